Background: an optimization exercise with open tools, aiming at small area and a short achievable clock period. Do not read the settings as production practice.
Only simulation tests tie the RTL to the original design; equivalence was not proved.
Order is by start time. A run may have started before the one above it ended, and the first run may already hold edits.
The series may have gaps, and a smaller design here may also do less where the tests do not look.

==> flow/design.v <==
module MPCA_top (
    input              clk,
    input      [127:0] packets,
    input       [11:0] channel_load,
    input        [8:0] channel_capacity,
    input       [63:0] KEY,
    output reg  [15:0] grant_channel
);
reg [127:0] packets_r;
reg  [11:0] channel_load_r;
reg   [8:0] channel_capacity_r;
reg  [63:0] KEY_r;
wire [15:0] grant_channel_w;
always @(posedge clk) begin
    packets_r          <= packets;
    channel_load_r     <= channel_load;
    channel_capacity_r <= channel_capacity;
    KEY_r              <= KEY;
    grant_channel      <= grant_channel_w;
end
MPCA u_mpca (
    .packets          (packets_r),
    .channel_load     (channel_load_r),
    .channel_capacity (channel_capacity_r),
    .KEY              (KEY_r),
    .grant_channel    (grant_channel_w)
);
endmodule

module MPCA(
    input [127:0] packets,
    input  [11:0] channel_load,
    input   [8:0] channel_capacity,
    input  [63:0] KEY,
    output reg [15:0] grant_channel
);
genvar r;
wire [3:0] ch_load [0:2];         
wire [2:0] ch_cap [0:2];          
reg [15:0] k [0:3];      
wire [15:0] packet_y [0:3], packet_x [0:3];
wire [15:0] de_packet_y[0:3], de_packet_x[0:3];
reg req_valid [0:7];
reg [1:0] qos [0:7];
reg [3:0] pkt_len [0:7];
reg [1:0] congestion [0:7];
reg [1:0] prefer_ch [0:7];
reg [2:0] src_hint [0:7];
reg mode [0:7];
wire signed [6:0] qos_signed [0:7];
wire signed [6:0] pkt_len_signed [0:7];
wire signed [6:0] congestion_signed [0:7];
wire signed [6:0] src_hint_signed [0:7];
reg signed [6:0] priority_score [0:7];    
wire [6:0] congestion_signed_m3 [0:7];
wire [2:0] rank_idx [0:7];      
reg [1:0] alloc_channel [0:7];       
wire [2:0] ch_cap_final [0:2];
reg [2:0] cap0_stages [0:8];     
reg [2:0] cap1_stages [0:8];
reg [2:0] cap2_stages [0:8];
reg [1:0] pivot_stages [0:8];    
reg [1:0] alloc_channel_tmp [0:7];
reg [2:0] current_cap [0:3];     
reg [1:0] current_pivot [0:7];
reg [1:0] current_search_ch1 [0:7], current_search_ch2 [0:7], current_search_ch3 [0:7];
reg [1:0] current_channel;     
wire [3:0] mask_score [0:7];     
reg [4:0] mask [0:7];       
reg [3:0] threshold [0:7];   
wire [2:0] div_3_result [0:2];  
reg failed [0:7];
reg [4:0] ch_load_new [0:2];         
wire [1:0] max_ch;   
reg have_rebalance_packet [0:8];
reg [2:0] rebalance_packet [0:8];     
assign ch_load[0] = channel_load[3:0];
assign ch_load[1] = channel_load[7:4];
assign ch_load[2] = channel_load[11:8];
assign ch_cap[0] = channel_capacity[2:0];
assign ch_cap[1] = channel_capacity[5:3];
assign ch_cap[2] = channel_capacity[8:6];
always @(*) begin
    k[0] = KEY[15:0];
    k[1] = ({k[0][6:0], k[0][15:7]} + KEY[31:16]) ^ 16'd0;
    k[2] = ({k[1][6:0], k[1][15:7]} + KEY[47:32]) ^ 16'd1;
    k[3] = ({k[2][6:0], k[2][15:7]} + KEY[63:48]) ^ 16'd2;
end
assign packet_x[0] = packets[15:0];
assign packet_y[0] = packets[31:16];
assign packet_x[1] = packets[47:32];
assign packet_y[1] = packets[63:48];
assign packet_x[2] = packets[79:64];
assign packet_y[2] = packets[95:80];
assign packet_x[3] = packets[111:96];
assign packet_y[3] = packets[127:112];
generate
    for (r = 0; r < 4; r = r + 1) begin : de_packet_xy_gen
        wire [15:0] tmp_x_0, tmp_x_1, tmp_x_2;
        wire [15:0] tmp_y_0, tmp_y_1, tmp_y_2;
        wire [15:0] pre_ROR_y_0, pre_ROR_y_1, pre_ROR_y_2, pre_ROR_y_3;
        wire [15:0] pre_ROL_x_0, pre_ROL_x_1, pre_ROL_x_2, pre_ROL_x_3;
        assign pre_ROR_y_0 = packet_y[r] ^ packet_x[r];         assign tmp_y_0 = {pre_ROR_y_0[1:0], pre_ROR_y_0[15:2]};
        assign pre_ROL_x_0 = (packet_x[r] ^ k[3]) - tmp_y_0;    assign tmp_x_0 = {pre_ROL_x_0[8:0], pre_ROL_x_0[15:9]};
        assign pre_ROR_y_1 = tmp_y_0 ^ tmp_x_0;                 assign tmp_y_1 = {pre_ROR_y_1[1:0], pre_ROR_y_1[15:2]};
        assign pre_ROL_x_1 = (tmp_x_0 ^ k[2]) - tmp_y_1;        assign tmp_x_1 = {pre_ROL_x_1[8:0], pre_ROL_x_1[15:9]};
        assign pre_ROR_y_2 = tmp_y_1 ^ tmp_x_1;                 assign tmp_y_2 = {pre_ROR_y_2[1:0], pre_ROR_y_2[15:2]};
        assign pre_ROL_x_2 = (tmp_x_1 ^ k[1]) - tmp_y_2;        assign tmp_x_2 = {pre_ROL_x_2[8:0], pre_ROL_x_2[15:9]};
        assign pre_ROR_y_3 = tmp_y_2 ^ tmp_x_2;                 assign de_packet_y[r] = {pre_ROR_y_3[1:0], pre_ROR_y_3[15:2]};
        assign pre_ROL_x_3 = (tmp_x_2 ^ k[0]) - de_packet_y[r]; assign de_packet_x[r] = {pre_ROL_x_3[8:0], pre_ROL_x_3[15:9]};
    end
endgenerate
always @(*) begin
    integer i;
    for (i = 0; i < 4; i = i + 1) begin
        req_valid[2*i]   = de_packet_x[i][15];
        req_valid[2*i+1] = de_packet_y[i][15];
    end
end
always @(*) begin
    integer i;
    for (i = 0; i < 4; i = i + 1) begin
        qos[2*i]   = de_packet_x[i][14:13];
        qos[2*i+1] = de_packet_y[i][14:13];
    end
end
always @(*) begin
    integer i;
    for (i = 0; i < 4; i = i + 1) begin
        pkt_len[2*i]   = de_packet_x[i][12:9];
        pkt_len[2*i+1] = de_packet_y[i][12:9];
    end
end
always @(*) begin
    integer i;
    for (i = 0; i < 4; i = i + 1) begin
        congestion[2*i]   = de_packet_x[i][8:7];
        congestion[2*i+1] = de_packet_y[i][8:7];
    end
end
always @(*) begin
    integer i;
    for (i = 0; i < 4; i = i + 1) begin
        prefer_ch[2*i]   = de_packet_x[i][6:5];
        prefer_ch[2*i+1] = de_packet_y[i][6:5];
    end
end
always @(*) begin
    integer i;
    for (i = 0; i < 4; i = i + 1) begin
        src_hint[2*i]   = de_packet_x[i][4:2];
        src_hint[2*i+1] = de_packet_y[i][4:2];
    end
end
always @(*) begin
    integer i;
    for (i = 0; i < 4; i = i + 1) begin
        mode[2*i]   = de_packet_x[i][1];
        mode[2*i+1] = de_packet_y[i][1];
    end
end
generate
    for (r = 0; r < 8; r = r + 1) begin : unsigned_structure
        assign qos_signed[r]        = mode[r] ? {{5{qos[r][1]}}       , qos[r]        }: {5'b0, qos[r]};
        assign pkt_len_signed[r]    = mode[r] ? {{3{pkt_len[r][3]}}   , pkt_len[r]    }: {3'b0, pkt_len[r]};
        assign congestion_signed[r] = mode[r] ? {{5{congestion[r][1]}}, congestion[r] }: {5'b0, congestion[r]};
        assign src_hint_signed[r]   = mode[r] ? {{4{src_hint[r][2]}}  , src_hint[r]   }: {4'b0, src_hint[r]};
    end
endgenerate
wire [55:0] congestion_signed_p, congestion_signed_m3_p;
generate
    for (r = 0; r < 8; r = r + 1) begin : m3_port_pack
        assign congestion_signed_p[7*r +: 7] = congestion_signed[r];
        assign congestion_signed_m3[r] = congestion_signed_m3_p[7*r +: 7];
    end
endgenerate
MUL_SIGNED_3_TABLE m3_1 (.operand_p(congestion_signed_p), .result_p(congestion_signed_m3_p));
always @(*) begin
    integer i;
    for (i = 0; i < 8; i = i + 1) begin
        priority_score[i] = (qos_signed[i] <<< 2) - (pkt_len_signed[i] <<< 1) - congestion_signed_m3[i] + src_hint_signed[i] + 7;
    end
end
wire [7:0] req_valid_p;
wire [55:0] priority_score_p;
wire [23:0] rank_idx_p;
generate
    for (r = 0; r < 8; r = r + 1) begin : sort_port_pack
        assign req_valid_p[r] = req_valid[r];
        assign priority_score_p[7*r +: 7] = priority_score[r];
        assign rank_idx[r] = rank_idx_p[3*r +: 3];
    end
endgenerate
SORT_OPTIMIZED s1 (.req_valid_p(req_valid_p), .priority_score_p(priority_score_p), .rank_idx_p(rank_idx_p));
function [1:0] add1_mod3;      
    input [1:0] operand;
    add1_mod3 = {operand[0], (~operand[1] & ~operand[0])};       
endfunction
function [1:0] add2_mod3;      
    input [1:0] operand;
    add2_mod3 = {(~operand[1] & ~operand[0]), operand[1]};       
endfunction
always @(*) begin
    integer i;
    cap0_stages[0] = ch_cap[0];
    cap1_stages[0] = ch_cap[1];
    cap2_stages[0] = ch_cap[2];
    pivot_stages[0] = 2'd3;  
    for (i = 0; i < 8; i = i + 1) alloc_channel_tmp[i] = 2'b11;
    for (i = 0; i < 8; i = i + 1) begin
        current_cap[0] = cap0_stages[i];
        current_cap[1] = cap1_stages[i];
        current_cap[2] = cap2_stages[i];
        current_cap[3] = 3'd0;
        current_pivot[i]      = 2'd0;
        current_search_ch1[i] = 2'd0;
        current_search_ch2[i] = 2'd0;
        current_search_ch3[i] = 2'd0;
        if (req_valid[rank_idx[i]]) begin
            if (current_cap[prefer_ch[rank_idx[i]]] > 0) begin
                current_channel   = prefer_ch[rank_idx[i]];
                pivot_stages[i+1] = pivot_stages[i];
            end
            else begin
                current_pivot[i] = (pivot_stages[i] == 2'd3) ? prefer_ch[rank_idx[i]] : pivot_stages[i];
                current_search_ch1[i] = current_pivot[i];
                current_search_ch2[i] = add1_mod3(current_pivot[i]);
                current_search_ch3[i] = add2_mod3(current_pivot[i]);
                if      (current_cap[current_search_ch1[i]] > 0) current_channel = current_search_ch1[i];
                else if (current_cap[current_search_ch2[i]] > 0) current_channel = current_search_ch2[i];
                else if (current_cap[current_search_ch3[i]] > 0) current_channel = current_search_ch3[i];
                else                                             current_channel = 2'd3;
                if (current_cap[current_search_ch1[i]] > 0 || current_cap[current_search_ch2[i]] > 0 || current_cap[current_search_ch3[i]] > 0)
                     pivot_stages[i+1] = add1_mod3(current_pivot[i]);    
                else pivot_stages[i+1] = add2_mod3(current_pivot[i]);    
            end
        end
        else begin
            current_channel   = 2'b11;
            pivot_stages[i+1] = pivot_stages[i];
        end
        alloc_channel_tmp[rank_idx[i]] = current_channel;
        case(current_channel)
            2'd0:    begin cap0_stages[i+1] = current_cap[0] - 1; cap1_stages[i+1] = current_cap[1]    ; cap2_stages[i+1] = current_cap[2]    ; end
            2'd1:    begin cap0_stages[i+1] = current_cap[0]    ; cap1_stages[i+1] = current_cap[1] - 1; cap2_stages[i+1] = current_cap[2]    ; end
            2'd2:    begin cap0_stages[i+1] = current_cap[0]    ; cap1_stages[i+1] = current_cap[1]    ; cap2_stages[i+1] = current_cap[2] - 1; end
            default: begin cap0_stages[i+1] = current_cap[0]    ; cap1_stages[i+1] = current_cap[1]    ; cap2_stages[i+1] = current_cap[2]    ; end      
        endcase
    end
end
assign ch_cap_final[0] = cap0_stages[8];
assign ch_cap_final[1] = cap1_stages[8];
assign ch_cap_final[2] = cap2_stages[8];
always @(*) begin
    integer i;
    for (i = 0; i < 8; i = i + 1) begin
        mask[i] = ({priority_score[i][2:1], 1'b0} + prefer_ch[i]) + ((src_hint[i] ^ 3'd3) + ch_load[alloc_channel_tmp[i]]);
    end
end
wire [39:0] mask_p;
wire [31:0] mask_score_p;
generate
    for (r = 0; r < 8; r = r + 1) begin : m10_port_pack
        assign mask_p[5*r +: 5] = mask[r];
        assign mask_score[r] = mask_score_p[4*r +: 4];
    end
endgenerate
MOD_10_TABLE m10_1 (.operand_p(mask_p), .result_p(mask_score_p));
wire [8:0] div_3_result_p;
generate
    for (r = 0; r < 3; r = r + 1) begin : d3_port_pack
        assign div_3_result[r] = div_3_result_p[3*r +: 3];
    end
endgenerate
DIV_3_TABLE d3_1 (.operand_p(channel_load), .result_p(div_3_result_p));
always @(*) begin
    integer i;
    for (i = 0; i < 8; i = i + 1) begin
        threshold[i] = div_3_result[alloc_channel_tmp[i]] + 4'd7;
    end
end
always @(*) begin
    integer i;
    for (i = 0; i < 8; i = i + 1) begin
        failed[i] = (mask_score[i] >= threshold[i]) ? 1'b1 : 1'b0;
    end
end
always @(*) begin
    integer i;
    for (i = 0; i < 3; i = i + 1) begin      
        ch_load_new[i] = ch_load[i] +
                         (alloc_channel_tmp[0] == i) +
                         (alloc_channel_tmp[1] == i) +
                         (alloc_channel_tmp[2] == i) +
                         (alloc_channel_tmp[3] == i) +
                         (alloc_channel_tmp[4] == i) +
                         (alloc_channel_tmp[5] == i) +
                         (alloc_channel_tmp[6] == i) +
                         (alloc_channel_tmp[7] == i);
    end
end
wire tmp_ch;     
assign tmp_ch = ch_load_new[1] > ch_load_new[0];
assign max_ch = (ch_load_new[2] > ch_load_new[tmp_ch]) ? 2'd2 : tmp_ch;
always @(*) begin
    integer i;
    have_rebalance_packet[0] = 1'b0;
    rebalance_packet[0] = 3'd0;
    for (i = 0; i < 8; i = i + 1) begin
        if (~have_rebalance_packet[i] && ~failed[rank_idx[7-i]] && alloc_channel_tmp[rank_idx[7-i]] == max_ch) begin
            have_rebalance_packet[i+1] = 1'b1;
            rebalance_packet[i+1]      = rank_idx[7-i];
        end
        else begin
            have_rebalance_packet[i+1] = have_rebalance_packet[i];
            rebalance_packet[i+1]      = rebalance_packet[i];
        end
    end
end
wire [1:0] max_add1_ch, max_add2_ch;
assign max_add1_ch = add1_mod3(max_ch);
assign max_add2_ch = add2_mod3(max_ch);
always @(*) begin
    integer i;
    for (i = 0; i < 8; i = i + 1) alloc_channel[i] = alloc_channel_tmp[i];
    if (have_rebalance_packet[8] && ~(ch_load_new[0] == ch_load_new[1] && ch_load_new[1] == ch_load_new[2])) begin
        if      (ch_cap_final[max_add1_ch] > 0 && ch_load_new[max_add1_ch] < 15) alloc_channel[rebalance_packet[8]] = max_add1_ch;
        else if (ch_cap_final[max_add2_ch] > 0 && ch_load_new[max_add2_ch] < 15) alloc_channel[rebalance_packet[8]] = max_add2_ch;
        else                                                                     alloc_channel[rebalance_packet[8]] = 2'd3;
    end
end
always @(*) begin
    grant_channel = {alloc_channel[7], alloc_channel[6], alloc_channel[5], alloc_channel[4],
                     alloc_channel[3], alloc_channel[2], alloc_channel[1], alloc_channel[0]};
end
endmodule
module SORT_OPTIMIZED(
    input [7:0] req_valid_p,
    input [55:0] priority_score_p,
    output [23:0] rank_idx_p
);
wire req_valid [0:7];
wire signed [6:0] priority_score [0:7];
wire [2:0] rank_idx [0:7];
genvar gp;
generate
    for (gp = 0; gp < 8; gp = gp + 1) begin : port_unpack
        assign req_valid[gp] = req_valid_p[gp];
        assign priority_score[gp] = priority_score_p[7*gp +: 7];
        assign rank_idx_p[3*gp +: 3] = rank_idx[gp];
    end
endgenerate
reg [10:0] layer0_0, layer0_1, layer0_2, layer0_3, layer0_4, layer0_5, layer0_6, layer0_7;
reg [10:0] layer1_0, layer1_1, layer1_2, layer1_3, layer1_4, layer1_5, layer1_6, layer1_7;
reg [10:0] layer2_0, layer2_1, layer2_2, layer2_3, layer2_4, layer2_5, layer2_6, layer2_7;
reg [10:0]                     layer3_2, layer3_3, layer3_4, layer3_5                    ;
reg [10:0]           layer4_1,           layer4_3, layer4_4,           layer4_6          ;
reg [10:0]           layer5_1, layer5_2, layer5_3, layer5_4, layer5_5, layer5_6          ;
wire [10:0] input_pack [0:7];
assign input_pack[0] = {req_valid[0], priority_score[0], 3'd0};
assign input_pack[1] = {req_valid[1], priority_score[1], 3'd1};
assign input_pack[2] = {req_valid[2], priority_score[2], 3'd2};
assign input_pack[3] = {req_valid[3], priority_score[3], 3'd3};
assign input_pack[4] = {req_valid[4], priority_score[4], 3'd4};
assign input_pack[5] = {req_valid[5], priority_score[5], 3'd5};
assign input_pack[6] = {req_valid[6], priority_score[6], 3'd6};
assign input_pack[7] = {req_valid[7], priority_score[7], 3'd7};
function should_swap_packed;
    input [10:0] pack_a, pack_b;
    reg req_a, req_b;
    reg signed [6:0] score_a, score_b;
    reg [2:0] idx_a, idx_b;
    begin        
        req_a = pack_a[10];
        req_b = pack_b[10];
        score_a = pack_a[9:3];
        score_b = pack_b[9:3];
        idx_a = pack_a[2:0];
        idx_b = pack_b[2:0];
        if (req_b && (~req_a || 
                     (score_a < score_b) || 
                     (score_a == score_b && idx_a > idx_b))) should_swap_packed = 1;
        else should_swap_packed = 0;
    end
endfunction
always @(*) begin
    if (should_swap_packed(input_pack[0], input_pack[2])) begin
        layer0_0 = input_pack[2];
        layer0_2 = input_pack[0];
    end
    else begin
        layer0_0 = input_pack[0];
        layer0_2 = input_pack[2];
    end
    if (should_swap_packed(input_pack[1], input_pack[3])) begin
        layer0_1 = input_pack[3];
        layer0_3 = input_pack[1];
    end
    else begin
        layer0_1 = input_pack[1];
        layer0_3 = input_pack[3];
    end
    if (should_swap_packed(input_pack[4], input_pack[6])) begin
        layer0_4 = input_pack[6];
        layer0_6 = input_pack[4];
    end
    else begin
        layer0_4 = input_pack[4];
        layer0_6 = input_pack[6];
    end
    if (should_swap_packed(input_pack[5], input_pack[7])) begin
        layer0_5 = input_pack[7];
        layer0_7 = input_pack[5];
    end
    else begin
        layer0_5 = input_pack[5];
        layer0_7 = input_pack[7];
    end
    if (should_swap_packed(layer0_0, layer0_4)) begin
        layer1_0 = layer0_4;
        layer1_4 = layer0_0;
    end
    else begin
        layer1_0 = layer0_0;
        layer1_4 = layer0_4;
    end
    if (should_swap_packed(layer0_1, layer0_5)) begin
        layer1_1 = layer0_5;
        layer1_5 = layer0_1;
    end
    else begin
        layer1_1 = layer0_1;
        layer1_5 = layer0_5;
    end
    if (should_swap_packed(layer0_2, layer0_6)) begin
        layer1_2 = layer0_6;
        layer1_6 = layer0_2;
    end
    else begin
        layer1_2 = layer0_2;
        layer1_6 = layer0_6;
    end
    if (should_swap_packed(layer0_3, layer0_7)) begin
        layer1_3 = layer0_7;
        layer1_7 = layer0_3;
    end
    else begin
        layer1_3 = layer0_3;
        layer1_7 = layer0_7;
    end
    if (should_swap_packed(layer1_0, layer1_1)) begin
        layer2_0 = layer1_1;
        layer2_1 = layer1_0;
    end
    else begin
        layer2_0 = layer1_0;
        layer2_1 = layer1_1;
    end
    if (should_swap_packed(layer1_2, layer1_3)) begin
        layer2_2 = layer1_3;
        layer2_3 = layer1_2;
    end
    else begin
        layer2_2 = layer1_2;
        layer2_3 = layer1_3;
    end
    if (should_swap_packed(layer1_4, layer1_5)) begin
        layer2_4 = layer1_5;
        layer2_5 = layer1_4;
    end
    else begin
        layer2_4 = layer1_4;
        layer2_5 = layer1_5;
    end
    if (should_swap_packed(layer1_6, layer1_7)) begin
        layer2_6 = layer1_7;
        layer2_7 = layer1_6;
    end
    else begin
        layer2_6 = layer1_6;
        layer2_7 = layer1_7;
    end
    if (should_swap_packed(layer2_2, layer2_4)) begin
        layer3_2 = layer2_4;
        layer3_4 = layer2_2;
    end
    else begin
        layer3_2 = layer2_2;
        layer3_4 = layer2_4;
    end
    if (should_swap_packed(layer2_3, layer2_5)) begin
        layer3_3 = layer2_5;
        layer3_5 = layer2_3;
    end
    else begin
        layer3_3 = layer2_3;
        layer3_5 = layer2_5;
    end
    if (should_swap_packed(layer2_1, layer3_4)) begin
        layer4_1 = layer3_4;
        layer4_4 = layer2_1;
    end
    else begin
        layer4_1 = layer2_1;
        layer4_4 = layer3_4;
    end
    if (should_swap_packed(layer3_3, layer2_6)) begin
        layer4_3 = layer2_6;
        layer4_6 = layer3_3;
    end
    else begin
        layer4_3 = layer3_3;
        layer4_6 = layer2_6;
    end
    if (should_swap_packed(layer4_1, layer3_2)) begin
        layer5_1 = layer3_2;
        layer5_2 = layer4_1;
    end
    else begin
        layer5_1 = layer4_1;
        layer5_2 = layer3_2;
    end
    if (should_swap_packed(layer4_3, layer4_4)) begin
        layer5_3 = layer4_4;
        layer5_4 = layer4_3;
    end
    else begin
        layer5_3 = layer4_3;
        layer5_4 = layer4_4;
    end
    if (should_swap_packed(layer3_5, layer4_6)) begin
        layer5_5 = layer4_6;
        layer5_6 = layer3_5;
    end
    else begin
        layer5_5 = layer3_5;
        layer5_6 = layer4_6;
    end
end
assign rank_idx[0] = layer2_0[2:0];      
assign rank_idx[1] = layer5_1[2:0];
assign rank_idx[2] = layer5_2[2:0];
assign rank_idx[3] = layer5_3[2:0];
assign rank_idx[4] = layer5_4[2:0];
assign rank_idx[5] = layer5_5[2:0];
assign rank_idx[6] = layer5_6[2:0];
assign rank_idx[7] = layer2_7[2:0];      
endmodule
module MUL_SIGNED_3_TABLE(
    input [55:0] operand_p,        
    output [55:0] result_p     
);
wire signed [6:0] operand [0:7];
reg [6:0] result [0:7];
genvar r;
generate
    for (r = 0; r < 8; r = r + 1) begin : port_unpack
        assign operand[r] = operand_p[7*r +: 7];
        assign result_p[7*r +: 7] = result[r];
    end
endgenerate
generate
    for (r = 0; r < 8; r = r + 1) begin : MUL_SIGNED_3_TABLE_gen
        always @(*) begin
            case (operand[r])
                -2: result[r] = 7'b1111010;
                -1: result[r] = 7'b1111101;
                0:  result[r] = 7'b0000000;
                1:  result[r] = 7'b0000011;
                2:  result[r] = 7'b0000110;
                3:  result[r] = 7'b0001001;
                default: result[r] = 7'b1111111;
            endcase
        end
    end
endgenerate
endmodule
module MOD_10_TABLE(
    input [39:0] operand_p,       
    output [31:0] result_p    
);
wire [4:0] operand [0:7];
reg [3:0] result [0:7];
genvar r;
generate
    for (r = 0; r < 8; r = r + 1) begin : port_unpack
        assign operand[r] = operand_p[5*r +: 5];
        assign result_p[4*r +: 4] = result[r];
    end
endgenerate
generate
    for (r = 0; r < 8; r = r + 1) begin : MOD_10_TABLE_gen
        always @(*) begin
            case (operand[r])
                0, 10, 20, 30: result[r] = 4'd0;
                1, 11, 21    : result[r] = 4'd1;
                2, 12, 22    : result[r] = 4'd2;
                3, 13, 23    : result[r] = 4'd3;
                4, 14, 24    : result[r] = 4'd4;
                5, 15, 25    : result[r] = 4'd5;
                6, 16, 26    : result[r] = 4'd6;
                7, 17, 27    : result[r] = 4'd7;
                8, 18, 28    : result[r] = 4'd8;
                9, 19, 29    : result[r] = 4'd9;
                default: result[r] = 4'b1111;
            endcase
        end
    end
endgenerate
endmodule
module DIV_3_TABLE(
	input [11:0] operand_p,       
	output [8:0] result_p    
);
wire [3:0] operand [0:2];
reg [2:0] result [0:2];
genvar r;
generate
    for (r = 0; r < 3; r = r + 1) begin : port_unpack
        assign operand[r] = operand_p[4*r +: 4];
        assign result_p[3*r +: 3] = result[r];
    end
endgenerate
generate
    for (r = 0; r < 3; r = r + 1) begin
        always @(*) begin
            case(operand[r])
                0, 1, 2:    result[r] = 3'd0;
                3, 4, 5:    result[r] = 3'd1;
                6, 7, 8:    result[r] = 3'd2;
                9, 10, 11:  result[r] = 3'd3;
                12, 13, 14: result[r] = 3'd4;
                15:         result[r] = 3'd5;
                default: result[r] = 3'b111;
            endcase
        end
    end
endgenerate
endmodule
==> flow/run.sh <==
#!/bin/bash
# synth_recipe.tcl (not shown) runs the flow's synth.tcl, then flattens the netlist and writes it again
# the make line also repeats each setting of config.mk as NAME=value (left out here)
make -C /OpenROAD-flow-scripts/flow DESIGN_CONFIG=/design/flow/config.mk WORK_HOME=/design/flow/orfs CLKGATE_MAP_FILE= SYNTH_SCRIPT=/design/flow/synth_recipe.tcl finish
==> flow/config.mk <==
export PLATFORM = sky130hd
export DESIGN_NAME = MPCA_top
export DESIGN_NICKNAME = MPCA_top
export VERILOG_FILES = /design/flow/design.v
export SDC_FILE = /design/flow/constraint.sdc
export NUM_CORES = 4
export LEC_CHECK = 0
export CAP_MARGIN = 20
export CORE_MARGIN = 2
export CORE_UTILIZATION = 40
export SLEW_MARGIN = 20
==> flow/constraint.sdc <==
create_clock -name core_clock -period 55.0 [get_ports {clk}]
set_input_delay 11.0000 -clock core_clock [delete_from_list [all_inputs] [get_ports {clk}]]
set_output_delay 11.0000 -clock core_clock [all_outputs]
set_load 0.01 [all_outputs]
==> impl_metrics.toml, run 1 <==
[placed_design]
place_ws_ns = 1.57
port_buffers = 229
post-dp-hpwl_um = 167000
routabilityCongestion = 1.02

[synthesis]
ys_types = 135
syn_area_per_cell_sq_um = 7.86
synth_ff_type = "dfxtp_1"
synthArstFlopShare = 0
yosysSeqAreaShare = 0.0945
syn-num-nets = 7484
yosys-top-cells-area = "ha_1 (18%), xnor2_1 (9.9%), dfxtp_1 (9.5%)"
syn_area_sq_mm = 0.0504
synthCells = 6414
synth_top_area_frac = 0.176
yosys_warnings = 35
yosysTopAreaCell = "ha_1"
synth_edf_count = 0
ys_ff_latch = 238

[routing]
dr.max_layer_used = "met4"
drt-met1-wl_um = 80800
drc_errors = 0
ant_nets = 0
wl_um = 194000
route.vias.total = 48700
drtIter0Drc = 4473
drtPass1Iterations = 7
met2_length_um = 88800
met3_length_um = 12200
via_per_inst = 5.86
wl_per_cell_um = 23.4

[global_routing]
grt_pass1_wl_um = 291000
grt_pass1_vias = 47100
grt_usage = 0.290
antenna_found_initial = 1
grt_max_degree = 27
grt-ovfl-total = 0

[critical_path]
arrival_ns = 52.05
critPathBufInv = 18
crit_path_start_kind = "flop"
rr_worst_depth = 233
cpPeakStageDelay_ns = 0.74
crit_path_start = "KEY_r[7]$_DFF_P_"
r2r_end = "grant_channel[13]$_DFF_P_"
reg2reg_from = "KEY_r[7]$_DFF_P_"
required_ns = 55.56
path_class = "flop to flop"
critPathSlowestCell = "o21ai_0"
path_max_fanout = 25
r2r_slack_ns = 3.51
crit_family = "compound AO/OA/AOI/OAI gates"
cp-end-kind = "flop"
cp_common_cell = "o21ai_0"

[timing]
setup_viol = 0
fmax_mhz = 19.4
skew_ns = 0.0433
hold_violations = 0
tightest_slew_ns = 1.23
slew_violations = 0
finalCritPeriodShare = 0.936
hold_ws_ns = 1.69
post-route-min-period_ns = 51.49
slew_headroom = 0.175
setup_slack_ns = 3.51

[floorplanning]
pin_count = 230
die_w_um = 359
start_util = 0.402
die_h_um = 359
dieArea_sq_mm = 0.129
placementRows = 130
core_area_sq_mm = 0.125

[outcome]
status = "finished clean"

[cells_and_area]
n_antenna_cell = 0
synthToLayoutAreaGrowth_pct = 11.8
regArea_sq_mm = 0.00476
final_common_cell = "ha_1"
final_cell_mix = "ha_1 (709), inv_1 (569), xnor2_1 (556), a21oi_1 (467), nor2_1 (464)"
nets = 7717
fillers = 12600
drive_gt1_frac = 0.0684
multi_input_area_sq_mm = 0.0431

[clock_tree]
clk_latency_ns = 0.63
ctsHoldBuffers = 0
cts_root_buf = "clkbuf_16"
clockBufferDepth = 3
clk_pin_slew_ns = 0.09
cts_tree = "yes"
clkSinkCount = 238
h-tree-depth = 1
cts_buffers = 25

[min_path]
holdPathEnd = "grant_channel[0]$_DFF_P_"
hp-start = "channel_load_r[3]$_DFF_P_"
hp-class = "flop to flop"
hold_depth = 6

[flow_run]
max-cap-violations = 0
[worst max path at each step]
stage                                           end  slack, ns  depth (start not counted)
final                     grant_channel[13]$_DFF_P_       3.51                        233
after detailed placement   grant_channel[1]$_DFF_P_       1.57                        231
after global routing      grant_channel[14]$_DFF_P_      -0.07                        243
after CTS                  grant_channel[1]$_DFF_P_       1.34                        231
after global placement     grant_channel[1]$_DFF_P_       2.21                        230
after floorplan           grant_channel[13]$_DFF_P_       6.37                        252
[timing repair]
| action | in CTS | in global routing |
|---|---|---|
| gates resized for setup | 0 | 65 |
| setup endpoints to repair | 0 | 16 |
| setup buffers | 0 | 18 |
[metal layers]
layer	up-vias	track usage
met5	-	0
met2	2037	0.490
met4	0	0.154
met3	443	0.0305
met1	23000	0.364
li1	23200	-
[cell type report]
type                    count  share of cell area
clock buffers              35              0.0127
well taps                1650              0.0366
inverters                 579              0.0387
repair buffers            385              0.0615
multi-input cells        5418               0.764
flip-flops and latches    238              0.0846
clock inverters            11             0.00167
[cell families (layout without fill, tap and decap cells)]
| logic type | count (synthesis) | count (layout) | synth area share |
|---|---|---|---|
| buffers and inverters | 759 | 1010 | 0.0582 |
| XOR/XNOR | 959 | 959 | 0.171 |
| AND/OR/NAND/NOR | 1544 | 1545 | 0.147 |
| flip-flops | 238 | 238 | 0.0945 |
| multiplexers | 228 | 228 | 0.0503 |
| AO/OA/AOI/OAI | 1820 | 1820 | 0.243 |
| adder cells (fa/ha/maj) | 866 | 866 | 0.236 |
[per-stage QoR]
step           setup TNS, ns  cells  utilization  area, sq um
2_1_floorplan              0   6414            -        50400
3_3_place_gp               0   8251        0.440        55100
3_5_place_dp               0   8251        0.440        55100
4_1_cts                    0   8297        0.446        55900
5_1_grt               -0.312   8316        0.450        56300
6_report                   0   8316        0.450        56300
[flip-flops by register name, summed over array words and instances, names as in the netlist]
signal               cells
KEY_r                   64
packets_r              128
u_mpca.div_3_result      9
channel_load_r          12
grant_channel           16
channel_capacity_r       9
[Yosys cell counts, types with 19 or more instances]
master	n
o21bai_1	41
a211o_1	19
a21oi_1	471
inv_1	570
a31oi_1	51
clkbuf_1	115
a21o_1	168
o221ai_1	30
dfxtp_1	238
or3_1	29
mux2_2	43
a211oi_1	48
xor2_1	374
o21ai_1	34
buf_2	28
o31ai_1	26
nand2b_1	83
nor3_1	86
nand3_1	119
buf_1	23
a22oi_1	74
and3_1	53
o31a_1	21
xnor2_1	567
o22ai_1	38
o21a_1	83
nand2_1	425
fa_1	146
nand4_1	37
and2_1	38
nor2_1	465
a21boi_0	31
o211ai_1	57
nor2b_1	95
ha_1	710
o2111ai_1	23
o21ai_0	356
mux2i_1	163
[worst register-to-register path: cells and delay by family (launching register included)]
kind / cells / cell delay [ns]
multiplexers: 10 / 3.08
XOR/XNOR: 13 / 3.72
adder cells (fa/ha/maj): 28 / 9.79
flip-flops: 1 / 0.41
AO/OA/AOI/OAI: 105 / 20.84
AND/OR/NAND/NOR: 59 / 11.13
buffers and inverters: 18 / 2.44
Power of run 1 is left out: the tool's default activity adds up to more than one toggle a clock period on the data nets, which glitch-free logic cannot reach.
==> run 2, diff against run 1 <==
==> flow/design.v (replaced) <==
module MPCA_top (
    input              clk,
    input      [127:0] packets,
    input       [11:0] channel_load,
    input        [8:0] channel_capacity,
    input       [63:0] KEY,
    output reg  [15:0] grant_channel
);
reg [127:0] packets_r;
reg  [11:0] channel_load_r;
reg   [8:0] channel_capacity_r;
reg  [63:0] KEY_r;
wire [15:0] grant_channel_w;
always @(posedge clk) begin
    packets_r          <= packets;
    channel_load_r     <= channel_load;
    channel_capacity_r <= channel_capacity;
    KEY_r              <= KEY;
    grant_channel      <= grant_channel_w;
end
MPCA u_mpca (
    .packets          (packets_r),
    .channel_load     (channel_load_r),
    .channel_capacity (channel_capacity_r),
    .KEY              (KEY_r),
    .grant_channel    (grant_channel_w)
);
endmodule

module MPCA(
    input [127:0] packets,
    input  [11:0] channel_load,
    input   [8:0] channel_capacity,
    input  [63:0] KEY,
    output [15:0] grant_channel
);
integer i, j, p, c;
wire [15:0] k0 = KEY[15:0];
wire [15:0] k1 = ({k0[6:0], k0[15:7]} + KEY[31:16]);
wire [15:0] k2 = ({k1[6:0], k1[15:7]} + KEY[47:32]) ^ 16'd1;
wire [15:0] k3 = ({k2[6:0], k2[15:7]} + KEY[63:48]) ^ 16'd2;
wire [15:0] w [0:7];
genvar r;
generate
    for (r = 0; r < 4; r = r + 1) begin : dec
        wire [15:0] x0 = packets[32*r +: 16];
        wire [15:0] y0 = packets[32*r+16 +: 16];
        wire [15:0] ty1 = y0 ^ x0;              wire [15:0] y1 = {ty1[1:0], ty1[15:2]};
        wire [15:0] tx1 = (x0 ^ k3) - y1;       wire [15:0] x1 = {tx1[8:0], tx1[15:9]};
        wire [15:0] ty2 = y1 ^ x1;              wire [15:0] y2 = {ty2[1:0], ty2[15:2]};
        wire [15:0] tx2 = (x1 ^ k2) - y2;       wire [15:0] x2 = {tx2[8:0], tx2[15:9]};
        wire [15:0] ty3 = y2 ^ x2;              wire [15:0] y3 = {ty3[1:0], ty3[15:2]};
        wire [15:0] tx3 = (x2 ^ k1) - y3;       wire [15:0] x3 = {tx3[8:0], tx3[15:9]};
        wire [15:0] ty4 = y3 ^ x3;              wire [15:0] y4 = {ty4[1:0], ty4[15:2]};
        wire [15:0] tx4 = (x3 ^ k0) - y4;       wire [15:0] x4 = {tx4[8:0], tx4[15:9]};
        assign w[2*r]   = x4;
        assign w[2*r+1] = y4;
    end
endgenerate
reg        valid [0:7];
reg  [1:0] pref  [0:7];
reg  [6:0] score [0:7];
reg  [4:0] base  [0:7];    
reg  [7:0] key   [0:7];    
reg  [6:0] qe, le, ce, se;
always @(*) begin
    for (i = 0; i < 8; i = i + 1) begin
        valid[i] = w[i][15];
        pref[i]  = w[i][6:5];
        qe = w[i][1] ? {{5{w[i][14]}}, w[i][14:13]} : {5'b0, w[i][14:13]};
        le = w[i][1] ? {{3{w[i][12]}}, w[i][12:9]}  : {3'b0, w[i][12:9]};
        ce = w[i][1] ? {{5{w[i][8]}},  w[i][8:7]}   : {5'b0, w[i][8:7]};
        se = w[i][1] ? {{4{w[i][4]}},  w[i][4:2]}   : {4'b0, w[i][4:2]};
        score[i] = (qe << 2) - (le << 1) - (ce + (ce << 1)) + se + 7'd7;
        base[i]  = {2'b0, score[i][2:1], 1'b0} + {3'b0, w[i][6:5]} + {2'b0, w[i][4:2] ^ 3'd3};
        key[i]   = {w[i][15], ~score[i][6], score[i][5:0]};
    end
end
reg [63:0] bf;
reg [2:0] pos [0:7];
reg [63:0] sel;    
always @(*) begin
    for (i = 0; i < 8; i = i + 1) begin
        for (j = 0; j < 8; j = j + 1) begin
            if (j < i)      bf[8*j+i] = key[j] >= key[i];
            else if (j > i) bf[8*j+i] = key[j] >  key[i];
            else            bf[8*j+i] = 1'b0;
        end
    end
    for (i = 0; i < 8; i = i + 1) begin
        pos[i] = 3'd0;
        for (j = 0; j < 8; j = j + 1) pos[i] = pos[i] + bf[8*j+i];
    end
    for (p = 0; p < 8; p = p + 1)
        for (i = 0; i < 8; i = i + 1)
            sel[8*p+i] = (pos[i] == p);
end
reg       vs [0:7];
reg [1:0] ps [0:7];
reg [4:0] bs [0:7];
always @(*) begin
    for (p = 0; p < 8; p = p + 1) begin
        vs[p] = 1'b0; ps[p] = 2'd0; bs[p] = 5'd0;
        for (i = 0; i < 8; i = i + 1) begin
            vs[p] = vs[p] | (sel[8*p+i] & valid[i]);
            ps[p] = ps[p] | ({2{sel[8*p+i]}} & pref[i]);
            bs[p] = bs[p] | ({5{sel[8*p+i]}} & base[i]);
        end
    end
end
function [1:0] fa;   
    input [1:0] s;
    fa = {s[0], ~s[1] & ~s[0]};
endfunction
function [1:0] fb;   
    input [1:0] s;
    fb = {~s[1] & ~s[0], s[1]};
endfunction
wire [3:0] ld [0:2];
assign ld[0] = channel_load[3:0];
assign ld[1] = channel_load[7:4];
assign ld[2] = channel_load[11:8];
reg [6:0] T [0:2];       
reg [1:0] pv;            
reg [3:0] av;            
reg [1:0] g [0:7];       
reg [1:0] s;
reg       found;
always @(*) begin
    for (c = 0; c < 3; c = c + 1)
        for (j = 0; j < 7; j = j + 1)
            T[c][j] = channel_capacity[3*c +: 3] > j;
    pv = 2'd3;
    for (p = 0; p < 8; p = p + 1) begin
        av = {1'b0, T[2][0], T[1][0], T[0][0]};
        s = (pv == 2'd3) ? ps[p] : pv;
        found = av[s] | av[fa(s)] | av[fb(s)];
        if (!vs[p])            g[p] = 2'd3;
        else if (av[ps[p]])    g[p] = ps[p];
        else if (av[s])        g[p] = s;
        else if (av[fa(s)])    g[p] = fa(s);
        else if (av[fb(s)])    g[p] = fb(s);
        else                   g[p] = 2'd3;
        if (vs[p] && !av[ps[p]]) pv = found ? fa(s) : fb(s);
        for (c = 0; c < 3; c = c + 1)
            if (g[p] == c) T[c] = {1'b0, T[c][6:1]};
    end
end
reg [4:0] nw [0:2];      
reg [1:0] M;
reg       tmp;
reg       alleq;
reg [4:0] m;
reg [3:0] d;
reg [3:0] thr;
reg       fl [0:7];
reg       has;
reg [2:0] cand;
reg [1:0] dest;
reg [1:0] c1, c2;
reg [1:0] fin [0:7];
reg [3:0] cnt;
always @(*) begin
    for (c = 0; c < 3; c = c + 1) begin
        cnt = 4'd0;
        for (p = 0; p < 8; p = p + 1) cnt = cnt + (g[p] == c);
        nw[c] = ld[c] + cnt;
    end
    tmp = nw[1] > nw[0];
    M = (nw[2] > nw[tmp]) ? 2'd2 : {1'b0, tmp};
    alleq = (nw[0] == nw[1]) && (nw[1] == nw[2]);
    for (p = 0; p < 8; p = p + 1) begin
        m = bs[p] + ld[g[p][1:0] == 2'd3 ? 2'd0 : g[p]];
        d = (m == 5'd31) ? 4'd15 : m % 10;
        thr = ld[g[p][1:0] == 2'd3 ? 2'd0 : g[p]] / 3 + 4'd7;
        fl[p] = d >= thr;
    end
    has = 1'b0; cand = 3'd0;
    for (p = 7; p >= 0; p = p - 1)
        if (!has && g[p] == M && !fl[p]) begin has = 1'b1; cand = p; end
    c1 = fa(M); c2 = fb(M);
    if      (T[c1][0] && nw[c1] < 5'd15) dest = c1;
    else if (T[c2][0] && nw[c2] < 5'd15) dest = c2;
    else                                 dest = 2'd3;
    for (p = 0; p < 8; p = p + 1)
        fin[p] = (has && !alleq && cand == p) ? dest : g[p];
end
reg [15:0] gc;
always @(*) begin
    for (i = 0; i < 8; i = i + 1) begin
        gc[2*i +: 2] = 2'd0;
        for (p = 0; p < 8; p = p + 1)
            gc[2*i +: 2] = gc[2*i +: 2] | ({2{sel[8*p+i]}} & fin[p]);
    end
end
assign grant_channel = gc;
endmodule
==> run 2 against run 1 <==
Still clean. Cell count fell by 3.1%. Non-clock buffer count is 3 higher. Die area decreased by 2.9%. Global-route usage up 5.9 points. Via count down 0.90%. Count of clock-buffer cells in the layout decreased by 1. Wire length rose by 16%. Design area down 2.2%.
==> impl_metrics.toml, run 2 <==
[outcome]
status = "finished clean"

[routing]
via_per_inst = 5.99
wl_per_cell_um = 28.1
wl_um = 226000
met3_length_um = 20100
drtIter0Drc = 4889
drt-met1-wl_um = 97200
route.vias.total = 48300
ant_nets = 0
dr.max_layer_used = "met5"
met2_length_um = 96500
drc_errors = 0
drtPass1Iterations = 10

[cells_and_area]
postLayoutCoreUtil = 0.453
final_cell_mix = "ha_1 (829), inv_1 (610), xnor2_1 (493), a21oi_1 (420), xor2_1 (394)"
fillers = 12100
largest_register_ffs = 128
drive_gt1_frac = 0.0577
largest-register = "packets_r"
synthToLayoutAreaGrowth_pct = 12.6
final_common_cell = "ha_1"
nets = 7621

[floorplanning]
dieArea_sq_mm = 0.125
die_w_um = 354
core_area_sq_mm = 0.122
placementRows = 128
die_h_um = 354
pin_count = 230
start_util = 0.402

[clock_tree]
clk_pin_slew_ns = 0.10
clockBufferDepth = 3
clk_latency_ns = 0.68
h-tree-depth = 1
cts_root_buf = "clkbuf_16"
cts_tree = "yes"
clkSinkCount = 229
cts_buffers = 27
ctsHoldBuffers = 0

[placed_design]
place_ws_ns = 3.00
port_buffers = 229
routabilityCongestion = 1.05
post-dp-hpwl_um = 191000

[timing]
slew_violations = 0
hold_violations = 0
setup_slack_ns = 3.30
slew_headroom = 0.135
finalCritPeriodShare = 0.940
tightest_slew_ns = 1.30
setup_viol = 0
post-route-min-period_ns = 51.70
skew_ns = 0.0842
finalSetupTns_ns = 0
fmax_mhz = 19.3

[global_routing]
grt_pass1_wl_um = 323000
antenna_found_initial = 4
grt_pass1_vias = 46500
grt_usage = 0.349
grt-ovfl-total = 0
grt_max_degree = 26

[synthesis]
synth_commonest_cells = "ha_1 (832), inv_1 (610), xnor2_1 (510), a21oi_1 (420), xor2_1 (399)"
syn-num-nets = 7335
yosysMostFrequentCell = "ha_1"
ys_types = 135
yosysTopAreaCell = "ha_1"
synthCells = 6125
yosys_warnings = 16
yosys-top-cells-area = "ha_1 (21%), dfxtp_1 (9.4%), xnor2_1 (9.1%)"
synth_top_area_frac = 0.213
synth_edf_count = 0
synth_ff_type = "dfxtp_1"
synthArstFlopShare = 0
syn_area_sq_mm = 0.0489
ys_ff_latch = 229
syn_area_per_cell_sq_um = 7.99
yosysSeqAreaShare = 0.0937

[critical_path]
cp-end-kind = "flop"
crit_path_start_kind = "flop"
path_class = "flop to flop"
cp_common_cell = "a21oi_1"
path_max_fanout = 16
critPathSlowestCell = "xnor2_1"
required_ns = 55.47
cpPeakStageDelay_ns = 0.74
arrival_ns = 52.16

[min_path]
hp-class = "flop to flop"

[flow_run]
max-cap-violations = 0
## run 2: changes by cell type in the layout (fill, tap and decap cells not counted), moves of 31 or more
cell	delta
a21o_1	+71
a21oi_1	-47
ha_1	+120
inv_1	+41
mux2i_1	-133
nand2_1	-93
nand4_1	+36
nor2_1	-102
o21a_1	-38
o22ai_1	+50
xnor2_1	-63
xor2_1	+31
## run 2: worst paths after layout
| path | startpoint | endpoint | slack [ns] | cells after the start |
|---|---|---|---|---|
| max | KEY_r[7]$_DFF_P_ | grant_channel[9]$_DFF_P_ | 3.30 | 208 |
| min | channel_capacity_r[3]$_DFF_P_ | grant_channel[3]$_DFF_P_ | 1.50 | 6 |
| max reg2reg | KEY_r[7]$_DFF_P_ | grant_channel[9]$_DFF_P_ | 3.30 | 208 |
| min reg2reg | channel_capacity_r[3]$_DFF_P_ | grant_channel[3]$_DFF_P_ | 1.50 | 6 |
## run 2: metrics by stage
stage | hold WS, ns | std cells | cell area, sq um
after detailed placement | 1.47 | 8005 | 54100
after floorplan | 1.01 | 6125 | 48900
final | 1.50 | 8059 | 55100
after CTS | 1.47 | 8054 | 55000
after global routing | 1.59 | 8056 | 55100
after global placement | 1.40 | 8004 | 54100
## run 2: final cells by class
class,instances,area (sq um),share of cell area
Clock buffer,34,742,0.0135
Inverter,615,2310,0.0419
Tap cell,1625,2030,0.0369
Timing Repair Buffer,388,3480,0.0632
Antenna cell,3,7.51,0.000136
Clock inverter,15,159,0.00288
Sequential cell,229,4580,0.0832
Multi-Input combinational cell,5150,41800,0.758
## run 2: per-layer routing
| metal | vias up | global-route usage |
|---|---|---|
| li1 | 22400 | - |
| met1 | 23000 | 0.460 |
| met5 | - | 0 |
| met2 | 2324 | 0.542 |
| met3 | 530 | 0.0780 |
| met4 | 4 | 0.158 |
## run 2: critical path: cells and delay by family, from the launching register on
kind	cells	cell delay [ns]
buffers and inverters	22	3.06
multiplexers	3	1.28
flip-flops	1	0.40
AND/OR/NAND/NOR	37	7.79
XOR/XNOR	13	4.14
AO/OA/AOI/OAI	99	21.26
adder cells (fa/ha/maj)	34	13.43
## run 2: kinds of logic (layout without fill, tap and decap cells)
kind of cell | after synthesis | count (layout) | synth area share
other | 0 | 3 | 0
flip-flops | 229 | 229 | 0.0937
multiplexers | 40 | 40 | 0.00911
buffers and inverters | 746 | 1052 | 0.0579
AND/OR/NAND/NOR | 1379 | 1379 | 0.140
XOR/XNOR | 925 | 925 | 0.170
adder cells (fa/ha/maj) | 1005 | 1005 | 0.282
AO/OA/AOI/OAI | 1801 | 1801 | 0.248
## run 2: timing repair
action | CTS | global route
endpoints found under the setup margin | 0 | 16
setup buffers | 0 | 1
resized for setup | 0 | 21
Power of run 2 is left out for the same reason.
==> run 3, diff against run 2 <==
==> flow/design.v (replaced) <==
module MPCA_top (
    input              clk,
    input      [127:0] packets,
    input       [11:0] channel_load,
    input        [8:0] channel_capacity,
    input       [63:0] KEY,
    output reg  [15:0] grant_channel
);
reg [127:0] packets_r;
reg  [11:0] channel_load_r;
reg   [8:0] channel_capacity_r;
reg  [63:0] KEY_r;
wire [15:0] grant_channel_w;
always @(posedge clk) begin
    packets_r          <= packets;
    channel_load_r     <= channel_load;
    channel_capacity_r <= channel_capacity;
    KEY_r              <= KEY;
    grant_channel      <= grant_channel_w;
end
MPCA u_mpca (
    .packets          (packets_r),
    .channel_load     (channel_load_r),
    .channel_capacity (channel_capacity_r),
    .KEY              (KEY_r),
    .grant_channel    (grant_channel_w)
);
endmodule

module MPCA(
    input [127:0] packets,
    input  [11:0] channel_load,
    input   [8:0] channel_capacity,
    input  [63:0] KEY,
    output [15:0] grant_channel
);
integer i, j, p, c;
genvar r;
wire [15:0] k0 = KEY[15:0];
wire [15:0] k1, k2s, k3s;
add16 ka (.a({k0[6:0], k0[15:7]}), .b(KEY[31:16]), .cin(1'b0), .s(k1));
add16 kb (.a({k1[6:0], k1[15:7]}), .b(KEY[47:32]), .cin(1'b0), .s(k2s));
wire [15:0] k2 = k2s ^ 16'd1;
add16 kc (.a({k2[6:0], k2[15:7]}), .b(KEY[63:48]), .cin(1'b0), .s(k3s));
wire [15:0] k3 = k3s ^ 16'd2;
wire [15:0] w [0:7];
generate
    for (r = 0; r < 4; r = r + 1) begin : dec
        wire [15:0] x0 = packets[32*r +: 16];
        wire [15:0] y0 = packets[32*r+16 +: 16];
        wire [15:0] ty1 = y0 ^ x0;  wire [15:0] y1 = {ty1[1:0], ty1[15:2]};
        wire [15:0] tx1;  add16 s1 (.a(x0 ^ k3), .b(~y1), .cin(1'b1), .s(tx1));
        wire [15:0] x1 = {tx1[8:0], tx1[15:9]};
        wire [15:0] ty2 = y1 ^ x1;  wire [15:0] y2 = {ty2[1:0], ty2[15:2]};
        wire [15:0] tx2;  add16 s2 (.a(x1 ^ k2), .b(~y2), .cin(1'b1), .s(tx2));
        wire [15:0] x2 = {tx2[8:0], tx2[15:9]};
        wire [15:0] ty3 = y2 ^ x2;  wire [15:0] y3 = {ty3[1:0], ty3[15:2]};
        wire [15:0] tx3;  add16 s3 (.a(x2 ^ k1), .b(~y3), .cin(1'b1), .s(tx3));
        wire [15:0] x3 = {tx3[8:0], tx3[15:9]};
        wire [15:0] ty4 = y3 ^ x3;  wire [15:0] y4 = {ty4[1:0], ty4[15:2]};
        wire [15:0] tx4;  add16 s4 (.a(x3 ^ k0), .b(~y4), .cin(1'b1), .s(tx4));
        wire [15:0] x4 = {tx4[8:0], tx4[15:9]};
        assign w[2*r]   = x4;
        assign w[2*r+1] = y4;
    end
endgenerate
wire [7:0] rk [0:7];      
wire [4:0] base [0:7];    
wire [1:0] pref [0:7];
wire [7:0] valid;
generate
    for (r = 0; r < 8; r = r + 1) begin : fld
        wire m  = w[r][1];
        wire q0 = w[r][13], q1 = w[r][14];
        wire l0 = w[r][9], l1 = w[r][10], l2 = w[r][11], l3 = w[r][12];
        wire c0 = w[r][7], c1 = w[r][8];
        wire s0 = w[r][2], s1 = w[r][3], s2 = w[r][4];
        wire mc = m & c1;
    wire kk_t1 = ~c0 ^ s0;
    wire kk_t2 = ~c0 & s0;
    wire kk_t3 = ~l0 ^ ~c1 ^ ~c0;
    wire kk_t4 = (~l0 & ~c1) | (~l0 & ~c0) | (~c1 & ~c0);
    wire kk_t5 = s1 ^ kk_t2 ^ kk_t3;
    wire kk_t6 = (s1 & kk_t2) | (s1 & kk_t3) | (kk_t2 & kk_t3);
    wire kk_t7 = q0 ^ ~l1 ^ ~c1;
    wire kk_t8 = (q0 & ~l1) | (q0 & ~c1) | (~l1 & ~c1);
    wire kk_t9 = s2 ^ mc ^ kk_t4;
    wire kk_t10 = (s2 & mc) | (s2 & kk_t4) | (mc & kk_t4);
    wire kk_t11 = kk_t6 ^ kk_t7 ^ kk_t9;
    wire kk_t12 = (kk_t6 & kk_t7) | (kk_t6 & kk_t9) | (kk_t7 & kk_t9);
    wire kk_t13 = q1 ^ ~l2 ^ ~(m & s2);
    wire kk_t14 = (q1 & ~l2) | (q1 & ~(m & s2)) | (~l2 & ~(m & s2));
    wire kk_t15 = mc ^ kk_t8 ^ kk_t10;
    wire kk_t16 = (mc & kk_t8) | (mc & kk_t10) | (kk_t8 & kk_t10);
    wire kk_t17 = kk_t12 ^ kk_t13 ^ kk_t15;
    wire kk_t18 = (kk_t12 & kk_t13) | (kk_t12 & kk_t15) | (kk_t13 & kk_t15);
    wire kk_t19 = ~l3 ^ ~(m & q1) ^ kk_t14;
    wire kk_t20 = (~l3 & ~(m & q1)) | (~l3 & kk_t14) | (~(m & q1) & kk_t14);
    wire kk_t21 = kk_t16 ^ kk_t18 ^ kk_t19;
    wire kk_t22 = (kk_t16 & kk_t18) | (kk_t16 & kk_t19) | (kk_t18 & kk_t19);
    wire kk_t23 = m & l3 ^ kk_t20 ^ kk_t22;
    wire kk_t24 = (m & l3 & kk_t20) | (m & l3 & kk_t22) | (kk_t20 & kk_t22);
    wire [6:0] kk = {kk_t24, kk_t23, kk_t21, kk_t17, kk_t11, kk_t5, kk_t1};
        assign rk[r] = {w[r][15], kk};
    wire bb_t1 = w[r][5] ^ ~w[r][2];
    wire bb_t2 = w[r][5] & ~w[r][2];
    wire bb_t3 = kk[1] ^ w[r][6] ^ ~w[r][3];
    wire bb_t4 = (kk[1] & w[r][6]) | (kk[1] & ~w[r][3]) | (w[r][6] & ~w[r][3]);
    wire bb_t5 = bb_t2 ^ bb_t3;
    wire bb_t6 = bb_t2 & bb_t3;
    wire bb_t7 = kk[2] ^ w[r][4] ^ bb_t4;
    wire bb_t8 = (kk[2] & w[r][4]) | (kk[2] & bb_t4) | (w[r][4] & bb_t4);
    wire bb_t9 = bb_t6 ^ bb_t7;
    wire bb_t10 = bb_t6 & bb_t7;
    wire bb_t11 = bb_t8 ^ bb_t10;
    wire bb_t12 = bb_t8 & bb_t10;
    wire [4:0] bb = {bb_t12, bb_t11, bb_t9, bb_t5, bb_t1};
        assign base[r] = bb;
        assign pref[r] = w[r][6:5];
        assign valid[r] = w[r][15];
    end
endgenerate
function ge8;    
    input [7:0] a, b;
    integer n;
    reg t;
    begin
        t = 1'b1;
        for (n = 0; n < 8; n = n + 1) t = (a[n] & ~b[n]) | ((a[n] | ~b[n]) & t);
        ge8 = t;
    end
endfunction
function [1:0] fadd;
    input a, b, c;
    fadd = {(a & b) | (a & c) | (b & c), a ^ b ^ c};
endfunction
reg [63:0] bf;
always @(*) begin
    bf = 64'd0;
    for (i = 0; i < 8; i = i + 1)
        for (j = i + 1; j < 8; j = j + 1) begin
            bf[8*i+j] = ge8(rk[i], rk[j]);
            bf[8*j+i] = ~bf[8*i+j];
        end
end
wire [2:0] pos [0:7];
wire [63:0] sel;     
generate
    for (r = 0; r < 8; r = r + 1) begin : rnk
        wire [6:0] x;
        genvar t;
        for (t = 0; t < 7; t = t + 1) begin : cb
            assign x[t] = bf[8*(t < r ? t : t + 1) + r];
        end
        wire [1:0] a0 = fadd(x[0], x[1], x[2]);
        wire [1:0] a1 = fadd(x[3], x[4], x[5]);
        wire [1:0] a2 = fadd(a0[0], a1[0], x[6]);
        wire [1:0] a3 = fadd(a0[1], a1[1], a2[1]);
        assign pos[r] = {a3[1], a3[0], a2[0]};
        for (t = 0; t < 8; t = t + 1) begin : dc
            assign sel[8*t + r] = (pos[r] == t);
        end
    end
endgenerate
wire [1:0] v0 = fadd(valid[0], valid[1], valid[2]);
wire [1:0] v1 = fadd(valid[3], valid[4], valid[5]);
wire [1:0] v2 = fadd(valid[6], valid[7], v0[0]);
wire [1:0] v3 = fadd(v0[1], v1[1], v2[1]);
wire [1:0] v4 = fadd(v1[0], v2[0], 1'b0);
wire [1:0] v5 = fadd(v3[0], v4[1], 1'b0);
wire [1:0] v6 = fadd(v3[1], v5[1], 1'b0);
wire [3:0] nv = {v6[1], v6[0], v5[0], v4[0]};
reg       vs [0:7];
reg [1:0] ps [0:7];
always @(*) begin
    for (p = 0; p < 8; p = p + 1) begin
        vs[p] = (p == 0) ? |nv : (p < 4) ? (nv[3] | nv[2] | (p == 1 ? nv[1] : (p == 2 ? nv[1] & nv[0] : 1'b0))) :
                (p < 7) ? (nv[3] | (nv[2] & (p == 4 ? (nv[1] | nv[0]) : (p == 5 ? nv[1] : nv[1] & nv[0])))) : nv[3];
        ps[p] = 2'd0;
        for (i = 0; i < 8; i = i + 1)
            ps[p] = ps[p] | ({2{sel[8*p+i]}} & pref[i]);
    end
end
function [1:0] fa;   
    input [1:0] s;
    fa = {s[0], ~s[1] & ~s[0]};
endfunction
function [1:0] fb;   
    input [1:0] s;
    fb = {~s[1] & ~s[0], s[1]};
endfunction
wire [3:0] ld [0:2];
assign ld[0] = channel_load[3:0];
assign ld[1] = channel_load[7:4];
assign ld[2] = channel_load[11:8];
function cgt;    
    input [2:0] v;
    input integer k;
    case (k)
        0: cgt = |v;
        1: cgt = v[2] | v[1];
        2: cgt = v[2] | (v[1] & v[0]);
        3: cgt = v[2];
        4: cgt = v[2] & (v[1] | v[0]);
        5: cgt = v[2] & v[1];
        default: cgt = &v;
    endcase
endfunction
reg [6:0] T [0:2];       
reg [1:0] pv;            
reg [3:0] av;            
reg [1:0] g [0:7];       
reg [1:0] s;
reg       found;
always @(*) begin
    for (c = 0; c < 3; c = c + 1)
        for (j = 0; j < 7; j = j + 1)
            T[c][j] = cgt(channel_capacity[3*c +: 3], j);
    pv = 2'd3;
    for (p = 0; p < 8; p = p + 1) begin
        av = {1'b0, T[2][0], T[1][0], T[0][0]};
        s = (pv == 2'd3) ? ps[p] : pv;
        found = av[s] | av[fa(s)] | av[fb(s)];
        if (!vs[p])            g[p] = 2'd3;
        else if (av[ps[p]])    g[p] = ps[p];
        else if (av[s])        g[p] = s;
        else if (av[fa(s)])    g[p] = fa(s);
        else if (av[fb(s)])    g[p] = fb(s);
        else                   g[p] = 2'd3;
        if (vs[p] && !av[ps[p]]) pv = found ? fa(s) : fb(s);
        for (c = 0; c < 3; c = c + 1)
            if (g[p] == c) T[c] = {1'b0, T[c][6:1]};
    end
end
function [16:0] ft;
    input [3:0] L;
    case (L)
        4'd0: ft = 17'h00380;
        4'd1: ft = 17'h101c0;
        4'd2: ft = 17'h180e0;
        4'd3: ft = 17'h18060;
        4'd4: ft = 17'h0c030;
        4'd5: ft = 17'h06018;
        4'd6: ft = 17'h02008;
        4'd7: ft = 17'h01004;
        4'd8: ft = 17'h00802;
        4'd9: ft = 17'h00000;
        4'd10: ft = 17'h00000;
        4'd11: ft = 17'h00000;
        4'd12: ft = 17'h00000;
        4'd13: ft = 17'h00000;
        4'd14: ft = 17'h00000;
        4'd15: ft = 17'h10000;
    endcase
endfunction
reg [16:0] ftab [0:2];
reg [2:0] fl [0:7];      
always @(*) begin
    for (c = 0; c < 3; c = c + 1) ftab[c] = ft(ld[c]);
    for (i = 0; i < 8; i = i + 1)
        for (c = 0; c < 3; c = c + 1)
            fl[i][c] = ftab[c][base[i]];
end
function gt5;    
    input [4:0] a, b;
    integer n;
    reg t;
    begin
        t = 1'b0;
        for (n = 0; n < 5; n = n + 1) t = (a[n] & ~b[n]) | ((a[n] | ~b[n]) & t);
        gt5 = t;
    end
endfunction
reg [4:0] nw [0:2];      
reg [7:0] eqc;
reg [1:0] a0, a1, a2, a3, a4, a5, a6;
reg [3:0] cnt;
reg [1:0] M;
reg       g10, g01, g21, g12, g20, g02;
reg       alleq;
reg [1:0] gr [0:7];      
reg [7:0] el [0:2];      
reg [7:0] cr [0:2];      
reg       hs [0:2];
reg [7:0] isc;
reg       mv;
reg [1:0] dest;
reg [1:0] c1, c2;
reg       cy;
reg [15:0] gc;
always @(*) begin
    for (i = 0; i < 8; i = i + 1) begin
        gr[i] = 2'd0;
        for (p = 0; p < 8; p = p + 1)
            gr[i] = gr[i] | ({2{sel[8*p+i]}} & g[p]);
    end
    for (c = 0; c < 3; c = c + 1) begin
        for (p = 0; p < 8; p = p + 1) eqc[p] = (g[p] == c);
        a0 = fadd(eqc[0], eqc[1], eqc[2]);
        a1 = fadd(eqc[3], eqc[4], eqc[5]);
        a2 = fadd(eqc[6], eqc[7], a0[0]);
        a3 = fadd(a0[1], a1[1], a2[1]);
        a4 = fadd(a1[0], a2[0], 1'b0);
        a5 = fadd(a3[0], a4[1], 1'b0);
        a6 = fadd(a3[1], a5[1], 1'b0);
        cnt = {a6[1], a6[0], a5[0], a4[0]};
        cy = 1'b0;
        for (j = 0; j < 4; j = j + 1) begin
            {cy, nw[c][j]} = fadd(ld[c][j], cnt[j], cy);
        end
        nw[c][4] = cy;
        for (i = 0; i < 8; i = i + 1) el[c][i] = (gr[i] == c) & ~fl[i][c];
        for (i = 0; i < 8; i = i + 1) begin
            cr[c][i] = el[c][i];
            for (j = 0; j < 8; j = j + 1)
                if (j != i) cr[c][i] = cr[c][i] & (~el[c][j] | bf[8*j+i]);
        end
        hs[c] = |el[c];
    end
    g10 = gt5(nw[1], nw[0]); g01 = gt5(nw[0], nw[1]);
    g21 = gt5(nw[2], nw[1]); g12 = gt5(nw[1], nw[2]);
    g20 = gt5(nw[2], nw[0]); g02 = gt5(nw[0], nw[2]);
    M = (g10 ? g21 : g20) ? 2'd2 : {1'b0, g10};
    alleq = ~g10 & ~g01 & ~g21 & ~g12;
    isc = cr[M];
    mv = hs[M] & ~alleq;
    c1 = fa(M); c2 = fb(M);
    if      (T[c1][0] && !(nw[c1][4] | &nw[c1][3:0])) dest = c1;
    else if (T[c2][0] && !(nw[c2][4] | &nw[c2][3:0])) dest = c2;
    else                                              dest = 2'd3;
    for (i = 0; i < 8; i = i + 1)
        gc[2*i +: 2] = (mv & isc[i]) ? dest : gr[i];
end
assign grant_channel = gc;
endmodule
module add16(input [15:0] a, input [15:0] b, input cin, output [15:0] s);
wire [15:0] p = a ^ b;
wire [15:0] g0;
assign g0[0] = (a[0] & b[0]) | (p[0] & cin);
assign g0[15:1] = a[15:1] & b[15:1];
wire [15:0] t0 = p;
wire g1_15 = g0[15] | (t0[15] & g0[14]);
wire t1_15 = t0[15] & t0[14];
wire g1_14 = g0[14] | (t0[14] & g0[13]);
wire t1_14 = t0[14] & t0[13];
wire g1_13 = g0[13] | (t0[13] & g0[12]);
wire t1_13 = t0[13] & t0[12];
wire g1_12 = g0[12] | (t0[12] & g0[11]);
wire t1_12 = t0[12] & t0[11];
wire g1_11 = g0[11] | (t0[11] & g0[10]);
wire t1_11 = t0[11] & t0[10];
wire g1_10 = g0[10] | (t0[10] & g0[9]);
wire t1_10 = t0[10] & t0[9];
wire g1_9 = g0[9] | (t0[9] & g0[8]);
wire t1_9 = t0[9] & t0[8];
wire g1_8 = g0[8] | (t0[8] & g0[7]);
wire t1_8 = t0[8] & t0[7];
wire g1_7 = g0[7] | (t0[7] & g0[6]);
wire t1_7 = t0[7] & t0[6];
wire g1_6 = g0[6] | (t0[6] & g0[5]);
wire t1_6 = t0[6] & t0[5];
wire g1_5 = g0[5] | (t0[5] & g0[4]);
wire t1_5 = t0[5] & t0[4];
wire g1_4 = g0[4] | (t0[4] & g0[3]);
wire t1_4 = t0[4] & t0[3];
wire g1_3 = g0[3] | (t0[3] & g0[2]);
wire t1_3 = t0[3] & t0[2];
wire g1_2 = g0[2] | (t0[2] & g0[1]);
wire t1_2 = t0[2] & t0[1];
wire g1_1 = g0[1] | (t0[1] & g0[0]);
wire g2_15 = g1_15 | (t1_15 & g1_13);
wire t2_15 = t1_15 & t1_13;
wire g2_14 = g1_14 | (t1_14 & g1_12);
wire t2_14 = t1_14 & t1_12;
wire g2_13 = g1_13 | (t1_13 & g1_11);
wire t2_13 = t1_13 & t1_11;
wire g2_12 = g1_12 | (t1_12 & g1_10);
wire t2_12 = t1_12 & t1_10;
wire g2_11 = g1_11 | (t1_11 & g1_9);
wire t2_11 = t1_11 & t1_9;
wire g2_10 = g1_10 | (t1_10 & g1_8);
wire t2_10 = t1_10 & t1_8;
wire g2_9 = g1_9 | (t1_9 & g1_7);
wire t2_9 = t1_9 & t1_7;
wire g2_8 = g1_8 | (t1_8 & g1_6);
wire t2_8 = t1_8 & t1_6;
wire g2_7 = g1_7 | (t1_7 & g1_5);
wire t2_7 = t1_7 & t1_5;
wire g2_6 = g1_6 | (t1_6 & g1_4);
wire t2_6 = t1_6 & t1_4;
wire g2_5 = g1_5 | (t1_5 & g1_3);
wire t2_5 = t1_5 & t1_3;
wire g2_4 = g1_4 | (t1_4 & g1_2);
wire t2_4 = t1_4 & t1_2;
wire g2_3 = g1_3 | (t1_3 & g1_1);
wire g2_2 = g1_2 | (t1_2 & g0[0]);
wire g3_15 = g2_15 | (t2_15 & g2_11);
wire t3_15 = t2_15 & t2_11;
wire g3_14 = g2_14 | (t2_14 & g2_10);
wire t3_14 = t2_14 & t2_10;
wire g3_13 = g2_13 | (t2_13 & g2_9);
wire t3_13 = t2_13 & t2_9;
wire g3_12 = g2_12 | (t2_12 & g2_8);
wire t3_12 = t2_12 & t2_8;
wire g3_11 = g2_11 | (t2_11 & g2_7);
wire t3_11 = t2_11 & t2_7;
wire g3_10 = g2_10 | (t2_10 & g2_6);
wire t3_10 = t2_10 & t2_6;
wire g3_9 = g2_9 | (t2_9 & g2_5);
wire t3_9 = t2_9 & t2_5;
wire g3_8 = g2_8 | (t2_8 & g2_4);
wire t3_8 = t2_8 & t2_4;
wire g3_7 = g2_7 | (t2_7 & g2_3);
wire g3_6 = g2_6 | (t2_6 & g2_2);
wire g3_5 = g2_5 | (t2_5 & g1_1);
wire g3_4 = g2_4 | (t2_4 & g0[0]);
wire g4_15 = g3_15 | (t3_15 & g3_7);
wire g4_14 = g3_14 | (t3_14 & g3_6);
wire g4_13 = g3_13 | (t3_13 & g3_5);
wire g4_12 = g3_12 | (t3_12 & g3_4);
wire g4_11 = g3_11 | (t3_11 & g2_3);
wire g4_10 = g3_10 | (t3_10 & g2_2);
wire g4_9 = g3_9 | (t3_9 & g1_1);
wire g4_8 = g3_8 | (t3_8 & g0[0]);
assign s[0] = p[0] ^ cin;
assign s[1] = p[1] ^ g0[0];
assign s[2] = p[2] ^ g1_1;
assign s[3] = p[3] ^ g2_2;
assign s[4] = p[4] ^ g2_3;
assign s[5] = p[5] ^ g3_4;
assign s[6] = p[6] ^ g3_5;
assign s[7] = p[7] ^ g3_6;
assign s[8] = p[8] ^ g3_7;
assign s[9] = p[9] ^ g4_8;
assign s[10] = p[10] ^ g4_9;
assign s[11] = p[11] ^ g4_10;
assign s[12] = p[12] ^ g4_11;
assign s[13] = p[13] ^ g4_12;
assign s[14] = p[14] ^ g4_13;
assign s[15] = p[15] ^ g4_14;
endmodule
==> run 3 against run 2 <==
Design area is 14% lower. Synthesized cell count is 16% lower. Register-to-register slack better by 10 ns. Sequential cell count is 30 higher. First-iteration DRC count is 20% lower. Clock skew is 0.068 ns lower. Utilization is 0.31 points lower. Via count is 15% lower. Cell count is 17% lower. Maximum frequency is 24% higher.
==> impl_metrics.toml, run 3 <==
[placed_design]
port_buffers = 229
dp.cells = 6653
routabilityCongestion = 1.06
post-dp-hpwl_um = 149000

[critical_path]
cp-end-kind = "flop"
reg2reg_from = "KEY_r[8]$_DFF_P_"
critPathSlowestCell = "fa_1"
cpPeakStageDelay_ns = 0.88
path_max_fanout = 23
r2r_slack_ns = 13.42
cp_common_cell = "a21oi_1"
critPathBufInv = 13
r2r_end = "grant_channel[4]$_DFF_P_"
crit_family = "compound AO/OA/AOI/OAI gates"
path_class = "flop to flop"
arrival_ns = 42.08
crit_path_start_kind = "flop"
required_ns = 55.50
rr_worst_depth = 158

[clock_tree]
clockBufferDepth = 3
ctsHoldBuffers = 0
clk_latency_ns = 0.63
h-tree-depth = 1
ctsResizeCount = 0
cts_root_buf = "clkbuf_16"
cts_tree = "yes"
cts_buffers = 29
clk_pin_slew_ns = 0.07
clkSinkCount = 259
postCtsSetupBuffers = 0

[routing]
via_per_inst = 6.11
wl_um = 177000
drc_errors = 0
wl_per_cell_um = 26.4
drtPass1Iterations = 18
route.vias.total = 41000
drtIter0Drc = 3898
ant_nets = 0

[floorplanning]
dieArea_sq_mm = 0.109
die_h_um = 330
pin_count = 230
core_area_sq_mm = 0.105
start_util = 0.403
die_w_um = 330
placementRows = 119

[cells_and_area]
nets = 6054
final_cell_mix = "inv_1 (473), xnor2_1 (394), a21oi_1 (382), ha_1 (368), xor2_1 (353)"
fillers = 10500
largest_register_ffs = 128
largest-register = "packets_r"
drive_gt1_frac = 0.0677
synthToLayoutAreaGrowth_pct = 11.6
finish.cell_count_without_fillers = 6710
final_common_cell = "inv_1"

[min_path]
hp-start = "u_mpca.ftab[2][16]$_DFF_P_"
holdPathEnd = "grant_channel[1]$_DFF_P_"
hold_depth = 4
hp-class = "flop to flop"

[timing]
post-route-min-period_ns = 41.58
setup_viol = 0
fmax_mhz = 24.1
slew_headroom = 0.113
finalCritPeriodShare = 0.756
rsz0062_at_grt = "false"
hold_violations = 0
tightest_slew_ns = 1.33
skew_ns = 0.0159
finalSetupTns_ns = 0
slew_violations = 0

[synthesis]
ys_ff_latch = 259
synth-simple-area-share = 0.133
yosysTopAreaCell = "dfxtp_1"
yosys-top-cells-area = "dfxtp_1 (12%), ha_1 (11%), fa_1 (8.4%)"
yosys_warnings = 13
synth_ff_type = "dfxtp_1"
syn_area_sq_mm = 0.0425
synth_edf_count = 0
yosysMostFrequentCell = "inv_1"
syn_area_per_cell_sq_um = 8.30
muxShareOfSynthArea = 0.0540
synth_top_family_by_area = "compound AO/OA/AOI/OAI gates"
ys_types = 137
synth_compound_area_frac = 0.245
synthArstFlopShare = 0
synth_top_area_frac = 0.122
synth_commonest_cells = "inv_1 (473), xnor2_1 (402), a21oi_1 (382), ha_1 (368), xor2_1 (356)"
syn-num-nets = 5883
synthAdderAreaFrac = 0.221
yosysSeqAreaShare = 0.122
synth_xor_area_frac = 0.168
synthCells = 5123

[global_routing]
antenna_found_initial = 4
grt_pass1_wl_um = 259000
grt-ovfl-total = 0
grt_pass1_vias = 40100
grt_max_degree = 24
grt_usage = 0.317

[flow_run]
max-cap-violations = 0

[outcome]
status = "finished clean"
-- run 3: changes by cell type after synthesis, moves of 62 or more --
cell and delta:
a21o_1 -131, ha_1 -464, inv_1 -137, maj3_1 +111
mux4_2 +62, nor2_1 -95, o21ai_0 -119, xnor2_1 -108
-- run 3: cells by family (layout without fill, tap and decap cells) --
family | count (synthesis) | after routing
AOI/OAI and AO/OA | 1513 | 1513
xor gates and xnor gates | 781 | 781
adders and majority gates | 667 | 667
buffers and inverters | 632 | 826
DFF | 259 | 259
muxes | 144 | 144
other | 0 | 2
and+or+nand+nor | 1127 | 1127
-- run 3: tightest hold or removal path, delay by kind of cell, from the launching register on --
| family | cells | cell delay (ns) |
|---|---|---|
| AO/OA/AOI/OAI | 2 | 0.65 |
| flip-flops | 1 | 0.47 |
| multiplexers | 1 | 0.14 |
| AND/OR/NAND/NOR | 1 | 0.11 |
-- run 3: area by class of cell --
type                    instances  area (sq um)  area share
multi-input cells            4232         35000       0.737
flip-flops and latches        259          5180       0.109
repair buffers                288          2740      0.0576
inverters                     484          1820      0.0384
well taps                    1391          1740      0.0367
clock buffers                  37           796      0.0168
clock inverters                17           198     0.00417
diodes                          2          5.00    0.000105
-- run 3: worst max path at each step --
| stage | start | endpoint | slack, ns | cells past startpoint |
|---|---|---|---|---|
| final | KEY_r[8]$_DFF_P_ | grant_channel[4]$_DFF_P_ | 13.42 | 158 |
| after global routing | KEY_r[8]$_DFF_P_ | grant_channel[4]$_DFF_P_ | 10.72 | 161 |
| after CTS | KEY_r[8]$_DFF_P_ | grant_channel[4]$_DFF_P_ | 13.78 | 158 |
| after detailed placement | KEY_r[8]$_DFF_P_ | grant_channel[4]$_DFF_P_ | 13.91 | 158 |
| after global placement | KEY_r[8]$_DFF_P_ | grant_channel[0]$_DFF_P_ | 14.18 | 157 |
| after floorplan | KEY_r[8]$_DFF_P_ | grant_channel[0]$_DFF_P_ | 20.87 | 161 |
-- run 3: per-stage QoR --
step | worst slack [ns] | hold WS (ns) | utilization | instance area, sq um
after global placement | 14.18 | 1.35 | 0.441 | 46400
after CTS | 13.78 | 1.36 | 0.450 | 47400
after floorplan | 20.87 | 1.05 | - | 42500
after global routing | 10.72 | 1.41 | 0.450 | 47500
final | 13.42 | 1.42 | 0.450 | 47500
after detailed placement | 13.91 | 1.32 | 0.441 | 46500
-- run 3: metal layers --
metal / GRT usage / up-vias / routed length, um
li1: - / 18900 / -
met5: 0 / - / 13
met4: 0.171 / 2 / 11500
met2: 0.544 / 1950 / 83300
met1: 0.386 / 19700 / 71100
met3: 0.0385 / 477 / 11200
Power of run 3 is left out for the same reason.
==> run 4, diff against run 3 <==
--- a/flow/design.v
+++ b/flow/design.v
@@ -234,30 +234,35 @@
 end
-function [16:0] ft;
+function [10:0] fw;    
     input [3:0] L;
     case (L)
-        4'd0: ft = 17'h00380;
-        4'd1: ft = 17'h101c0;
-        4'd2: ft = 17'h180e0;
-        4'd3: ft = 17'h18060;
-        4'd4: ft = 17'h0c030;
-        4'd5: ft = 17'h06018;
-        4'd6: ft = 17'h02008;
-        4'd7: ft = 17'h01004;
-        4'd8: ft = 17'h00802;
-        4'd9: ft = 17'h00000;
-        4'd10: ft = 17'h00000;
-        4'd11: ft = 17'h00000;
-        4'd12: ft = 17'h00000;
-        4'd13: ft = 17'h00000;
-        4'd14: ft = 17'h00000;
-        4'd15: ft = 17'h10000;
+        4'd0: fw = {1'b0, 10'h380};
+        4'd1: fw = {1'b1, 10'h1c0};
+        4'd2: fw = {1'b1, 10'h0e0};
+        4'd3: fw = {1'b1, 10'h060};
+        4'd4: fw = {1'b0, 10'h030};
+        4'd5: fw = {1'b0, 10'h018};
+        4'd6: fw = {1'b0, 10'h008};
+        4'd7: fw = {1'b0, 10'h004};
+        4'd8: fw = {1'b0, 10'h002};
+        4'd9: fw = {1'b0, 10'h000};
+        4'd10: fw = {1'b0, 10'h000};
+        4'd11: fw = {1'b0, 10'h000};
+        4'd12: fw = {1'b0, 10'h000};
+        4'd13: fw = {1'b0, 10'h000};
+        4'd14: fw = {1'b0, 10'h000};
+        4'd15: fw = {1'b1, 10'h000};
     endcase
 endfunction
-reg [16:0] ftab [0:2];
+reg [10:0] fwin [0:2];
+reg [10:0] bm [0:7];     
 reg [2:0] fl [0:7];      
 always @(*) begin
-    for (c = 0; c < 3; c = c + 1) ftab[c] = ft(ld[c]);
-    for (i = 0; i < 8; i = i + 1)
+    for (c = 0; c < 3; c = c + 1) fwin[c] = fw(ld[c]);
+    for (i = 0; i < 8; i = i + 1) begin
+        for (j = 0; j < 10; j = j + 1)
+            bm[i][j] = (base[i] == j) | (base[i] == j + 10);
+        bm[i][10] = base[i][4];
         for (c = 0; c < 3; c = c + 1)
-            fl[i][c] = ftab[c][base[i]];
+            fl[i][c] = |(bm[i] & fwin[c]);
+    end
 end
==> flow/flow/run.sh (new file) <==
#!/bin/bash
# The standard layout (standard.sh) with two changes to how it is made:
# - synthesis maps no full/half adder cells (ADDER_MAP_FILE empty), so ABC
#   maps all of the arbiter's logic itself, seeing whole paths; registers,
#   flattening and names are as in the standard synthesis;
# - every input and output port is still buffered, with the smallest buffer
#   (sky130_fd_sc_hd__buf_1) instead of the resizer's pick.
# The clock, the SDC and all other settings are left as they are.
set -euo pipefail
export ADDER_MAP_FILE=
export BUFFER_PORTS_ARGS="-buffer_cell sky130_fd_sc_hd__buf_1"
bash standard.sh > standard_flow.log 2>&1
==> flow/standard.sh (new file) <==
#!/bin/bash
# synth_recipe.tcl (not shown) runs the flow's synth.tcl, then flattens the netlist and writes it again
# the make line also repeats each setting of config.mk as NAME=value (left out here)
make -C /OpenROAD-flow-scripts/flow DESIGN_CONFIG=/design/flow/config.mk WORK_HOME=/design/flow/orfs CLKGATE_MAP_FILE= SYNTH_SCRIPT=/design/flow/synth_recipe.tcl "${@:-finish}"
--- a/flow/config.mk
+++ b/flow/config.mk
@@ -7,2 +7,3 @@
 export LEC_CHECK = 0
+export ABC_AREA = 1
 export CAP_MARGIN = 20
removed: flow/run.sh
==> run 4 against run 3 <==
Sequential cell count stayed put. Design area is 37% higher. Wire length is 68% higher. Utilization is 1.8 points lower. Critical path depth is 23 higher. Worst setup slack better by 15 ns. Die area is 41% higher. Critical path type unchanged.
==> impl_metrics.toml, run 4 <==
[timing]
hold_violations = 0
slew_violations = 0
finalSetupTns_ns = 0
rsz0062_at_grt = "false"
tightest_slew_ns = 1.28
fmax_mhz = 38.2
skew_ns = 0.0267
finalCritPeriodShare = 0.476
post-route-min-period_ns = 26.20
setup_viol = 0
slew_headroom = 0.136

[synthesis]
synth_commonest_cells = "nand2_1 (3487), nand3_1 (1485), inv_1 (1152), nand2_2 (903), nor2_1 (661)"
synthArstFlopShare = 0
yosysTopAreaCell = "nand2_1"
syn-num-nets = 11000
yosys_warnings = 14
yosys-top-cells-area = "nand2_1 (22%), nand3_1 (12%), nand2_2 (9.4%)"
synth_edf_count = 0
syn_area_sq_mm = 0.0604
syn_area_per_cell_sq_um = 5.62
synthCells = 10700
yosysSeqAreaShare = 0.0859
synth_top_area_frac = 0.217
ys_types = 102
ys_ff_latch = 259
synth_ff_type = "dfxtp_1"
yosysMostFrequentCell = "nand2_1"

[clock_tree]
postCtsSetupBuffers = 0
h-tree-depth = 1
cts_root_buf = "clkbuf_16"
cts_buffers = 31
cts_tree = "yes"
clockBufferDepth = 3
clk_pin_slew_ns = 0.06
ctsResizeCount = 0
ctsHoldBuffers = 0
clkSinkCount = 259
clk_latency_ns = 0.69

[placed_design]
port_buffers = 229
routabilityCongestion = 1.07
post-dp-hpwl_um = 260000

[cells_and_area]
synthToLayoutAreaGrowth_pct = 7.43
largest-register = "packets_r"
drive_gt1_frac = 0.208
nets = 11200
regArea_sq_mm = 0.00518
fillers = 16700
largest_register_ffs = 128
final_cell_mix = "nand2_1 (3487), nand3_1 (1485), inv_1 (1152), nand2_2 (903), nor2_1 (661)"
multi_input_area_sq_mm = 0.0490
final_common_cell = "nand2_1"

[critical_path]
path_max_fanout = 24
critPathSlowestCell = "dfxtp_1"
crit_family = "simple AND/OR/NAND/NOR gates"
required_ns = 55.57
arrival_ns = 26.78
critPathBufInv = 14
path_class = "flop to flop"
crit_path_start_kind = "flop"
cpPeakStageDelay_ns = 0.92
cp_common_cell = "nand2_1"
cp-end-kind = "flop"

[routing]
via_per_inst = 5.53
drc_errors = 0
route.vias.total = 72200
drtPass1Iterations = 9
wl_per_cell_um = 22.8
drtIter0Drc = 6344
wl_um = 298000
ant_nets = 0

[global_routing]
grt_usage = 0.374
antenna_found_initial = 10
grt-ovfl-total = 0
grt_max_degree = 25
grt_pass1_vias = 66400
grt_pass1_wl_um = 429000

[floorplanning]
die_w_um = 393
dieArea_sq_mm = 0.154
core_area_sq_mm = 0.150
pin_count = 230
die_h_um = 393
start_util = 0.403
placementRows = 142

[flow_run]
max-cap-violations = 0

[outcome]
status = "finished clean"

[min_path]
hp-class = "flop to flop"
-- run 4: changes by cell type after synthesis, moves of 178 or more --
cell	delta
nand3_1	+1414
nand3_2	+258
ha_1	-368
inv_1	+679
nor2_1	+393
xnor2_1	-285
nand2_2	+902
nand2_1	+3160
nand2_4	+227
inv_2	+234
a21oi_1	-228
fa_1	-178
-- run 4: layout make-up --
cell class / count / share of cell area
antenna: 5 / 0.000193
clock buffer: 36 / 0.0129
clock inverter: 20 / 0.00413
inverter: 1478 / 0.0899
multi-input combinational: 8965 / 0.756
sequential: 259 / 0.0799
tap: 2016 / 0.0389
timing repair buffer: 275 / 0.0186
-- run 4: cell families after synthesis --
kind of cell	count (synthesis)	share of synthesized area
AND/OR/NAND/NOR	7662	0.641
buffers and inverters	1521	0.103
AO/OA/AOI/OAI	853	0.0926
XOR/XNOR	448	0.0767
flip-flops	259	0.0859
multiplexers	1	0.000166
adder cells (fa/ha/maj)	1	0.000166
-- run 4: worst reg2reg max path, delay by kind of cell, from the launching register on --
family	cells	cell delay (ns)
AO/OA/AOI/OAI	9	2.10
XOR/XNOR	4	1.87
buffers and inverters	14	1.63
flip-flops	1	0.92
AND/OR/NAND/NOR	154	19.59
-- run 4: metrics by stage --
stage	worst slack, ns	instance area (sq um)	utilization	cells	hold WS, ns
2_1_floorplan	36.92	60400	-	10700	0.942
3_3_place_gp	29.53	63700	0.425	13000	1.20
3_5_place_dp	29.35	63700	0.425	13000	1.21
4_1_cts	29.21	64900	0.432	13000	1.22
5_1_grt	26.76	64900	0.433	13100	1.30
6_report	28.80	64900	0.433	13100	1.24
-- run 4: per-layer routing --
metal | routed length [um] | share of wire | vias to the layer above | track usage
li1 | - | - | 35100 | -
met1 | 111000 | 0.37 | 32900 | 0.412
met2 | 134000 | 0.45 | 3234 | 0.619
met3 | 19000 | 0.064 | 1009 | 0.0481
met4 | 34700 | 0.12 | 0 | 0.357
met5 | 0 | 0 | - | 0
-- run 4: worst paths after layout --
path / start / end / slack (ns) / cells after the start
setup / recovery: KEY_r[1]$_DFF_P_ / grant_channel[1]$_DFF_P_ / 28.80 / 181
hold reg to reg: channel_load_r[3]$_DFF_P_ / grant_channel[11]$_DFF_P_ / 1.24 / 9
hold / removal: channel_load_r[3]$_DFF_P_ / grant_channel[11]$_DFF_P_ / 1.24 / 9
setup reg to reg: KEY_r[1]$_DFF_P_ / grant_channel[1]$_DFF_P_ / 28.80 / 181
Power of run 4 is left out for the same reason.
==> run 5, diff against run 4 <==
==> flow/flow/run.sh (replaced) <==
#!/bin/bash
# The standard layout (standard.sh) with three changes to how it is made:
# - synthesis maps no full/half adder cells (ADDER_MAP_FILE empty), so ABC
#   maps all of the arbiter's logic itself, seeing whole paths; registers,
#   flattening and names are as in the standard synthesis;
# - every input and output port is still buffered, with the smallest buffer
#   (sky130_fd_sc_hd__buf_1) instead of the resizer's pick;
# - the resizer's setup repair aims at a shorter period than the clock's:
#   SETUP_SLACK_MARGIN asks repair_timing for that much positive slack.
# The clock, the SDC and all other settings are left as they are.
set -euo pipefail
export ADDER_MAP_FILE=
export BUFFER_PORTS_ARGS="-buffer_cell sky130_fd_sc_hd__buf_1"
export SETUP_SLACK_MARGIN=32
export TNS_END_PERCENT=5
bash standard.sh > standard_flow.log 2>&1
==> run 5 against run 4 <==
Still clean on timing, DRC and antenna. First-iteration DRC count grew 2.2%. Clock skew grew 0.0048 ns. Non-clock buffer count grew 186. Area after synthesis is the same. Maximum frequency grew 17%. Die area is the same. Sequential cell count is the same. Cell count grew 1.5%. Design area grew 7.4%. Critical path type unchanged.
==> impl_metrics.toml, run 5 <==
[clock_tree]
cts_buffers = 31
cts_tree = "yes"
clk_latency_ns = 0.70
cts_root_buf = "clkbuf_16"
ctsHoldBuffers = 0
h-tree-depth = 1
clk_pin_slew_ns = 0.07
clockBufferDepth = 3
clkSinkCount = 259

[critical_path]
crit_path_start_kind = "flop"
arrival_ns = 23.03
crit_family = "simple AND/OR/NAND/NOR gates"
required_ns = 55.58
critPathSlowestCell = "dfxtp_1"
critPathBufInv = 24
cp-end-kind = "flop"
path_class = "flop to flop"
cp_common_cell = "nand2_1"
path_max_fanout = 9
cpPeakStageDelay_ns = 0.36

[timing]
fmax_mhz = 44.5
skew_ns = 0.0314
rsz0062_at_grt = "true"
tightest_slew_ns = 1.26
finalCritPeriodShare = 0.408
slew_violations = 0
setup_viol = 0
slew_headroom = 0.152
hold_violations = 0
post-route-min-period_ns = 22.45
finalSetupTns_ns = 0

[synthesis]
syn_area_sq_mm = 0.0604
yosysMostFrequentCell = "nand2_1"
syn_area_per_cell_sq_um = 5.62
synth_edf_count = 0
synth_commonest_cells = "nand2_1 (3487), nand3_1 (1485), inv_1 (1152), nand2_2 (903), nor2_1 (661)"
synth_xor_area_frac = 0.0767
yosys-top-cells-area = "nand2_1 (22%), nand3_1 (12%), nand2_2 (9.4%)"
synth_ff_type = "dfxtp_1"
muxShareOfSynthArea = 0.000166
syn-num-nets = 11000
synth_top_area_frac = 0.217
yosysSeqAreaShare = 0.0859
synthArstFlopShare = 0
synthCells = 10700
synth_top_family_by_area = "simple AND/OR/NAND/NOR gates"
synth_compound_area_frac = 0.0926
yosys_warnings = 14
ys_ff_latch = 259
yosysTopAreaCell = "nand2_1"
synthAdderAreaFrac = 0.000166
synth-simple-area-share = 0.641
ys_types = 102

[cells_and_area]
largest-register = "packets_r"
final_common_cell = "nand2_1"
drive_gt1_frac = 0.258
nets = 11400
fillers = 16400
largest_register_ffs = 128
final_cell_mix = "nand2_1 (3338), nand3_1 (1413), inv_1 (1143), nand2_2 (960), nor2_1 (596)"
synthToLayoutAreaGrowth_pct = 15.4

[global_routing]
grt-ovfl-total = 0
grt_usage = 0.376
grt_pass1_wl_um = 431000
antenna_found_initial = 10
grt_pass1_vias = 66800
grt_max_degree = 17

[routing]
ant_nets = 0
wl_um = 303000
drtIter0Drc = 6484
wl_per_cell_um = 22.9
via_per_inst = 5.53
route.vias.total = 73200
drc_errors = 0
drtPass1Iterations = 7

[floorplanning]
dieArea_sq_mm = 0.154
start_util = 0.403
core_area_sq_mm = 0.150
die_w_um = 393
placementRows = 142
die_h_um = 393
pin_count = 230

[outcome]
status = "finished clean"

[placed_design]
port_buffers = 229
routabilityCongestion = 1.07
post-dp-hpwl_um = 260000

[flow_run]
max-cap-violations = 0

[min_path]
hp-class = "flop to flop"
[run 5: cell counts after synthesis]
No cell type changed its count.
[run 5: logic make-up after synthesis]
| logic type | Yosys count |
|---|---|
| simple gates | 7662 |
| buf+inv | 1521 |
| compound gates | 853 |
| xor+xnor | 448 |
| flops | 259 |
| mux | 1 |
| fa+ha+maj | 1 |
[run 5: timing repair]
action | CTS | global route
cloned | 1 | 4
setup buffers | 39 | 147
resized for setup | 155 | 543
endpoints found under the setup margin | 16 | 16
pin swaps | 21 | 132
[run 5: path summary, 6_finish.rpt]
| kind | start | end | slack (ns) | cells past startpoint |
|---|---|---|---|---|
| max | KEY_r[0]$_DFF_P_ | grant_channel[1]$_DFF_P_ | 32.55 | 186 |
| min | channel_load_r[3]$_DFF_P_ | grant_channel[11]$_DFF_P_ | 1.24 | 8 |
| max reg2reg | KEY_r[0]$_DFF_P_ | grant_channel[1]$_DFF_P_ | 32.55 | 186 |
| min reg2reg | channel_load_r[3]$_DFF_P_ | grant_channel[11]$_DFF_P_ | 1.24 | 8 |
[run 5: worst min-delay path, stage by stage (launching register included)]
cell and delay, ns:
dfxtp_1 0.48, nand2_2 0.15, nand2_1 0.07, a21oi_1 0.08
nand2_1 0.12, nand2_4 0.08, nand3_4 0.11, nand3_1 0.07
nand2_1 0.06
[run 5: cell type report]
class | count | area [sq um] | area share
sequential | 259 | 5220 | 0.0749
antenna | 5 | 12.5 | 0.000180
clock inverter | 20 | 268 | 0.00384
timing repair buffer | 461 | 2870 | 0.0412
clock buffer | 36 | 835 | 0.0120
multi-input combinational | 8970 | 52000 | 0.747
inverter | 1478 | 5910 | 0.0849
tap | 2016 | 2520 | 0.0362
[run 5: per-layer routing]
metal / vias to the layer above / GRT usage / part of all wire
met3: 1062 / 0.0467 / 0.063
met4: 0 / 0.362 / 0.12
met5: - / 0 / 0
li1: 35400 / - / -
met2: 3285 / 0.621 / 0.45
met1: 33500 / 0.414 / 0.37
[run 5: through the flow]
step / setup WS (ns) / hold WS [ns] / utilization / std cells / area [sq um]
floorplan: 36.92 / 0.942 / - / 10700 / 60400
global placement: 29.53 / 1.20 / 0.425 / 13000 / 63700
detailed placement: 29.35 / 1.21 / 0.425 / 13000 / 63700
CTS: 32.00 / 1.22 / 0.440 / 13100 / 66000
global route: 30.99 / 1.33 / 0.465 / 13200 / 69700
finish: 32.55 / 1.24 / 0.465 / 13200 / 69700
Power of run 5 is left out for the same reason.
==> run 6, diff against run 5 <==
--- a/flow/design.v
+++ b/flow/design.v
@@ -78,41 +78,99 @@
         wire mc = m & c1;
-    wire kk_t1 = ~c0 ^ s0;
-    wire kk_t2 = ~c0 & s0;
-    wire kk_t3 = ~l0 ^ ~c1 ^ ~c0;
-    wire kk_t4 = (~l0 & ~c1) | (~l0 & ~c0) | (~c1 & ~c0);
-    wire kk_t5 = s1 ^ kk_t2 ^ kk_t3;
-    wire kk_t6 = (s1 & kk_t2) | (s1 & kk_t3) | (kk_t2 & kk_t3);
-    wire kk_t7 = q0 ^ ~l1 ^ ~c1;
-    wire kk_t8 = (q0 & ~l1) | (q0 & ~c1) | (~l1 & ~c1);
-    wire kk_t9 = s2 ^ mc ^ kk_t4;
-    wire kk_t10 = (s2 & mc) | (s2 & kk_t4) | (mc & kk_t4);
-    wire kk_t11 = kk_t6 ^ kk_t7 ^ kk_t9;
-    wire kk_t12 = (kk_t6 & kk_t7) | (kk_t6 & kk_t9) | (kk_t7 & kk_t9);
-    wire kk_t13 = q1 ^ ~l2 ^ ~(m & s2);
-    wire kk_t14 = (q1 & ~l2) | (q1 & ~(m & s2)) | (~l2 & ~(m & s2));
-    wire kk_t15 = mc ^ kk_t8 ^ kk_t10;
-    wire kk_t16 = (mc & kk_t8) | (mc & kk_t10) | (kk_t8 & kk_t10);
-    wire kk_t17 = kk_t12 ^ kk_t13 ^ kk_t15;
-    wire kk_t18 = (kk_t12 & kk_t13) | (kk_t12 & kk_t15) | (kk_t13 & kk_t15);
-    wire kk_t19 = ~l3 ^ ~(m & q1) ^ kk_t14;
-    wire kk_t20 = (~l3 & ~(m & q1)) | (~l3 & kk_t14) | (~(m & q1) & kk_t14);
-    wire kk_t21 = kk_t16 ^ kk_t18 ^ kk_t19;
-    wire kk_t22 = (kk_t16 & kk_t18) | (kk_t16 & kk_t19) | (kk_t18 & kk_t19);
-    wire kk_t23 = m & l3 ^ kk_t20 ^ kk_t22;
-    wire kk_t24 = (m & l3 & kk_t20) | (m & l3 & kk_t22) | (kk_t20 & kk_t22);
-    wire [6:0] kk = {kk_t24, kk_t23, kk_t21, kk_t17, kk_t11, kk_t5, kk_t1};
+    wire kk_t1 = ~l0 ^ ~c1 ^ ~c0;
+    wire kk_t2 = (~l0 & ~c1) | (~l0 & ~c0) | (~c1 & ~c0);
+    wire kk_t3 = q0 ^ ~l1 ^ ~c1;
+    wire kk_t4 = (q0 & ~l1) | (q0 & ~c1) | (~l1 & ~c1);
+    wire kk_t5 = q1 ^ ~l2 ^ ~(m & s2);
+    wire kk_t6 = (q1 & ~l2) | (q1 & ~(m & s2)) | (~l2 & ~(m & s2));
+    wire kk_t7 = kk_t2 ^ kk_t3 ^ s2;
+    wire kk_t8 = (kk_t2 & kk_t3) | (kk_t2 & s2) | (kk_t3 & s2);
+    wire kk_t9 = kk_t4 ^ kk_t5 ^ mc;
+    wire kk_t10 = (kk_t4 & kk_t5) | (kk_t4 & mc) | (kk_t5 & mc);
+    wire kk_t11 = kk_t6 ^ ~l3 ^ ~(m & q1);
+    wire kk_t12 = (kk_t6 & ~l3) | (kk_t6 & ~(m & q1)) | (~l3 & ~(m & q1));
+    wire kk_t13 = ~c0 & s0;
+    wire kk_t14 = kk_t1 & s1;
+    wire kk_t15 = kk_t7 & mc;
+    wire kk_t16 = kk_t8 & kk_t9;
+    wire kk_t17 = kk_t10 & kk_t11;
+    wire kk_t18 = kk_t12 & m & l3;
+    wire kk_t19 = 1'b0 & 1'b0;
+    wire kk_t20 = ~c0 ^ s0;
+    wire kk_t21 = kk_t1 ^ s1;
+    wire kk_t22 = kk_t7 ^ mc;
+    wire kk_t23 = kk_t8 ^ kk_t9;
+    wire kk_t24 = kk_t10 ^ kk_t11;
+    wire kk_t25 = kk_t12 ^ m & l3;
+    wire kk_t26 = 1'b0 ^ 1'b0;
+    wire kk_t27 = kk_t14 | (kk_t21 & kk_t13);
+    wire kk_t28 = kk_t21 & kk_t20;
+    wire kk_t29 = kk_t15 | (kk_t22 & kk_t14);
+    wire kk_t30 = kk_t22 & kk_t21;
+    wire kk_t31 = kk_t16 | (kk_t23 & kk_t15);
+    wire kk_t32 = kk_t23 & kk_t22;
+    wire kk_t33 = kk_t17 | (kk_t24 & kk_t16);
+    wire kk_t34 = kk_t24 & kk_t23;
+    wire kk_t35 = kk_t18 | (kk_t25 & kk_t17);
+    wire kk_t36 = kk_t25 & kk_t24;
+    wire kk_t37 = kk_t19 | (kk_t26 & kk_t18);
+    wire kk_t38 = kk_t26 & kk_t25;
+    wire kk_t39 = kk_t29 | (kk_t30 & kk_t13);
+    wire kk_t40 = kk_t30 & kk_t20;
+    wire kk_t41 = kk_t31 | (kk_t32 & kk_t27);
+    wire kk_t42 = kk_t32 & kk_t28;
+    wire kk_t43 = kk_t33 | (kk_t34 & kk_t29);
+    wire kk_t44 = kk_t34 & kk_t30;
+    wire kk_t45 = kk_t35 | (kk_t36 & kk_t31);
+    wire kk_t46 = kk_t36 & kk_t32;
+    wire kk_t47 = kk_t37 | (kk_t38 & kk_t33);
+    wire kk_t48 = kk_t38 & kk_t34;
+    wire kk_t49 = kk_t43 | (kk_t44 & kk_t13);
+    wire kk_t50 = kk_t44 & kk_t20;
+    wire kk_t51 = kk_t45 | (kk_t46 & kk_t27);
+    wire kk_t52 = kk_t46 & kk_t28;
+    wire kk_t53 = kk_t47 | (kk_t48 & kk_t39);
+    wire kk_t54 = kk_t48 & kk_t40;
+    wire kk_t55 = kk_t21 ^ kk_t13;
+    wire kk_t56 = kk_t22 ^ kk_t27;
+    wire kk_t57 = kk_t23 ^ kk_t39;
+    wire kk_t58 = kk_t24 ^ kk_t41;
+    wire kk_t59 = kk_t25 ^ kk_t49;
+    wire kk_t60 = kk_t26 ^ kk_t51;
+    wire [6:0] kk = {kk_t60, kk_t59, kk_t58, kk_t57, kk_t56, kk_t55, kk_t20};
         assign rk[r] = {w[r][15], kk};
-    wire bb_t1 = w[r][5] ^ ~w[r][2];
-    wire bb_t2 = w[r][5] & ~w[r][2];
-    wire bb_t3 = kk[1] ^ w[r][6] ^ ~w[r][3];
-    wire bb_t4 = (kk[1] & w[r][6]) | (kk[1] & ~w[r][3]) | (w[r][6] & ~w[r][3]);
-    wire bb_t5 = bb_t2 ^ bb_t3;
-    wire bb_t6 = bb_t2 & bb_t3;
-    wire bb_t7 = kk[2] ^ w[r][4] ^ bb_t4;
-    wire bb_t8 = (kk[2] & w[r][4]) | (kk[2] & bb_t4) | (w[r][4] & bb_t4);
-    wire bb_t9 = bb_t6 ^ bb_t7;
-    wire bb_t10 = bb_t6 & bb_t7;
-    wire bb_t11 = bb_t8 ^ bb_t10;
-    wire bb_t12 = bb_t8 & bb_t10;
-    wire [4:0] bb = {bb_t12, bb_t11, bb_t9, bb_t5, bb_t1};
+    wire bb_t1 = kk[1] ^ w[r][6] ^ ~w[r][3];
+    wire bb_t2 = (kk[1] & w[r][6]) | (kk[1] & ~w[r][3]) | (w[r][6] & ~w[r][3]);
+    wire bb_t3 = bb_t2 ^ kk[2] ^ w[r][4];
+    wire bb_t4 = (bb_t2 & kk[2]) | (bb_t2 & w[r][4]) | (kk[2] & w[r][4]);
+    wire bb_t5 = w[r][5] & ~w[r][2];
+    wire bb_t6 = bb_t1 & 1'b0;
+    wire bb_t7 = bb_t3 & 1'b0;
+    wire bb_t8 = bb_t4 & 1'b0;
+    wire bb_t9 = 1'b0 & 1'b0;
+    wire bb_t10 = w[r][5] ^ ~w[r][2];
+    wire bb_t11 = bb_t1 ^ 1'b0;
+    wire bb_t12 = bb_t3 ^ 1'b0;
+    wire bb_t13 = bb_t4 ^ 1'b0;
+    wire bb_t14 = 1'b0 ^ 1'b0;
+    wire bb_t15 = bb_t6 | (bb_t11 & bb_t5);
+    wire bb_t16 = bb_t11 & bb_t10;
+    wire bb_t17 = bb_t7 | (bb_t12 & bb_t6);
+    wire bb_t18 = bb_t12 & bb_t11;
+    wire bb_t19 = bb_t8 | (bb_t13 & bb_t7);
+    wire bb_t20 = bb_t13 & bb_t12;
+    wire bb_t21 = bb_t9 | (bb_t14 & bb_t8);
+    wire bb_t22 = bb_t14 & bb_t13;
+    wire bb_t23 = bb_t17 | (bb_t18 & bb_t5);
+    wire bb_t24 = bb_t18 & bb_t10;
+    wire bb_t25 = bb_t19 | (bb_t20 & bb_t15);
+    wire bb_t26 = bb_t20 & bb_t16;
+    wire bb_t27 = bb_t21 | (bb_t22 & bb_t17);
+    wire bb_t28 = bb_t22 & bb_t18;
+    wire bb_t29 = bb_t27 | (bb_t28 & bb_t5);
+    wire bb_t30 = bb_t28 & bb_t10;
+    wire bb_t31 = bb_t11 ^ bb_t5;
+    wire bb_t32 = bb_t12 ^ bb_t15;
+    wire bb_t33 = bb_t13 ^ bb_t23;
+    wire bb_t34 = bb_t14 ^ bb_t25;
+    wire [4:0] bb = {bb_t34, bb_t33, bb_t32, bb_t31, bb_t10};
         assign base[r] = bb;
@@ -346,85 +404,39 @@
 wire [15:0] t0 = p;
-wire g1_15 = g0[15] | (t0[15] & g0[14]);
-wire t1_15 = t0[15] & t0[14];
-wire g1_14 = g0[14] | (t0[14] & g0[13]);
-wire t1_14 = t0[14] & t0[13];
-wire g1_13 = g0[13] | (t0[13] & g0[12]);
-wire t1_13 = t0[13] & t0[12];
-wire g1_12 = g0[12] | (t0[12] & g0[11]);
-wire t1_12 = t0[12] & t0[11];
-wire g1_11 = g0[11] | (t0[11] & g0[10]);
-wire t1_11 = t0[11] & t0[10];
-wire g1_10 = g0[10] | (t0[10] & g0[9]);
-wire t1_10 = t0[10] & t0[9];
-wire g1_9 = g0[9] | (t0[9] & g0[8]);
-wire t1_9 = t0[9] & t0[8];
-wire g1_8 = g0[8] | (t0[8] & g0[7]);
-wire t1_8 = t0[8] & t0[7];
-wire g1_7 = g0[7] | (t0[7] & g0[6]);
-wire t1_7 = t0[7] & t0[6];
-wire g1_6 = g0[6] | (t0[6] & g0[5]);
-wire t1_6 = t0[6] & t0[5];
-wire g1_5 = g0[5] | (t0[5] & g0[4]);
-wire t1_5 = t0[5] & t0[4];
-wire g1_4 = g0[4] | (t0[4] & g0[3]);
-wire t1_4 = t0[4] & t0[3];
+wire g1_1 = g0[1] | (t0[1] & g0[0]);
 wire g1_3 = g0[3] | (t0[3] & g0[2]);
 wire t1_3 = t0[3] & t0[2];
-wire g1_2 = g0[2] | (t0[2] & g0[1]);
-wire t1_2 = t0[2] & t0[1];
-wire g1_1 = g0[1] | (t0[1] & g0[0]);
-wire g2_15 = g1_15 | (t1_15 & g1_13);
-wire t2_15 = t1_15 & t1_13;
-wire g2_14 = g1_14 | (t1_14 & g1_12);
-wire t2_14 = t1_14 & t1_12;
-wire g2_13 = g1_13 | (t1_13 & g1_11);
-wire t2_13 = t1_13 & t1_11;
-wire g2_12 = g1_12 | (t1_12 & g1_10);
-wire t2_12 = t1_12 & t1_10;
-wire g2_11 = g1_11 | (t1_11 & g1_9);
-wire t2_11 = t1_11 & t1_9;
-wire g2_10 = g1_10 | (t1_10 & g1_8);
-wire t2_10 = t1_10 & t1_8;
-wire g2_9 = g1_9 | (t1_9 & g1_7);
-wire t2_9 = t1_9 & t1_7;
-wire g2_8 = g1_8 | (t1_8 & g1_6);
-wire t2_8 = t1_8 & t1_6;
+wire g1_5 = g0[5] | (t0[5] & g0[4]);
+wire t1_5 = t0[5] & t0[4];
+wire g1_7 = g0[7] | (t0[7] & g0[6]);
+wire t1_7 = t0[7] & t0[6];
+wire g1_9 = g0[9] | (t0[9] & g0[8]);
+wire t1_9 = t0[9] & t0[8];
+wire g1_11 = g0[11] | (t0[11] & g0[10]);
+wire t1_11 = t0[11] & t0[10];
+wire g1_13 = g0[13] | (t0[13] & g0[12]);
+wire t1_13 = t0[13] & t0[12];
+wire g1_15 = g0[15] | (t0[15] & g0[14]);
+wire t1_15 = t0[15] & t0[14];
+wire g2_3 = g1_3 | (t1_3 & g1_1);
 wire g2_7 = g1_7 | (t1_7 & g1_5);
 wire t2_7 = t1_7 & t1_5;
-wire g2_6 = g1_6 | (t1_6 & g1_4);
-wire t2_6 = t1_6 & t1_4;
-wire g2_5 = g1_5 | (t1_5 & g1_3);
-wire t2_5 = t1_5 & t1_3;
-wire g2_4 = g1_4 | (t1_4 & g1_2);
-wire t2_4 = t1_4 & t1_2;
-wire g2_3 = g1_3 | (t1_3 & g1_1);
-wire g2_2 = g1_2 | (t1_2 & g0[0]);
+wire g2_11 = g1_11 | (t1_11 & g1_9);
+wire t2_11 = t1_11 & t1_9;
+wire g2_15 = g1_15 | (t1_15 & g1_13);
+wire t2_15 = t1_15 & t1_13;
+wire g3_7 = g2_7 | (t2_7 & g2_3);
 wire g3_15 = g2_15 | (t2_15 & g2_11);
 wire t3_15 = t2_15 & t2_11;
-wire g3_14 = g2_14 | (t2_14 & g2_10);
-wire t3_14 = t2_14 & t2_10;
-wire g3_13 = g2_13 | (t2_13 & g2_9);
-wire t3_13 = t2_13 & t2_9;
-wire g3_12 = g2_12 | (t2_12 & g2_8);
-wire t3_12 = t2_12 & t2_8;
-wire g3_11 = g2_11 | (t2_11 & g2_7);
-wire t3_11 = t2_11 & t2_7;
-wire g3_10 = g2_10 | (t2_10 & g2_6);
-wire t3_10 = t2_10 & t2_6;
-wire g3_9 = g2_9 | (t2_9 & g2_5);
-wire t3_9 = t2_9 & t2_5;
-wire g3_8 = g2_8 | (t2_8 & g2_4);
-wire t3_8 = t2_8 & t2_4;
-wire g3_7 = g2_7 | (t2_7 & g2_3);
-wire g3_6 = g2_6 | (t2_6 & g2_2);
-wire g3_5 = g2_5 | (t2_5 & g1_1);
-wire g3_4 = g2_4 | (t2_4 & g0[0]);
 wire g4_15 = g3_15 | (t3_15 & g3_7);
-wire g4_14 = g3_14 | (t3_14 & g3_6);
-wire g4_13 = g3_13 | (t3_13 & g3_5);
-wire g4_12 = g3_12 | (t3_12 & g3_4);
-wire g4_11 = g3_11 | (t3_11 & g2_3);
-wire g4_10 = g3_10 | (t3_10 & g2_2);
-wire g4_9 = g3_9 | (t3_9 & g1_1);
-wire g4_8 = g3_8 | (t3_8 & g0[0]);
+wire g5_11 = g2_11 | (t2_11 & g3_7);
+wire g6_5 = g1_5 | (t1_5 & g2_3);
+wire g6_9 = g1_9 | (t1_9 & g3_7);
+wire g6_13 = g1_13 | (t1_13 & g5_11);
+wire g7_2 = g0[2] | (t0[2] & g1_1);
+wire g7_4 = g0[4] | (t0[4] & g2_3);
+wire g7_6 = g0[6] | (t0[6] & g6_5);
+wire g7_8 = g0[8] | (t0[8] & g3_7);
+wire g7_10 = g0[10] | (t0[10] & g6_9);
+wire g7_12 = g0[12] | (t0[12] & g5_11);
+wire g7_14 = g0[14] | (t0[14] & g6_13);
 assign s[0] = p[0] ^ cin;
@@ -432,15 +444,15 @@
 assign s[2] = p[2] ^ g1_1;
-assign s[3] = p[3] ^ g2_2;
+assign s[3] = p[3] ^ g7_2;
 assign s[4] = p[4] ^ g2_3;
-assign s[5] = p[5] ^ g3_4;
-assign s[6] = p[6] ^ g3_5;
-assign s[7] = p[7] ^ g3_6;
+assign s[5] = p[5] ^ g7_4;
+assign s[6] = p[6] ^ g6_5;
+assign s[7] = p[7] ^ g7_6;
 assign s[8] = p[8] ^ g3_7;
-assign s[9] = p[9] ^ g4_8;
-assign s[10] = p[10] ^ g4_9;
-assign s[11] = p[11] ^ g4_10;
-assign s[12] = p[12] ^ g4_11;
-assign s[13] = p[13] ^ g4_12;
-assign s[14] = p[14] ^ g4_13;
-assign s[15] = p[15] ^ g4_14;
+assign s[9] = p[9] ^ g7_8;
+assign s[10] = p[10] ^ g6_9;
+assign s[11] = p[11] ^ g7_10;
+assign s[12] = p[12] ^ g5_11;
+assign s[13] = p[13] ^ g7_12;
+assign s[14] = p[14] ^ g6_13;
+assign s[15] = p[15] ^ g7_14;
 endmodule
==> flow/flow/run.sh (replaced) <==
#!/bin/bash
# The standard layout (standard.sh) with two changes to how it is made:
# - synthesis maps no full/half adder cells (ADDER_MAP_FILE empty), so ABC
#   maps all of the arbiter's logic itself, seeing whole paths; registers,
#   flattening and names are as in the standard synthesis;
# - every input and output port is still buffered, with the smallest buffer
#   (sky130_fd_sc_hd__buf_1) instead of the resizer's pick.
# The clock, the SDC and all other settings are left as they are.
set -euo pipefail
export ADDER_MAP_FILE=
export BUFFER_PORTS_ARGS="-buffer_cell sky130_fd_sc_hd__buf_1"
bash standard.sh > standard_flow.log 2>&1
==> run 6 against run 5 <==
Cell count decreased by 21%. Critical endpoint is now grant_channel[11]$_DFF_P_. Register-to-register slack got worse by 5.1 ns. Maximum frequency decreased by 19%. Worst setup slack got worse by 5.1 ns. Non-clock buffer count decreased by 189. Still clean. Hold slack got worse by 0.069 ns. Clock skew decreased by 0.0067 ns. Global-route usage decreased by 1.0 points. Wire length decreased by 24%. Sequential cell count unchanged.
==> impl_metrics.toml, run 6 <==
[timing]
fmax_mhz = 36.3
finalCritPeriodShare = 0.501
post-route-min-period_ns = 27.57
rsz0062_at_grt = "false"
hold_violations = 0
tightest_slew_ns = 1.32
hold_ws_ns = 1.17
finalSetupTns_ns = 0
slew_headroom = 0.115
setup_viol = 0
slew_violations = 0
skew_ns = 0.0248

[critical_path]
crit_family = "simple AND/OR/NAND/NOR gates"
rr_worst_depth = 194
path_class = "flop to flop"
required_ns = 55.50
r2r_end = "grant_channel[11]$_DFF_P_"
cp_common_cell = "nand2_1"
critPathBufInv = 16
crit_path_start = "KEY_r[8]$_DFF_P_"
arrival_ns = 28.06
path_max_fanout = 26
critPathSlowestCell = "xor2_1"
reg2reg_from = "KEY_r[8]$_DFF_P_"
r2r_slack_ns = 27.43
crit_path_start_kind = "flop"
cpPeakStageDelay_ns = 0.92
cp-end-kind = "flop"

[clock_tree]
ctsHoldBuffers = 0
h-tree-depth = 1
clkSinkCount = 259
ctsResizeCount = 0
postCtsSetupBuffers = 0
cts_tree = "yes"
clk_latency_ns = 0.62
clk_pin_slew_ns = 0.07
clockBufferDepth = 3
cts_root_buf = "clkbuf_16"
cts_buffers = 29

[routing]
ant_nets = 0
drc_errors = 0
via_per_inst = 5.47
wl_um = 230000
route.vias.total = 57000
drtPass1Iterations = 9
drtIter0Drc = 5329
wl_per_cell_um = 22.0

[synthesis]
yosys-top-cells-area = "nand2_1 (24%), nand3_1 (12%), dfxtp_1 (11%)"
synthCells = 8602
yosysSeqAreaShare = 0.110
ys_ff_latch = 259
yosysMostFrequentCell = "nand2_1"
syn_area_per_cell_sq_um = 5.49
yosys_warnings = 14
ys_types = 95
syn_area_sq_mm = 0.0473
yosysTopAreaCell = "nand2_1"
synth_edf_count = 0
synthArstFlopShare = 0
synth_commonest_cells = "nand2_1 (3014), nand3_1 (1113), inv_1 (1033), nor2_1 (583), nand2_2 (378)"
syn-num-nets = 8816
synth_ff_type = "dfxtp_1"
synth_top_area_frac = 0.239

[placed_design]
routabilityCongestion = 1.08
port_buffers = 229
post-dp-hpwl_um = 201000
dp.cells = 10400

[cells_and_area]
largest_register_ffs = 128
nets = 9085
final_common_cell = "nand2_1"
largest-register = "packets_r"
fillers = 13000
regArea_sq_mm = 0.00518
drive_gt1_frac = 0.128
synthToLayoutAreaGrowth_pct = 8.11
multi_input_area_sq_mm = 0.0369
finish.cell_count_without_fillers = 10400
final_cell_mix = "nand2_1 (3014), nand3_1 (1113), inv_1 (1033), nor2_1 (583), nand2_2 (378)"

[global_routing]
grt_max_degree = 27
grt-ovfl-total = 0
grt_pass1_wl_um = 331000
grt_usage = 0.365
grt_pass1_vias = 52500
antenna_found_initial = 5

[floorplanning]
die_h_um = 348
placementRows = 126
start_util = 0.402
dieArea_sq_mm = 0.121
core_area_sq_mm = 0.118
pin_count = 230
die_w_um = 348

[min_path]
holdPathEnd = "grant_channel[3]$_DFF_P_"
hold_depth = 10
hp-start = "channel_load_r[11]$_DFF_P_"
hp-class = "flop to flop"

[flow_run]
max-cap-violations = 0

[outcome]
status = "finished clean"
run 6: changes by cell type in the layout (fill, tap and decap cells not counted), moves of 55 or more:
cell     delta
nand3_1   -300
nand2_1   -324
nand3_2   -193
nand4_1    -94
buf_4     -159
xor2_1    +155
inv_1     -110
nand2_4   -203
xor2_2     -69
nor2_2    -156
inv_2      -55
nand2_2   -582
run 6: per-stage QoR:
step | cell area [sq um] | setup WS (ns) | utilization
after floorplan | 47300 | 36.15 | -
after global placement | 50100 | 28.05 | 0.426
after detailed placement | 50100 | 27.90 | 0.426
after CTS | 51100 | 27.80 | 0.434
after global routing | 51100 | 25.44 | 0.434
final | 51100 | 27.43 | 0.434
run 6: worst max path at each step:
stage,end,cells after the start
floorplan,grant_channel[13]$_DFF_P_,215
global placement,grant_channel[4]$_DFF_P_,191
detailed placement,grant_channel[4]$_DFF_P_,194
CTS,grant_channel[4]$_DFF_P_,194
global route,grant_channel[7]$_DFF_P_,193
finish,grant_channel[11]$_DFF_P_,194
run 6: cell families (layout without fill, tap and decap cells):
family	after synthesis	in the layout	share of synthesized area
XOR/XNOR	525	525	0.100
multiplexers	5	5	0.00109
AO/OA/AOI/OAI	776	776	0.106
buffers and inverters	1292	1584	0.111
other	0	4	0
adder cells (fa/ha/maj)	2	2	0.000477
AND/OR/NAND/NOR	5743	5743	0.571
flip-flops	259	259	0.110
run 6: layout make-up:
cell class | instances | share of cell area
diodes | 4 | 0.000196
clock buffers | 37 | 0.0152
clock inverters | 17 | 0.00426
inverters | 1258 | 0.0960
multi-input cells | 7051 | 0.722
flip-flops and latches | 259 | 0.101
well taps | 1536 | 0.0376
repair buffers | 272 | 0.0231
run 6: worst reg2reg max path, delay by kind of cell (launching register included):
family,cells,cell delay (ns)
DFF,1,0.78
AOI/OAI and AO/OA,7,1.62
and+or+nand+nor,168,21.14
buffers and inverters,16,2.02
xor gates and xnor gates,3,1.89
run 6: routing by layer:
metal / up-vias / part of all wire / GRT usage
met4: 0 / 0.12 / 0.354
met1: 25700 / 0.36 / 0.384
met3: 841 / 0.061 / 0.0461
li1: 28100 / - / -
met2: 2436 / 0.46 / 0.628
met5: - / 0 / 0
Power of run 6 is left out for the same reason.
==> run 7, diff against run 6 <==
==> flow/flow/run.sh (replaced) <==
#!/bin/bash
# The standard layout (standard.sh) with three changes to how it is made:
# - synthesis maps no full/half adder cells (ADDER_MAP_FILE empty), so ABC
#   maps all of the arbiter's logic itself, seeing whole paths; registers,
#   flattening and names are as in the standard synthesis;
# - every input and output port is still buffered, with the smallest buffer
#   (sky130_fd_sc_hd__buf_1) instead of the resizer's pick;
# - the resizer's setup repair aims at a shorter period than the clock's:
#   SETUP_SLACK_MARGIN asks repair_timing for that much positive slack.
# The clock, the SDC and all other settings are left as they are.
set -euo pipefail
export ADDER_MAP_FILE=
export BUFFER_PORTS_ARGS="-buffer_cell sky130_fd_sc_hd__buf_1"
export SETUP_SLACK_MARGIN=33
export TNS_END_PERCENT=5
bash standard.sh > standard_flow.log 2>&1
==> run 7 against run 6 <==
Register-to-register slack better by 4.9 ns. Sequential share of layout area down 1.5 points. Highest routed layer unchanged. Global-route usage up 1.1 points. Synthesized cell count unchanged. Still clean.
==> impl_metrics.toml, run 7 <==
[floorplanning]
core_area_sq_mm = 0.118
die_h_um = 348
placementRows = 126
die_w_um = 348
start_util = 0.402
dieArea_sq_mm = 0.121
pin_count = 230

[critical_path]
path_class = "flop to flop"
crit_path_start_kind = "flop"
critPathSlowestCell = "nor4_1"
arrival_ns = 23.20
cp_common_cell = "nand2_1"
cp-end-kind = "flop"
path_max_fanout = 8
cpPeakStageDelay_ns = 0.69
required_ns = 55.50

[cells_and_area]
drive_gt1_frac = 0.264
nets = 9458
fillers = 12300
largest-register = "packets_r"
largest_register_ffs = 128
final_common_cell = "nand2_1"
multi_input_area_sq_mm = 0.0430
regArea_sq_mm = 0.00522
synthToLayoutAreaGrowth_pct = 27.9
final_cell_mix = "nand2_1 (2587), inv_1 (1005), nand3_1 (850), nand2_2 (591), nor2_1 (514)"

[global_routing]
grt_pass1_wl_um = 342000
grt_max_degree = 18
grt_usage = 0.376
grt_pass1_vias = 55100
grt-ovfl-total = 0
antenna_found_initial = 5

[placed_design]
port_buffers = 229
post-dp-hpwl_um = 201000
routabilityCongestion = 1.08

[synthesis]
ys_ff_latch = 259
synth_commonest_cells = "nand2_1 (3014), nand3_1 (1113), inv_1 (1033), nor2_1 (583), nand2_2 (378)"
syn-num-nets = 8816
ys_types = 95
yosysTopAreaCell = "nand2_1"
synth_edf_count = 0
yosys_warnings = 14
yosys-top-cells-area = "nand2_1 (24%), nand3_1 (12%), dfxtp_1 (11%)"
syn_area_sq_mm = 0.0473
syn_area_per_cell_sq_um = 5.49
yosysSeqAreaShare = 0.110
yosysMostFrequentCell = "nand2_1"
synth_top_area_frac = 0.239
synthArstFlopShare = 0
synth_ff_type = "dfxtp_1"
synthCells = 8602

[timing]
finalSetupTns_ns = 0
rsz0062_at_grt = "true"
hold_violations = 0
slew_violations = 0
setup_viol = 0
fmax_mhz = 44.1
post-route-min-period_ns = 22.70
slew_headroom = 0.165
skew_ns = 0.0269
finalCritPeriodShare = 0.413
tightest_slew_ns = 1.25

[flow_run]
max-cap-violations = 0

[routing]
wl_um = 240000
drtPass1Iterations = 8
wl_per_cell_um = 22.2
drtIter0Drc = 5185
route.vias.total = 59700
ant_nets = 0
via_per_inst = 5.52
drc_errors = 0

[clock_tree]
clk_latency_ns = 0.63
clk_pin_slew_ns = 0.08
cts_tree = "yes"
cts_root_buf = "clkbuf_16"
clkSinkCount = 259
h-tree-depth = 1
cts_buffers = 29
clockBufferDepth = 3
ctsHoldBuffers = 0

[min_path]
hp-class = "flop to flop"

[outcome]
status = "finished clean"
run 7: worst max-delay path: cells and delay by family (launching register included):
| family | cells | cell delay (ns) |
|---|---|---|
| flops | 1 | 0.31 |
| compound gates | 7 | 1.97 |
| xor+xnor | 1 | 0.15 |
| simple gates | 140 | 16.48 |
| buf+inv | 24 | 3.54 |
run 7: through the flow:
step / cells / hold WS (ns) / utilization / setup WS, ns / cell area [sq um]
detailed placement: 10400 / 1.17 / 0.426 / 27.90 / 50100
global route: 10800 / 1.25 / 0.514 / 30.94 / 60400
CTS: 10600 / 1.17 / 0.479 / 32.65 / 56300
floorplan: 8602 / 0.939 / - / 36.15 / 47300
finish: 10800 / 1.17 / 0.514 / 32.30 / 60400
global placement: 10400 / 1.15 / 0.426 / 28.05 / 50100
run 7: path summary, 6_finish.rpt:
path / from / depth (start not counted) / slack (ns) / end
max reg2reg: KEY_r[11]$_DFF_P_ / 172 / 32.30 / grant_channel[7]$_DFF_P_
max: KEY_r[11]$_DFF_P_ / 172 / 32.30 / grant_channel[7]$_DFF_P_
min reg2reg: channel_load_r[11]$_DFF_P_ / 10 / 1.17 / grant_channel[5]$_DFF_P_
min: channel_load_r[11]$_DFF_P_ / 10 / 1.17 / grant_channel[5]$_DFF_P_
run 7: cell families after synthesis:
logic type | synth area share
simple gates | 0.571
mux | 0.00109
xor+xnor | 0.100
compound gates | 0.106
buf+inv | 0.111
fa+ha+maj | 0.000477
flops | 0.110
run 7: final cells by class:
cell class,instances,share of cell area
antenna,4,0.000166
sequential,259,0.0863
timing repair buffer,640,0.0704
tap,1536,0.0318
multi-input combinational,7056,0.711
clock buffer,37,0.0128
clock inverter,17,0.00360
inverter,1258,0.0834
run 7: repair_timing:
action | in CTS | in global routing
gates resized for setup | 769 | 688
buffers inserted | 212 | 156
cloned | 4 | 1
endpoints found under the setup margin | 16 | 16
pin swaps | 238 | 324
run 7: metal layers:
metal	wire, um	GRT usage
met1	83200	0.388
met5	0	0
met4	30800	0.380
met3	15700	0.0551
met2	110000	0.643
Power of run 7 is left out for the same reason.
==> run 8, diff against run 7 <==
==> flow/flow/run.sh (replaced) <==
#!/bin/bash
# The standard layout (standard.sh) with these changes to how it is made:
# - synthesis maps no full/half adder cells (ADDER_MAP_FILE empty), so ABC
#   maps all of the arbiter's logic itself, seeing whole paths; registers,
#   flattening and names are as in the standard synthesis;
# - every input and output port is still buffered, with the smallest buffer
#   (sky130_fd_sc_hd__buf_1) instead of the resizer's pick;
set -euo pipefail
export ADDER_MAP_FILE=
export BUFFER_PORTS_ARGS="-buffer_cell sky130_fd_sc_hd__buf_1"
export TNS_END_PERCENT=5
SETUP_SLACK_MARGIN=31.5 bash standard.sh cts > standard_to_cts.log 2>&1
SETUP_SLACK_MARGIN=30.5 bash standard.sh > standard_finish.log 2>&1
==> run 8 against run 7 <==
Largest cell class unchanged. Utilization fell by 3.1 points. Clock skew is 0.0043 ns lower. Worst setup slack got worse by 0.65 ns. Wire length fell by 2.0%. Critical path type unchanged. Highest routed layer unchanged. Maximum frequency decreased by 2.8%. Sequential share of layout area up 0.55 points. Design area fell by 6.1%. First-iteration DRC count shrank 0.75%. Via count shrank 2.0%. Area after synthesis did not move. Cell count is 1.6% lower.
==> impl_metrics.toml, run 8 <==
[cells_and_area]
final_common_cell = "nand2_1"
final_cell_mix = "nand2_1 (2761), inv_1 (1014), nand3_1 (946), nor2_1 (531), nand2_2 (490)"
nets = 9290
largest_register_ffs = 128
drive_gt1_frac = 0.213
regArea_sq_mm = 0.00521
largest-register = "packets_r"
design_area_sq_mm = 0.0567
fillers = 12600
synthToLayoutAreaGrowth_pct = 20.0
multi_input_area_sq_mm = 0.0408

[clock_tree]
clkSinkCount = 259
clk_latency_ns = 0.62
cts_buffers = 29
cts_tree = "yes"
clk_pin_slew_ns = 0.08
cts_root_buf = "clkbuf_16"
clockBufferDepth = 3
h-tree-depth = 1

[timing]
fmax_mhz = 42.8
post-route-min-period_ns = 23.35
finalCritPeriodShare = 0.425
hold_ws_ns = 1.18
tightest_slew_ns = 1.22
slew_headroom = 0.182
hold_violations = 0
rsz0062_at_grt = "true"
skew_ns = 0.0226
finalSetupTns_ns = 0
setup_slack_ns = 31.65
slew_violations = 0
setup_viol = 0

[synthesis]
yosysTopAreaCell = "nand2_1"
ys_ff_latch = 259
syn-num-nets = 8816
yosys-top-cells-area = "nand2_1 (24%), nand3_1 (12%), dfxtp_1 (11%)"
synthArstFlopShare = 0
yosysSeqAreaShare = 0.110
synthCells = 8602
yosys_warnings = 14
synth_commonest_cells = "nand2_1 (3014), nand3_1 (1113), inv_1 (1033), nor2_1 (583), nand2_2 (378)"
synth_edf_count = 0
synth_top_area_frac = 0.239
syn_area_per_cell_sq_um = 5.49
yosysMostFrequentCell = "nand2_1"
syn_area_sq_mm = 0.0473
ys_types = 95
synth_ff_type = "dfxtp_1"

[placed_design]
place_ws_ns = 27.90
post-dp-hpwl_um = 201000
routabilityCongestion = 1.08
dpl-instance-area_sq_mm = 0.0501
port_buffers = 229

[critical_path]
reg2reg_from = "KEY_r[11]$_DFF_P_"
r2r_slack_ns = 31.65
rr_worst_depth = 182
required_ns = 55.50
cp-end-kind = "flop"
critPathSlowestCell = "o21ai_0"
r2r_end = "grant_channel[7]$_DFF_P_"
path_max_fanout = 9
crit_path_start_kind = "flop"
cp_common_cell = "nand2_2"
arrival_ns = 23.85
cpPeakStageDelay_ns = 0.79
path_class = "flop to flop"

[global_routing]
grt_pass1_vias = 53200
antenna_found_initial = 5
grt.met2_usage = 0.628
grt-ovfl-total = 0
grt_max_degree = 18
met1_usage = 0.385
gr-usage-met3 = 0.0491
grt_usage = 0.368
grt_pass1_wl_um = 334000
grt-busiest-layer = "met2"

[floorplanning]
placementRows = 126
die_w_um = 348
start_util = 0.402
pin_count = 230
core_area_sq_mm = 0.118
die_h_um = 348
dieArea_sq_mm = 0.121

[min_path]
hp-start = "channel_load_r[11]$_DFF_P_"
hp-class = "flop to flop"
hold_depth = 10
holdPathEnd = "grant_channel[3]$_DFF_P_"

[routing]
ant_nets = 0
via_per_inst = 5.50
route.vias.total = 58500
drtPass1Iterations = 9
wl_per_cell_um = 22.1
wl_um = 235000
drc_errors = 0
drtIter0Drc = 5146

[flow_run]
max-cap-violations = 0

[outcome]
status = "finished clean"
[run 8: cell counts after synthesis]
No cell type changed its count.
[run 8: worst max-delay path by stage]
stage,startpoint,end,cells after the start
2_1_floorplan,KEY_r[11]$_DFF_P_,grant_channel[13]$_DFF_P_,215
3_3_place_gp,KEY_r[8]$_DFF_P_,grant_channel[4]$_DFF_P_,191
3_5_place_dp,KEY_r[8]$_DFF_P_,grant_channel[4]$_DFF_P_,194
4_1_cts,KEY_r[11]$_DFF_P_,grant_channel[4]$_DFF_P_,216
5_1_grt,KEY_r[11]$_DFF_P_,grant_channel[4]$_DFF_P_,217
6_report,KEY_r[11]$_DFF_P_,grant_channel[7]$_DFF_P_,182
[run 8: worst max-delay path: cells and delay by family, from the launching register on]
family,cells,cell delay (ns)
AO/OA/AOI/OAI,8,1.87
AND/OR/NAND/NOR,149,16.98
buffers and inverters,23,2.80
XOR/XNOR,2,1.15
flip-flops,1,0.30
[run 8: timing repair]
action                                 4_1_cts  5_1_grt
resized for setup                          240      684
setup buffers                               30      172
gates cloned                                 3        0
endpoints found under the hold margin        0        0
hold buffers                                 0        0
pin swaps                                   29      218
setup endpoints to repair                   16       16
[run 8: logic make-up after synthesis]
group	synth area share
muxes	0.00109
adders and majority gates	0.000477
DFF	0.110
buffers and inverters	0.111
AOI/OAI and AO/OA	0.106
and+or+nand+nor	0.571
xor gates and xnor gates	0.100
[run 8: metal layers]
layer / vias to the layer above / share of wire
met3: 930 / 0.061
met5: - / 0
li1: 28500 / -
met2: 2591 / 0.46
met1: 26500 / 0.35
met4: 0 / 0.13
[run 8: layout make-up]
cell class,instances,share of cell area
flip-flops and latches,259,0.0919
clock inverters,17,0.00384
inverters,1258,0.0880
multi-input cells,7054,0.719
clock buffers,37,0.0137
well taps,1536,0.0339
diodes,4,0.000176
repair buffers,474,0.0500
[run 8: per-stage QoR]
stage                      util  std cells
after floorplan               -       8602
after global placement    0.426      10400
after detailed placement  0.426      10400
after CTS                 0.446      10500
after global routing      0.482      10600
final                     0.482      10600
Power of run 8 is left out for the same reason.
==> run 9, diff against run 8 <==
--- a/flow/config.mk
+++ b/flow/config.mk
@@ -10,3 +10,4 @@
 export CORE_MARGIN = 2
-export CORE_UTILIZATION = 40
+export CORE_UTILIZATION = 50
+export PLACE_DENSITY = 0.68
 export SLEW_MARGIN = 20
==> run 9 against run 8 <==
Sequential share of layout area increased by 0.55 points. Clock skew up 0.0064 ns. Design area shrank 5.8%. Global-route usage up 5.8 points. Synthesized cell count did not move. Non-clock buffer count down 116. Via count increased by 0.71%. Critical endpoint is now grant_channel[3]$_DFF_P_. Still clean. Maximum frequency is 1.1% lower. Sequential cell count unchanged. First-iteration DRC count grew 6.2%. Hold slack improved by 0.075 ns. Count of clock-buffer cells in the layout shrank 3.
==> impl_metrics.toml, run 9 <==
[outcome]
status = "finished clean"

[timing]
skew_ns = 0.0289
fmax_mhz = 42.3
slew_headroom = 0.156
hold_violations = 0
rsz0062_at_grt = "true"
tightest_slew_ns = 1.26
hold_ws_ns = 1.26
slew_violations = 0
post-route-min-period_ns = 23.62
setup_viol = 0
finalCritPeriodShare = 0.429
finalSetupTns_ns = 0

[routing]
ant_nets = 0
drc_errors = 0
route.vias.total = 58900
via_per_inst = 5.75
drtIter0Drc = 5467
wl_per_cell_um = 21.3
drtPass1Iterations = 10
wl_um = 218000

[clock_tree]
cts_buffers = 27
clockBufferDepth = 3
clkSinkCount = 259
cts_root_buf = "clkbuf_16"
h-tree-depth = 1
clk_latency_ns = 0.65
clk_pin_slew_ns = 0.06
cts_tree = "yes"

[synthesis]
yosys_warnings = 14
synthArstFlopShare = 0
syn_area_per_cell_sq_um = 5.49
synth_ff_type = "dfxtp_1"
yosysSeqAreaShare = 0.110
yosysTopAreaCell = "nand2_1"
synth_xor_area_frac = 0.100
synthAdderAreaFrac = 0.000477
synth_top_area_frac = 0.239
muxShareOfSynthArea = 0.00109
synth_edf_count = 0
ys_ff_latch = 259
synth_compound_area_frac = 0.106
yosys-top-cells-area = "nand2_1 (24%), nand3_1 (12%), dfxtp_1 (11%)"
syn_area_sq_mm = 0.0473
yosysMostFrequentCell = "nand2_1"
ys_types = 95
synthCells = 8602
synth_commonest_cells = "nand2_1 (3014), nand3_1 (1113), inv_1 (1033), nor2_1 (583), nand2_2 (378)"
syn-num-nets = 8816
synth-simple-area-share = 0.571
synth_top_family_by_area = "simple AND/OR/NAND/NOR gates"

[critical_path]
path_max_fanout = 12
cpPeakStageDelay_ns = 0.90
cp-end-kind = "flop"
critPathSlowestCell = "nor3_1"
cp_common_cell = "nand2_1"
required_ns = 55.51
crit_path_start_kind = "flop"
path_class = "flop to flop"
arrival_ns = 24.13

[floorplanning]
pin_count = 230
dieArea_sq_mm = 0.0970
die_h_um = 311
placementRows = 112
die_w_um = 311
core_area_sq_mm = 0.0935
start_util = 0.506

[placed_design]
routabilityCongestion = 1.09
dp.cells = 10100
post-dp-hpwl_um = 184000
port_buffers = 229

[cells_and_area]
finish.cell_count_without_fillers = 10200
largest_register_ffs = 128
synthToLayoutAreaGrowth_pct = 13.1
final_common_cell = "nand2_1"
largest-register = "packets_r"
final_cell_mix = "nand2_1 (2893), nand3_1 (1044), inv_1 (1026), nor2_1 (545), nand2_2 (419)"
drive_gt1_frac = 0.170
nets = 9172
fillers = 9630

[flow_run]
max-cap-violations = 0

[global_routing]
grt_max_degree = 22
antenna_found_initial = 12
grt_pass1_vias = 52800
grt_pass1_wl_um = 316000
grt-ovfl-total = 0
grt_usage = 0.426

[min_path]
hp-class = "flop to flop"
-- run 9: repair_timing --
| action | in CTS | in global routing |
|---|---|---|
| endpoints found under the setup margin | 16 | 16 |
| gates resized for setup | 145 | 355 |
| gates cloned | 2 | 1 |
| hold buffers | 0 | 0 |
| pin swaps | 13 | 84 |
| buffers inserted | 14 | 82 |
-- run 9: logic make-up after synthesis --
kind of cell / count (synthesis)
flops: 259
compound gates: 776
simple gates: 5743
mux: 5
buf+inv: 1292
fa+ha+maj: 2
xor+xnor: 525
-- run 9: layout make-up --
cell class	count	area, sq um	area share
multi-input cells	7054	39000	0.730
flip-flops and latches	259	5200	0.0973
inverters	1258	4950	0.0927
repair buffers	358	1860	0.0347
well taps	1254	1570	0.0293
clock buffers	34	722	0.0135
clock inverters	12	116	0.00218
diodes	10	25.0	0.000468
-- run 9: path summary, 6_finish.rpt --
path	start	endpoint	slack, ns	cells past startpoint
setup / recovery	KEY_r[7]$_DFF_P_	grant_channel[3]$_DFF_P_	31.38	172
hold reg to reg	channel_load_r[11]$_DFF_P_	grant_channel[8]$_DFF_P_	1.26	8
hold / removal	channel_load_r[11]$_DFF_P_	grant_channel[8]$_DFF_P_	1.26	8
setup reg to reg	KEY_r[7]$_DFF_P_	grant_channel[3]$_DFF_P_	31.38	172
-- run 9: stage by stage --
stage,instance area (sq um),worst slack (ns),util
after global placement,49600,29.02,0.531
after CTS,51300,31.50,0.548
final,53500,31.38,0.572
after floorplan,47300,36.15,-
after global routing,53400,29.89,0.572
after detailed placement,49600,28.85,0.531
-- run 9: worst max-delay path: cells and delay by family, from the launching register on --
family          cells  cell delay (ns)
simple gates      130            16.07
compound gates     15             3.08
buf+inv            24             2.87
xor+xnor            3             0.93
flops               1             0.39
-- run 9: routing by layer --
layer | global-route usage | vias to the layer above | share of wire
met5 | 0 | - | 0.00021
met4 | 0.417 | 6 | 0.12
met3 | 0.0758 | 1069 | 0.081
met2 | 0.712 | 3233 | 0.45
met1 | 0.448 | 26300 | 0.35
li1 | - | 28300 | -
Power of run 9 is left out for the same reason.
==> run 10, diff against run 9 <==
--- a/flow/design.v
+++ b/flow/design.v
@@ -231,3 +231,3 @@
 reg       vs [0:7];
-reg [1:0] ps [0:7];
+reg [2:0] pp [0:7];      
 always @(*) begin
@@ -236,5 +236,5 @@
                 (p < 7) ? (nv[3] | (nv[2] & (p == 4 ? (nv[1] | nv[0]) : (p == 5 ? nv[1] : nv[1] & nv[0])))) : nv[3];
-        ps[p] = 2'd0;
+        pp[p] = 3'd0;
         for (i = 0; i < 8; i = i + 1)
-            ps[p] = ps[p] | ({2{sel[8*p+i]}} & pref[i]);
+            pp[p] = pp[p] | ({3{sel[8*p+i]}} & {pref[i] == 2'd2, pref[i] == 2'd1, pref[i] == 2'd0});
     end
@@ -267,7 +267,9 @@
 reg [6:0] T [0:2];       
-reg [1:0] pv;            
-reg [3:0] av;            
-reg [1:0] g [0:7];       
-reg [1:0] s;
-reg       found;
+reg [3:0] pv;            
+reg [3:0] P;             
+reg [3:0] S;             
+reg [2:0] A;             
+reg [2:0] F;             
+reg [2:0] G [0:7];       
+reg       hit, fbk;
 always @(*) begin
@@ -276,16 +278,16 @@
             T[c][j] = cgt(channel_capacity[3*c +: 3], j);
-    pv = 2'd3;
+    pv = 4'b1000;
     for (p = 0; p < 8; p = p + 1) begin
-        av = {1'b0, T[2][0], T[1][0], T[0][0]};
-        s = (pv == 2'd3) ? ps[p] : pv;
-        found = av[s] | av[fa(s)] | av[fb(s)];
-        if (!vs[p])            g[p] = 2'd3;
-        else if (av[ps[p]])    g[p] = ps[p];
-        else if (av[s])        g[p] = s;
-        else if (av[fa(s)])    g[p] = fa(s);
-        else if (av[fb(s)])    g[p] = fb(s);
-        else                   g[p] = 2'd3;
-        if (vs[p] && !av[ps[p]]) pv = found ? fa(s) : fb(s);
+        A = {T[2][0], T[1][0], T[0][0]};
+        P = {~|pp[p], pp[p]};
+        S = pv[3] ? P : pv;
+        hit = |(P[2:0] & A);
+        F[0] = A[0] & (S[0] | (S[2] & ~A[2]) | (S[1] & ~A[1] & ~A[2]));
+        F[1] = A[1] & (S[1] | (S[0] & ~A[0]) | (S[2] & ~A[2] & ~A[0]) | (S[3] & ~A[2]));
+        F[2] = A[2] & (S[2] | (S[1] & ~A[1]) | (S[0] & ~A[0] & ~A[1]) | S[3]);
+        fbk = vs[p] & ~hit;
+        G[p] = vs[p] ? (hit ? (P[2:0] & A) : F) : 3'b000;
+        if (fbk) pv = (|F) ? {1'b0, S[1] | S[3], S[0], S[2]} : {1'b0, S[0], S[2] | S[3], S[1]};
         for (c = 0; c < 3; c = c + 1)
-            if (g[p] == c) T[c] = {1'b0, T[c][6:1]};
+            if (G[p][c]) T[c] = {1'b0, T[c][6:1]};
     end
@@ -343,3 +345,3 @@
 reg       alleq;
-reg [1:0] gr [0:7];      
+reg [2:0] gr [0:7];      
 reg [7:0] el [0:2];      
@@ -355,8 +357,8 @@
     for (i = 0; i < 8; i = i + 1) begin
-        gr[i] = 2'd0;
+        gr[i] = 3'd0;
         for (p = 0; p < 8; p = p + 1)
-            gr[i] = gr[i] | ({2{sel[8*p+i]}} & g[p]);
+            gr[i] = gr[i] | ({3{sel[8*p+i]}} & G[p]);
     end
     for (c = 0; c < 3; c = c + 1) begin
-        for (p = 0; p < 8; p = p + 1) eqc[p] = (g[p] == c);
+        for (p = 0; p < 8; p = p + 1) eqc[p] = G[p][c];
         a0 = fadd(eqc[0], eqc[1], eqc[2]);
@@ -374,3 +376,3 @@
         nw[c][4] = cy;
-        for (i = 0; i < 8; i = i + 1) el[c][i] = (gr[i] == c) & ~fl[i][c];
+        for (i = 0; i < 8; i = i + 1) el[c][i] = gr[i][c] & ~fl[i][c];
         for (i = 0; i < 8; i = i + 1) begin
@@ -394,3 +396,3 @@
     for (i = 0; i < 8; i = i + 1)
-        gc[2*i +: 2] = (mv & isc[i]) ? dest : gr[i];
+        gc[2*i +: 2] = (mv & isc[i]) ? dest : {~gr[i][0] & ~gr[i][1], ~gr[i][0] & ~gr[i][2]};
 end
--- a/flow/config.mk
+++ b/flow/config.mk
@@ -10,4 +10,3 @@
 export CORE_MARGIN = 2
-export CORE_UTILIZATION = 50
-export PLACE_DENSITY = 0.68
+export CORE_UTILIZATION = 40
 export SLEW_MARGIN = 20
==> run 10 against run 9 <==
Critical path depth is 6 lower. Synthesized cell count is 0.14% higher. Design area is 3.7% lower. First-iteration DRC count is 24% higher.
==> impl_metrics.toml, run 10 <==
[cells_and_area]
fillers = 13100
largest_register_ffs = 128
largest-register = "packets_r"
final_common_cell = "nand2_1"
drive_gt1_frac = 0.133
multi_input_area_sq_mm = 0.0370
regArea_sq_mm = 0.00520
final_cell_mix = "nand2_1 (3044), inv_1 (1046), nand3_1 (989), nor2_1 (553), nand2_2 (395)"
synthToLayoutAreaGrowth_pct = 8.94
nets = 9110

[routing]
ant_nets = 0
drc_errors = 0
wl_um = 228000
route.vias.total = 57800
drtIter0Drc = 6768
drtPass1Iterations = 8
wl_per_cell_um = 21.9
via_per_inst = 5.53

[outcome]
status = "finished clean"

[clock_tree]
cts_buffers = 28
cts_tree = "yes"
clkSinkCount = 259
ctsHoldBuffers = 0
cts_root_buf = "clkbuf_16"
clk_pin_slew_ns = 0.07
clockBufferDepth = 3
clk_latency_ns = 0.67
h-tree-depth = 1

[timing]
hold_violations = 0
slew_headroom = 0.193
hold_ws_ns = 1.21
rsz0062_at_grt = "false"
tightest_slew_ns = 1.20
slew_violations = 0
fmax_mhz = 44.3
finalCritPeriodShare = 0.411
post-route-min-period_ns = 22.58
setup_viol = 0
finalSetupTns_ns = 0
skew_ns = 0.0608

[critical_path]
crit_end = "grant_channel[14]$_DFF_P_"
r2r_slack_ns = 32.42
cp_common_cell = "nand2_1"
crit_path_start_kind = "flop"
arrival_ns = 23.14
critPathSlowestCell = "o221ai_1"
path_max_fanout = 20
required_ns = 55.56
cp-end-kind = "flop"
r2r_end = "grant_channel[14]$_DFF_P_"
reg2reg_from = "KEY_r[12]$_DFF_P_"
cpPeakStageDelay_ns = 0.83
crit_path_start = "KEY_r[12]$_DFF_P_"
rr_worst_depth = 166
path_class = "flop to flop"

[synthesis]
synthCells = 8614
yosys_warnings = 14
yosysSeqAreaShare = 0.110
synthAdderAreaFrac = 0.000212
yosysMostFrequentCell = "nand2_1"
muxShareOfSynthArea = 0.000238
syn-num-nets = 8828
synth_top_family_by_area = "simple AND/OR/NAND/NOR gates"
synth_compound_area_frac = 0.121
ys_ff_latch = 259
synth_edf_count = 0
synth_commonest_cells = "nand2_1 (3063), inv_1 (1047), nand3_1 (995), nor2_1 (556), nand2_2 (387)"
ys_types = 90
syn_area_sq_mm = 0.0472
synthArstFlopShare = 0
synth_xor_area_frac = 0.0987
yosys-top-cells-area = "nand2_1 (24%), dfxtp_1 (11%), nand3_1 (11%)"
synth_top_area_frac = 0.243
synth-simple-area-share = 0.557
syn_area_per_cell_sq_um = 5.48
yosysTopAreaCell = "nand2_1"
synth_ff_type = "dfxtp_1"

[floorplanning]
pin_count = 230
start_util = 0.402
placementRows = 126
dieArea_sq_mm = 0.121
die_h_um = 348
core_area_sq_mm = 0.118
die_w_um = 348

[placed_design]
post-dp-hpwl_um = 196000
routabilityCongestion = 1.02
port_buffers = 229

[flow_run]
max-cap-violations = 0

[global_routing]
grt_pass1_vias = 51100
grt_pass1_wl_um = 330000
grt_max_degree = 24
grt-ovfl-total = 0
antenna_found_initial = 1
grt_usage = 0.362

[min_path]
hp-class = "flop to flop"
-- run 10: cell count changes after synthesis, moves of 14 or more --
cell and change:
nand3_1 -118, a21oi_1 -17, a221o_1 +16, inv_2 +24, nand3_2 -15, nand2_1 +49
inv_1 +14, nor2_1 -27, o221ai_1 +28, o22ai_1 +48, nand4_1 +24
-- run 10: kinds of logic after synthesis --
family / count (synthesis)
simple gates: 5645
buf+inv: 1331
compound gates: 860
xor+xnor: 517
flops: 259
mux: 1
fa+ha+maj: 1
-- run 10: final cells by class --
type | count | share of cell area
inverter | 1289 | 0.0972
antenna | 3 | 0.000146
clock buffer | 35 | 0.0151
sequential | 259 | 0.101
multi-input combinational | 7024 | 0.719
clock inverter | 15 | 0.00357
timing repair buffer | 294 | 0.0262
tap | 1536 | 0.0373
-- run 10: worst min path at each step --
stage / from / slack, ns / cells after the start / endpoint
3_3_place_gp: channel_load_r[7]$_DFF_P_ / 1.15 / 8 / grant_channel[11]$_DFF_P_
2_1_floorplan: u_mpca.fwin[0][7]$_SDFF_PP0_ / 0.91 / 6 / grant_channel[13]$_DFF_P_
3_5_place_dp: channel_load_r[7]$_DFF_P_ / 1.16 / 8 / grant_channel[0]$_DFF_P_
4_1_cts: channel_load_r[7]$_DFF_P_ / 1.17 / 8 / grant_channel[0]$_DFF_P_
5_1_grt: channel_load_r[7]$_DFF_P_ / 1.26 / 8 / grant_channel[6]$_DFF_P_
6_report: channel_load_r[7]$_DFF_P_ / 1.21 / 8 / grant_channel[0]$_DFF_P_
-- run 10: worst max-delay path: cells and delay by family, from the launching register on --
family                    cells  cell delay, ns
AOI/OAI and AO/OA            18            4.81
and+or+nand+nor             128           14.03
xor gates and xnor gates      4            1.33
DFF                           1            0.52
buffers and inverters        16            1.68
-- run 10: stage by stage --
step / instance area (sq um) / worst slack (ns) / util / std cells
2_1_floorplan: 47200 / 37.50 / - / 8614
3_3_place_gp: 50000 / 31.74 / 0.425 / 10400
3_5_place_dp: 50000 / 31.51 / 0.425 / 10400
4_1_cts: 50900 / 31.63 / 0.433 / 10400
5_1_grt: 51500 / 30.46 / 0.437 / 10500
6_report: 51500 / 32.42 / 0.438 / 10500
-- run 10: timing repair --
item,4_1_cts,5_1_grt
endpoints found under the setup margin,16,16
buffers inserted,0,24
pin swaps,0,12
gates resized for setup,1,79
-- run 10: routing by layer --
metal | GRT usage | vias up | share of wire
met5 | 0 | - | 0
met4 | 0.140 | 0 | 0.046
met1 | 0.518 | 26500 | 0.45
met2 | 0.542 | 2647 | 0.41
li1 | - | 28200 | -
met3 | 0.0534 | 445 | 0.091
Power of run 10 is left out for the same reason.
==> run 11, diff against run 10 <==
--- a/flow/config.mk
+++ b/flow/config.mk
@@ -10,3 +10,4 @@
 export CORE_MARGIN = 2
-export CORE_UTILIZATION = 40
+export CORE_UTILIZATION = 50
+export PLACE_DENSITY = 0.68
 export SLEW_MARGIN = 20
==> run 11 against run 10 <==
Die area shrank 20%. Area after synthesis unchanged. Global-route usage up 6.5 points. Synthesized cell count stayed put. Sequential cell count unchanged. Critical endpoint is now grant_channel[7]$_DFF_P_.
==> impl_metrics.toml, run 11 <==
[global_routing]
grt_max_degree = 24
grt_pass1_vias = 51500
grt-ovfl-total = 0
antenna_found_initial = 2
grt_pass1_wl_um = 318000
grt_usage = 0.427

[clock_tree]
clockBufferDepth = 3
cts_root_buf = "clkbuf_16"
clk_pin_slew_ns = 0.07
cts_tree = "yes"
cts_buffers = 26
clkSinkCount = 259
ctsHoldBuffers = 0
h-tree-depth = 1
clk_latency_ns = 0.63

[critical_path]
cp_common_cell = "nand2_1"
critPathSlowestCell = "o41ai_1"
crit_path_start = "KEY_r[12]$_DFF_P_"
arrival_ns = 23.38
path_max_fanout = 16
crit_path_start_kind = "flop"
r2r_slack_ns = 32.18
reg2reg_from = "KEY_r[12]$_DFF_P_"
cp-end-kind = "flop"
path_class = "flop to flop"
required_ns = 55.56
cpPeakStageDelay_ns = 0.91

[placed_design]
post-dp-hpwl_um = 184000
port_buffers = 229
routabilityCongestion = 1.09

[flow_run]
max-cap-violations = 0

[synthesis]
ys_types = 90
synth_commonest_cells = "nand2_1 (3063), inv_1 (1047), nand3_1 (995), nor2_1 (556), nand2_2 (387)"
synth_top_area_frac = 0.243
yosysTopAreaCell = "nand2_1"
syn_area_per_cell_sq_um = 5.48
yosys-top-cells-area = "nand2_1 (24%), dfxtp_1 (11%), nand3_1 (11%)"
synthCells = 8614
yosys_warnings = 14
synthArstFlopShare = 0
syn_area_sq_mm = 0.0472
yosysMostFrequentCell = "nand2_1"
synth_edf_count = 0
ys_ff_latch = 259
synth_ff_type = "dfxtp_1"
syn-num-nets = 8828
yosysSeqAreaShare = 0.110

[timing]
setup_viol = 0
slew_headroom = 0.120
slew_violations = 0
hold_violations = 0
tightest_slew_ns = 1.29
finalSetupTns_ns = 0
post-route-min-period_ns = 22.82
finalCritPeriodShare = 0.415
fmax_mhz = 43.8
skew_ns = 0.0286
rsz0062_at_grt = "false"

[min_path]
hp-class = "flop to flop"
hp-start = "channel_load_r[7]$_DFF_P_"

[routing]
ant_nets = 0
wl_um = 218000
drtIter0Drc = 8077
wl_per_cell_um = 21.5
via_per_inst = 5.82
route.vias.total = 59200
drc_errors = 0
drtPass1Iterations = 10

[floorplanning]
core_area_sq_mm = 0.0935
die_w_um = 311
placementRows = 112
die_h_um = 311
pin_count = 230
start_util = 0.505
dieArea_sq_mm = 0.0969

[cells_and_area]
multi_input_area_sq_mm = 0.0370
synthToLayoutAreaGrowth_pct = 7.85
final_common_cell = "nand2_1"
largest_register_ffs = 128
final_cell_mix = "nand2_1 (3042), inv_1 (1047), nand3_1 (991), nor2_1 (552), nand2_2 (402)"
largest-register = "packets_r"
fillers = 9884
regArea_sq_mm = 0.00520
drive_gt1_frac = 0.132
nets = 9101

[outcome]
status = "finished clean"
## run 11: cell counts after synthesis
Identical to the previous run, type by type.
## run 11: stage by stage
stage | hold slack, ns | std cells | utilization | cell area (sq um) | setup slack [ns]
after global routing | 1.23 | 10200 | 0.545 | 50900 | 30.39
final | 1.13 | 10200 | 0.545 | 50900 | 32.18
after floorplan | 0.914 | 8614 | - | 47200 | 37.50
after CTS | 1.11 | 10100 | 0.540 | 50500 | 31.61
after global placement | 1.09 | 10100 | 0.530 | 49600 | 32.10
after detailed placement | 1.10 | 10100 | 0.531 | 49600 | 31.70
## run 11: final timing paths
check                              end  cells after the start
max           grant_channel[7]$_DFF_P_                    165
min          grant_channel[11]$_DFF_P_                      8
max reg2reg   grant_channel[7]$_DFF_P_                    165
min reg2reg  grant_channel[11]$_DFF_P_                      8
## run 11: logic make-up (layout without fill, tap and decap cells)
kind of cell / count (synthesis) / in the layout / share of synthesized area
AND/OR/NAND/NOR: 5645 / 5647 / 0.557
buffers and inverters: 1331 / 1622 / 0.113
AO/OA/AOI/OAI: 860 / 860 / 0.121
XOR/XNOR: 517 / 517 / 0.0987
flip-flops: 259 / 259 / 0.110
adder cells (fa/ha/maj): 1 / 1 / 0.000212
multiplexers: 1 / 1 / 0.000238
other: 0 / 2 / 0
## run 11: worst max-delay path, delay by kind of cell, from the launching register on
family / cells / cell delay, ns
AO/OA/AOI/OAI: 17 / 4.08
XOR/XNOR: 4 / 1.32
buffers and inverters: 17 / 2.05
flip-flops: 1 / 0.47
AND/OR/NAND/NOR: 127 / 14.70
## run 11: cell type report
class,instances,area share
clock buffers,29,0.0134
diodes,2,0.0000982
flip-flops and latches,259,0.102
inverters,1289,0.0982
multi-input cells,7026,0.726
repair buffers,285,0.0252
well taps,1254,0.0308
clock inverters,19,0.00420
## run 11: routing by layer
metal,vias to the layer above,part of all wire,track usage
li1,28200,-,-
met3,617,0.12,0.0975
met1,26800,0.42,0.585
met4,4,0.059,0.202
met5,-,0.00011,0
met2,3565,0.40,0.627
## run 11: what timing repair did
action,in CTS,in global routing
resized for setup,0,73
buffers inserted,0,19
setup endpoints to repair,0,16
Power of run 11 is left out for the same reason.
==> run 12, diff against run 11 <==
--- a/flow/config.mk
+++ b/flow/config.mk
@@ -10,4 +10,4 @@
 export CORE_MARGIN = 2
-export CORE_UTILIZATION = 50
-export PLACE_DENSITY = 0.68
+export CORE_UTILIZATION = 56
+export PLACE_DENSITY = 0.74
 export SLEW_MARGIN = 20
==> run 12 against run 11 <==
The layout now fails its checks (max-capacitance violations, max-slew violations). Count of clock-buffer cells in the layout stayed put. Via count is 0.93% higher. Design area fell by 0.66%. Largest cell class unchanged. Global-route usage grew 3.6 points. Synthesized cell count is the same. Critical endpoint is now grant_channel[1]$_DFF_P_. Hold slack better by 0.017 ns. Clock skew is 0.0042 ns higher.
==> impl_metrics.toml, run 12 <==
[routing]
wl_um = 209000
via_per_inst = 5.99
drtIter0Drc = 7753
ant_nets = 0
wl_per_cell_um = 21.0
drc_errors = 0
drtPass1Iterations = 9
route.vias.total = 59700

[outcome]
check.faults = "max-capacitance violations, max-slew violations"
status = "complete, but fails checks"

[clock_tree]
clkSinkCount = 259
h-tree-depth = 1
cts_root_buf = "clkbuf_16"
clk_pin_slew_ns = 0.07
clockBufferDepth = 3
cts_tree = "yes"
clk_latency_ns = 0.63
cts_buffers = 26

[global_routing]
antenna_found_initial = 3
grt_pass1_wl_um = 308000
grt_max_degree = 24
grt_usage = 0.463
grt_pass1_vias = 52600
grt-ovfl-total = 0

[synthesis]
synth_top_area_frac = 0.243
synth_edf_count = 0
syn-num-nets = 8828
synth_ff_type = "dfxtp_1"
synthArstFlopShare = 0
yosysTopAreaCell = "nand2_1"
yosysMostFrequentCell = "nand2_1"
yosysSeqAreaShare = 0.110
yosys-top-cells-area = "nand2_1 (24%), dfxtp_1 (11%), nand3_1 (11%)"
synth_commonest_cells = "nand2_1 (3063), inv_1 (1047), nand3_1 (995), nor2_1 (556), nand2_2 (387)"
ys_types = 90
synthCells = 8614
ys_ff_latch = 259
syn_area_per_cell_sq_um = 5.48
yosys_warnings = 14
syn_area_sq_mm = 0.0472

[timing]
setup_viol = 0
finalSetupTns_ns = 0
slew_headroom = -0.0134
post-route-min-period_ns = 22.76
rsz0062_at_grt = "false"
skew_ns = 0.0328
fmax_mhz = 43.9
tightest_slew_ns = 1.48
finalCritPeriodShare = 0.414
slew_violations = 1
hold_violations = 0

[critical_path]
path_max_fanout = 23
arrival_ns = 23.30
critPathSlowestCell = "xor2_1"
crit_cells = 187
cp_common_cell = "nand2_2"
cp-end-kind = "flop"
required_ns = 55.54
rr_worst_depth = 187
critPathBufInv = 17
path_class = "flop to flop"
crit_path_start_kind = "flop"
crit_family = "simple AND/OR/NAND/NOR gates"
cpPeakStageDelay_ns = 0.56

[floorplanning]
placementRows = 106
die_h_um = 294
dieArea_sq_mm = 0.0867
pin_count = 230
die_w_um = 294
core_area_sq_mm = 0.0836
start_util = 0.565

[cells_and_area]
largest_register_ffs = 128
nets = 9083
synthToLayoutAreaGrowth_pct = 7.14
largest-register = "packets_r"
drive_gt1_frac = 0.130
final_common_cell = "nand2_1"
final_cell_mix = "nand2_1 (3043), inv_1 (1047), nand3_1 (991), nor2_1 (551), nand2_2 (400)"

[min_path]
hp-class = "flop to flop"
hold_depth = 8

[placed_design]
port_buffers = 229
post-dp-hpwl_um = 174000
routabilityCongestion = 1.14

[flow_run]
max-cap-violations = 1
-- run 12: per-layer routing --
layer	track usage	share of wire	up-vias
met5	0	0.00018	-
met4	0.278	0.076	6
met3	0.133	0.14	881
met2	0.671	0.39	3988
met1	0.604	0.39	26700
li1	-	-	28200
-- run 12: cells by family after synthesis --
logic type | Yosys count | share of synthesized area
AND/OR/NAND/NOR | 5645 | 0.557
multiplexers | 1 | 0.000238
XOR/XNOR | 517 | 0.0987
adder cells (fa/ha/maj) | 1 | 0.000212
AO/OA/AOI/OAI | 860 | 0.121
flip-flops | 259 | 0.110
buffers and inverters | 1331 | 0.113
-- run 12: stage by stage --
stage	cells	utilization	hold WS (ns)	setup slack, ns	instance area [sq um]
2_1_floorplan	8614	-	0.914	37.50	47200
3_3_place_gp	9911	0.590	1.12	32.41	49300
3_5_place_dp	9911	0.590	1.13	31.97	49300
4_1_cts	9957	0.601	1.15	31.82	50200
5_1_grt	9967	0.606	1.25	30.44	50600
6_report	9968	0.606	1.14	32.24	50600
-- run 12: worst register-to-register path: cells and delay by family (launching register included) --
kind                      cells  cell delay, ns
AOI/OAI and AO/OA            20            3.63
xor gates and xnor gates      2            0.93
buffers and inverters        17            1.86
DFF                           1            0.33
and+or+nand+nor             148           15.94
-- run 12: path summary, 6_finish.rpt --
check	startpoint	to	slack, ns
worst min register to register	channel_load_r[7]$_DFF_P_	grant_channel[10]$_DFF_P_	1.14
worst max register to register	KEY_r[10]$_DFF_P_	grant_channel[1]$_DFF_P_	32.24
worst max-delay path	KEY_r[10]$_DFF_P_	grant_channel[1]$_DFF_P_	32.24
worst min-delay path	channel_load_r[7]$_DFF_P_	grant_channel[10]$_DFF_P_	1.14
-- run 12: final cells by class --
cell class	instances	area, sq um
clock buffer	29	682
fill	8592	32900
clock inverter	17	230
antenna	1	2.50
sequential	259	5200
timing repair buffer	269	1170
multi-input combinational	7024	37000
inverter	1289	5000
tap	1080	1350
-- run 12: timing repair --
item | in CTS | in global routing
setup endpoints to repair | 0 | 16
buffers inserted | 0 | 10
resized for setup | 0 | 71
hold buffers | 0 | 0
Power of run 12 is left out for the same reason.
==> run 13, diff against run 12 <==
--- a/flow/flow/run.sh
+++ b/flow/flow/run.sh
@@ -11,3 +11,3 @@
 export TNS_END_PERCENT=5
-SETUP_SLACK_MARGIN=31.5 bash standard.sh cts > standard_to_cts.log 2>&1
-SETUP_SLACK_MARGIN=30.5 bash standard.sh > standard_finish.log 2>&1
+SETUP_SLACK_MARGIN=34 bash standard.sh cts > standard_to_cts.log 2>&1
+SETUP_SLACK_MARGIN=32.5 bash standard.sh > standard_finish.log 2>&1
--- a/flow/config.mk
+++ b/flow/config.mk
@@ -10,4 +10,4 @@
 export CORE_MARGIN = 2
-export CORE_UTILIZATION = 56
-export PLACE_DENSITY = 0.74
+export CORE_UTILIZATION = 50
+export PLACE_DENSITY = 0.68
 export SLEW_MARGIN = 20
==> run 13 against run 12 <==
Register-to-register slack better by 1.0 ns. Wire length is 5.8% higher. Critical path depth is 23 lower. Now clean on timing, DRC and antenna. Synthesized cell count stayed put. Sequential cell count stayed put. Critical endpoint is now grant_channel[7]$_DFF_P_. Die area is 12% higher.
==> impl_metrics.toml, run 13 <==
[timing]
slew_violations = 0
post-route-min-period_ns = 21.75
skew_ns = 0.0371
rsz0062_at_grt = "true"
tightest_slew_ns = 1.22
finalCritPeriodShare = 0.396
setup_viol = 0
hold_violations = 0
slew_headroom = 0.167
finalSetupTns_ns = 0
fmax_mhz = 46.0

[routing]
drc_errors = 0
via_per_inst = 5.84
wl_um = 221000
ant_nets = 0
drtPass1Iterations = 9
route.vias.total = 59800
wl_per_cell_um = 21.6
drtIter0Drc = 7768

[cells_and_area]
largest-register = "packets_r"
largest_register_ffs = 128
final_cell_mix = "nand2_1 (2922), inv_1 (1044), nand3_1 (903), nor2_1 (529), nand2_2 (464)"
synthToLayoutAreaGrowth_pct = 12.5
postLayoutCoreUtil = 0.569
final_common_cell = "nand2_1"
nets = 9176
fillers = 9658
drive_gt1_frac = 0.172
design_area_sq_mm = 0.0531

[critical_path]
path_max_fanout = 14
reg2reg_from = "KEY_r[2]$_DFF_P_"
cp-end-kind = "flop"
r2r_slack_ns = 33.25
cpPeakStageDelay_ns = 0.94
rr_worst_depth = 164
required_ns = 55.55
arrival_ns = 22.31
crit_path_start_kind = "flop"
r2r_end = "grant_channel[7]$_DFF_P_"
cp_common_cell = "nand2_1"
path_class = "flop to flop"
critPathSlowestCell = "o41ai_1"

[synthesis]
yosysSeqAreaShare = 0.110
yosysTopAreaCell = "nand2_1"
synth_top_area_frac = 0.243
yosys_warnings = 14
ys_types = 90
ys_ff_latch = 259
synthCells = 8614
yosys-top-cells-area = "nand2_1 (24%), dfxtp_1 (11%), nand3_1 (11%)"
syn_area_per_cell_sq_um = 5.48
synthArstFlopShare = 0
syn-num-nets = 8828
yosysMostFrequentCell = "nand2_1"
synth_commonest_cells = "nand2_1 (3063), inv_1 (1047), nand3_1 (995), nor2_1 (556), nand2_2 (387)"
syn_area_sq_mm = 0.0472
synth_edf_count = 0
synth_ff_type = "dfxtp_1"

[clock_tree]
cts_buffers = 26
cts_root_buf = "clkbuf_16"
cts_tree = "yes"
clk_latency_ns = 0.63
clockBufferDepth = 3
clk_pin_slew_ns = 0.08
h-tree-depth = 1
clkSinkCount = 259

[floorplanning]
start_util = 0.505
placementRows = 112
die_w_um = 311
die_h_um = 311
pin_count = 230
dieArea_sq_mm = 0.0969
core_area_sq_mm = 0.0935

[min_path]
holdPathEnd = "grant_channel[11]$_DFF_P_"
hp-class = "flop to flop"
hp-start = "channel_load_r[7]$_DFF_P_"
hold_depth = 8

[global_routing]
grt_max_degree = 19
antenna_found_initial = 2
grt_pass1_vias = 52300
grt_usage = 0.430
grt-ovfl-total = 0
grt_pass1_wl_um = 321000

[placed_design]
routabilityCongestion = 1.09
post-dp-hpwl_um = 184000
dpl-instance-area_sq_mm = 0.0496
port_buffers = 229

[flow_run]
max-cap-violations = 0

[outcome]
status = "finished clean"
[run 13: changes by cell type in the layout (fill, tap and decap cells not counted), sizes merged]
| cell | before | now |
|---|---|---|
| clkinv | 40 | 42 |
| nand2 | 3566 | 3569 |
| diode | 1 | 2 |
| buf | 269 | 359 |
| bufinv | 10 | 8 |
| inv | 1254 | 1256 |
[run 13: kinds of logic (layout without fill, tap and decap cells)]
family	count (synthesis)	count (layout)	synth area share
AO/OA/AOI/OAI	860	860	0.121
XOR/XNOR	517	517	0.0987
adder cells (fa/ha/maj)	1	1	0.000212
buffers and inverters	1331	1696	0.113
flip-flops	259	259	0.110
multiplexers	1	1	0.000238
other	0	2	0
AND/OR/NAND/NOR	5645	5648	0.557
[run 13: worst max-delay path, delay by kind of cell, from the launching register on]
family                 cells  cell delay (ns)
AO/OA/AOI/OAI             25             4.66
AND/OR/NAND/NOR          114            13.13
flip-flops                 1             0.41
buffers and inverters     21             2.33
XOR/XNOR                   4             1.06
[run 13: per-layer routing]
| metal | vias to the layer above | GRT usage | share of wire |
|---|---|---|---|
| met2 | 3627 | 0.634 | 0.40 |
| met1 | 27200 | 0.582 | 0.41 |
| met3 | 648 | 0.104 | 0.13 |
| met4 | 6 | 0.211 | 0.060 |
| li1 | 28300 | - | - |
| met5 | - | 0 | 0.00016 |
[run 13: worst max path at each step]
stage	startpoint	to	slack (ns)	depth (start not counted)
floorplan	KEY_r[12]$_DFF_P_	grant_channel[0]$_DFF_P_	37.50	196
global placement	KEY_r[11]$_DFF_P_	grant_channel[5]$_DFF_P_	32.10	181
detailed placement	KEY_r[12]$_DFF_P_	grant_channel[4]$_DFF_P_	31.70	181
CTS	KEY_r[9]$_DFF_P_	grant_channel[4]$_DFF_P_	34.00	201
global route	KEY_r[2]$_DFF_P_	grant_channel[4]$_DFF_P_	31.88	207
finish	KEY_r[2]$_DFF_P_	grant_channel[7]$_DFF_P_	33.25	164
[run 13: layout make-up]
| cell class | count | area (sq um) | area share |
|---|---|---|---|
| clock buffer | 29 | 682 | 0.0128 |
| sequential | 259 | 5220 | 0.0982 |
| timing repair buffer | 359 | 1840 | 0.0346 |
| inverter | 1289 | 5010 | 0.0943 |
| tap | 1254 | 1570 | 0.0295 |
| clock inverter | 19 | 214 | 0.00403 |
| multi-input combinational | 7027 | 38600 | 0.726 |
| antenna | 2 | 5.00 | 0.0000942 |
[run 13: repair_timing]
item,in CTS,in global routing
buffers inserted,39,54
setup endpoints to repair,16,16
pin swaps,31,91
gates cloned,3,0
hold buffers,0,0
resized for setup,143,329
[run 13: per-stage QoR]
stage | instances | worst slack, ns | hold slack, ns
final | 10200 | 33.25 | 1.11
after global routing | 10200 | 31.88 | 1.21
after CTS | 10200 | 34.00 | 1.10
after detailed placement | 10100 | 31.70 | 1.10
after global placement | 10100 | 32.10 | 1.09
after floorplan | 8614 | 37.50 | 0.914
Power of run 13 is left out for the same reason.
==> run 14, diff against run 13 <==
--- a/flow/design.v
+++ b/flow/design.v
@@ -339,5 +339,3 @@
 reg [4:0] nw [0:2];      
-reg [7:0] eqc;
-reg [1:0] a0, a1, a2, a3, a4, a5, a6;
-reg [3:0] cnt;
+reg [2:0] rem;
 reg [1:0] M;
@@ -353,3 +351,2 @@
 reg [1:0] c1, c2;
-reg       cy;
 reg [15:0] gc;
@@ -362,16 +359,5 @@
     for (c = 0; c < 3; c = c + 1) begin
-        for (p = 0; p < 8; p = p + 1) eqc[p] = G[p][c];
-        a0 = fadd(eqc[0], eqc[1], eqc[2]);
-        a1 = fadd(eqc[3], eqc[4], eqc[5]);
-        a2 = fadd(eqc[6], eqc[7], a0[0]);
-        a3 = fadd(a0[1], a1[1], a2[1]);
-        a4 = fadd(a1[0], a2[0], 1'b0);
-        a5 = fadd(a3[0], a4[1], 1'b0);
-        a6 = fadd(a3[1], a5[1], 1'b0);
-        cnt = {a6[1], a6[0], a5[0], a4[0]};
-        cy = 1'b0;
-        for (j = 0; j < 4; j = j + 1) begin
-            {cy, nw[c][j]} = fadd(ld[c][j], cnt[j], cy);
-        end
-        nw[c][4] = cy;
+        rem = {T[c][3], (T[c][1] & ~T[c][3]) | T[c][5],
+               (T[c][0] & ~T[c][1]) | (T[c][2] & ~T[c][3]) | (T[c][4] & ~T[c][5]) | T[c][6]};
+        nw[c] = ({1'b0, ld[c]} + {2'b0, channel_capacity[3*c +: 3]}) - {2'b0, rem};
         for (i = 0; i < 8; i = i + 1) el[c][i] = gr[i][c] & ~fl[i][c];
--- a/flow/flow/run.sh
+++ b/flow/flow/run.sh
@@ -11,3 +11,3 @@
 export TNS_END_PERCENT=5
-SETUP_SLACK_MARGIN=34 bash standard.sh cts > standard_to_cts.log 2>&1
-SETUP_SLACK_MARGIN=32.5 bash standard.sh > standard_finish.log 2>&1
+SETUP_SLACK_MARGIN=31.5 bash standard.sh cts > standard_to_cts.log 2>&1
+SETUP_SLACK_MARGIN=30.5 bash standard.sh > standard_finish.log 2>&1
--- a/flow/config.mk
+++ b/flow/config.mk
@@ -10,4 +10,3 @@
 export CORE_MARGIN = 2
-export CORE_UTILIZATION = 50
-export PLACE_DENSITY = 0.68
+export CORE_UTILIZATION = 40
 export SLEW_MARGIN = 20
==> run 14 against run 13 <==
Still clean. Sequential share of layout area up 0.36 points. Design area is 3.9% lower. Clock skew fell by 0.015 ns. Register-to-register slack lost 0.92 ns. Via count fell by 1.3%. Wire length rose by 1.8%. Worst setup slack got worse by 0.92 ns. Highest routed layer unchanged.
==> impl_metrics.toml, run 14 <==
[outcome]
status = "finished clean"

[synthesis]
ys_ff_latch = 259
yosysSeqAreaShare = 0.112
synthCells = 8752
yosys-top-cells-area = "nand2_1 (26%), nand3_1 (12%), dfxtp_1 (11%)"
synth_ff_type = "dfxtp_1"
yosys_warnings = 14
syn_area_per_cell_sq_um = 5.27
synth_top_area_frac = 0.264
yosysMostFrequentCell = "nand2_1"
synth_edf_count = 0
ys_types = 84
syn_area_sq_mm = 0.0461
yosysTopAreaCell = "nand2_1"
synth_commonest_cells = "nand2_1 (3240), nand3_1 (1116), inv_1 (1095), nor2_1 (623), xor2_1 (361)"
synthArstFlopShare = 0
syn-num-nets = 8966

[cells_and_area]
synthToLayoutAreaGrowth_pct = 10.8
nets = 9262
largest-register = "packets_r"
fillers = 12800
largest_register_ffs = 128
finish.cell_count_without_fillers = 10600
final_common_cell = "nand2_1"
drive_gt1_frac = 0.109
final_cell_mix = "nand2_1 (3166), inv_1 (1093), nand3_1 (1084), nor2_1 (611), xor2_1 (352)"

[timing]
hold_violations = 0
tightest_slew_ns = 1.33
skew_ns = 0.0226
slew_headroom = 0.114
setup_viol = 0
finalSetupTns_ns = 0
slew_violations = 0
finalCritPeriodShare = 0.412
hold_ws_ns = 1.14
rsz0062_at_grt = "false"
post-route-min-period_ns = 22.67
fmax_mhz = 44.1

[routing]
drtIter0Drc = 6937
drtPass1Iterations = 8
drc_errors = 0
met3_length_um = 21200
via_per_inst = 5.57
drt-met1-wl_um = 88300
route.vias.total = 59000
ant_nets = 0
wl_per_cell_um = 21.3
dr.max_layer_used = "met5"
wl_um = 225000
met2_length_um = 95000

[critical_path]
crit_path_start_kind = "flop"
path_max_fanout = 15
required_ns = 55.47
critPathSlowestCell = "dfxtp_2"
path_class = "flop to flop"
arrival_ns = 23.15
cp_common_cell = "nand2_1"
cpPeakStageDelay_ns = 0.51
cp-end-kind = "flop"

[global_routing]
grt_pass1_vias = 51900
grt_pass1_wl_um = 324000
grt_max_degree = 22
grt-ovfl-total = 0
grt_usage = 0.364
antenna_found_initial = 5

[clock_tree]
clockBufferDepth = 3
cts_tree = "yes"
cts_buffers = 25
clk_pin_slew_ns = 0.07
clkSinkCount = 259
h-tree-depth = 1
cts_root_buf = "clkbuf_16"
clk_latency_ns = 0.60

[floorplanning]
dieArea_sq_mm = 0.118
die_h_um = 344
core_area_sq_mm = 0.114
die_w_um = 344
start_util = 0.403
pin_count = 230
placementRows = 124

[placed_design]
port_buffers = 229
post-dp-hpwl_um = 194000
routabilityCongestion = 1.12
dp.cells = 10500

[min_path]
hp-class = "flop to flop"

[flow_run]
max-cap-violations = 0
## run 14: cell count changes in the layout (fill, tap and decap cells not counted), moves of 82 or more
| cell | change |
|---|---|
| nor2_1 | +82 |
| nand2_4 | -99 |
| nand2_1 | +244 |
| nand2_2 | -171 |
| nand3_2 | -105 |
| nand3_1 | +181 |
## run 14: path summary, 6_finish.rpt
kind,startpoint,endpoint,slack (ns),depth (start not counted)
max reg2reg,KEY_r[11]$_DFF_P_,grant_channel[12]$_DFF_P_,32.33,187
max,KEY_r[11]$_DFF_P_,grant_channel[12]$_DFF_P_,32.33,187
min,u_mpca.fwin[0][8]$_SDFF_PP0_,grant_channel[0]$_DFF_P_,1.14,9
min reg2reg,u_mpca.fwin[0][8]$_SDFF_PP0_,grant_channel[0]$_DFF_P_,1.14,9
## run 14: logic make-up after synthesis
kind of cell	share of synthesized area
AO/OA/AOI/OAI	0.118
XOR/XNOR	0.102
adder cells (fa/ha/maj)	0.000217
buffers and inverters	0.115
flip-flops	0.112
multiplexers	0.00111
AND/OR/NAND/NOR	0.552
## run 14: layout make-up
cell class              instances  area (sq um)  share of cell area
inverters                    1307          4960              0.0971
clock inverters                12           164             0.00321
repair buffers                317          1530              0.0300
flip-flops and latches        259          5200               0.102
diodes                          4          10.0            0.000196
multi-input cells            7138         36600               0.717
clock buffers                  33           696              0.0136
well taps                    1512          1890              0.0370
## run 14: through the flow
| step | instance area, sq um | worst slack, ns | utilization |
|---|---|---|---|
| 2_1_floorplan | 46100 | 37.32 | - |
| 3_3_place_gp | 48800 | 31.28 | 0.427 |
| 3_5_place_dp | 48800 | 30.86 | 0.427 |
| 4_1_cts | 49800 | 31.51 | 0.435 |
| 5_1_grt | 51100 | 30.40 | 0.447 |
| 6_report | 51100 | 32.33 | 0.447 |
## run 14: critical path, delay by kind of cell (launching register included)
| kind | cells | cell delay (ns) |
|---|---|---|
| XOR/XNOR | 1 | 0.32 |
| buffers and inverters | 12 | 1.26 |
| AO/OA/AOI/OAI | 16 | 2.90 |
| AND/OR/NAND/NOR | 158 | 17.51 |
| flip-flops | 1 | 0.51 |
## run 14: what timing repair did
| item | 4_1_cts | 5_1_grt |
|---|---|---|
| gates resized for setup | 24 | 222 |
| pin swaps | 0 | 33 |
| setup endpoints to repair | 16 | 16 |
| hold buffers | 0 | 0 |
| cloned | 0 | 3 |
| endpoints found under the hold margin | 0 | 0 |
| setup buffers | 1 | 51 |
## run 14: metal layers
layer,track usage,vias up
met5,0,-
met4,0.277,4
met3,0.0646,811
met2,0.567,3123
met1,0.445,26400
li1,-,28700
Power of run 14 is left out for the same reason.

==> afterwards: timing with drivers on the ports <==
Ports are ideal in the flow. The routed layouts listed here were re-timed in OpenROAD. Step 1 (the two cells are an assumption about what drives the block):
set clk [get_ports {clk}]
set_driving_cell -lib_cell sky130_fd_sc_hd__clkbuf_16 $clk
set_driving_cell -lib_cell sky130_fd_sc_hd__buf_2 [delete_from_list [all_inputs] $clk]
Step 2 also shifts input and output timing later by t, the mid clock arrival at the registers, as if the neighbouring blocks saw the same clock. a / b / c = ideal ports / drivers / drivers and shift; a / b = the first two.
| run | t (ns) | setup slack, ns | clock arrival spread, ns |
|---|---|---|---|
| run 1 | 0.701 | 3.510 / 3.510 / 3.510 | 0.067 / 0.066 |
| run 2 | 0.716 | 3.301 / 3.301 / 3.301 | 0.084 / 0.084 |
| run 3 | 0.688 | 13.423 / 13.423 / 13.423 | 0.024 / 0.024 |
| run 4 | 0.768 | 28.795 / 28.795 / 28.795 | 0.042 / 0.041 |
| run 5 | 0.768 | 32.553 / 32.553 / 32.553 | 0.044 / 0.044 |
| run 6 | 0.691 | 27.434 / 27.434 / 27.434 | 0.028 / 0.028 |
| run 7 | 0.695 | 32.300 / 32.300 / 32.300 | 0.031 / 0.030 |
| run 8 | 0.693 | 31.645 / 31.645 / 31.645 | 0.026 / 0.025 |
| run 9 | 0.712 | 31.381 / 31.381 / 31.381 | 0.033 / 0.033 |
| run 10 | 0.711 | 32.420 / 32.420 / 32.420 | 0.065 / 0.065 |
| run 11 | 0.691 | 32.180 / 32.180 / 32.180 | 0.029 / 0.029 |
| run 12 | 0.686 | 32.237 / 32.237 / 32.237 | 0.033 / 0.033 |
| run 13 | 0.686 | 33.247 / 33.247 / 33.247 | 0.037 / 0.037 |
| run 14 | 0.653 | 32.326 / 32.326 / 32.326 | 0.030 / 0.031 |
